This is an optimization exercise on Yosys and OpenROAD, whose aim is small area, a short achievable clock period and few clock cycles per item, not a production implementation. Where RTL was checked, it was by simulation tests only, not by an equivalence proof against the original. Order is by start time. A run may have started before the one above it ended, and the first run may already hold edits. Not every run is shown, and edits may drop behaviour that the tests do not exercise. Only the layout flow was run in runs 2 to 8, 15, 19 and 21; the RTL was not checked for function there. No activity file was given, so power comes from the tool's default toggle rates.

==> design.v <==
module joinC #(parameter N = 2)(
	input [N - 1 : 0] valid_in,
	output reg  [N - 1 : 0] ready_in,
	output valid_out,
	input ready_out
);
	assign valid_out = &valid_in; 
	reg[N - 1 : 0] singleValid;
	integer i, j;
	always @(*)begin
		for(i = 0; i < N; i = i + 1)begin
			singleValid[i] = 1;
			for(j = 0; j < N; j = j + 1)
				if(i != j)
					singleValid[i] = singleValid[i] & valid_in[j];
		end
		for(i = 0; i < N; i = i + 1)begin
			ready_in[i] = singleValid[i] & ready_out;
		end
	end
endmodule
module OEHB #(parameter INPUTS = 2,
		parameter OUTPUTS = 1,
		parameter DATA_IN_SIZE = 32,
		parameter DATA_OUT_SIZE = 32)
	(
		input clk,
		input rst,
		input [INPUTS * (DATA_IN_SIZE)- 1 : 0]data_in_bus,
		input [INPUTS - 1 : 0]valid_in_bus,
		output [INPUTS - 1 : 0] ready_in_bus,
		output [OUTPUTS * (DATA_OUT_SIZE) - 1 : 0]data_out_bus,
		output reg [OUTPUTS - 1 : 0]valid_out_bus,
		input 	[OUTPUTS - 1 : 0] ready_out_bus
);
	wire reg_en;
	reg [DATA_IN_SIZE - 1 : 0] data_reg;
	always@(posedge clk, posedge rst)
		if(rst)
			valid_out_bus[0] <= 0;
		else
			valid_out_bus[0] <= valid_in_bus[0] | ~ready_in_bus[0];
	always@(posedge clk, posedge rst)
		if(rst)
			data_reg <= 0;
		else if(reg_en)
			data_reg <= data_in_bus[0 * DATA_IN_SIZE +: DATA_IN_SIZE];
	assign data_out_bus[0 * DATA_OUT_SIZE +: DATA_OUT_SIZE] = data_reg;
	assign ready_in_bus[0] = ~valid_out_bus[0] | ready_out_bus[0];
	assign reg_en = ready_in_bus[0] & valid_in_bus[0];
endmodule
module sdiv_op #(parameter INPUTS = 2,
		parameter OUTPUTS = 1,
		parameter DATA_IN_SIZE = 32,
		parameter DATA_OUT_SIZE = 32)
		(
		input clk,
		input rst,
		input [INPUTS * (DATA_IN_SIZE)- 1 : 0]data_in_bus,
		input [INPUTS - 1 : 0]valid_in_bus,
		output [INPUTS - 1 : 0] ready_in_bus,
		output [OUTPUTS * (DATA_OUT_SIZE) - 1 : 0]data_out_bus,
		output [OUTPUTS - 1 : 0]valid_out_bus,
		input [OUTPUTS - 1 : 0] ready_out_bus
);
	wire signed [(DATA_IN_SIZE)- 1 : 0] data_in_0, data_in_1;
	wire signed [(DATA_OUT_SIZE)- 1 : 0] data_out_0;
	assign data_in_0 = data_in_bus[0 * DATA_IN_SIZE +: DATA_IN_SIZE];
	assign data_in_1 = data_in_bus[1 * DATA_IN_SIZE +: DATA_IN_SIZE];
	assign data_out_0 = data_in_0 / data_in_1;
	wire join_valid, oehb_ready;
	joinC #(.N(INPUTS)) add_fork(.valid_in(valid_in_bus), .ready_in(ready_in_bus), .valid_out(join_valid), .ready_out(oehb_ready));
	OEHB #(.INPUTS(1), .OUTPUTS(1), .DATA_IN_SIZE(DATA_OUT_SIZE), .DATA_OUT_SIZE(DATA_OUT_SIZE)) oehb_buffer (.clk(clk), .rst(rst),
		.data_in_bus(data_out_0), .valid_in_bus(join_valid), .ready_in_bus(oehb_ready),
		.data_out_bus(data_out_bus[0 * DATA_OUT_SIZE +: DATA_OUT_SIZE]), .valid_out_bus(valid_out_bus[0]), .ready_out_bus(ready_out_bus[0]));
endmodule
==> run.sh <==
#!/bin/bash
# synth_recipe.tcl (not shown) runs the flow's synth.tcl, then flattens the netlist and writes it again
# the make line also repeats each setting of config.mk as NAME=value (left out here)
make -C /OpenROAD-flow-scripts/flow DESIGN_CONFIG=/design/flow/config.mk WORK_HOME=/design/flow/orfs CLKGATE_MAP_FILE= SYNTH_SCRIPT=/design/flow/synth_recipe.tcl finish
==> config.mk <==
export PLATFORM = sky130hd
export DESIGN_NAME = sdiv_op
export DESIGN_NICKNAME = sdiv_op
export VERILOG_FILES = /design/flow/design.v
export SDC_FILE = /design/flow/constraint.sdc
export NUM_CORES = 4
export LEC_CHECK = 0
export CAP_MARGIN = 20
export CORE_MARGIN = 2
export CORE_UTILIZATION = 40
export SLEW_MARGIN = 20
==> constraint.sdc <==
create_clock -name core_clock -period 90.0 [get_ports {clk}]
set_input_delay 18.0000 -clock core_clock [delete_from_list [all_inputs] [get_ports {clk}]]
set_output_delay 18.0000 -clock core_clock [all_outputs]
set_load 0.01 [all_outputs]
==> results of run 1 <==
## layout by cell type (no fill, tap or decap), drive strengths merged, types with 36 or more instances in the layout
master / instances
or3: 65
a211oi: 37
a21o: 160
xnor2: 257
mux2: 59
xor2: 180
inv: 147
mux2i: 40
clkdlybuf4s50: 101
nor2: 429
o21a: 121
ha: 532
o31ai: 62
nor2b: 71
o21ai: 319
buf: 544
nand2: 499
nand4: 67
nand3: 122
a21oi: 407
o21bai: 41
nand2b: 54
and3: 40
a31oi: 70
nor3: 166
or2: 36
and2: 45
o211ai: 48
## final cells by class
type,instances,area [um2]
Fill cell,8075,39200
Antenna cell,4,10.0
Tap cell,1060,1330
Timing Repair Buffer,651,5500
Sequential cell,33,826
Inverter,149,563
Clock buffer,6,139
Clock inverter,2,37.5
Multi-Input combinational cell,4332,32500
## path summary, 6_finish.rpt
path,to,startpoint,cells after the start,slack [ns]
min,oehb_buffer.data_reg[29],oehb_buffer.data_reg[29],2,0.48
max in group asynchronous,oehb_buffer.data_reg[3],rst,2,71.14
min in group asynchronous,oehb_buffer.data_reg[15],rst,2,18.19
max,oehb_buffer.data_reg[28],data_in_bus[32],342,2.58
max reg2reg,oehb_buffer.data_reg[2],oehb_buffer.valid_out_bus,4,88.50
min reg2reg,oehb_buffer.data_reg[29],oehb_buffer.data_reg[29],2,0.48
## power by group
group | internal (W) | switching (W) | total (W)
Sequential | 0.0000215 | 0.00000574 | 0.0000273
Clock | 0.0000139 | 0.0000102 | 0.0000241
Combinational | 0.000285 | 0.000371 | 0.000656
Total | 0.000320 | 0.000387 | 0.000707
## through the flow
step	area [um2]	hold slack, ns	worst slack [ns]
after floorplan	32400	0.516	0.0351
after global placement	37600	0.461	-2.27
after detailed placement	37600	0.470	-3.25
after CTS	38200	0.486	0.0112
after global routing	40900	0.506	-0.569
final	40900	0.482	2.58
## what timing repair did
item	CTS	global route
setup buffers	15	104
endpoints found under the setup margin	32	32
pin swaps	11	121
gates cloned	0	9
resized for setup	67	391
## cell families after synthesis
family / Yosys count
AND/OR/NAND/NOR: 1705
AO/OA/AOI/OAI: 1556
adder cells (fa/ha/maj): 532
XOR/XNOR: 437
buffers and inverters: 323
multiplexers: 99
flip-flops: 33
## routing by layer
layer,share of wire [%],up-vias,GRT usage (%),routed length (um)
li1,-,18479,-,-
met2,44,1877,57.2,68400
met3,8.9,385,5.62,13900
met4,4.4,2,11.8,6920
met1,43,18578,48.2,67100
met5,0.0083,-,0,13
## critical path: cells and delay by family
family	cells	cell delay (ns)
buffers and inverters	38	6.44
XOR/XNOR	2	0.40
AO/OA/AOI/OAI	169	33.10
multiplexers	6	1.94
adder cells (fa/ha/maj)	33	9.30
AND/OR/NAND/NOR	94	18.24
==> metrics.md, run 1 <==
| Metric | Value |
|---|---|
| DRC errors left | 0 |
| Synth async-reset ratio | 100% |
| Synth area leader | ha_1 |
| Pin count of the biggest net entering global routing | 65 |
| Mean Syn Cell Area | 6.88 um2 |
| Largest cells by area after synthesis | ha_1 (21%), xnor2_1 (7.0%), a21oi_1 (6.3%) |
| Most common cell in the netlist | ha_1 |
| Clock sink total | 33 |
| Core Region | 80200 um2 |
| Synth Net Count | 5286 |
| Vias per Instance | 6.30 |
| Global-route wire length before repair | 226 mm |
| Yosys warns | 2 |
| Die H | 288 um |
| Post-Synth Simple-Gate Area | 25.6% |
| Max stage delay cell, worst path | or4_4 |
| CTS tree | yes |
| Post-route ant nets | 0 |
| Compound-cell area share of the yosys netlist | 32.0% |
| Peak Freq | 11.4 MHz |
| Routed wire length | 156 mm |
| Number of synthesized flops with an enable pin | 0 |
| Initial core utilization | 40.2% |
| Final core occ | 51.1% |
| Total gr overflow | 0 |
| CP Data Required Time | 90.16 ns |
| DRT Pass-1 Iters | 6 |
| Vias in the first global route | 36355 |
| Startpoint Class | input pin |
| CTS root buf | clkbuf_16 |
| Crit path arrival time | 87.58 ns |
| Tcrit/Tclk final | 97.1% |
| Nature of the critical path endpoint | register |
| DP HPWL | 123 mm |
| Max rail drop VDD | 0.0000138 V |
| Max-cap violations | 0 |
| Slew Limit Fails | 0 |
| Largest family of logic cells by synthesized area | compound AO/OA/AOI/OAI gates |
| Slowest stage delay, CP | 0.58 ns |
| Max clock buf depth | 2 |
| Worst-Margin Slew | 1.21 ns |
| Starting DRT DRC Count | 3464 |
| Die width | 288 um |
| Slew HR | 19.2% |
| Worst hold path class | register to register |
| Post-Synthesis Cell Area | 32200 um2 |
| Power density cells | 17.3 nW/um2 |
| Final setup vio count | 0 |
| Clock skew | 0.0190 ns |
| Initial antenna violation count | 3 |
| DR WL/cell | 25.1 um |
| Post-Syn Instances | 4685 |
| Via Count | 39321 |
| P_leak | 18.2 nW |
| Yosys reg bits | 33 |
| Die ar. | 82800 um2 |
| Fraction of synthesized area in multiplexers | 3.32% |
| Placed Cells | 6097 |
| Outcome | complete, no violations |
| Most used cell along the critical path | ha_1 |
| Cell Rows | 104 |
| Synth cell count leaders | ha_1 (532), nand2_1 (497), nor2_1 (429), a21oi_1 (405), o21ai_0 (298) |
| Hold_buf cts | 0 |
| Top FF cell, synth | dfrtp_1 |
| Boundary pin count | 104 |
| Cell Count, Final, Fillers Out | 6237 |
| CTS buffer count | 5 |
| Setup TNS | 0 ns |
| Adder-cell share of the synthesized area | 20.7% |
| Post-Synth XOR/XNOR Area | 11.9% |
| Tmin final | 87.42 ns |
| Top-area cell type share of the netlist area | 20.7% |
| Nets | 5773 |
| GP Congestion | 1.04 |
| Post-synthesis sequential area ratio | 2.56% |
| Final hold viol count | 0 |
| Synth cell types | 112 |
| Worst-path clk slew | 0.07 ns |
| Flip-flop count of the largest register after layout | 32 |
| IO Port Bufs | 103 |
| Power, Total | 0.000707 W |
| Ratio of cells with drive above 1 in the final layout | 20.9% |
| WS Path Type | input pin to register |
| Clk latency of the worst-skew pair | 0.33 ns |
| CTS H-tree lvls | 2 |
| Synthesis-to-finish area growth | 27.1% |
| CP Max Fanout | 18 |
| Total GRT Usage | 35.6% |
Testbench counts, summed over its fixed seeds: cycles 2,408, items 2,400.
==> inputs of run 2 (changes only) <==
--- a/design.v
+++ b/design.v
@@ -64,13 +64,121 @@
 		input [OUTPUTS - 1 : 0] ready_out_bus
 );
-	wire signed [(DATA_IN_SIZE)- 1 : 0] data_in_0, data_in_1;
-	wire signed [(DATA_OUT_SIZE)- 1 : 0] data_out_0;
-	assign data_in_0 = data_in_bus[0 * DATA_IN_SIZE +: DATA_IN_SIZE];
-	assign data_in_1 = data_in_bus[1 * DATA_IN_SIZE +: DATA_IN_SIZE];
-	assign data_out_0 = data_in_0 / data_in_1;
-	wire join_valid, oehb_ready;
-	joinC #(.N(INPUTS)) add_fork(.valid_in(valid_in_bus), .ready_in(ready_in_bus), .valid_out(join_valid), .ready_out(oehb_ready));
-	OEHB #(.INPUTS(1), .OUTPUTS(1), .DATA_IN_SIZE(DATA_OUT_SIZE), .DATA_OUT_SIZE(DATA_OUT_SIZE)) oehb_buffer (.clk(clk), .rst(rst),
-		.data_in_bus(data_out_0), .valid_in_bus(join_valid), .ready_in_bus(oehb_ready),
-		.data_out_bus(data_out_bus[0 * DATA_OUT_SIZE +: DATA_OUT_SIZE]), .valid_out_bus(valid_out_bus[0]), .ready_out_bus(ready_out_bus[0]));
+	localparam K    = 4;                  
+	localparam MODE = 1;                  
+	localparam NC   = (32 + K - 1) / K;   
+	localparam CW   = (NC > 1) ? $clog2(NC) : 1;
+	localparam DW   = NC * K;             
+	function [5:0] clz;
+		input [31:0] x;
+		integer i;
+		begin
+			clz = 6'd32;
+			for (i = 0; i < 32; i = i + 1)
+				if (x[i]) clz = 6'd31 - i;
+		end
+	endfunction
+	reg [31:0] ia, ib;
+	reg f0, f1;           
+	reg rdy0, rdy1;       
+	reg          busy;
+	reg          fin;     
+	reg [CW-1:0] cnt;     
+	reg [30:0]   rem;
+	reg [DW-1:0] dq;      
+	reg [31:0]   dvs;     
+	reg          dsn;     
+	reg          neg;     
+	reg [31:0] qout;
+	reg        qvalid;
+	assign ready_in_bus  = {rdy1, rdy0};
+	assign data_out_bus  = qout;
+	assign valid_out_bus = qvalid;
+	wire start    = ~busy & f0 & f1;
+	wire [31:0] amag = ia[31] ? -ia : ia;
+	wire [31:0] bx   = ib ^ {32{ib[31]}};    
+	wire [31:0] bmag = bx + ib[31];
+	reg [CW-1:0] c1;      
+	reg [30:0]   rem0;
+	reg [DW-1:0] dq0;
+	reg [6:0]    nb;      
+	integer c;
+	always @(*) begin
+		c1 = NC - 1;
+		if (MODE == 0) begin
+			for (c = NC - 1; c >= 1; c = c - 1)
+				if ((amag >> (c * K)) < bmag)
+					c1 = c - 1;
+		end else begin
+			if (MODE == 1)
+				nb = {1'b0, clz(bx)} - {1'b0, clz(amag)} + 7'd1;
+			else
+				nb = {1'b0, clz(bx)} - {1'b0, clz(ia ^ {32{ia[31]}})} + ia[31] + 7'd1;
+			for (c = NC - 1; c >= 1; c = c - 1)
+				if ($signed(nb) <= c * K)
+					c1 = c - 1;
+		end
+		rem0 = 31'd0;
+		dq0  = {DW{1'b0}};
+		for (c = 1; c <= NC; c = c + 1)
+			if (c1 == c - 1) begin
+				rem0 = (c * K >= 32) ? 31'd0 : (amag >> (c * K));
+				dq0  = {{(DW-32){1'b0}}, amag} << (DW - c * K);
+			end
+	end
+	reg [30:0]   r;
+	reg [DW-1:0] d;
+	reg [31:0]   bv;
+	reg          bs;
+	reg [33:0]   sum;
+	integer j;
+	always @(*) begin
+		r  = busy ? rem : rem0;
+		d  = busy ? dq  : dq0;
+		bv = busy ? dvs : bx;
+		bs = busy ? dsn : ib[31];
+		for (j = 0; j < K; j = j + 1) begin
+			sum = {1'b0, r, d[DW-1], 1'b1} + {1'b0, ~bv, ~bs};
+			r   = sum[33] ? sum[31:1] : {r[29:0], d[DW-1]};
+			d   = {d[DW-2:0], sum[33]};
+		end
+	end
+	wire        last = busy ? ((cnt == 0) | fin) : (c1 == 0);
+	wire        sgn  = busy ? neg : (ia[31] ^ ib[31]);
+	wire [31:0] qf   = (busy & fin) ? dq[31:0] : d[31:0];
+	wire [31:0] res  = sgn ? -qf : qf;
+	wire take    = start | busy;                   
+	wire wload   = start | (busy & ~last);         
+	wire hold_o  = qvalid & ~ready_out_bus[0];     
+	wire busy_n  = (take & ~last) | (take & last & hold_o);
+	wire f0_n    = rdy0 ? valid_in_bus[0] : f0;
+	wire f1_n    = rdy1 ? valid_in_bus[1] : f1;
+	always @(posedge clk, posedge rst)
+		if (rst) begin
+			f0 <= 1'b0; f1 <= 1'b0;
+			rdy0 <= 1'b1; rdy1 <= 1'b1;
+			busy <= 1'b0;
+			qvalid <= 1'b0;
+		end else begin
+			f0 <= f0_n; f1 <= f1_n;
+			rdy0 <= ~f0_n | (f1_n & ~busy_n);
+			rdy1 <= ~f1_n | (f0_n & ~busy_n);
+			busy <= busy_n;
+			qvalid <= hold_o | (take & last);
+		end
+	always @(posedge clk) begin
+		if (~f0 | start) ia <= data_in_bus[31:0];    
+		if (~f1 | start) ib <= data_in_bus[63:32];   
+		if (~hold_o) qout <= res;
+		if (start) begin
+			dvs <= bx;
+			dsn <= ib[31];
+			neg <= ia[31] ^ ib[31];
+		end
+		if (wload) begin
+			rem <= r;
+			dq  <= d;
+			cnt <= busy ? cnt - 1'b1 : c1 - 1'b1;
+			fin <= ~busy & last;
+		end
+	end
 endmodule
==> metrics.md, run 2 <==
| Metric | Value |
|---|---|
| CP startpoint | ia[6] (was data_in_bus[32]) |
| Synthesis-to-finish area growth | 13.3% (was 27.1%) |
| CTS root buf | clkbuf_16 (unchanged) |
| CTS resizes | 0 (was 67) |
| Die H | 227 um (was 288 um) |
| Max stage delay cell, worst path | ha_1 (was or4_4) |
| Synth Net Count | 2431 (was 5286) |
| Synth async-reset ratio | 2.97% (was 100%) |
| Fillers | 4723 (was 8075) |
| Core Region | 49000 um2 (was 80200 um2) |
| Hold Crit Start | dq[18] (was oehb_buffer.data_reg[29]) |
| Worst-path clk slew | 0.06 ns (was 0.07 ns) |
| Post-route setup slack | 66.56 ns (was 2.58 ns) |
| Adder-cell share of the synthesized area | 9.66% (was 20.7%) |
| Design Area, Final | 22400 um2 (was 40900 um2) |
| DR WL/cell | 21.6 um (was 25.1 um) |
| IO Port Bufs | 103 (unchanged) |
| RR Endpoint | qout[28] (was oehb_buffer.data_reg[2]) |
| Most common cell in the netlist | a21oi_1 (was ha_1) |
| Synth cell count leaders | a21oi_1 (206), edfxtp_1 (196), nand2_1 (191), nor2_1 (175), ha_1 (145) (was ha_1 (532), nand2_1 (497), nor2_1 (429), a21oi_1 (405), o21ai_0 (298)) |
| Synth area leader | edfxtp_1 (was ha_1) |
| Peak Freq | 42.7 MHz (was 11.4 MHz) |
| Vias per Instance | 5.95 (was 6.30) |
| Total gr overflow | 0 (unchanged) |
| CTS H-tree lvls | 1 (was 2) |
| Crit path arrival time | 23.75 ns (was 87.58 ns) |
| Die width | 227 um (was 288 um) |
| Starting DRT DRC Count | 1317 (was 3464) |
| Most frequent cells in the layout | a21oi_1 (206), edfxtp_1 (196), nand2_1 (191) (was ha_1 (509), buf_4 (506), nand2_1 (486)) |
| Yosys reg bits | 202 (was 33) |
| Setup TNS | 0 ns (unchanged) |
| Multi-input gate area | 13100 um2 (was 32500 um2) |
| Initial core utilization | 40.5% (was 40.2%) |
| Clock skew | 0.0187 ns (was 0.0190 ns) |
| Hold path cells | 1 (was 2) |
| Slew Limit Fails | 0 (unchanged) |
| Clock sink total | 202 (was 33) |
| Hold_buf cts | 0 (unchanged) |
| R2r setup slk | 66.56 ns (was 88.50 ns) |
| CP Max Fanout | 38 (was 18) |
| Post-route ant nets | 0 (unchanged) |
| Startpoint Class | register (was input pin) |
| Boundary pin count | 104 (unchanged) |
| Max clock buf depth | 3 (was 2) |
| DRT Pass-1 Iters | 6 (unchanged) |
| Tmin final | 23.44 ns (was 87.42 ns) |
| Most used cell along the critical path | ha_1 (unchanged) |
| Max-cap violations | 0 (unchanged) |
| Post-Synth Simple-Gate Area | 14.5% (was 25.6%) |
| GP Congestion | 0.988 (was 1.04) |
| Largest family of logic cells by synthesized area | compound AO/OA/AOI/OAI gates (unchanged) |
| WS Path Type | register to register (was input pin to register) |
| Cells on worst reg2reg path | 73 (was 4) |
| Global-route wire length before repair | 98.2 mm (was 226 mm) |
| Compound-cell area share of the yosys netlist | 23.7% (was 32.0%) |
| DRC errors left | 0 (unchanged) |
| Die ar. | 51300 um2 (was 82800 um2) |
| Setup Buffers After CTS | 0 (was 15) |
| Ratio of cells with drive above 1 in the final layout | 9.71% (was 20.9%) |
| Tcrit/Tclk final | 26.0% (was 97.1%) |
| Top-area cell type share of the netlist area | 29.7% (was 20.7%) |
| Slew HR | 24.7% (was 19.2%) |
| DP HPWL | 50.1 mm (was 123 mm) |
| Worst Hold Path EP | dq[22] (was oehb_buffer.data_reg[29]) |
| Yosys warns | 1 (was 2) |
| Commonest non-fill, non-tap cell in the layout | a21oi_1 (was ha_1) |
| Final setup vio count | 0 (unchanged) |
| Total GRT Usage | 24.6% (was 35.6%) |
| Cell Rows | 81 (was 104) |
| Largest cells by area after synthesis | edfxtp_1 (30%), ha_1 (9.2%), mux2_2 (5.6%) (was ha_1 (21%), xnor2_1 (7.0%), a21oi_1 (6.3%)) |
| Area of placed instances | 21500 um2 (was 37600 um2) |
| Mean Syn Cell Area | 8.96 um2 (was 6.88 um2) |
| Routed wire length | 64.0 mm (was 156 mm) |
| Post-synthesis sequential area ratio | 30.5% (was 2.56%) |
| Via Count | 17598 (was 39321) |
| Pin count of the biggest net entering global routing | 56 (was 65) |
| Pre-CTS setup slack | 66.88 ns (was -3.25 ns) |
| Post-Synth XOR/XNOR Area | 8.97% (was 11.9%) |
| Initial antenna violation count | 0 (was 3) |
| RSZ-0062 raised after global routing | false |
| CTS buffer count | 26 (was 5) |
| CP Data Required Time | 90.31 ns (was 90.16 ns) |
| Nets | 2495 (was 5773) |
| Final hold viol count | 0 (unchanged) |
| Post-Syn Instances | 2212 (was 4685) |
| Synth cell types | 100 (was 112) |
| Outcome | complete, no violations (unchanged) |
| Worst-Margin Slew | 1.12 ns (was 1.21 ns) |
| Clk latency of the worst-skew pair | 0.58 ns (was 0.33 ns) |
| Nature of the critical path endpoint | register (unchanged) |
| Storage cell area | 6040 um2 (was 826 um2) |
| Post-Synthesis Cell Area | 19800 um2 (was 32200 um2) |
| Number of synthesized flops with an enable pin | 196 (was 0) |
| Fraction of synthesized area in multiplexers | 9.28% (was 3.32%) |
| Worst hold path class | register to register (unchanged) |
| Vias in the first global route | 17122 (was 36355) |
| N_diodes | 0 (was 4) |
| CTS tree | yes (unchanged) |
| FF-to-FF Start | ia[6] (was oehb_buffer.valid_out_bus) |
| Top FF cell, synth | edfxtp_1 (was dfrtp_1) |
| Slowest stage delay, CP | 0.89 ns (was 0.58 ns) |
==> run 2: cells by family after synthesis <==
group | count (synthesis)
AND/OR/NAND/NOR | 611
XOR/XNOR | 202
buffers and inverters | 172
AO/OA/AOI/OAI | 709
adder cells (fa/ha/maj) | 150
flip-flops | 202
multiplexers | 166
==> run 2: metrics by stage <==
step	utilization, %	instances	hold slack [ns]
floorplan	-	2212	0.421
global placement	43.9	2911	0.553
detailed placement	43.9	2911	0.566
CTS	45.8	2959	0.576
global route	45.8	2960	0.601
finish	45.8	2960	0.577
==> run 2: area by class of cell <==
type                    instances  area share, %
clock buffers                  32           3.09
clock inverters                16          0.848
inverters                      81           1.37
multi-input cells            1838           58.6
flip-flops and latches        202           26.9
well taps                     664           3.70
repair buffers                127           5.49
==> run 2: how the worst max path moves through the flow <==
stage                     to  slack, ns  cells past startpoint
detailed placement  qout[28]      66.88                     72
finish              qout[28]      66.56                     73
floorplan            qout[0]      70.93                      2
global placement    qout[28]      67.29                     72
CTS                 qout[28]      66.77                     72
global route        qout[28]      64.79                     73
==> run 2: metal layers <==
layer | track usage, % | wire, um
met1 | 32.3 | 28300
met2 | 41.6 | 29700
met3 | 2.73 | 3390
met4 | 9.38 | 2680
met5 | 0 | 0
==> run 2: critical path, delay by kind of cell, from the launching register on <==
| kind | cells | cell delay, ns |
|---|---|---|
| fa+ha+maj | 9 | 3.38 |
| compound gates | 33 | 9.54 |
| flops | 1 | 0.52 |
| buf+inv | 3 | 1.24 |
| mux | 4 | 1.25 |
| simple gates | 21 | 6.05 |
| xor+xnor | 3 | 1.08 |
Power of run 2 is left out: the tool's default activity adds up to more than one toggle a clock period on the data nets, which glitch-free logic cannot reach.
==> inputs of run 3 (changes only) <==
--- a/design.v
+++ b/design.v
@@ -65,5 +65,4 @@
 );
 	localparam K    = 4;                  
-	localparam MODE = 1;                  
 	localparam NC   = (32 + K - 1) / K;   
 	localparam CW   = (NC > 1) ? $clog2(NC) : 1;
@@ -98,24 +97,16 @@
 	wire [31:0] bx   = ib ^ {32{ib[31]}};    
 	wire [31:0] bmag = bx + ib[31];
+	wire [31:0] ax   = ia ^ {32{ia[31]}};
+	wire        apow = ia[31] & ~|(ia[30:0] & ~ia[31:1]);    
+	wire [6:0]  nb   = {1'b0, clz(bx)} - {1'b0, clz(ax)} + {6'd0, apow} + 7'd1;
 	reg [CW-1:0] c1;      
 	reg [30:0]   rem0;
 	reg [DW-1:0] dq0;
-	reg [6:0]    nb;      
 	integer c;
 	always @(*) begin
 		c1 = NC - 1;
-		if (MODE == 0) begin
-			for (c = NC - 1; c >= 1; c = c - 1)
-				if ((amag >> (c * K)) < bmag)
-					c1 = c - 1;
-		end else begin
-			if (MODE == 1)
-				nb = {1'b0, clz(bx)} - {1'b0, clz(amag)} + 7'd1;
-			else
-				nb = {1'b0, clz(bx)} - {1'b0, clz(ia ^ {32{ia[31]}})} + ia[31] + 7'd1;
-			for (c = NC - 1; c >= 1; c = c - 1)
-				if ($signed(nb) <= c * K)
-					c1 = c - 1;
-		end
+		for (c = NC - 1; c >= 1; c = c - 1)
+			if ($signed(nb) <= c * K)
+				c1 = c - 1;
 		rem0 = 31'd0;
 		dq0  = {DW{1'b0}};
--- a/config.mk
+++ b/config.mk
@@ -8,4 +8,5 @@
 export CAP_MARGIN = 20
 export CORE_MARGIN = 2
-export CORE_UTILIZATION = 40
+export CORE_UTILIZATION = 70
+export PLACE_DENSITY = 0.75
 export SLEW_MARGIN = 20
==> metrics.md, run 3 <==
| Metric | Value |
|---|---|
| Peak Freq | 40.6 MHz (was 42.7 MHz) |
| Synth area leader | edfxtp_1 (unchanged) |
| Boundary pin count | 104 (unchanged) |
| IO Port Bufs | 103 (unchanged) |
| Die width | 176 um (was 227 um) |
| CP Max Fanout | 75 (was 38) |
| CTS tree | yes (unchanged) |
| Final hold viol count | 0 (unchanged) |
| CTS resizes | 0 (unchanged) |
| Cell Rows | 62 (was 81) |
| Top FF cell, synth | edfxtp_1 (unchanged) |
| Synth async-reset ratio | 2.97% (unchanged) |
| Max clock buf depth | 3 (unchanged) |
| Slew Limit Fails | 0 (unchanged) |
| WS Path Type | register to register (unchanged) |
| Synth Net Count | 2573 (was 2431) |
| Nature of the critical path endpoint | register (unchanged) |
| Synthesis-to-finish area growth | 9.87% (was 13.3%) |
| DRT Pass-1 Iters | 7 (was 6) |
| Vias in the first global route | 19511 (was 17122) |
| Global-route wire length before repair | 112 mm (was 98.2 mm) |
| Pin count of the biggest net entering global routing | 76 (was 56) |
| Post-synthesis sequential area ratio | 29.2% (was 30.5%) |
| Commonest non-fill, non-tap cell in the layout | nand2_1 (was a21oi_1) |
| Total gr overflow | 0 (unchanged) |
| Crit path arrival time | 24.87 ns (was 23.75 ns) |
| Core Region | 28900 um2 (was 49000 um2) |
| Nets | 2610 (was 2495) |
| Post-Synthesis Cell Area | 20700 um2 (was 19800 um2) |
| Clock sink total | 202 (unchanged) |
| Startpoint Class | register (unchanged) |
| Tmin final | 24.61 ns (was 23.44 ns) |
| Post-Syn Instances | 2354 (was 2212) |
| Setup Buffers After CTS | 0 (unchanged) |
| DP HPWL | 52.5 mm (was 50.1 mm) |
| Worst hold path class | register to register (unchanged) |
| Slew HR | 19.0% (was 24.7%) |
| CTS buffer count | 23 (was 26) |
| DR WL/cell | 26.3 um (was 21.6 um) |
| Clock skew | 0.0130 ns (was 0.0187 ns) |
| Slowest stage delay, CP | 0.72 ns (was 0.89 ns) |
| Top-area cell type share of the netlist area | 28.4% (was 29.7%) |
| Most common cell in the netlist | nand2_1 (was a21oi_1) |
| Clk latency of the worst-skew pair | 0.53 ns (was 0.58 ns) |
| Final setup vio count | 0 (unchanged) |
| Yosys warns | 1 (unchanged) |
| Initial antenna violation count | 3 (was 0) |
| Most frequent cells in the layout | nand2_1 (243), edfxtp_1 (196), a21oi_1 (186) (was a21oi_1 (206), edfxtp_1 (196), nand2_1 (191)) |
| Hold_buf cts | 0 (unchanged) |
| Outcome | complete, no violations (unchanged) |
| Fillers | 1820 (was 4723) |
| RSZ-0062 raised after global routing | false (unchanged) |
| CP Data Required Time | 90.26 ns (was 90.31 ns) |
| Vias per Instance | 7.43 (was 5.95) |
| Max stage delay cell, worst path | a2111oi_1 (was ha_1) |
| Largest cells by area after synthesis | edfxtp_1 (28%), ha_1 (8.7%), mux2_2 (5.3%) (was edfxtp_1 (30%), ha_1 (9.2%), mux2_2 (5.6%)) |
| Synth cell types | 100 (unchanged) |
| Synth cell count leaders | nand2_1 (244), edfxtp_1 (196), a21oi_1 (186), nor2_1 (160), ha_1 (144) (was a21oi_1 (206), edfxtp_1 (196), nand2_1 (191), nor2_1 (175), ha_1 (145)) |
| Total GRT Usage | 46.4% (was 24.6%) |
| Post-route ant nets | 0 (unchanged) |
| Die ar. | 31000 um2 (was 51300 um2) |
| Tcrit/Tclk final | 27.3% (was 26.0%) |
| Via Count | 20751 (was 17598) |
| Number of synthesized flops with an enable pin | 196 (unchanged) |
| Worst-path clk slew | 0.07 ns (was 0.06 ns) |
| Initial core utilization | 71.6% (was 40.5%) |
| GP Congestion | 1.09 (was 0.988) |
| Yosys reg bits | 202 (unchanged) |
| Worst-Margin Slew | 1.21 ns (was 1.12 ns) |
| CTS root buf | clkbuf_16 (unchanged) |
| CTS H-tree lvls | 1 (unchanged) |
| Die H | 176 um (was 227 um) |
| Starting DRT DRC Count | 3482 (was 1317) |
| Mean Syn Cell Area | 8.80 um2 (was 8.96 um2) |
| Max-cap violations | 0 (unchanged) |
| Ratio of cells with drive above 1 in the final layout | 9.14% (was 9.71%) |
| Setup TNS | 0 ns (unchanged) |
| Routed wire length | 73.5 mm (was 64.0 mm) |
| DRC errors left | 0 (unchanged) |
[run 3: cell count changes after synthesis, moves of 9 or more]
| cell | previous run | this run |
|---|---|---|
| a211oi_1 | 20 | 30 |
| nand2_1 | 191 | 244 |
| o21ai_0 | 126 | 135 |
| xnor2_1 | 98 | 117 |
| buf_2 | 3 | 13 |
| a21oi_1 | 206 | 186 |
| nor2_1 | 175 | 160 |
| a21o_1 | 64 | 80 |
| a32oi_1 | 0 | 9 |
[run 3: layer usage]
layer,global-route usage (%),up-vias,wire length (um)
li1,-,8892,-
met1,57.0,9376,25600
met2,72.2,1958,31900
met3,13.8,521,10200
met4,28.0,4,5730
met5,0,-,34
[run 3: critical path: cells and delay by family, from the launching register on]
kind,cells,cell delay [ns]
buffers and inverters,10,4.22
XOR/XNOR,1,0.16
AND/OR/NAND/NOR,21,5.99
adder cells (fa/ha/maj),8,2.41
flip-flops,1,0.34
AO/OA/AOI/OAI,37,9.44
multiplexers,4,1.62
[run 3: cell type report]
cell class                 instances  area [um2]  area share (%)
clock buffer                      28         594            2.61
clock inverter                    12         163           0.715
tap                              384         480            2.11
timing repair buffer             131        1260            5.54
sequential                       202        6040            26.6
inverter                          84         315            1.39
antenna                            2        5.00          0.0220
multi-input combinational       1949       13900            61.0
[run 3: final timing paths]
| path | from | end | slack [ns] | cells after the start |
|---|---|---|---|---|
| setup / recovery | ia[31] | qout[28] | 65.39 | 81 |
| hold reg to reg | dq[19] | dq[23] | 0.60 | 2 |
| setup reg to reg | ia[31] | qout[28] | 65.39 | 81 |
| max in group asynchronous | rst | rdy0 | 72.04 | 2 |
| min in group asynchronous | rst | f1 | 17.70 | 2 |
| hold / removal | dq[19] | dq[23] | 0.60 | 2 |
[run 3: kinds of logic after synthesis]
group / after synthesis / share of synthesized area (%)
multiplexers: 160 / 8.47
buffers and inverters: 203 / 3.91
XOR/XNOR: 217 / 9.29
AND/OR/NAND/NOR: 662 / 15.0
AO/OA/AOI/OAI: 760 / 24.8
flip-flops: 202 / 29.2
adder cells (fa/ha/maj): 150 / 9.28
[run 3: per-stage QoR]
stage | instance area (um2) | hold slack [ns] | util [%] | worst slack [ns] | cells
2_1_floorplan | 20700 | 0.421 | - | 70.61 | 2354
3_3_place_gp | 21900 | 0.562 | 75.8 | 67.80 | 2748
3_5_place_dp | 21900 | 0.563 | 75.8 | 66.89 | 2748
4_1_cts | 22700 | 0.587 | 78.5 | 66.43 | 2788
5_1_grt | 22700 | 0.614 | 78.6 | 64.46 | 2790
6_report | 22700 | 0.600 | 78.6 | 65.39 | 2792
Power of run 3 is left out for the same reason.
==> inputs of run 4 (changes only) <==
--- a/config.mk
+++ b/config.mk
@@ -6,7 +6,7 @@
 export NUM_CORES = 4
 export LEC_CHECK = 0
-export CAP_MARGIN = 20
+export CAP_MARGIN = 60
 export CORE_MARGIN = 2
 export CORE_UTILIZATION = 70
 export PLACE_DENSITY = 0.75
-export SLEW_MARGIN = 20
+export SLEW_MARGIN = 60
==> metrics.md, run 4 <==
| Metric | Value |
|---|---|
| Outcome | complete, no violations (unchanged) |
| Synth cell types | 100 (unchanged) |
| Max stage delay cell, worst path | edfxtp_1 (was a2111oi_1) |
| Nets | 2615 (was 2610) |
| Top-area cell type share of the netlist area | 28.4% (unchanged) |
| Final hold viol count | 0 (unchanged) |
| Design Area, Final | 23300 um2 (was 22700 um2) |
| Cell Rows | 62 (unchanged) |
| Commonest non-fill, non-tap cell in the layout | nand2_1 (unchanged) |
| CTS tree | yes (unchanged) |
| Yosys reg bits | 202 (unchanged) |
| Die width | 176 um (unchanged) |
| CTS buffer count | 22 (was 23) |
| Boundary pin count | 104 (unchanged) |
| Initial core utilization | 71.6% (unchanged) |
| N_diodes | 0 (was 2) |
| Tmin final | 22.80 ns (was 24.61 ns) |
| Setup Buffers After CTS | 0 (unchanged) |
| CTS resizes | 0 (unchanged) |
| CP Data Required Time | 90.29 ns (was 90.26 ns) |
| Slew HR | 54.9% (was 19.0%) |
| Worst-Margin Slew | 0.674 ns (was 1.21 ns) |
| Total gr overflow | 0 (unchanged) |
| Synthesis-to-finish area growth | 12.7% (was 9.87%) |
| Mean Syn Cell Area | 8.80 um2 (unchanged) |
| Post-route ant nets | 0 (unchanged) |
| Post-Syn Instances | 2354 (unchanged) |
| Yosys warns | 1 (unchanged) |
| Vias per Instance | 7.50 (was 7.43) |
| Die ar. | 31000 um2 (unchanged) |
| Slew Limit Fails | 0 (unchanged) |
| Vias in the first global route | 19632 (was 19511) |
| IO Port Bufs | 103 (unchanged) |
| Synth Net Count | 2573 (unchanged) |
| Peak Freq | 43.9 MHz (was 40.6 MHz) |
| Most used cell along the critical path | a21oi_1 |
| Cells on worst reg2reg path | 80 (was 81) |
| Total GRT Usage | 45.7% (was 46.4%) |
| Area of placed instances | 22500 um2 (was 21900 um2) |
| Worst Hold Path EP | dq[28] (was dq[23]) |
| Slowest stage delay, CP | 0.65 ns (was 0.72 ns) |
| DR WL/cell | 26.8 um (was 26.3 um) |
| RSZ-0062 raised after global routing | false (unchanged) |
| Nature of the critical path endpoint | register (unchanged) |
| Clock skew | 0.0420 ns (was 0.0130 ns) |
| Clock sink total | 202 (unchanged) |
| Most common cell in the netlist | nand2_1 (unchanged) |
| RR Endpoint | qout[18] (was qout[28]) |
| Crit path arrival time | 23.08 ns (was 24.87 ns) |
| Clk latency of the worst-skew pair | 0.55 ns (was 0.53 ns) |
| Hold_buf cts | 0 (unchanged) |
| Hold Crit Start | dq[24] (was dq[19]) |
| CTS root buf | clkbuf_16 (unchanged) |
| Largest cells by area after synthesis | edfxtp_1 (28%), ha_1 (8.7%), mux2_2 (5.3%) (unchanged) |
| GP Congestion | 1.09 (unchanged) |
| DP HPWL | 53.8 mm (was 52.5 mm) |
| Initial antenna violation count | 1 (was 3) |
| Synth async-reset ratio | 2.97% (unchanged) |
| Worst hold path class | register to register (unchanged) |
| WS Path Type | register to register (unchanged) |
| R2r setup slk | 67.20 ns (was 65.39 ns) |
| DRC errors left | 0 (unchanged) |
| Hold path cells | 1 (was 2) |
| Synth cell count leaders | nand2_1 (244), edfxtp_1 (196), a21oi_1 (186), nor2_1 (160), ha_1 (144) (unchanged) |
| Routed wire length | 74.8 mm (was 73.5 mm) |
| DRT Pass-1 Iters | 10 (was 7) |
| Die H | 176 um (unchanged) |
| Tcrit/Tclk final | 25.3% (was 27.3%) |
| Max clock buf depth | 3 (unchanged) |
| Ratio of cells with drive above 1 in the final layout | 12.6% (was 9.14%) |
| Setup TNS | 0 ns (unchanged) |
| CP Max Fanout | 58 (was 75) |
| Starting DRT DRC Count | 3514 (was 3482) |
| CTS H-tree lvls | 1 (unchanged) |
| Top FF cell, synth | edfxtp_1 (unchanged) |
| Worst-path clk slew | 0.07 ns (about the same) |
| Via Count | 20949 (was 20751) |
| FF-to-FF Start | ib[31] (was ia[31]) |
| Final setup vio count | 0 (unchanged) |
| Core Region | 28900 um2 (unchanged) |
| Number of synthesized flops with an enable pin | 196 (unchanged) |
| Post-Synthesis Cell Area | 20700 um2 (unchanged) |
| Startpoint Class | register (unchanged) |
| Synth area leader | edfxtp_1 (unchanged) |
| Most frequent cells in the layout | nand2_1 (242), edfxtp_1 (196), a21oi_1 (184) (was nand2_1 (243), edfxtp_1 (196), a21oi_1 (186)) |
| Post-synthesis sequential area ratio | 29.2% (unchanged) |
| Global-route wire length before repair | 110 mm (was 112 mm) |
| Pin count of the biggest net entering global routing | 76 (unchanged) |
| Max-cap violations | 0 (unchanged) |
==> run 4: changes by cell type in the layout (fill, tap and decap cells not counted), sizes merged <==
cell | before | now
inv | 84 | 86
clkinv | 7 | 5
clkinvlp | 1 | 2
bufinv | 4 | 0
diode | 2 | 0
buf | 28 | 33
clkbuf | 28 | 29
==> run 4: metal layers <==
layer	vias to the layer above	wire, um	track usage, %
met5	-	16	0
met4	2	6360	27.5
met1	9620	25700	56.0
li1	8937	-	-
met3	529	10100	12.8
met2	1861	32600	72.1
==> run 4: kinds of logic after synthesis <==
kind of cell | after synthesis | share of synthesized area (%)
simple gates | 662 | 15.0
buf+inv | 203 | 3.91
mux | 160 | 8.47
compound gates | 760 | 24.8
flops | 202 | 29.2
xor+xnor | 217 | 9.29
fa+ha+maj | 150 | 9.28
==> run 4: stage by stage <==
stage          instances  util (%)  setup WS (ns)  hold WS (ns)
2_1_floorplan       2354         -          70.61         0.421
3_5_place_dp        2756      77.7          67.69         0.571
3_3_place_gp        2748      75.8          67.80         0.562
4_1_cts             2793      80.0          67.57         0.589
6_report            2793      80.7          67.20         0.595
5_1_grt             2793      80.7          66.27         0.619
==> run 4: how the worst max path moves through the flow <==
stage                     start       end  slack, ns  cells after the start
5_1_grt                  ia[31]  qout[18]      66.27                     81
3_5_place_dp             ia[31]  qout[18]      67.69                     81
6_report                 ib[31]  qout[18]      67.20                     80
4_1_cts                  ia[31]  qout[18]      67.57                     81
3_3_place_gp             ia[31]  qout[18]      67.80                     81
2_1_floorplan  ready_out_bus[0]      rdy0      70.61                      3
==> run 4: final cells by class <==
type	instances	area [um2]
multi-input cells	1949	14500
flip-flops and latches	202	6040
fillers	1748	5590
repair buffers	137	1330
clock buffers	28	594
well taps	384	480
inverters	84	330
clock inverters	9	57.6
==> run 4: critical path, delay by kind of cell, from the launching register on <==
kind	cells	cell delay, ns
AO/OA/AOI/OAI	36	8.51
AND/OR/NAND/NOR	21	5.73
buffers and inverters	9	2.77
flip-flops	1	0.65
multiplexers	4	1.51
XOR/XNOR	2	0.82
adder cells (fa/ha/maj)	8	2.45
Power of run 4 is left out for the same reason.
==> inputs of run 5 (changes only) <==
--- a/design.v
+++ b/design.v
@@ -65,7 +65,8 @@
 );
 	localparam K    = 4;                  
-	localparam NC   = (32 + K - 1) / K;   
+	localparam K1   = 3;                  
+	localparam NC   = 1 + (32 - K1 + K - 1) / K;   
 	localparam CW   = (NC > 1) ? $clog2(NC) : 1;
-	localparam DW   = NC * K;             
+	localparam DW   = K1 + (NC - 1) * K;  
 	function [5:0] clz;
 		input [31:0] x;
@@ -77,5 +78,39 @@
 		end
 	endfunction
-	reg [31:0] ia, ib;
+	function [32:0] add32;
+		input [31:0] x, y;
+		input        cin;
+		reg [31:0] g, p, G, P;
+		reg [32:0] cy;
+		integer i, l, w;
+		begin
+			g = x & y;
+			p = x ^ y;
+			G = g;
+			P = p;
+			for (l = 0; l < 5; l = l + 1) begin
+				w = 1 << l;
+				for (i = 31; i >= 0; i = i - 1)
+					if (i % (2 * w) == 2 * w - 1) begin
+						G[i] = G[i] | (P[i] & G[i - w]);
+						P[i] = P[i] & P[i - w];
+					end
+			end
+			for (l = 3; l >= 0; l = l - 1) begin
+				w = 1 << l;
+				for (i = 31; i >= 0; i = i - 1)
+					if (i >= 3 * w - 1 && i % (2 * w) == w - 1) begin
+						G[i] = G[i] | (P[i] & G[i - w]);
+						P[i] = P[i] & P[i - w];
+					end
+			end
+			cy[0] = cin;
+			for (i = 0; i < 32; i = i + 1)
+				cy[i + 1] = G[i] | (P[i] & cin);
+			add32 = {cy[32], p ^ cy[31:0]};
+		end
+	endfunction
+	reg        sa, sb;
+	reg [30:0] ma, mb;
 	reg f0, f1;           
 	reg rdy0, rdy1;       
@@ -83,5 +118,5 @@
 	reg          fin;     
 	reg [CW-1:0] cnt;     
-	reg [30:0]   rem;
+	reg [31:0]   rem;     
 	reg [DW-1:0] dq;      
 	reg [31:0]   dvs;     
@@ -94,9 +129,11 @@
 	assign valid_out_bus = qvalid;
 	wire start    = ~busy & f0 & f1;
-	wire [31:0] amag = ia[31] ? -ia : ia;
-	wire [31:0] bx   = ib ^ {32{ib[31]}};    
-	wire [31:0] bmag = bx + ib[31];
-	wire [31:0] ax   = ia ^ {32{ia[31]}};
-	wire        apow = ia[31] & ~|(ia[30:0] & ~ia[31:1]);    
+	wire [31:0] ax   = {1'b0, ma};            
+	wire [31:0] bx   = {1'b0, mb};            
+	wire [31:0] amag = ax + sa;
+	wire [32:0] adif = {1'b0, amag} + {1'b0, ~bx} + {32'd0, ~sb};    
+	wire        sgn1 = (sa ^ sb) & adif[32];
+	wire [31:0] dvd  = sgn1 ? adif[31:0] : amag;
+	wire        apow = sa & ~|(ma[30:1] & ~ma[29:0]);    
 	wire [6:0]  nb   = {1'b0, clz(bx)} - {1'b0, clz(ax)} + {6'd0, apow} + 7'd1;
 	reg [CW-1:0] c1;      
@@ -107,41 +144,49 @@
 		c1 = NC - 1;
 		for (c = NC - 1; c >= 1; c = c - 1)
-			if ($signed(nb) <= c * K)
+			if ($signed(nb) <= K1 + (c - 1) * K)
 				c1 = c - 1;
 		rem0 = 31'd0;
 		dq0  = {DW{1'b0}};
-		for (c = 1; c <= NC; c = c + 1)
-			if (c1 == c - 1) begin
-				rem0 = (c * K >= 32) ? 31'd0 : (amag >> (c * K));
-				dq0  = {{(DW-32){1'b0}}, amag} << (DW - c * K);
-			end
-	end
-	reg [30:0]   r;
+		for (c = 0; c < NC; c = c + 1)
+			if (c1 == c) begin
+				rem0 = (K1 + c * K >= 32) ? 31'd0 : (dvd >> (K1 + c * K));
+				dq0  = {{(DW-32){1'b0}}, dvd} << (DW - K1 - c * K);
+			end
+	end
+	reg [31:0]   w;
 	reg [DW-1:0] d;
 	reg [31:0]   bv;
 	reg          bs;
-	reg [33:0]   sum;
+	reg          op;
+	reg [32:0]   sum;
 	integer j;
 	always @(*) begin
-		r  = busy ? rem : rem0;
-		d  = busy ? dq  : dq0;
-		bv = busy ? dvs : bx;
-		bs = busy ? dsn : ib[31];
+		w  = rem;
+		d  = dq;
+		bv = dvs;
+		bs = dsn;
 		for (j = 0; j < K; j = j + 1) begin
-			sum = {1'b0, r, d[DW-1], 1'b1} + {1'b0, ~bv, ~bs};
-			r   = sum[33] ? sum[31:1] : {r[29:0], d[DW-1]};
-			d   = {d[DW-2:0], sum[33]};
+			if (j == K - K1 && !busy) begin
+				w  = {1'b0, rem0};
+				d  = dq0;
+				bv = bx;
+				bs = sb;
+			end
+			op  = ~w[31];
+			sum = add32({w[30:0], d[DW-1]}, bv ^ {32{op}}, op ^ bs);
+			w   = sum[31:0];
+			d   = {d[DW-2:0], ~w[31]};
 		end
 	end
 	wire        last = busy ? ((cnt == 0) | fin) : (c1 == 0);
-	wire        sgn  = busy ? neg : (ia[31] ^ ib[31]);
+	wire        sgn  = busy ? neg : sgn1;
 	wire [31:0] qf   = (busy & fin) ? dq[31:0] : d[31:0];
-	wire [31:0] res  = sgn ? -qf : qf;
+	wire [31:0] res  = qf ^ {32{sgn}};
 	wire take    = start | busy;                   
 	wire wload   = start | (busy & ~last);         
 	wire hold_o  = qvalid & ~ready_out_bus[0];     
 	wire busy_n  = (take & ~last) | (take & last & hold_o);
-	wire f0_n    = rdy0 ? valid_in_bus[0] : f0;
-	wire f1_n    = rdy1 ? valid_in_bus[1] : f1;
+	wire f0_n    = (~f0 | start) ? valid_in_bus[0] : f0;    
+	wire f1_n    = (~f1 | start) ? valid_in_bus[1] : f1;
 	always @(posedge clk, posedge rst)
 		if (rst) begin
@@ -158,14 +203,20 @@
 		end
 	always @(posedge clk) begin
-		if (~f0 | start) ia <= data_in_bus[31:0];    
-		if (~f1 | start) ib <= data_in_bus[63:32];   
+		if (~f0 | start) begin                       
+			sa <= data_in_bus[31];
+			ma <= data_in_bus[30:0] ^ {31{data_in_bus[31]}};
+		end
+		if (~f1 | start) begin                       
+			sb <= data_in_bus[63];
+			mb <= data_in_bus[62:32] ^ {31{data_in_bus[63]}};
+		end
 		if (~hold_o) qout <= res;
 		if (start) begin
 			dvs <= bx;
-			dsn <= ib[31];
-			neg <= ia[31] ^ ib[31];
+			dsn <= sb;
+			neg <= sgn1;
 		end
 		if (wload) begin
-			rem <= r;
+			rem <= w;
 			dq  <= d;
 			cnt <= busy ? cnt - 1'b1 : c1 - 1'b1;
--- a/config.mk
+++ b/config.mk
@@ -6,7 +6,6 @@
 export NUM_CORES = 4
 export LEC_CHECK = 0
-export CAP_MARGIN = 60
+export CAP_MARGIN = 20
 export CORE_MARGIN = 2
-export CORE_UTILIZATION = 70
-export PLACE_DENSITY = 0.75
-export SLEW_MARGIN = 60
+export CORE_UTILIZATION = 40
+export SLEW_MARGIN = 20
==> metrics.md, run 5 <==
| Metric | Value |
|---|---|
| Post-Syn Instances | 2389 (was 2354) |
| Nature of the critical path endpoint | primary output (was register) |
| Synthesis-to-finish area growth | 12.9% (was 12.7%) |
| CP Max Fanout | 1 (was 58) |
| Startpoint Class | register (unchanged) |
| Cell Rows | 84 (was 62) |
| Setup Buffers After CTS | 0 (unchanged) |
| CTS H-tree lvls | 1 (unchanged) |
| Worst-Margin Slew | 1.13 ns (was 0.674 ns) |
| Worst-path clk slew | 0.06 ns (was 0.07 ns) |
| CTS tree | yes (unchanged) |
| Hold Crit Start | f1 (was dq[24]) |
| R2r setup slk | 71.85 ns (was 67.20 ns) |
| Crit path buffers/inverters | 1 (was 9) |
| Fillers | 5060 (was 1748) |
| Commonest non-fill, non-tap cell in the layout | xnor2_1 (was nand2_1) |
| Vias in the first global route | 18040 (was 19632) |
| Global-route wire length before repair | 107 mm (was 110 mm) |
| Top-area cell type share of the netlist area | 28.6% (was 28.4%) |
| Die H | 234 um (was 176 um) |
| Initial antenna violation count | 0 (was 1) |
| Starting DRT DRC Count | 1967 (was 3514) |
| Tmin final | 19.62 ns (was 22.80 ns) |
| Hold_buf cts | 0 (unchanged) |
| Total gr overflow | 0 (unchanged) |
| Core Region | 52300 um2 (was 28900 um2) |
| Worst Hold Path EP | f1 (was dq[28]) |
| CP delay by family, top | buffers and inverters (was compound AO/OA/AOI/OAI gates) |
| Most frequent cells in the layout | xnor2_1 (259), edfxtp_1 (201), nor2_1 (191) (was nand2_1 (242), edfxtp_1 (196), a21oi_1 (184)) |
| CP Data Required Time | 72.00 ns (was 90.29 ns) |
| Slew Limit Fails | 0 (unchanged) |
| Largest cells by area after synthesis | edfxtp_1 (29%), xnor2_1 (11%), ha_1 (10%) (was edfxtp_1 (28%), ha_1 (8.7%), mux2_2 (5.3%)) |
| FF-to-FF Start | mb[1] (was ib[31]) |
| Worst hold path class | register to register (unchanged) |
| Die width | 234 um (was 176 um) |
| Tcrit/Tclk final | 21.8% (was 25.3%) |
| Routed wire length | 70.9 mm (was 74.8 mm) |
| RSZ-0062 raised after global routing | false (unchanged) |
| Setup TNS | 0 ns (unchanged) |
| Pin count of the biggest net entering global routing | 73 (was 76) |
| Initial core utilization | 40.3% (was 71.6%) |
| Crit path arrival time | 1.62 ns (was 23.08 ns) |
| Most common cell in the netlist | xnor2_1 (was nand2_1) |
| Ratio of cells with drive above 1 in the final layout | 5.17% (was 12.6%) |
| Number of synthesized flops with an enable pin | 201 (was 196) |
| Max stage delay cell, worst path | clkdlybuf4s50_1 (was edfxtp_1) |
| Via Count | 18839 (was 20949) |
| Cells on worst reg2reg path | 78 (was 80) |
| CTS resizes | 0 (unchanged) |
| Final hold viol count | 0 (unchanged) |
| Mean Syn Cell Area | 8.82 um2 (was 8.80 um2) |
| WS Path Type | register to primary output (was register to register) |
| Synth cell types | 91 (was 100) |
| Yosys warns | 1 (unchanged) |
| Total GRT Usage | 25.5% (was 45.7%) |
| Hold path cells | 2 (was 1) |
| Flip-flop count of the largest register after layout | 35 |
| Slew HR | 24.3% (was 54.9%) |
| Yosys reg bits | 207 (was 202) |
| Clock sink total | 207 (was 202) |
| Boundary pin count | 104 (unchanged) |
| CTS root buf | clkbuf_16 (unchanged) |
| IO Port Bufs | 103 (unchanged) |
| DP HPWL | 53.6 mm (was 53.8 mm) |
| Post-synthesis sequential area ratio | 29.4% (was 29.2%) |
| DR WL/cell | 22.4 um (was 26.8 um) |
| Die ar. | 54600 um2 (was 31000 um2) |
| DRT Pass-1 Iters | 6 (was 10) |
| Placed Cells | 3116 (was 2756) |
| Cell Count, Final, Fillers Out | 3163 (was 2793) |
| Vias per Instance | 5.96 (was 7.50) |
| Nets | 2704 (was 2615) |
| N_diodes | 0 (unchanged) |
| Final setup vio count | 0 (unchanged) |
| Outcome | complete, no violations (unchanged) |
| Max-cap violations | 0 (unchanged) |
| Crit-path cells | clkdlybuf4s50_1 |
| Top FF cell, synth | edfxtp_1 (unchanged) |
| Clock skew | 0.0313 ns (was 0.0420 ns) |
| Peak Freq | 51.0 MHz (was 43.9 MHz) |
| Post-Synthesis Cell Area | 21100 um2 (was 20700 um2) |
| CTS buffer count | 26 (was 22) |
| GP Congestion | 0.962 (was 1.09) |
| Slowest stage delay, CP | 0.53 ns (was 0.65 ns) |
| Synth async-reset ratio | 2.90% (was 2.97%) |
| DRC errors left | 0 (unchanged) |
| Synth cell count leaders | xnor2_1 (261), edfxtp_1 (201), nor2_1 (192), ha_1 (171), a21oi_1 (168) (was nand2_1 (244), edfxtp_1 (196), a21oi_1 (186), nor2_1 (160), ha_1 (144)) |
| Clk latency of the worst-skew pair | 0.59 ns (was 0.55 ns) |
| Max clock buf depth | 3 (unchanged) |
| RR Endpoint | qout[0] (was qout[18]) |
| Post-route ant nets | 0 (unchanged) |
| Synth area leader | edfxtp_1 (unchanged) |
| Synth Net Count | 2637 (was 2573) |
## run 5: cell count changes after synthesis, moves of 32 or more
| cell | change |
|---|---|
| xnor2_1 | +144 |
| mux2_2 | -95 |
| nand2_1 | -93 |
| inv_1 | +45 |
| o22ai_1 | +40 |
| nor2_1 | +32 |
## run 5: per-stage QoR
| stage | hold slack (ns) | util, % | worst slack (ns) | instance area (um2) |
|---|---|---|---|---|
| finish | 0.560 | 45.5 | 70.38 | 23800 |
| global route | 0.598 | 45.5 | 70.34 | 23800 |
| CTS | 0.548 | 45.4 | 70.34 | 23800 |
| detailed placement | 0.534 | 43.7 | 70.53 | 22900 |
| global placement | 0.526 | 43.7 | 70.09 | 22900 |
| floorplan | 0.473 | - | 70.88 | 21100 |
## run 5: layout make-up
cell class	count	area, um2	area share, %
Sequential cell	207	6190	26.0
Inverter	130	490	2.06
Timing Repair Buffer	145	1340	5.62
Tap cell	688	861	3.62
Clock buffer	31	669	2.81
Multi-Input combinational cell	1946	14000	58.9
Clock inverter	16	221	0.931
## run 5: how the worst max path moves through the flow
stage                     startpoint         endpoint  slack [ns]  cells after the start
floorplan           ready_out_bus[0]           qvalid       70.88                      3
global placement    ready_out_bus[0]           qvalid       70.09                      4
detailed placement  ready_out_bus[0]           qvalid       70.53                      4
CTS                             rdy0  ready_in_bus[0]       70.34                      1
global route                    rdy1  ready_in_bus[1]       70.34                      1
finish                          rdy0  ready_in_bus[0]       70.38                      1
## run 5: kinds of logic after synthesis
family	count (synthesis)	synth area share [%]
flops	207	29.4
compound gates	692	21.9
mux	74	3.53
fa+ha+maj	179	10.9
xor+xnor	382	16.0
buf+inv	236	4.35
simple gates	619	13.9
## run 5: worst reg2reg max path, delay by kind of cell (launching register included)
family	cells	cell delay, ns
fa+ha+maj	7	2.31
simple gates	17	4.14
xor+xnor	6	1.03
flops	1	0.60
buf+inv	7	1.61
compound gates	41	8.21
## run 5: routing by layer
metal | part of all wire, % | up-vias | track usage, %
li1 | - | 8927 | -
met1 | 44 | 8912 | 35.0
met2 | 43 | 827 | 38.9
met3 | 8.7 | 173 | 4.94
met4 | 4.8 | 0 | 11.0
met5 | 0 | - | 0
Power of run 5 is left out for the same reason.
==> inputs of run 6 (changes only) <==
--- a/config.mk
+++ b/config.mk
@@ -6,6 +6,6 @@
 export NUM_CORES = 4
 export LEC_CHECK = 0
-export CAP_MARGIN = 20
+export CAP_MARGIN = 80
 export CORE_MARGIN = 2
 export CORE_UTILIZATION = 40
-export SLEW_MARGIN = 20
+export SLEW_MARGIN = 80
==> metrics.md, run 6 <==
| Metric | Value |
|---|---|
| Synth Net Count | 2637 (unchanged) |
| DR WL/cell | 22.1 um (was 22.4 um) |
| Nature of the critical path endpoint | primary output (unchanged) |
| Vias in the first global route | 19245 (was 18040) |
| Slowest stage delay, CP | 0.53 ns (about the same) |
| Worst hold path class | register to register (unchanged) |
| Top FF cell, synth | edfxtp_1 (unchanged) |
| Boundary pin count | 104 (unchanged) |
| Die ar. | 54600 um2 (unchanged) |
| Routed wire length | 73.8 mm (was 70.9 mm) |
| Startpoint Class | register (unchanged) |
| N_diodes | 0 (unchanged) |
| Synth cell types | 91 (unchanged) |
| Slew Limit Fails | 0 (unchanged) |
| Starting DRT DRC Count | 1930 (was 1967) |
| Largest cells by area after synthesis | edfxtp_1 (29%), xnor2_1 (11%), ha_1 (10%) (unchanged) |
| IO Port Bufs | 103 (unchanged) |
| Area of placed instances | 26000 um2 (was 22900 um2) |
| Initial antenna violation count | 1 (was 0) |
| Final setup vio count | 0 (unchanged) |
| Min Hold Slack | 0.544 ns (was 0.560 ns) |
| Synth async-reset ratio | 2.90% (unchanged) |
| Worst-Margin Slew | 0.319 ns (was 1.13 ns) |
| Post-synthesis sequential area ratio | 29.4% (unchanged) |
| Post-Synthesis Cell Area | 21100 um2 (unchanged) |
| Post-Syn Instances | 2389 (unchanged) |
| CTS resizes | 0 (unchanged) |
| Synthesis-to-finish area growth | 30.4% (was 12.9%) |
| Most common cell in the netlist | xnor2_1 (unchanged) |
| Yosys warns | 1 (unchanged) |
| Core Region | 52300 um2 (unchanged) |
| DRC errors left | 0 (unchanged) |
| Clock sink total | 207 (unchanged) |
| DRT Pass-1 Iters | 8 (was 6) |
| Total gr overflow | 0 (unchanged) |
| Crit-path cells | clkdlybuf4s50_1 (unchanged) |
| Mean Syn Cell Area | 8.82 um2 (unchanged) |
| Ratio of cells with drive above 1 in the final layout | 19.2% (was 5.17%) |
| Most frequent cells in the layout | xnor2_1 (237), edfxtp_1 (201), nor2_1 (175) (was xnor2_1 (259), edfxtp_1 (201), nor2_1 (191)) |
| Post-route ant nets | 0 (unchanged) |
| Number of synthesized flops with an enable pin | 201 (unchanged) |
| RSZ-0062 raised after global routing | false (unchanged) |
| Commonest non-fill, non-tap cell in the layout | xnor2_1 (unchanged) |
| Top-area cell type share of the netlist area | 28.6% (unchanged) |
| Outcome | complete, no violations (unchanged) |
| WS Path Type | register to primary output (unchanged) |
| Max clock buf depth | 3 (unchanged) |
| Setup Buffers After CTS | 0 (unchanged) |
| Nets | 2887 (was 2704) |
| Tcrit/Tclk final | 21.8% (about the same) |
| Cell Rows | 84 (unchanged) |
| Clock skew | 0.0195 ns (was 0.0313 ns) |
| Synth area leader | edfxtp_1 (unchanged) |
| Initial core utilization | 40.3% (unchanged) |
| Via Count | 19785 (was 18839) |
| Clk latency of the worst-skew pair | 0.59 ns (about the same) |
| Fillers | 4784 (was 5060) |
| Design Area, Final | 27500 um2 (was 23800 um2) |
| Final hold viol count | 0 (unchanged) |
| Global-route wire length before repair | 112 mm (was 107 mm) |
| Total GRT Usage | 26.5% (was 25.5%) |
| CTS buffer count | 27 (was 26) |
| Vias per Instance | 5.91 (was 5.96) |
| Yosys reg bits | 207 (unchanged) |
| CTS H-tree lvls | 1 (unchanged) |
| Crit path buffers/inverters | 1 (unchanged) |
| Worst-path clk slew | 0.06 ns (about the same) |
| GP Congestion | 0.962 (unchanged) |
| CP Data Required Time | 72.00 ns (about the same) |
| Pin count of the biggest net entering global routing | 47 (was 73) |
| Storage cell area | 6190 um2 (unchanged) |
| CTS root buf | clkbuf_16 (unchanged) |
| Peak Freq | 51.0 MHz (about the same) |
| Tmin final | 19.63 ns (was 19.62 ns) |
| Die width | 234 um (unchanged) |
| Max stage delay cell, worst path | clkdlybuf4s50_1 (unchanged) |
| DP HPWL | 58.0 mm (was 53.6 mm) |
| Crit path arrival time | 1.63 ns (was 1.62 ns) |
| CP delay by family, top | buffers and inverters (unchanged) |
| Flip-flop count of the largest register after layout | 35 (unchanged) |
| Multi-input gate area | 16100 um2 (was 14000 um2) |
| Slew HR | 78.5% (was 24.3%) |
| Synth cell count leaders | xnor2_1 (261), edfxtp_1 (201), nor2_1 (192), ha_1 (171), a21oi_1 (168) (unchanged) |
| Setup TNS | 0 ns (unchanged) |
| Die H | 234 um (unchanged) |
| CP Max Fanout | 1 (unchanged) |
| Hold_buf cts | 0 (unchanged) |
| CTS tree | yes (unchanged) |
| Max-cap violations | 0 (unchanged) |
-- run 6: cell counts after synthesis --
No cell type changed its count.
-- run 6: logic make-up after synthesis --
logic type / after synthesis / share of synthesized area [%]
AO/OA/AOI/OAI: 692 / 21.9
AND/OR/NAND/NOR: 619 / 13.9
XOR/XNOR: 382 / 16.0
buffers and inverters: 236 / 4.35
flip-flops: 207 / 29.4
adder cells (fa/ha/maj): 179 / 10.9
multiplexers: 74 / 3.53
-- run 6: per-layer routing --
layer	up-vias	wire length, um	track usage, %
met1	9460	32700	36.5
met4	0	2970	10.5
li1	9311	-	-
met3	163	5590	4.14
met2	851	32500	41.6
met5	-	0	0
-- run 6: worst paths after layout --
path | start | end | slack (ns) | depth (start not counted)
min reg2reg | mb[13] | dvs[13] | 0.54 | 0
max reg2reg | sa | dq[0] | 73.30 | 74
max | rdy0 | ready_in_bus[0] | 70.37 | 1
min | mb[13] | dvs[13] | 0.54 | 0
max in group asynchronous | rst | rdy0 | 72.12 | 2
min in group asynchronous | rst | busy | 17.63 | 2
-- run 6: per-stage QoR --
step / utilization [%] / cells / setup WS [ns]
6_report: 52.5 / 3346 / 70.37
5_1_grt: 52.5 / 3346 / 70.31
4_1_cts: 51.2 / 3320 / 70.34
3_5_place_dp: 49.6 / 3272 / 70.78
3_3_place_gp: 43.7 / 3116 / 70.09
2_1_floorplan: - / 2389 / 70.88
-- run 6: area by class of cell --
class | instances | area share [%]
inverter | 130 | 1.92
clock buffer | 34 | 2.55
timing repair buffer | 327 | 10.7
sequential | 207 | 22.5
multi-input combinational | 1946 | 58.7
clock inverter | 14 | 0.532
tap | 688 | 3.13
Power of run 6 is left out for the same reason.
==> inputs of run 7 (changes only) <==
--- a/design.v
+++ b/design.v
@@ -184,5 +184,4 @@
 	wire [31:0] res  = qf ^ {32{sgn}};
 	wire take    = start | busy;                   
-	wire wload   = start | (busy & ~last);         
 	wire hold_o  = qvalid & ~ready_out_bus[0];     
 	wire busy_n  = (take & ~last) | (take & last & hold_o);
@@ -192,14 +191,15 @@
 		if (rst) begin
 			f0 <= 1'b0; f1 <= 1'b0;
-			rdy0 <= 1'b1; rdy1 <= 1'b1;
 			busy <= 1'b0;
 			qvalid <= 1'b0;
 		end else begin
 			f0 <= f0_n; f1 <= f1_n;
-			rdy0 <= ~f0_n | (f1_n & ~busy_n);
-			rdy1 <= ~f1_n | (f0_n & ~busy_n);
 			busy <= busy_n;
 			qvalid <= hold_o | (take & last);
 		end
+	always @(posedge clk) begin
+		rdy0 <= ~f0_n | (f1_n & ~busy_n);
+		rdy1 <= ~f1_n | (f0_n & ~busy_n);
+	end
 	always @(posedge clk) begin
 		if (~f0 | start) begin                       
@@ -212,15 +212,13 @@
 		end
 		if (~hold_o) qout <= res;
-		if (start) begin
+		if (~busy) begin
 			dvs <= bx;
 			dsn <= sb;
 			neg <= sgn1;
 		end
-		if (wload) begin
-			rem <= w;
-			dq  <= d;
-			cnt <= busy ? cnt - 1'b1 : c1 - 1'b1;
-			fin <= ~busy & last;
-		end
+		rem <= w;
+		if (~(busy & fin)) dq <= d;
+		fin <= last;
+		if (start | busy) cnt <= busy ? cnt - 1'b1 : c1 - 1'b1;
 	end
 endmodule
--- a/config.mk
+++ b/config.mk
@@ -6,6 +6,6 @@
 export NUM_CORES = 4
 export LEC_CHECK = 0
-export CAP_MARGIN = 80
+export CAP_MARGIN = 20
 export CORE_MARGIN = 2
 export CORE_UTILIZATION = 40
-export SLEW_MARGIN = 80
+export SLEW_MARGIN = 20
==> metrics.md, run 7 <==
| Metric | Value |
|---|---|
| Die H | 228 um (was 234 um) |
| RSZ-0062 raised after global routing | false (unchanged) |
| Worst-Margin Slew | 1.22 ns (was 0.319 ns) |
| Max-cap violations | 0 (unchanged) |
| Worst-path clk slew | 0.06 ns (about the same) |
| Cell Rows | 82 (was 84) |
| CTS buffer count | 26 (was 27) |
| Largest cells by area after synthesis | edfxtp_1 (20%), xnor2_1 (12%), ha_1 (11%) (was edfxtp_1 (29%), xnor2_1 (11%), ha_1 (10%)) |
| Die width | 228 um (was 234 um) |
| Yosys warns | 1 (unchanged) |
| DR WL/cell | 21.6 um (was 22.1 um) |
| Post-Syn Instances | 2351 (was 2389) |
| Final hold viol count | 0 (unchanged) |
| Slowest stage delay, CP | 0.56 ns (was 0.53 ns) |
| Synth async-reset ratio | 1.92% (was 2.90%) |
| CTS resizes | 0 (unchanged) |
| Tcrit/Tclk final | 21.6% (was 21.8%) |
| Cells on worst reg2reg path | 71 (was 74) |
| Hold path cells | 1 (was 0) |
| Pin count of the biggest net entering global routing | 60 (was 47) |
| Initial antenna violation count | 1 (unchanged) |
| Peak Freq | 51.4 MHz (was 51.0 MHz) |
| Most common cell in the netlist | xnor2_1 (unchanged) |
| FF-to-FF Start | mb[1] (was sa) |
| IO Port Bufs | 103 (unchanged) |
| Clock sink total | 208 (was 207) |
| CTS root buf | clkbuf_16 (unchanged) |
| N_diodes | 0 (unchanged) |
| Synth Net Count | 2599 (was 2637) |
| Flip-flop count of the largest register after layout | 35 (unchanged) |
| CP delay by family, top | buffers and inverters (unchanged) |
| Top FF cell, synth | edfxtp_1 (unchanged) |
| Pre-CTS setup slack | 70.38 ns (was 70.78 ns) |
| Multi-input gate area | 13600 um2 (was 16100 um2) |
| Via Count | 18144 (was 19785) |
| Tmin final | 19.47 ns (was 19.63 ns) |
| Worst Hold Path EP | dq[7] (was dvs[13]) |
| DRT Pass-1 Iters | 9 (was 8) |
| Clock skew | 0.0101 ns (was 0.0195 ns) |
| Post-route setup slack | 70.53 ns (was 70.37 ns) |
| Ratio of cells with drive above 1 in the final layout | 4.82% (was 19.2%) |
| Vias in the first global route | 17327 (was 19245) |
| Crit path arrival time | 1.47 ns (was 1.63 ns) |
| Commonest non-fill, non-tap cell in the layout | xnor2_1 (unchanged) |
| Total gr overflow | 0 (unchanged) |
| Setup TNS | 0 ns (unchanged) |
| Synth area leader | edfxtp_1 (unchanged) |
| Vias per Instance | 5.85 (was 5.91) |
| Hold_buf cts | 0 (unchanged) |
| Mean Syn Cell Area | 8.57 um2 (was 8.82 um2) |
| Final setup vio count | 0 (unchanged) |
| RR Endpoint | qout[0] (was dq[0]) |
| Setup Buffers After CTS | 0 (unchanged) |
| Post-Synthesis Cell Area | 20100 um2 (was 21100 um2) |
| Worst hold path class | register to register (unchanged) |
| Boundary pin count | 104 (unchanged) |
| R2r setup slk | 71.42 ns (was 73.30 ns) |
| Post-synthesis sequential area ratio | 27.5% (was 29.4%) |
| GP Congestion | 0.963 (was 0.962) |
| Clk latency of the worst-skew pair | 0.56 ns (was 0.59 ns) |
| Total GRT Usage | 25.1% (was 26.5%) |
| DRC errors left | 0 (unchanged) |
| Post-route ant nets | 0 (unchanged) |
| Max stage delay cell, worst path | clkdlybuf4s50_1 (unchanged) |
| DP HPWL | 52.1 mm (was 58.0 mm) |
| Outcome | complete, no violations (unchanged) |
| Nature of the critical path endpoint | primary output (unchanged) |
| Global-route wire length before repair | 103 mm (was 112 mm) |
| Hold Crit Start | dq[3] (was mb[13]) |
| Top-area cell type share of the netlist area | 20.1% (was 28.6%) |
| Synth cell count leaders | xnor2_1 (274), a21oi_1 (188), inv_1 (179), ha_1 (171), nor2_1 (170) (was xnor2_1 (261), edfxtp_1 (201), nor2_1 (192), ha_1 (171), a21oi_1 (168)) |
| WS Path Type | register to primary output (unchanged) |
| CTS tree | yes (unchanged) |
| CP Data Required Time | 72.00 ns (about the same) |
| Slew HR | 16.3% (was 78.5%) |
| Routed wire length | 67.1 mm (was 73.8 mm) |
| CP Max Fanout | 1 (unchanged) |
| Nets | 2657 (was 2887) |
| Die ar. | 52200 um2 (was 54600 um2) |
| Initial core utilization | 40.3% (about the same) |
| Number of synthesized flops with an enable pin | 135 (was 201) |
| Storage cell area | 5540 um2 (was 6190 um2) |
| Core Region | 50000 um2 (was 52300 um2) |
| Slew Limit Fails | 0 (unchanged) |
| Synth cell types | 81 (was 91) |
| Most frequent cells in the layout | xnor2_1 (274), a21oi_1 (186), inv_1 (179) (was xnor2_1 (237), edfxtp_1 (201), nor2_1 (175)) |
| Crit-path cells | clkdlybuf4s50_1 (unchanged) |
| CTS H-tree lvls | 1 (unchanged) |
| Fillers | 4965 (was 4784) |
| Startpoint Class | register (unchanged) |
| Yosys reg bits | 208 (was 207) |
| Synthesis-to-finish area growth | 13.1% (was 30.4%) |
| Starting DRT DRC Count | 1670 (was 1930) |
| Max clock buf depth | 3 (unchanged) |
| Crit path buffers/inverters | 1 (unchanged) |
run 7: cell types whose count changed after synthesis, sizes merged, moves of 8 or more:
cell    before  now
o22ai       60   49
o21bai      17   27
a21o        57   49
mux2         2   13
edfxtp     201  135
nand2      151  134
xor2       118  109
xnor2      262  274
dfxtp        0   69
nor2       193  170
inv        130  183
a21oi      168  188
o21ai      128  114
o211ai      26   10
run 7: layer usage:
metal	track usage [%]	vias up	share of wire, %
met5	0	-	0.022
met4	7.64	2	3.5
met3	4.85	147	8.1
li1	-	8582	-
met2	39.8	773	44
met1	34.5	8640	45
run 7: final cells by class:
| cell class | count | share of cell area [%] |
|---|---|---|
| Timing Repair Buffer | 133 | 5.47 |
| Clock inverter | 14 | 0.807 |
| Sequential cell | 208 | 24.3 |
| Clock buffer | 34 | 3.17 |
| Inverter | 183 | 3.01 |
| Multi-Input combinational cell | 1857 | 59.5 |
| Tap cell | 672 | 3.69 |
run 7: cells by family after synthesis:
logic type,count (synthesis),synth area share [%]
compound gates,649,21.2
simple gates,555,13.0
xor+xnor,386,17.1
buf+inv,286,5.43
flops,208,27.5
fa+ha+maj,179,11.4
mux,88,4.45
run 7: stage by stage:
step,instance area [um2],std cells,utilization [%],hold slack [ns]
detailed placement,21900,3053,43.8,0.562
global placement,21900,3053,43.8,0.546
finish,22800,3101,45.6,0.580
CTS,22800,3101,45.6,0.577
global route,22800,3101,45.6,0.605
floorplan,20100,2351,-,0.482
run 7: how the worst max path moves through the flow:
stage | startpoint | endpoint | slack [ns] | cells after the start
2_1_floorplan | ready_out_bus[0] | rdy1 | 70.71 | 3
3_3_place_gp | ready_out_bus[0] | rdy0 | 70.39 | 4
3_5_place_dp | ready_out_bus[0] | rdy1 | 70.38 | 4
4_1_cts | qout[2] | data_out_bus[2] | 70.47 | 1
5_1_grt | mb[1] | qout[0] | 70.12 | 72
6_report | qout[1] | data_out_bus[1] | 70.53 | 1
Power of run 7 is left out for the same reason.
==> inputs of run 8 (changes only) <==
--- a/config.mk
+++ b/config.mk
@@ -9,3 +9,4 @@
 export CORE_MARGIN = 2
 export CORE_UTILIZATION = 40
+export CTS_BUF_LIST = sky130_fd_sc_hd__clkbuf_4
 export SLEW_MARGIN = 20
==> metrics.md, run 8 <==
| Metric | Value |
|---|---|
| Outcome | complete, no violations (unchanged) |
| Most common cell in the netlist | xnor2_1 (unchanged) |
| Peak Freq | 50.7 MHz (was 51.4 MHz) |
| Nature of the critical path endpoint | primary output (unchanged) |
| Pin count of the biggest net entering global routing | 60 (unchanged) |
| Fillers | 4992 (was 4965) |
| DRT Pass-1 Iters | 9 (unchanged) |
| Global-route wire length before repair | 104 mm (was 103 mm) |
| Initial core utilization | 40.3% (unchanged) |
| Post-synthesis sequential area ratio | 27.5% (unchanged) |
| Hold_buf cts | 0 (unchanged) |
| Worst Hold Path EP | dvs[31] (was dq[7]) |
| Worst hold path class | register to register (unchanged) |
| CP delay by family, top | buffers and inverters (unchanged) |
| Die width | 228 um (unchanged) |
| Core Region | 50000 um2 (unchanged) |
| Post-route setup slack | 70.28 ns (was 70.53 ns) |
| Routed wire length | 67.7 mm (was 67.1 mm) |
| Synth cell count leaders | xnor2_1 (274), a21oi_1 (188), inv_1 (179), ha_1 (171), nor2_1 (170) (unchanged) |
| Post-Syn Instances | 2351 (unchanged) |
| Post-route ant nets | 0 (unchanged) |
| Die ar. | 52200 um2 (unchanged) |
| Synthesis-to-finish area growth | 12.7% (was 13.1%) |
| Most frequent cells in the layout | xnor2_1 (274), a21oi_1 (187), inv_1 (179) (was xnor2_1 (274), a21oi_1 (186), inv_1 (179)) |
| Crit-path cells | clkdlybuf4s50_1 (unchanged) |
| Max stage delay cell, worst path | clkdlybuf4s50_1 (unchanged) |
| Die H | 228 um (unchanged) |
| Vias per Instance | 5.79 (was 5.85) |
| Cell Rows | 82 (unchanged) |
| Initial antenna violation count | 2 (was 1) |
| Clk latency of the worst-skew pair | 0.85 ns (was 0.56 ns) |
| FF-to-FF Start | mb[1] (unchanged) |
| Worst-Margin Slew | 1.33 ns (was 1.22 ns) |
| Total GRT Usage | 25.5% (was 25.1%) |
| Worst-path clk slew | 0.07 ns (was 0.06 ns) |
| Setup TNS | 0 ns (unchanged) |
| Synth Net Count | 2599 (unchanged) |
| IO Port Bufs | 103 (unchanged) |
| Synth cell types | 81 (unchanged) |
| Max-cap violations | 0 (unchanged) |
| Final setup vio count | 0 (unchanged) |
| Max clock buf depth | 3 (unchanged) |
| Yosys warns | 1 (unchanged) |
| Crit path arrival time | 1.72 ns (was 1.47 ns) |
| Total gr overflow | 0 (unchanged) |
| Post-Synthesis Cell Area | 20100 um2 (unchanged) |
| WS Path Type | register to primary output (unchanged) |
| CP Max Fanout | 2 (was 1) |
| Cells on worst reg2reg path | 71 (unchanged) |
| Boundary pin count | 104 (unchanged) |
| Setup Buffers After CTS | 0 (unchanged) |
| RR Endpoint | qout[0] (unchanged) |
| GP Congestion | 0.963 (unchanged) |
| Crit path buffers/inverters | 1 (unchanged) |
| Mean Syn Cell Area | 8.57 um2 (unchanged) |
| CTS tree | yes (unchanged) |
| Number of synthesized flops with an enable pin | 135 (unchanged) |
| Tmin final | 19.72 ns (was 19.47 ns) |
| RSZ-0062 raised after global routing | false (unchanged) |
| CTS resizes | 0 (unchanged) |
| Clock skew | 0.0508 ns (was 0.0101 ns) |
| Pre-CTS setup slack | 70.38 ns (unchanged) |
| Slowest stage delay, CP | 0.55 ns (was 0.56 ns) |
| CP Data Required Time | 72.00 ns (about the same) |
| Starting DRT DRC Count | 1498 (was 1670) |
| Hold Crit Start | dvs[31] (was dq[3]) |
| Largest cells by area after synthesis | edfxtp_1 (20%), xnor2_1 (12%), ha_1 (11%) (unchanged) |
| Startpoint Class | register (unchanged) |
| Nets | 2687 (was 2657) |
| Slew HR | 11.3% (was 16.3%) |
| Vias in the first global route | 17614 (was 17327) |
| Slew Limit Fails | 0 (unchanged) |
| Yosys reg bits | 208 (unchanged) |
| Synth area leader | edfxtp_1 (unchanged) |
| DR WL/cell | 21.4 um (was 21.6 um) |
| DP HPWL | 52.1 mm (unchanged) |
| DRC errors left | 0 (unchanged) |
| Commonest non-fill, non-tap cell in the layout | xnor2_1 (unchanged) |
| Flip-flop count of the largest register after layout | 35 (unchanged) |
| Tcrit/Tclk final | 21.9% (was 21.6%) |
| Hold path cells | 2 (was 1) |
| Final hold viol count | 0 (unchanged) |
| CTS root buf | clkbuf_4 (was clkbuf_16) |
| Ratio of cells with drive above 1 in the final layout | 6.84% (was 4.82%) |
| Clock sink total | 208 (unchanged) |
| Final core occ | 45.4% (was 45.6%) |
| Synth async-reset ratio | 1.92% (unchanged) |
| Via Count | 18277 (was 18144) |
| CTS H-tree lvls | 2 (was 1) |
| Top-area cell type share of the netlist area | 20.1% (unchanged) |
| CTS buffer count | 56 (was 26) |
| R2r setup slk | 71.33 ns (was 71.42 ns) |
| Top FF cell, synth | edfxtp_1 (unchanged) |
## run 8: worst register-to-register path: cells and delay by family, from the launching register on
family | cells | cell delay, ns
and+or+nand+nor | 11 | 3.53
AOI/OAI and AO/OA | 41 | 8.77
DFF | 1 | 0.61
xor gates and xnor gates | 6 | 1.67
adders and majority gates | 7 | 2.37
buffers and inverters | 6 | 1.46
## run 8: worst max path at each step
stage,startpoint,end,slack (ns),cells after the start
2_1_floorplan,ready_out_bus[0],rdy1,70.71,3
3_3_place_gp,ready_out_bus[0],rdy0,70.39,4
3_5_place_dp,ready_out_bus[0],rdy1,70.38,4
4_1_cts,qout[2],data_out_bus[2],70.18,1
5_1_grt,mb[1],qout[0],70.13,72
6_report,qvalid,valid_out_bus[0],70.28,1
## run 8: layer usage
metal / global-route usage (%) / routed length [um]
met1: 34.1 / 30100
met5: 0 / 0
met3: 5.99 / 5720
met4: 10.1 / 2540
met2: 39.5 / 29300
## run 8: cells by family after synthesis
group | count (synthesis) | synth area share (%)
flops | 208 | 27.5
xor+xnor | 386 | 17.1
fa+ha+maj | 179 | 11.4
mux | 88 | 4.45
buf+inv | 286 | 5.43
simple gates | 555 | 13.0
compound gates | 649 | 21.2
## run 8: final cells by class
class	instances	area, um2	share of cell area, %
multi-input combinational	1857	13600	59.7
sequential	208	5540	24.4
timing repair buffer	133	1250	5.49
tap	672	841	3.70
inverter	183	687	3.03
clock buffer	77	578	2.55
clock inverter	27	245	1.08
antenna	1	2.50	0.0110
## run 8: per-stage QoR
stage	hold slack, ns	instance area [um2]	cells
detailed placement	0.562	21900	3053
global placement	0.546	21900	3053
global route	0.605	22700	3158
finish	0.580	22700	3158
floorplan	0.482	20100	2351
CTS	0.581	22700	3157
Power of run 8 is left out for the same reason.
==> inputs of run 9 (changes only) <==
--- a/design.v
+++ b/design.v
@@ -67,5 +67,5 @@
 	localparam K1   = 3;                  
 	localparam NC   = 1 + (32 - K1 + K - 1) / K;   
-	localparam CW   = (NC > 1) ? $clog2(NC) : 1;
+	localparam CW   = (NC > 8) ? 4 : (NC > 4) ? 3 : (NC > 2) ? 2 : 1;
 	localparam DW   = K1 + (NC - 1) * K;  
 	function [5:0] clz;
@@ -144,5 +144,5 @@
 		c1 = NC - 1;
 		for (c = NC - 1; c >= 1; c = c - 1)
-			if ($signed(nb) <= K1 + (c - 1) * K)
+			if (nb[6] || nb <= K1 + (c - 1) * K)        
 				c1 = c - 1;
 		rem0 = 31'd0;
--- a/config.mk
+++ b/config.mk
@@ -9,4 +9,3 @@
 export CORE_MARGIN = 2
 export CORE_UTILIZATION = 40
-export CTS_BUF_LIST = sky130_fd_sc_hd__clkbuf_4
 export SLEW_MARGIN = 20
==> metrics.md, run 9 <==
| Metric | Value |
|---|---|
| Post-Synth XOR/XNOR Area | 17.4% (was 17.1%) |
| Synth async-reset ratio | 1.92% (unchanged) |
| Post-Syn Instances | 2353 (was 2351) |
| Clock sink total | 208 (unchanged) |
| Max clock buf depth | 3 (unchanged) |
| Commonest non-fill, non-tap cell in the layout | xnor2_1 (unchanged) |
| Crit-path cells | clkdlybuf4s50_1 (unchanged) |
| CTS buffer count | 25 (was 56) |
| Largest cells by area after synthesis | edfxtp_1 (20%), xnor2_1 (12%), ha_1 (11%) (unchanged) |
| Routed wire length | 67.2 mm (was 67.7 mm) |
| Setup TNS | 0 ns (unchanged) |
| Final hold viol count | 0 (unchanged) |
| Synth area leader | edfxtp_1 (unchanged) |
| Yosys reg bits | 208 (unchanged) |
| Number of synthesized flops with an enable pin | 135 (unchanged) |
| CTS resizes | 0 (unchanged) |
| Compound-cell area share of the yosys netlist | 21.3% (was 21.2%) |
| Die width | 229 um (was 228 um) |
| Worst-Margin Slew | 1.25 ns (was 1.33 ns) |
| Slew Limit Fails | 0 (unchanged) |
| Tcrit/Tclk final | 21.6% (was 21.9%) |
| Tmin final | 19.44 ns (was 19.72 ns) |
| Largest family of logic cells by synthesized area | compound AO/OA/AOI/OAI gates (unchanged) |
| Boundary pin count | 104 (unchanged) |
| CTS tree | yes (unchanged) |
| Post-route ant nets | 0 (unchanged) |
| Max stage delay cell, worst path | clkdlybuf4s50_1 (unchanged) |
| Min Hold Slack | 0.570 ns (was 0.580 ns) |
| Storage cell area | 5540 um2 (unchanged) |
| Flip-flop count of the largest register after layout | 35 (unchanged) |
| Setup Buffers After CTS | 0 (unchanged) |
| R2r setup slk | 72.18 ns (was 71.33 ns) |
| Die ar. | 52600 um2 (was 52200 um2) |
| RR Endpoint | qout[0] (unchanged) |
| Via Count | 18041 (was 18277) |
| Most common cell in the netlist | xnor2_1 (unchanged) |
| Mean Syn Cell Area | 8.63 um2 (was 8.57 um2) |
| Nature of the critical path endpoint | primary output (unchanged) |
| DR WL/cell | 21.7 um (was 21.4 um) |
| Vias per Instance | 5.81 (was 5.79) |
| Synth cell count leaders | xnor2_1 (274), a21oi_1 (191), ha_1 (171), inv_1 (171), nor2_1 (159) (was xnor2_1 (274), a21oi_1 (188), inv_1 (179), ha_1 (171), nor2_1 (170)) |
| Starting DRT DRC Count | 1712 (was 1498) |
| Post-synthesis sequential area ratio | 27.3% (was 27.5%) |
| Worst-path clk slew | 0.06 ns (was 0.07 ns) |
| DRC errors left | 0 (unchanged) |
| Hold path cells | 2 (unchanged) |
| Crit path arrival time | 1.44 ns (was 1.72 ns) |
| Nets | 2662 (was 2687) |
| Post-Synthesis Cell Area | 20300 um2 (was 20100 um2) |
| Top FF cell, synth | edfxtp_1 (unchanged) |
| RSZ-0062 raised after global routing | false (unchanged) |
| Top-area cell type share of the netlist area | 20.0% (was 20.1%) |
| Pin count of the biggest net entering global routing | 68 (was 60) |
| Die H | 229 um (was 228 um) |
| Ratio of cells with drive above 1 in the final layout | 5.31% (was 6.84%) |
| Hold_buf cts | 0 (unchanged) |
| Slowest stage delay, CP | 0.54 ns (was 0.55 ns) |
| WS Path Type | register to primary output (unchanged) |
| Design Area, Final | 22900 um2 (was 22700 um2) |
| Total gr overflow | 0 (unchanged) |
| Worst hold path class | register to register (unchanged) |
| Slew HR | 16.2% (was 11.3%) |
| Post-Synth Simple-Gate Area | 12.6% (was 13.0%) |
| Synth Net Count | 2601 (was 2599) |
| Fillers | 4930 (was 4992) |
| Most frequent cells in the layout | xnor2_1 (273), a21oi_1 (191), inv_1 (171), ha_1 (171), nor2_1 (159) (was xnor2_1 (274), a21oi_1 (187), inv_1 (179)) |
| Yosys warns | 1 (unchanged) |
| Initial antenna violation count | 1 (was 2) |
| Core Region | 50200 um2 (was 50000 um2) |
| Peak Freq | 51.4 MHz (was 50.7 MHz) |
| GP Congestion | 0.966 (was 0.963) |
| CP Data Required Time | 72.00 ns (about the same) |
| CTS root buf | clkbuf_16 (was clkbuf_4) |
| Global-route wire length before repair | 105 mm (was 104 mm) |
| Clock skew | 0.0186 ns (was 0.0508 ns) |
| FF-to-FF Start | mb[2] (was mb[1]) |
| DP HPWL | 51.9 mm (was 52.1 mm) |
| Outcome | complete, no violations (unchanged) |
| Vias in the first global route | 17965 (was 17614) |
| Adder-cell share of the synthesized area | 11.4% (about the same) |
| Area of placed instances | 22000 um2 (was 21900 um2) |
| CP Max Fanout | 1 (was 2) |
| Fraction of synthesized area in multiplexers | 4.68% (was 4.45%) |
| Clk latency of the worst-skew pair | 0.56 ns (was 0.85 ns) |
| Multi-input gate area | 13700 um2 (was 13600 um2) |
| Synth cell types | 98 (was 81) |
| DRT Pass-1 Iters | 9 (unchanged) |
| Total GRT Usage | 25.2% (was 25.5%) |
| Synthesis-to-finish area growth | 12.6% (was 12.7%) |
| Initial core utilization | 40.5% (was 40.3%) |
| Final setup vio count | 0 (unchanged) |
| Hold Crit Start | dvs[31] (unchanged) |
| CP delay by family, top | buffers and inverters (unchanged) |
| IO Port Bufs | 103 (unchanged) |
| Crit path buffers/inverters | 1 (unchanged) |
| Worst Hold Path EP | dvs[31] (unchanged) |
| CTS H-tree lvls | 1 (was 2) |
| Max-cap violations | 0 (unchanged) |
| Startpoint Class | register (unchanged) |
| Cell Rows | 82 (unchanged) |
| Cells on worst reg2reg path | 77 (was 71) |
[run 9: cell types whose count changed after synthesis, moves of 9 or more]
| cell | previous run | this run |
|---|---|---|
| o21ai_1 | 2 | 29 |
| a31oi_1 | 22 | 10 |
| o221ai_1 | 27 | 15 |
| buf_1 | 20 | 9 |
| nor2_1 | 170 | 159 |
| a21boi_0 | 10 | 1 |
[run 9: cells by family after synthesis]
| logic type | count (synthesis) |
|---|---|
| simple gates | 539 |
| buf+inv | 276 |
| xor+xnor | 394 |
| flops | 208 |
| mux | 90 |
| fa+ha+maj | 180 |
| compound gates | 666 |
[run 9: area by class of cell]
cell class	count	share of cell area [%]
multi-input cells	1869	60.0
clock inverters	17	0.908
diodes	1	0.0109
well taps	672	3.68
inverters	175	2.87
flip-flops and latches	208	24.2
repair buffers	135	5.53
clock buffers	27	2.77
[run 9: how the worst max path moves through the flow]
stage / from / slack, ns / end / cells after the start
finish: qout[1] / 70.56 / data_out_bus[1] / 1
floorplan: ready_out_bus[0] / 70.71 / rdy1 / 3
global route: qout[2] / 70.52 / data_out_bus[2] / 1
CTS: qout[1] / 70.52 / data_out_bus[1] / 1
global placement: ready_out_bus[0] / 70.60 / rdy1 / 5
detailed placement: ready_out_bus[0] / 70.60 / rdy1 / 5
[run 9: per-stage QoR]
stage / utilization, % / setup WS [ns] / instances
final: 45.6 / 70.56 / 3104
after global placement: 43.9 / 70.60 / 3057
after CTS: 45.5 / 70.52 / 3102
after detailed placement: 43.9 / 70.60 / 3058
after floorplan: - / 70.71 / 2353
after global routing: 45.6 / 70.52 / 3103
[run 9: per-layer routing]
metal	up-vias	share of wire, %	global-route usage [%]
met2	724	43	39.6
li1	8587	-	-
met4	0	4.3	9.66
met5	-	0	0
met3	160	7.2	4.26
met1	8570	45	34.6
Testbench counts for the RTL of run 9, summed over its fixed seeds: cycles 5,387, items 2,400.
Power of run 9 is left out for the same reason.
==> inputs of run 10 (changes only) <==
==> flow/run.sh (new file) <==
#!/bin/bash
# The standard layout, except that the port buffers are buf_2 cells
# rather than the cell buffer_ports picks by default (clkdlybuf4s50_1).
set -euo pipefail
export BUFFER_PORTS_ARGS="-buffer_cell sky130_fd_sc_hd__buf_2"
bash standard.sh > standard_make.log 2>&1
==> standard.sh (new file) <==
#!/bin/bash
# synth_recipe.tcl (not shown) runs the flow's synth.tcl, then flattens the netlist and writes it again
# the make line also repeats each setting of config.mk as NAME=value (left out here)
make -C /OpenROAD-flow-scripts/flow DESIGN_CONFIG=/design/flow/config.mk WORK_HOME=/design/flow/orfs CLKGATE_MAP_FILE= SYNTH_SCRIPT=/design/flow/synth_recipe.tcl "${@:-finish}"
removed: run.sh
==> metrics.md, run 10 <==
| Metric | Value |
|---|---|
| Outcome | complete, no violations (unchanged) |
| Tmin final | 19.08 ns (was 19.44 ns) |
| Max stage delay cell, worst path | edfxtp_1 (was clkdlybuf4s50_1) |
| Cells on worst reg2reg path | 77 (unchanged) |
| Nature of the critical path endpoint | primary output (unchanged) |
| Top FF cell, synth | edfxtp_1 (unchanged) |
| GP Congestion | 0.955 (was 0.966) |
| Pin count of the biggest net entering global routing | 53 (was 68) |
| Final hold viol count | 0 (unchanged) |
| IO Port Bufs | 103 (unchanged) |
| Hold path cells | 1 (was 2) |
| Die ar. | 52600 um2 (unchanged) |
| Number of synthesized flops with an enable pin | 135 (unchanged) |
| Crit-path cells | buf_2 (was clkdlybuf4s50_1) |
| Worst-path clk slew | 0.06 ns (about the same) |
| Synth async-reset ratio | 1.92% (unchanged) |
| Most common cell in the netlist | xnor2_1 (unchanged) |
| Routed wire length | 66.3 mm (was 67.2 mm) |
| Hold Crit Start | dq[3] (was dvs[31]) |
| Post-Synthesis Cell Area | 20300 um2 (unchanged) |
| DRC errors left | 0 (unchanged) |
| Worst hold path class | register to register (unchanged) |
| Peak Freq | 52.4 MHz (was 51.4 MHz) |
| Fillers | 4963 (was 4930) |
| Die width | 229 um (unchanged) |
| Worst-Margin Slew | 1.17 ns (was 1.25 ns) |
| Yosys reg bits | 208 (unchanged) |
| Core Region | 50200 um2 (unchanged) |
| Nets | 2661 (was 2662) |
| Boundary pin count | 104 (unchanged) |
| CTS H-tree lvls | 1 (unchanged) |
| Max-cap violations | 0 (unchanged) |
| Vias in the first global route | 17371 (was 17965) |
| Slowest stage delay, CP | 0.38 ns (was 0.54 ns) |
| WS Path Type | register to primary output (unchanged) |
| Synthesis-to-finish area growth | 9.89% (was 12.6%) |
| Setup TNS | 0 ns (unchanged) |
| Vias per Instance | 5.81 (about the same) |
| DP HPWL | 51.3 mm (was 51.9 mm) |
| Clock skew | 0.0205 ns (was 0.0186 ns) |
| Starting DRT DRC Count | 1606 (was 1712) |
| Yosys warns | 1 (unchanged) |
| Ratio of cells with drive above 1 in the final layout | 9.42% (was 5.31%) |
| RSZ-0062 raised after global routing | false (unchanged) |
| RR Endpoint | qout[0] (unchanged) |
| Max clock buf depth | 3 (unchanged) |
| Synth area leader | edfxtp_1 (unchanged) |
| CTS resizes | 0 (unchanged) |
| Total GRT Usage | 24.5% (was 25.2%) |
| Synth cell count leaders | xnor2_1 (274), a21oi_1 (191), ha_1 (171), inv_1 (171), nor2_1 (159) (unchanged) |
| Crit path buffers/inverters | 1 (unchanged) |
| Global-route wire length before repair | 102 mm (was 105 mm) |
| Clk latency of the worst-skew pair | 0.56 ns (about the same) |
| N_diodes | 0 (was 1) |
| DR WL/cell | 21.4 um (was 21.7 um) |
| CP delay by family, top | flip-flops (was buffers and inverters) |
| Final setup vio count | 0 (unchanged) |
| Clock sink total | 208 (unchanged) |
| Slew Limit Fails | 0 (unchanged) |
| Total gr overflow | 0 (unchanged) |
| Die H | 229 um (unchanged) |
| Setup Buffers After CTS | 0 (unchanged) |
| CTS root buf | clkbuf_16 (unchanged) |
| CTS buffer count | 25 (unchanged) |
| Synth cell types | 98 (unchanged) |
| Flip-flop count of the largest register after layout | 35 (unchanged) |
| CTS tree | yes (unchanged) |
| Hold_buf cts | 0 (unchanged) |
| Worst Hold Path EP | dq[7] (was dvs[31]) |
| Startpoint Class | register (unchanged) |
| Post-synthesis sequential area ratio | 27.3% (unchanged) |
| Initial antenna violation count | 0 (was 1) |
| Largest cells by area after synthesis | edfxtp_1 (20%), xnor2_1 (12%), ha_1 (11%) (unchanged) |
| Crit path arrival time | 1.08 ns (was 1.44 ns) |
| Mean Syn Cell Area | 8.63 um2 (unchanged) |
| Most frequent cells in the layout | xnor2_1 (273), a21oi_1 (191), inv_1 (171), ha_1 (171), nor2_1 (159) (unchanged) |
| Post-route ant nets | 0 (unchanged) |
| Slew HR | 19.7% (was 16.2%) |
| CP Max Fanout | 1 (unchanged) |
| R2r setup slk | 72.00 ns (was 72.18 ns) |
| Synth Net Count | 2601 (unchanged) |
| CP Data Required Time | 72.00 ns (about the same) |
| Commonest non-fill, non-tap cell in the layout | xnor2_1 (unchanged) |
| Tcrit/Tclk final | 21.2% (was 21.6%) |
| Initial core utilization | 40.5% (unchanged) |
| Top-area cell type share of the netlist area | 20.0% (unchanged) |
| Post-Syn Instances | 2353 (unchanged) |
| DRT Pass-1 Iters | 6 (was 9) |
| FF-to-FF Start | mb[1] (was mb[2]) |
| Via Count | 18030 (was 18041) |
| Cell Rows | 82 (unchanged) |
-- run 10: cell types whose count changed in the layout (fill, tap and decap cells not counted), sizes merged --
cell,change
clkdlybuf4s50,-101
buf,+100
clkbuf,+5
bufinv,-2
clkinv,-1
clkinvlp,-1
diode,-1
-- run 10: cell families after synthesis --
logic type / count (synthesis) / synth area share (%)
buffers and inverters: 276 / 5.34
flip-flops: 208 / 27.3
AND/OR/NAND/NOR: 539 / 12.6
XOR/XNOR: 394 / 17.4
AO/OA/AOI/OAI: 666 / 21.3
multiplexers: 90 / 4.68
adder cells (fa/ha/maj): 180 / 11.4
-- run 10: worst register-to-register path: cells and delay by family, from the launching register on --
kind                       cells  cell delay (ns)
adders and majority gates      6             1.87
buffers and inverters          3             0.47
and+or+nand+nor               13             3.58
DFF                            1             0.58
xor gates and xnor gates       6             1.10
AOI/OAI and AO/OA             49            10.16
-- run 10: through the flow --
stage	util, %	area [um2]	cells	hold WS [ns]	setup slack (ns)
3_5_place_dp	42.9	21500	3058	0.564	70.81
3_3_place_gp	42.9	21500	3058	0.565	70.86
2_1_floorplan	-	20300	2353	0.486	70.71
6_report	44.5	22300	3103	0.582	70.92
4_1_cts	44.5	22300	3103	0.580	70.88
5_1_grt	44.5	22300	3103	0.599	70.89
-- run 10: worst max-delay path by stage --
stage	from	end	slack, ns	cells past startpoint
3_3_place_gp	data_in_bus[63]	mb[28]	70.86	2
6_report	qout[23]	data_out_bus[23]	70.92	1
3_5_place_dp	data_in_bus[31]	ma[27]	70.81	2
4_1_cts	qout[23]	data_out_bus[23]	70.88	1
5_1_grt	qout[23]	data_out_bus[23]	70.89	1
2_1_floorplan	ready_out_bus[0]	rdy1	70.71	3
-- run 10: final cells by class --
cell class | count | area (um2) | area share (%)
sequential | 208 | 5540 | 24.8
inverter | 175 | 657 | 2.94
multi-input combinational | 1869 | 13700 | 61.5
clock inverter | 13 | 150 | 0.673
clock buffer | 32 | 662 | 2.97
timing repair buffer | 134 | 748 | 3.35
tap | 672 | 841 | 3.77
-- run 10: per-layer routing --
layer | routed length (um) | global-route usage (%) | vias to the layer above
met5 | 0 | 0 | -
met4 | 2150 | 7.43 | 0
met3 | 4880 | 3.69 | 144
met2 | 29500 | 39.3 | 732
met1 | 29800 | 34.0 | 8568
li1 | - | - | 8586
Power of run 10 is left out for the same reason.
==> inputs of run 11 (changes only) <==
--- a/design.v
+++ b/design.v
@@ -66,5 +66,5 @@
 	localparam K    = 4;                  
 	localparam K1   = 3;                  
-	localparam NC   = 1 + (32 - K1 + K - 1) / K;   
+	localparam NC   = 1 + (31 - K1 + K - 1) / K;   
 	localparam CW   = (NC > 8) ? 4 : (NC > 4) ? 3 : (NC > 2) ? 2 : 1;
 	localparam DW   = K1 + (NC - 1) * K;  
@@ -150,6 +150,6 @@
 		for (c = 0; c < NC; c = c + 1)
 			if (c1 == c) begin
-				rem0 = (K1 + c * K >= 32) ? 31'd0 : (dvd >> (K1 + c * K));
-				dq0  = {{(DW-32){1'b0}}, dvd} << (DW - K1 - c * K);
+				rem0 = dvd >> (K1 + c * K);
+				dq0  = dvd << (DW - K1 - c * K);
 			end
 	end
@@ -181,6 +181,6 @@
 	wire        last = busy ? ((cnt == 0) | fin) : (c1 == 0);
 	wire        sgn  = busy ? neg : sgn1;
-	wire [31:0] qf   = (busy & fin) ? dq[31:0] : d[31:0];
-	wire [31:0] res  = qf ^ {32{sgn}};
+	wire [30:0] qf   = (busy & fin) ? dq[30:0] : d[30:0];    
+	wire [31:0] res  = {1'b0, qf} ^ {32{sgn}};
 	wire take    = start | busy;                   
 	wire hold_o  = qvalid & ~ready_out_bus[0];     
==> metrics.md, run 11 <==
| Metric | Value |
|---|---|
| Outcome | complete, no violations (unchanged) |
| FF-to-FF Start | mb[0] (was mb[1]) |
| Yosys reg bits | 203 (was 208) |
| Hold_buf cts | 0 (unchanged) |
| GP Congestion | 0.968 (was 0.955) |
| Most frequent cells in the layout | xnor2_1 (241), ha_1 (173), a21oi_1 (165) (was xnor2_1 (273), a21oi_1 (191), inv_1 (171), ha_1 (171), nor2_1 (159)) |
| Final hold viol count | 0 (unchanged) |
| Fillers | 4655 (was 4963) |
| DRC errors left | 0 (unchanged) |
| Yosys warns | 1 (unchanged) |
| Peak Freq | 52.4 MHz (about the same) |
| CTS H-tree lvls | 1 (unchanged) |
| Worst hold path class | register to register (unchanged) |
| Setup Buffers After CTS | 0 (unchanged) |
| IO Port Bufs | 103 (unchanged) |
| Worst-path clk slew | 0.06 ns (about the same) |
| Cell Count, Final, Fillers Out | 3014 (was 3103) |
| Placed Cells | 2968 (was 3058) |
| Routed wire length | 62.1 mm (was 66.3 mm) |
| CTS resizes | 0 (unchanged) |
| Initial antenna violation count | 0 (unchanged) |
| Die width | 225 um (was 229 um) |
| CP startpoint | qout[26] (was qout[23]) |
| R2r setup slk | 71.89 ns (was 72.00 ns) |
| Synthesis-to-finish area growth | 11.2% (was 9.89%) |
| Multi-input gate area | 13600 um2 (was 13700 um2) |
| Number of synthesized flops with an enable pin | 99 (was 135) |
| Pin count of the biggest net entering global routing | 57 (was 53) |
| Post-route ant nets | 0 (unchanged) |
| Tmin final | 19.09 ns (was 19.08 ns) |
| Crit path arrival time | 1.09 ns (was 1.08 ns) |
| Die H | 225 um (was 229 um) |
| Max clock buf depth | 3 (unchanged) |
| Hold Crit Start | dq[2] (was dq[3]) |
| Post-Syn Instances | 2300 (was 2353) |
| Starting DRT DRC Count | 1585 (was 1606) |
| Total GRT Usage | 24.1% (was 24.5%) |
| Mean Syn Cell Area | 8.48 um2 (was 8.63 um2) |
| CTS tree | yes (unchanged) |
| Setup TNS | 0 ns (unchanged) |
| Post-Synthesis Cell Area | 19500 um2 (was 20300 um2) |
| Synth cell types | 81 (was 98) |
| Max stage delay cell, worst path | edfxtp_1 (unchanged) |
| Max-cap violations | 0 (unchanged) |
| Ratio of cells with drive above 1 in the final layout | 9.88% (was 9.42%) |
| CP delay by family, top | flip-flops (unchanged) |
| Initial core utilization | 40.7% (was 40.5%) |
| Clock sink total | 203 (was 208) |
| Nets | 2630 (was 2661) |
| Tcrit/Tclk final | 21.2% (about the same) |
| DP HPWL | 48.3 mm (was 51.3 mm) |
| Top-area cell type share of the netlist area | 15.2% (was 20.0%) |
| Synth async-reset ratio | 1.97% (was 1.92%) |
| Die ar. | 50500 um2 (was 52600 um2) |
| RSZ-0062 raised after global routing | false (unchanged) |
| Cell Rows | 80 (was 82) |
| Total gr overflow | 0 (unchanged) |
| DRT Pass-1 Iters | 6 (unchanged) |
| Clock skew | 0.0240 ns (was 0.0205 ns) |
| DR WL/cell | 20.6 um (was 21.4 um) |
| Slew Limit Fails | 0 (unchanged) |
| Worst-Margin Slew | 1.09 ns (was 1.17 ns) |
| N_diodes | 0 (unchanged) |
| Clk latency of the worst-skew pair | 0.57 ns (was 0.56 ns) |
| Commonest non-fill, non-tap cell in the layout | xnor2_1 (unchanged) |
| Vias in the first global route | 17202 (was 17371) |
| CP Max Fanout | 1 (unchanged) |
| Largest cells by area after synthesis | edfxtp_1 (15%), ha_1 (11%), xnor2_1 (11%) (was edfxtp_1 (20%), xnor2_1 (12%), ha_1 (11%)) |
| Storage cell area | 5080 um2 (was 5540 um2) |
| CP Data Required Time | 72.00 ns (about the same) |
| Synth cell count leaders | xnor2_1 (241), ha_1 (173), a21oi_1 (166), nor2_1 (162), inv_1 (148) (was xnor2_1 (274), a21oi_1 (191), ha_1 (171), inv_1 (171), nor2_1 (159)) |
| Global-route wire length before repair | 96.0 mm (was 102 mm) |
| Final setup vio count | 0 (unchanged) |
| Top FF cell, synth | dfxtp_1 (was edfxtp_1) |
| Core Region | 47900 um2 (was 50200 um2) |
| CTS buffer count | 25 (unchanged) |
| Startpoint Class | register (unchanged) |
| Via Count | 17719 (was 18030) |
| WS Path Type | register to primary output (unchanged) |
| Most common cell in the netlist | xnor2_1 (unchanged) |
| CTS root buf | clkbuf_16 (unchanged) |
| Crit path buffers/inverters | 1 (unchanged) |
| Crit-path cells | buf_2 (unchanged) |
| Synth Net Count | 2550 (was 2601) |
| Slew HR | 27.4% (was 19.7%) |
| Nature of the critical path endpoint | primary output (unchanged) |
| Vias per Instance | 5.88 (was 5.81) |
| Post-synthesis sequential area ratio | 26.0% (was 27.3%) |
| Synth area leader | edfxtp_1 (unchanged) |
| Slowest stage delay, CP | 0.37 ns (was 0.38 ns) |
| Boundary pin count | 104 (unchanged) |
[run 11: cell count changes after synthesis, sizes merged, moves of 29 or more]
cell	before	now
dfxtp	69	100
edfxtp	135	99
o22ai	56	27
xnor2	277	241
[run 11: final timing paths]
path	end	depth (start not counted)
setup / recovery	data_out_bus[26]	1
hold / removal	dq[2]	1
setup reg to reg	qout[0]	73
hold reg to reg	dq[2]	1
max in group asynchronous	busy	2
min in group asynchronous	busy	2
[run 11: stage by stage]
step / utilization [%] / cell area [um2] / hold slack, ns / setup WS, ns
2_1_floorplan: - / 19500 / 0.486 / 70.71
3_3_place_gp: 43.3 / 20800 / 0.526 / 70.81
3_5_place_dp: 43.4 / 20800 / 0.522 / 70.76
4_1_cts: 45.2 / 21700 / 0.537 / 70.87
5_1_grt: 45.2 / 21700 / 0.553 / 70.71
6_report: 45.2 / 21700 / 0.531 / 70.91
[run 11: final cells by class]
class,count,area share [%]
Multi-Input combinational cell,1858,62.5
Sequential cell,203,23.4
Timing Repair Buffer,143,3.85
Tap cell,615,3.55
Clock buffer,32,3.34
Inverter,149,2.58
Clock inverter,14,0.704
[run 11: logic make-up after synthesis]
kind of cell / count (synthesis) / synth area share, %
AO/OA/AOI/OAI: 628 / 21.3
multiplexers: 87 / 4.60
adder cells (fa/ha/maj): 181 / 11.9
AND/OR/NAND/NOR: 580 / 14.2
XOR/XNOR: 382 / 17.3
buffers and inverters: 239 / 4.69
flip-flops: 203 / 26.0
[run 11: metal layers]
| metal | wire, um | track usage (%) | vias up |
|---|---|---|---|
| met4 | 2580 | 8.82 | 0 |
| met3 | 4450 | 4.36 | 167 |
| met2 | 27800 | 39.8 | 623 |
| met5 | 0 | 0 | - |
| li1 | - | - | 8477 |
| met1 | 27200 | 31.5 | 8452 |
Testbench counts for the RTL of run 11, summed over its fixed seeds: cycles 5,387, items 2,400.
Power of run 11 is left out for the same reason.
==> inputs of run 12 (changes only) <==
--- a/config.mk
+++ b/config.mk
@@ -9,3 +9,5 @@
 export CORE_MARGIN = 2
 export CORE_UTILIZATION = 40
+export CTS_CLUSTER_DIAMETER = 100
+export CTS_CLUSTER_SIZE = 20
 export SLEW_MARGIN = 20
==> metrics.md, run 12 <==
| Metric | Value |
|---|---|
| RSZ-0062 raised after global routing | false (unchanged) |
| Synth cell count leaders | xnor2_1 (241), ha_1 (173), a21oi_1 (166), nor2_1 (162), inv_1 (148) (unchanged) |
| Synth async-reset ratio | 1.97% (unchanged) |
| Slew HR | 26.1% (was 27.4%) |
| Die width | 225 um (unchanged) |
| Max clock buf depth | 3 (unchanged) |
| Boundary pin count | 104 (unchanged) |
| GP Congestion | 0.968 (unchanged) |
| Synth Net Count | 2550 (unchanged) |
| Total GRT Usage | 24.1% (about the same) |
| N_diodes | 0 (unchanged) |
| Design Area, Final | 21300 um2 (was 21700 um2) |
| Slew Limit Fails | 0 (unchanged) |
| Post-route ant nets | 0 (unchanged) |
| CTS resizes | 0 (unchanged) |
| Max-cap violations | 0 (unchanged) |
| Post-Syn Instances | 2300 (unchanged) |
| Tmin final | 19.07 ns (was 19.09 ns) |
| DRC errors left | 0 (unchanged) |
| Crit path arrival time | 1.07 ns (was 1.09 ns) |
| Commonest non-fill, non-tap cell in the layout | xnor2_1 (unchanged) |
| Hold_buf cts | 0 (unchanged) |
| Clock skew | 0.0234 ns (was 0.0240 ns) |
| Post-synthesis sequential area ratio | 26.0% (unchanged) |
| Synth cell types | 81 (unchanged) |
| Most Crowded Layer GR | met2 (unchanged) |
| Nature of the critical path endpoint | primary output (unchanged) |
| Final hold viol count | 0 (unchanged) |
| Total gr overflow | 0 (unchanged) |
| WS Path Type | register to primary output (unchanged) |
| Peak Freq | 52.4 MHz (about the same) |
| Cell Rows | 80 (unchanged) |
| Die H | 225 um (unchanged) |
| DR WL/cell | 20.7 um (was 20.6 um) |
| R2r setup slk | 71.92 ns (was 71.89 ns) |
| Initial core utilization | 40.7% (unchanged) |
| Worst-Margin Slew | 1.10 ns (was 1.09 ns) |
| Clk latency of the worst-skew pair | 0.54 ns (was 0.57 ns) |
| Via Count | 17745 (was 17719) |
| Die ar. | 50500 um2 (unchanged) |
| DP HPWL | 48.3 mm (unchanged) |
| Nets | 2622 (was 2630) |
| Synthesis-to-finish area growth | 9.43% (was 11.2%) |
| Met1 usage | 31.7% (was 31.5%) |
| Most common cell in the netlist | xnor2_1 (unchanged) |
| Yosys reg bits | 203 (unchanged) |
| Largest cells by area after synthesis | edfxtp_1 (15%), ha_1 (11%), xnor2_1 (11%) (unchanged) |
| Startpoint Class | register (unchanged) |
| CTS buffer count | 17 (was 25) |
| CTS H-tree lvls | 1 (unchanged) |
| Setup Buffers After CTS | 0 (unchanged) |
| Yosys warns | 1 (unchanged) |
| CTS tree | yes (unchanged) |
| Core Region | 47900 um2 (unchanged) |
| Vias in the first global route | 17049 (was 17202) |
| DRT Pass-1 Iters | 6 (unchanged) |
| Post-Synthesis Cell Area | 19500 um2 (unchanged) |
| Global-route wire length before repair | 95.8 mm (was 96.0 mm) |
| Outcome | complete, no violations (unchanged) |
| Vias per Instance | 5.92 (was 5.88) |
| Routed wire length | 61.9 mm (was 62.1 mm) |
| CP delay by family, top | flip-flops (unchanged) |
| Setup TNS | 0 ns (unchanged) |
| Slowest stage delay, CP | 0.38 ns (was 0.37 ns) |
| Ratio of cells with drive above 1 in the final layout | 9.32% (was 9.88%) |
| Initial antenna violation count | 0 (unchanged) |
| Final setup vio count | 0 (unchanged) |
| Min Hold Slack | 0.537 ns (was 0.531 ns) |
| Max stage delay cell, worst path | edfxtp_1 (unchanged) |
| Area of placed instances | 20800 um2 (unchanged) |
| CP Max Fanout | 1 (unchanged) |
| CP Data Required Time | 72.00 ns (about the same) |
| IO Port Bufs | 103 (unchanged) |
| Worst-path clk slew | 0.09 ns (was 0.06 ns) |
| Mean Syn Cell Area | 8.48 um2 (unchanged) |
| Cell Count, Final, Fillers Out | 2997 (was 3014) |
| Met2 usage | 39.5% (was 39.8%) |
| CTS root buf | clkbuf_16 (unchanged) |
| Top FF cell, synth | dfxtp_1 (unchanged) |
| Clock sink total | 203 (unchanged) |
| Met3 Use GR | 4.05% (was 4.36%) |
| Synth area leader | edfxtp_1 (unchanged) |
| Top-area cell type share of the netlist area | 15.2% (unchanged) |
| Crit-path cells | buf_2 (unchanged) |
| Most frequent cells in the layout | xnor2_1 (241), ha_1 (173), a21oi_1 (165) (unchanged) |
| Crit path buffers/inverters | 1 (unchanged) |
| Placed Cells | 2968 (unchanged) |
| Worst hold path class | register to register (unchanged) |
| Tcrit/Tclk final | 21.2% (about the same) |
| Starting DRT DRC Count | 1486 (was 1585) |
| Pin count of the biggest net entering global routing | 57 (unchanged) |
| Number of synthesized flops with an enable pin | 99 (unchanged) |
==> run 12: area by class of cell <==
| cell class | count | area, um2 |
|---|---|---|
| fill | 4681 | 26600 |
| multi-input combinational | 1858 | 13600 |
| sequential | 203 | 5080 |
| timing repair buffer | 143 | 836 |
| tap | 615 | 769 |
| inverter | 149 | 559 |
| clock buffer | 19 | 433 |
| clock inverter | 10 | 101 |
==> run 12: cells by family after synthesis <==
| group | after synthesis | synth area share (%) |
|---|---|---|
| AO/OA/AOI/OAI | 628 | 21.3 |
| XOR/XNOR | 382 | 17.3 |
| adder cells (fa/ha/maj) | 181 | 11.9 |
| buffers and inverters | 239 | 4.69 |
| flip-flops | 203 | 26.0 |
| multiplexers | 87 | 4.60 |
| AND/OR/NAND/NOR | 580 | 14.2 |
==> run 12: worst paths after layout <==
| kind | depth (start not counted) | to | start |
|---|---|---|---|
| setup / recovery | 1 | data_out_bus[26] | qout[26] |
| hold / removal | 1 | dq[2] | dq[2] |
| setup reg to reg | 71 | qout[0] | mb[0] |
| hold reg to reg | 1 | dq[2] | dq[2] |
| max in group asynchronous | 2 | busy | rst |
| min in group asynchronous | 2 | f0 | rst |
==> run 12: routing by layer <==
| layer | up-vias | share of wire (%) | wire [um] |
|---|---|---|---|
| li1 | 8457 | - | - |
| met1 | 8464 | 44 | 27000 |
| met2 | 683 | 45 | 27800 |
| met3 | 141 | 7.4 | 4560 |
| met4 | 0 | 4.1 | 2550 |
| met5 | - | 0 | 0 |
==> run 12: metrics by stage <==
| stage | util (%) | worst slack, ns |
|---|---|---|
| 6_report | 44.5 | 70.93 |
| 2_1_floorplan | - | 70.71 |
| 3_3_place_gp | 43.3 | 70.81 |
| 4_1_cts | 44.5 | 70.89 |
| 5_1_grt | 44.5 | 70.71 |
| 3_5_place_dp | 43.4 | 70.76 |
Power of run 12 is left out for the same reason.
==> inputs of run 13 (changes only) <==
--- a/config.mk
+++ b/config.mk
@@ -6,8 +6,8 @@
 export NUM_CORES = 4
 export LEC_CHECK = 0
-export CAP_MARGIN = 20
+export CAP_MARGIN = 0
 export CORE_MARGIN = 2
 export CORE_UTILIZATION = 40
 export CTS_CLUSTER_DIAMETER = 100
 export CTS_CLUSTER_SIZE = 20
-export SLEW_MARGIN = 20
+export SLEW_MARGIN = 0
==> metrics.md, run 13 <==
| Metric | Value |
|---|---|
| Most frequent cells in the layout | xnor2_1 (241), ha_1 (173), a21oi_1 (165) (unchanged) |
| CTS root buf | clkbuf_16 (unchanged) |
| Commonest non-fill, non-tap cell in the layout | xnor2_1 (unchanged) |
| Crit path arrival time | 1.05 ns (was 1.07 ns) |
| WS Path Type | register to primary output (unchanged) |
| Synth area leader | edfxtp_1 (unchanged) |
| DP HPWL | 48.2 mm (was 48.3 mm) |
| Met1 usage | 31.9% (was 31.7%) |
| Via Count | 17506 (was 17745) |
| CP startpoint | qout[4] (was qout[26]) |
| Adder-cell share of the synthesized area | 11.9% (unchanged) |
| Synth async-reset ratio | 1.97% (unchanged) |
| Largest cells by area after synthesis | edfxtp_1 (15%), ha_1 (11%), xnor2_1 (11%) (unchanged) |
| Met3 Use GR | 3.87% (was 4.05%) |
| Post-Synthesis Cell Area | 19500 um2 (unchanged) |
| Boundary pin count | 104 (unchanged) |
| Post-route setup slack | 70.95 ns (was 70.93 ns) |
| Worst setup endpoint | data_out_bus[4] (was data_out_bus[26]) |
| Max-cap violations | 0 (unchanged) |
| Top-area cell type share of the netlist area | 15.2% (unchanged) |
| Yosys warns | 1 (unchanged) |
| Setup Buffers After CTS | 0 (unchanged) |
| Crit-path cells | buf_2 (unchanged) |
| R2r setup slk | 71.76 ns (was 71.92 ns) |
| Initial core utilization | 40.7% (unchanged) |
| Slowest stage delay, CP | 0.38 ns (about the same) |
| RR Endpoint | qout[0] (unchanged) |
| Yosys reg bits | 203 (unchanged) |
| Starting DRT DRC Count | 1545 (was 1486) |
| Post-Syn Instances | 2300 (unchanged) |
| FF-to-FF Start | mb[0] (unchanged) |
| Max stage delay cell, worst path | edfxtp_1 (unchanged) |
| GP Congestion | 0.968 (unchanged) |
| CTS tree | yes (unchanged) |
| WP depth | 1 (unchanged) |
| Total GRT Usage | 24.2% (was 24.1%) |
| Worst-Margin Slew | 1.24 ns (was 1.10 ns) |
| Ratio of cells with drive above 1 in the final layout | 9.20% (was 9.32%) |
| Pin count of the biggest net entering global routing | 57 (unchanged) |
| Number of synthesized flops with an enable pin | 99 (unchanged) |
| Post-route ant nets | 0 (unchanged) |
| Cell Count, Final, Fillers Out | 2995 (was 2997) |
| Tcrit/Tclk final | 21.2% (about the same) |
| Vias in the first global route | 17039 (was 17049) |
| Fraction of synthesized area in multiplexers | 4.60% (unchanged) |
| Die width | 225 um (unchanged) |
| Hold Crit Start | dq[2] (unchanged) |
| Total gr overflow | 0 (unchanged) |
| Die H | 225 um (unchanged) |
| Synth Net Count | 2550 (unchanged) |
| CP Data Required Time | 72.00 ns (about the same) |
| Synth cell types | 81 (unchanged) |
| IO Port Bufs | 103 (unchanged) |
| Initial antenna violation count | 0 (unchanged) |
| Post-Synth XOR/XNOR Area | 17.3% (unchanged) |
| Max clock buf depth | 3 (unchanged) |
| Pre-CTS setup slack | 70.75 ns (was 70.76 ns) |
| Mean Syn Cell Area | 8.48 um2 (unchanged) |
| Cells on worst reg2reg path | 73 (was 71) |
| Crit path buffers/inverters | 1 (unchanged) |
| Largest family of logic cells by synthesized area | compound AO/OA/AOI/OAI gates (unchanged) |
| Setup TNS | 0 ns (unchanged) |
| Post-Synth Simple-Gate Area | 14.2% (unchanged) |
| Worst-path clk slew | 0.08 ns (was 0.09 ns) |
| CTS resizes | 0 (unchanged) |
| Routed wire length | 61.8 mm (was 61.9 mm) |
| Clock sink total | 203 (unchanged) |
| DR WL/cell | 20.6 um (was 20.7 um) |
| Placed Cells | 2967 (was 2968) |
| CTS H-tree lvls | 1 (unchanged) |
| Met2 usage | 40.1% (was 39.5%) |
| Final hold viol count | 0 (unchanged) |
| Slew HR | 16.9% (was 26.1%) |
| Tmin final | 19.05 ns (was 19.07 ns) |
| Startpoint Class | register (unchanged) |
| RSZ-0062 raised after global routing | false (unchanged) |
| Vias per Instance | 5.85 (was 5.92) |
| Core Region | 47900 um2 (unchanged) |
| Synthesis-to-finish area growth | 9.35% (was 9.43%) |
| Most Crowded Layer GR | met2 (unchanged) |
| Slew Limit Fails | 0 (unchanged) |
| N_diodes | 0 (unchanged) |
| Outcome | complete, no violations (unchanged) |
| DRC errors left | 0 (unchanged) |
| CP delay by family, top | flip-flops (unchanged) |
| Hold_buf cts | 0 (unchanged) |
| Top FF cell, synth | dfxtp_1 (unchanged) |
| Cell Rows | 80 (unchanged) |
| Global-route wire length before repair | 96.2 mm (was 95.8 mm) |
| Clock skew | 0.0292 ns (was 0.0234 ns) |
| Nets | 2620 (was 2622) |
| Final setup vio count | 0 (unchanged) |
| Post-synthesis sequential area ratio | 26.0% (unchanged) |
| Nature of the critical path endpoint | primary output (unchanged) |
| Worst hold path class | register to register (unchanged) |
| CP Max Fanout | 1 (unchanged) |
| CTS buffer count | 16 (was 17) |
| DRT Pass-1 Iters | 6 (unchanged) |
| Peak Freq | 52.5 MHz (was 52.4 MHz) |
| Synth cell count leaders | xnor2_1 (241), ha_1 (173), a21oi_1 (166), nor2_1 (162), inv_1 (148) (unchanged) |
| Most common cell in the netlist | xnor2_1 (unchanged) |
| Die ar. | 50500 um2 (unchanged) |
| Clk latency of the worst-skew pair | 0.54 ns (about the same) |
| Compound-cell area share of the yosys netlist | 21.3% (unchanged) |
## run 13: cell counts after synthesis
No cell type changed its count.
## run 13: how the worst min path moves through the flow
stage,depth (start not counted),slack (ns),to
after floorplan,1,0.49,dq[1]
after global placement,1,0.53,dq[2]
after detailed placement,1,0.54,dq[2]
after CTS,1,0.56,dq[2]
after global routing,1,0.58,dq[2]
final,1,0.55,dq[2]
## run 13: stage by stage
stage,hold WS [ns],area (um2),util [%]
CTS,0.557,21300,44.5
detailed placement,0.539,20800,43.3
global route,0.578,21300,44.5
finish,0.555,21300,44.5
floorplan,0.486,19500,-
global placement,0.526,20800,43.3
## run 13: layer usage
layer	vias up	part of all wire, %
met4	0	3.8
met2	613	45
li1	8449	-
met3	130	6.5
met5	-	0
met1	8314	44
## run 13: cells by family (layout without fill, tap and decap cells)
group	count (synthesis)	count (layout)
compound gates	628	628
fa+ha+maj	181	181
xor+xnor	382	382
buf+inv	239	319
simple gates	580	580
mux	87	87
flops	203	203
## run 13: cell type report
cell class	instances	area, um2
fill	4737	26600
multi-input combinational	1858	13600
sequential	203	5080
timing repair buffer	142	808
tap	615	769
inverter	149	559
clock buffer	21	460
clock inverter	7	90.1
Power of run 13 is left out for the same reason.
==> inputs of run 14 (changes only) <==
--- a/config.mk
+++ b/config.mk
@@ -6,8 +6,8 @@
 export NUM_CORES = 4
 export LEC_CHECK = 0
-export CAP_MARGIN = 0
+export CAP_MARGIN = 20
 export CORE_MARGIN = 2
-export CORE_UTILIZATION = 40
+export CORE_UTILIZATION = 55
 export CTS_CLUSTER_DIAMETER = 100
 export CTS_CLUSTER_SIZE = 20
-export SLEW_MARGIN = 0
+export SLEW_MARGIN = 20
==> metrics.md, run 14 <==
| Metric | Value |
|---|---|
| Outcome | complete, no violations (unchanged) |
| GP Congestion | 0.988 (was 0.968) |
| Worst-Margin Slew | 1.20 ns (was 1.24 ns) |
| CP delay by family, top | flip-flops (unchanged) |
| Most Crowded Layer GR | met2 (unchanged) |
| Hold_buf cts | 0 (unchanged) |
| Cell Rows | 68 (was 80) |
| IO Port Bufs | 103 (unchanged) |
| Boundary pin count | 104 (unchanged) |
| Vias in the first global route | 16921 (was 17039) |
| Setup TNS | 0 ns (unchanged) |
| CTS resizes | 0 (unchanged) |
| Worst hold path class | register to register (unchanged) |
| Crit path buffers/inverters | 1 (unchanged) |
| Nets | 2613 (was 2620) |
| Mean Syn Cell Area | 8.48 um2 (unchanged) |
| Routed wire length | 60.5 mm (was 61.8 mm) |
| Setup Buffers After CTS | 0 (unchanged) |
| Starting DRT DRC Count | 1622 (was 1545) |
| Crit-path cells | buf_2 (unchanged) |
| Die width | 192 um (was 225 um) |
| Via Count | 17583 (was 17506) |
| Synth cell count leaders | xnor2_1 (241), ha_1 (173), a21oi_1 (166), nor2_1 (162), inv_1 (148) (unchanged) |
| Met2 usage | 52.7% (was 40.1%) |
| Post-route ant nets | 0 (unchanged) |
| CTS root buf | clkbuf_16 (unchanged) |
| CTS H-tree lvls | 1 (unchanged) |
| DP HPWL | 47.2 mm (was 48.2 mm) |
| Post-Synthesis Cell Area | 19500 um2 (unchanged) |
| Total GRT Usage | 32.6% (was 24.2%) |
| RSZ-0062 raised after global routing | false (unchanged) |
| Slowest stage delay, CP | 0.39 ns (was 0.38 ns) |
| Die ar. | 37000 um2 (was 50500 um2) |
| Post-Syn Instances | 2300 (unchanged) |
| Crit path arrival time | 1.05 ns (about the same) |
| Max-cap violations | 0 (unchanged) |
| Met1 usage | 44.1% (was 31.9%) |
| Most common cell in the netlist | xnor2_1 (unchanged) |
| WS Path Type | register to primary output (unchanged) |
| Cell Count, Final, Fillers Out | 2826 (was 2995) |
| Placed Cells | 2800 (was 2967) |
| N_diodes | 0 (unchanged) |
| Initial core utilization | 56.2% (was 40.7%) |
| Final setup vio count | 0 (unchanged) |
| Final hold viol count | 0 (unchanged) |
| Post-synthesis sequential area ratio | 26.0% (unchanged) |
| Synthesis-to-finish area growth | 7.90% (was 9.35%) |
| Die H | 192 um (was 225 um) |
| Startpoint Class | register (unchanged) |
| Core Region | 34700 um2 (was 47900 um2) |
| Design Area, Final | 21000 um2 (was 21300 um2) |
| Slew Limit Fails | 0 (unchanged) |
| Clock skew | 0.0165 ns (was 0.0292 ns) |
| Synth cell types | 81 (unchanged) |
| Commonest non-fill, non-tap cell in the layout | xnor2_1 (unchanged) |
| Most frequent cells in the layout | xnor2_1 (241), ha_1 (173), a21oi_1 (165) (unchanged) |
| Slew HR | 17.5% (was 16.9%) |
| Top FF cell, synth | dfxtp_1 (unchanged) |
| Yosys warns | 1 (unchanged) |
| Max stage delay cell, worst path | edfxtp_1 (unchanged) |
| CTS tree | yes (unchanged) |
| Ratio of cells with drive above 1 in the final layout | 8.69% (was 9.20%) |
| Top-area cell type share of the netlist area | 15.2% (unchanged) |
| Total gr overflow | 0 (unchanged) |
| Pin count of the biggest net entering global routing | 46 (was 57) |
| CP Max Fanout | 1 (unchanged) |
| Area of placed instances | 20500 um2 (was 20800 um2) |
| DR WL/cell | 21.4 um (was 20.6 um) |
| Synth area leader | edfxtp_1 (unchanged) |
| Vias per Instance | 6.22 (was 5.85) |
| Synth Net Count | 2550 (unchanged) |
| Max clock buf depth | 3 (unchanged) |
| DRT Pass-1 Iters | 6 (unchanged) |
| Tcrit/Tclk final | 21.2% (about the same) |
| Worst-path clk slew | 0.08 ns (about the same) |
| CTS buffer count | 14 (was 16) |
| CP Data Required Time | 72.00 ns (about the same) |
| Initial antenna violation count | 1 (was 0) |
| Largest cells by area after synthesis | edfxtp_1 (15%), ha_1 (11%), xnor2_1 (11%) (unchanged) |
| Tmin final | 19.05 ns (about the same) |
| Yosys reg bits | 203 (unchanged) |
| Synth async-reset ratio | 1.97% (unchanged) |
| Peak Freq | 52.5 MHz (about the same) |
| Global-route wire length before repair | 93.8 mm (was 96.2 mm) |
| Met3 Use GR | 5.24% (was 3.87%) |
| Nature of the critical path endpoint | primary output (unchanged) |
| Clk latency of the worst-skew pair | 0.51 ns (was 0.54 ns) |
| DRC errors left | 0 (unchanged) |
| Clock sink total | 203 (unchanged) |
| Number of synthesized flops with an enable pin | 99 (unchanged) |
-- run 14: cell counts after synthesis --
No cell type changed its count.
-- run 14: area by class of cell --
class / instances / area (um2)
inverters: 149 / 559
clock buffers: 22 / 454
multi-input cells: 1858 / 13600
flip-flops and latches: 203 / 5080
well taps: 455 / 569
repair buffers: 137 / 811
clock inverters: 2 / 11.3
fillers: 3173 / 13700
-- run 14: path summary, 6_finish.rpt --
| check | start | cells after the start | end | slack, ns |
|---|---|---|---|---|
| max | qout[11] | 1 | data_out_bus[11] | 70.95 |
| min | cnt[0] | 1 | cnt[0] | 0.58 |
| max reg2reg | ma[0] | 58 | qout[0] | 71.01 |
| min reg2reg | cnt[0] | 1 | cnt[0] | 0.58 |
| max in group asynchronous | rst | 2 | busy | 72.47 |
| min in group asynchronous | rst | 2 | qvalid | 17.36 |
-- run 14: cell families after synthesis --
kind of cell	after synthesis	share of synthesized area [%]
AOI/OAI and AO/OA	628	21.3
and+or+nand+nor	580	14.2
xor gates and xnor gates	382	17.3
buffers and inverters	239	4.69
DFF	203	26.0
adders and majority gates	181	11.9
muxes	87	4.60
-- run 14: stage by stage --
step / hold WS, ns / util [%] / setup WS (ns)
after floorplan: 0.486 / - / 70.71
after global placement: 0.555 / 59.1 / 70.90
after detailed placement: 0.561 / 59.1 / 70.85
after CTS: 0.581 / 60.5 / 70.94
after global routing: 0.594 / 60.6 / 70.11
final: 0.582 / 60.6 / 70.95
-- run 14: routing by layer --
| layer | vias up | wire (um) |
|---|---|---|
| met3 | 145 | 4670 |
| met1 | 8303 | 26500 |
| met4 | 0 | 2360 |
| met2 | 710 | 27000 |
| met5 | - | 0 |
| li1 | 8425 | - |
Power of run 14 is left out for the same reason.
==> inputs of run 15 (changes only) <==
--- a/design.v
+++ b/design.v
@@ -133,6 +133,8 @@
 	wire [31:0] amag = ax + sa;
 	wire [32:0] adif = {1'b0, amag} + {1'b0, ~bx} + {32'd0, ~sb};    
-	wire        sgn1 = (sa ^ sb) & adif[32];
-	wire [31:0] dvd  = sgn1 ? adif[31:0] : amag;
+	wire        dsg  = sa ^ sb;
+	wire        sgn1 = dsg & adif[32];
+	wire        zq   = dsg & ~adif[32];       
+	wire [31:0] dvd  = dsg ? adif[31:0] : amag;
 	wire        apow = sa & ~|(ma[30:1] & ~ma[29:0]);    
 	wire [6:0]  nb   = {1'b0, clz(bx)} - {1'b0, clz(ax)} + {6'd0, apow} + 7'd1;
@@ -181,5 +183,6 @@
 	wire        last = busy ? ((cnt == 0) | fin) : (c1 == 0);
 	wire        sgn  = busy ? neg : sgn1;
-	wire [30:0] qf   = (busy & fin) ? dq[30:0] : d[30:0];    
+	wire [30:0] df   = d[30:0] & {31{busy | ~zq}};
+	wire [30:0] qf   = (busy & fin) ? dq[30:0] : df;       
 	wire [31:0] res  = {1'b0, qf} ^ {32{sgn}};
 	wire take    = start | busy;                   
@@ -218,5 +221,5 @@
 		end
 		rem <= w;
-		if (~(busy & fin)) dq <= d;
+		if (~(busy & fin)) dq <= df;    
 		fin <= last;
 		if (start | busy) cnt <= busy ? cnt - 1'b1 : c1 - 1'b1;
--- a/config.mk
+++ b/config.mk
@@ -8,5 +8,5 @@
 export CAP_MARGIN = 20
 export CORE_MARGIN = 2
-export CORE_UTILIZATION = 55
+export CORE_UTILIZATION = 40
 export CTS_CLUSTER_DIAMETER = 100
 export CTS_CLUSTER_SIZE = 20
==> metrics.md, run 15 <==
| Metric | Value |
|---|---|
| Fraction of synthesized area in multiplexers | 3.33% (was 4.60%) |
| Setup Buffers After CTS | 0 (unchanged) |
| Most frequent cells in the layout | xnor2_1 (263), a21oi_1 (174), ha_1 (173) (was xnor2_1 (241), ha_1 (173), a21oi_1 (165)) |
| Die H | 224 um (was 192 um) |
| Outcome | complete, no violations (unchanged) |
| Clock skew | 0.0226 ns (was 0.0165 ns) |
| Final hold viol count | 0 (unchanged) |
| Boundary pin count | 104 (unchanged) |
| Largest cells by area after synthesis | edfxtp_1 (15%), xnor2_1 (12%), ha_1 (11%) (was edfxtp_1 (15%), ha_1 (11%), xnor2_1 (11%)) |
| Storage cell area | 5080 um2 (unchanged) |
| Global-route wire length before repair | 96.7 mm (was 93.8 mm) |
| Met3 Use GR | 3.46% (was 5.24%) |
| Tmin final | 19.08 ns (was 19.05 ns) |
| Vias in the first global route | 16812 (was 16921) |
| Yosys reg bits | 203 (unchanged) |
| Clk latency of the worst-skew pair | 0.53 ns (was 0.51 ns) |
| Routed wire length | 62.4 mm (was 60.5 mm) |
| CTS resizes | 0 (unchanged) |
| Most common cell in the netlist | xnor2_1 (unchanged) |
| Slew HR | 21.8% (was 17.5%) |
| Synth cell count leaders | xnor2_1 (264), a21oi_1 (174), ha_1 (173), o21ai_0 (157), inv_1 (153) (was xnor2_1 (241), ha_1 (173), a21oi_1 (166), nor2_1 (162), inv_1 (148)) |
| Pin count of the biggest net entering global routing | 40 (was 46) |
| Worst-path clk slew | 0.09 ns (was 0.08 ns) |
| CP Max Fanout | 33 (was 1) |
| Most Crowded Layer GR | met2 (unchanged) |
| Synth Net Count | 2566 (was 2550) |
| IO Port Bufs | 103 (unchanged) |
| Adder-cell share of the synthesized area | 12.0% (was 11.9%) |
| Post-Synthesis Cell Area | 19400 um2 (was 19500 um2) |
| Post-Synth XOR/XNOR Area | 17.3% (about the same) |
| Clock sink total | 203 (unchanged) |
| Post-Synth Simple-Gate Area | 13.5% (was 14.2%) |
| DRC errors left | 0 (unchanged) |
| Largest family of logic cells by synthesized area | compound AO/OA/AOI/OAI gates (unchanged) |
| Commonest non-fill, non-tap cell in the layout | xnor2_1 (unchanged) |
| Total gr overflow | 0 (unchanged) |
| Top-area cell type share of the netlist area | 15.3% (was 15.2%) |
| CTS tree | yes (unchanged) |
| Core Region | 47800 um2 (was 34700 um2) |
| Nature of the critical path endpoint | register (was primary output) |
| Tcrit/Tclk final | 21.2% (about the same) |
| Via Count | 17387 (was 17583) |
| Fillers | 4721 (was 3173) |
| Hold path cells | 2 (was 1) |
| Cell Count, Final, Fillers Out | 2994 (was 2826) |
| Top FF cell, synth | dfxtp_1 (unchanged) |
| Nets | 2619 (was 2613) |
| Most used cell along the critical path | a21oi_1 |
| Post-synthesis sequential area ratio | 26.1% (was 26.0%) |
| Post-route ant nets | 0 (unchanged) |
| Final setup vio count | 0 (unchanged) |
| WS Path Type | register to register (was register to primary output) |
| Met2 usage | 39.0% (was 52.7%) |
| Synth async-reset ratio | 1.97% (unchanged) |
| Die width | 224 um (was 192 um) |
| Slew Limit Fails | 0 (unchanged) |
| Cells on worst reg2reg path | 79 (was 58) |
| Starting DRT DRC Count | 1606 (was 1622) |
| Hold_buf cts | 0 (unchanged) |
| CTS root buf | clkbuf_16 (unchanged) |
| RSZ-0062 raised after global routing | false (unchanged) |
| Ratio of cells with drive above 1 in the final layout | 8.58% (was 8.69%) |
| Total GRT Usage | 24.4% (was 32.6%) |
| Post-route setup slack | 70.92 ns (was 70.95 ns) |
| Crit path arrival time | 19.36 ns (was 1.05 ns) |
| Max stage delay cell, worst path | edfxtp_1 (unchanged) |
| Multi-input gate area | 13400 um2 (was 13600 um2) |
| Synth cell types | 78 (was 81) |
| Die ar. | 50400 um2 (was 37000 um2) |
| Peak Freq | 52.4 MHz (was 52.5 MHz) |
| N_diodes | 0 (unchanged) |
| Met1 usage | 34.2% (was 44.1%) |
| Initial core utilization | 40.6% (was 56.2%) |
| Vias per Instance | 5.81 (was 6.22) |
| GP Congestion | 0.949 (was 0.988) |
| Yosys warns | 1 (unchanged) |
| Startpoint Class | register (unchanged) |
| Post-Syn Instances | 2316 (was 2300) |
| Pre-CTS setup slack | 70.78 ns (was 70.85 ns) |
| Max clock buf depth | 3 (unchanged) |
| Synth area leader | edfxtp_1 (unchanged) |
| CTS buffer count | 16 (was 14) |
| CP Data Required Time | 90.28 ns (was 72.00 ns) |
| DP HPWL | 48.9 mm (was 47.2 mm) |
| Number of synthesized flops with an enable pin | 99 (unchanged) |
| Worst-Margin Slew | 1.14 ns (was 1.20 ns) |
| Cell Rows | 80 (was 68) |
| Setup TNS | 0 ns (unchanged) |
| Max-cap violations | 0 (unchanged) |
| Compound-cell area share of the yosys netlist | 22.8% (was 21.3%) |
| DR WL/cell | 20.8 um (was 21.4 um) |
| Mean Syn Cell Area | 8.39 um2 (was 8.48 um2) |
| Slowest stage delay, CP | 0.67 ns (was 0.39 ns) |
| CTS H-tree lvls | 1 (unchanged) |
| Synthesis-to-finish area growth | 8.85% (was 7.90%) |
| DRT Pass-1 Iters | 7 (was 6) |
| Worst hold path class | register to register (unchanged) |
| Initial antenna violation count | 0 (was 1) |
| Placed Cells | 2966 (was 2800) |
## run 15: cell types whose count changed after synthesis, moves of 17 or more
cell and change:
clkbuf_1 +23, mux2i_1 -17, nand3_1 -21, o21ai_0 +43, xnor2_1 +23, xor2_1 -21
## run 15: worst max-delay path, delay by kind of cell (launching register included)
family,cells,cell delay [ns]
adder cells (fa/ha/maj),7,2.25
AND/OR/NAND/NOR,15,3.34
XOR/XNOR,3,0.56
multiplexers,1,0.48
buffers and inverters,3,0.75
flip-flops,1,0.67
AO/OA/AOI/OAI,50,10.73
## run 15: path summary, 6_finish.rpt
path | slack, ns | to | from
max | 70.92 | qout[0] | mb[1]
max in group asynchronous | 72.48 | busy | rst
min in group asynchronous | 17.35 | qvalid | rst
max reg2reg | 70.92 | qout[0] | mb[1]
min reg2reg | 0.53 | dq[4] | dq[4]
min | 0.53 | dq[4] | dq[4]
## run 15: cell families (layout without fill, tap and decap cells)
group                      Yosys count  count (layout)
DFF                                203             203
AOI/OAI and AO/OA                  682             682
xor gates and xnor gates           383             383
adders and majority gates          181             181
muxes                               63              63
and+or+nand+nor                    547             547
buffers and inverters              257             320
## run 15: routing by layer
| layer | part of all wire [%] | vias to the layer above |
|---|---|---|
| met2 | 44 | 563 |
| met4 | 3.2 | 0 |
| met3 | 6.4 | 99 |
| met5 | 0 | - |
| met1 | 46 | 8265 |
| li1 | - | 8460 |
## run 15: through the flow
step | hold slack, ns | instance area [um2] | utilization [%]
6_report | 0.533 | 21200 | 44.2
5_1_grt | 0.551 | 21200 | 44.2
4_1_cts | 0.525 | 21200 | 44.2
3_5_place_dp | 0.513 | 20600 | 43.2
3_3_place_gp | 0.504 | 20600 | 43.2
2_1_floorplan | 0.455 | 19400 | -
## run 15: layout make-up
type	instances	share of cell area (%)
clock buffers	22	2.10
clock inverters	6	0.307
inverters	154	2.73
multi-input cells	1856	63.5
flip-flops and latches	203	24.0
well taps	615	3.64
repair buffers	138	3.68
Power of run 15 is left out for the same reason.
==> inputs of run 16 (changes only) <==
--- a/design.v
+++ b/design.v
@@ -133,8 +133,6 @@
 	wire [31:0] amag = ax + sa;
 	wire [32:0] adif = {1'b0, amag} + {1'b0, ~bx} + {32'd0, ~sb};    
-	wire        dsg  = sa ^ sb;
-	wire        sgn1 = dsg & adif[32];
-	wire        zq   = dsg & ~adif[32];       
-	wire [31:0] dvd  = dsg ? adif[31:0] : amag;
+	wire        sgn1 = (sa ^ sb) & adif[32];
+	wire [31:0] dvd  = sgn1 ? adif[31:0] : amag;
 	wire        apow = sa & ~|(ma[30:1] & ~ma[29:0]);    
 	wire [6:0]  nb   = {1'b0, clz(bx)} - {1'b0, clz(ax)} + {6'd0, apow} + 7'd1;
@@ -183,6 +181,5 @@
 	wire        last = busy ? ((cnt == 0) | fin) : (c1 == 0);
 	wire        sgn  = busy ? neg : sgn1;
-	wire [30:0] df   = d[30:0] & {31{busy | ~zq}};
-	wire [30:0] qf   = (busy & fin) ? dq[30:0] : df;       
+	wire [30:0] qf   = (busy & fin) ? dq[30:0] : d[30:0];    
 	wire [31:0] res  = {1'b0, qf} ^ {32{sgn}};
 	wire take    = start | busy;                   
@@ -221,5 +218,5 @@
 		end
 		rem <= w;
-		if (~(busy & fin)) dq <= df;    
+		if (~(busy & fin)) dq <= d;
 		fin <= last;
 		if (start | busy) cnt <= busy ? cnt - 1'b1 : c1 - 1'b1;
--- a/config.mk
+++ b/config.mk
@@ -9,5 +9,5 @@
 export CORE_MARGIN = 2
 export CORE_UTILIZATION = 40
-export CTS_CLUSTER_DIAMETER = 100
-export CTS_CLUSTER_SIZE = 20
+export CTS_CLUSTER_DIAMETER = 120
+export CTS_CLUSTER_SIZE = 24
 export SLEW_MARGIN = 20
==> metrics.md, run 16 <==
| Metric | Value |
|---|---|
| Pin count of the biggest net entering global routing | 57 (was 40) |
| DRT Pass-1 Iters | 6 (was 7) |
| WS Path Type | register to primary output (was register to register) |
| Clk latency of the worst-skew pair | 0.52 ns (was 0.53 ns) |
| RSZ-0062 raised after global routing | false (unchanged) |
| DR WL/cell | 20.6 um (was 20.8 um) |
| Tmin final | 19.05 ns (was 19.08 ns) |
| GP Congestion | 0.968 (was 0.949) |
| Max stage delay cell, worst path | edfxtp_1 (unchanged) |
| CTS tree | yes (unchanged) |
| Final setup vio count | 0 (unchanged) |
| Nature of the critical path endpoint | primary output (was register) |
| Synth area leader | edfxtp_1 (unchanged) |
| Global-route wire length before repair | 95.5 mm (was 96.7 mm) |
| Synth cell count leaders | xnor2_1 (241), ha_1 (173), a21oi_1 (166), nor2_1 (162), inv_1 (148) (was xnor2_1 (264), a21oi_1 (174), ha_1 (173), o21ai_0 (157), inv_1 (153)) |
| Total GRT Usage | 24.0% (was 24.4%) |
| Starting DRT DRC Count | 1625 (was 1606) |
| Setup Buffers After CTS | 0 (unchanged) |
| Top sig layer | met4 (unchanged) |
| Max clock buf depth | 3 (unchanged) |
| Post-route ant nets | 0 (unchanged) |
| Worst-path clk slew | 0.10 ns (was 0.09 ns) |
| Crit path buffers/inverters | 1 (was 3) |
| Routed wl met3 | 4.22 mm (was 3.98 mm) |
| Yosys warns | 1 (unchanged) |
| Vias per Instance | 5.90 (was 5.81) |
| Met1 WL | 27.3 mm (was 28.9 mm) |
| IO Port Bufs | 103 (unchanged) |
| Synth async-reset ratio | 1.97% (unchanged) |
| Fillers | 4702 (was 4721) |
| Die H | 225 um (was 224 um) |
| Worst hold path class | register to register (unchanged) |
| Clock skew | 0.0218 ns (was 0.0226 ns) |
| Vias in the first global route | 17042 (was 16812) |
| Top-area cell type share of the netlist area | 15.2% (was 15.3%) |
| Largest cells by area after synthesis | edfxtp_1 (15%), ha_1 (11%), xnor2_1 (11%) (was edfxtp_1 (15%), xnor2_1 (12%), ha_1 (11%)) |
| Slew Limit Fails | 0 (unchanged) |
| Initial antenna violation count | 0 (unchanged) |
| Crit-path cells | buf_2 |
| CTS resizes | 0 (unchanged) |
| Final hold viol count | 0 (unchanged) |
| Hold_buf cts | 0 (unchanged) |
| Die ar. | 50500 um2 (was 50400 um2) |
| Max-cap violations | 0 (unchanged) |
| Slowest stage delay, CP | 0.39 ns (was 0.67 ns) |
| Placed Cells | 2968 (was 2966) |
| Startpoint Class | register (unchanged) |
| Cell Count, Final, Fillers Out | 2989 (was 2994) |
| Storage cell area | 5080 um2 (about the same) |
| Boundary pin count | 104 (unchanged) |
| Number of synthesized flops with an enable pin | 99 (unchanged) |
| Ratio of cells with drive above 1 in the final layout | 8.93% (was 8.58%) |
| CP delay by family, top | flip-flops (was compound AO/OA/AOI/OAI gates) |
| N_diodes | 0 (unchanged) |
| Synth cell types | 81 (was 78) |
| Multi-input gate area | 13600 um2 (was 13400 um2) |
| Setup TNS | 0 ns (unchanged) |
| Cell Rows | 80 (unchanged) |
| Mean Syn Cell Area | 8.48 um2 (was 8.39 um2) |
| Commonest non-fill, non-tap cell in the layout | xnor2_1 (unchanged) |
| Met2 WL | 27.8 mm (was 27.5 mm) |
| DP HPWL | 48.3 mm (was 48.9 mm) |
| Nets | 2618 (was 2619) |
| Total gr overflow | 0 (unchanged) |
| Tcrit/Tclk final | 21.2% (about the same) |
| Most frequent cells in the layout | xnor2_1 (241), ha_1 (173), a21oi_1 (165) (was xnor2_1 (263), a21oi_1 (174), ha_1 (173)) |
| Most common cell in the netlist | xnor2_1 (unchanged) |
| R2r setup slk | 71.84 ns (was 70.92 ns) |
| Post-Syn Instances | 2300 (was 2316) |
| Routed wire length | 61.7 mm (was 62.4 mm) |
| CP Data Required Time | 72.00 ns (was 90.28 ns) |
| CTS H-tree lvls | 1 (unchanged) |
| Outcome | complete, no violations (unchanged) |
| Worst-Margin Slew | 1.11 ns (was 1.14 ns) |
| Post-synthesis sequential area ratio | 26.0% (was 26.1%) |
| Synthesis-to-finish area growth | 8.68% (was 8.85%) |
| Top FF cell, synth | dfxtp_1 (unchanged) |
| CTS buffer count | 13 (was 16) |
| CP Max Fanout | 1 (was 33) |
| Core Region | 47900 um2 (was 47800 um2) |
| Die width | 225 um (was 224 um) |
| Crit path arrival time | 1.05 ns (was 19.36 ns) |
| Via Count | 17643 (was 17387) |
| CTS root buf | clkbuf_16 (unchanged) |
| Clock sink total | 203 (unchanged) |
| Yosys reg bits | 203 (unchanged) |
| DRC errors left | 0 (unchanged) |
| Synth Net Count | 2550 (was 2566) |
| Peak Freq | 52.5 MHz (was 52.4 MHz) |
| Post-Synthesis Cell Area | 19500 um2 (was 19400 um2) |
| Initial core utilization | 40.7% (was 40.6%) |
| Slew HR | 25.8% (was 21.8%) |
[run 16: metal layers]
| metal | GRT usage (%) | up-vias |
|---|---|---|
| li1 | - | 8428 |
| met1 | 31.6 | 8463 |
| met2 | 39.6 | 641 |
| met3 | 3.83 | 111 |
| met4 | 8.91 | 0 |
| met5 | 0 | - |
[run 16: area by class of cell]
type,instances,area share [%]
Multi-Input combinational cell,1858,64.0
Sequential cell,203,24.0
Tap cell,615,3.63
Timing Repair Buffer,143,3.94
Inverter,149,2.64
Clock buffer,17,1.61
Clock inverter,4,0.224
[run 16: metrics by stage]
stage | worst slack, ns | instance area, um2 | util, % | hold WS, ns
5_1_grt | 70.69 | 21200 | 44.2 | 0.560
3_5_place_dp | 70.76 | 20800 | 43.4 | 0.522
6_report | 70.95 | 21200 | 44.2 | 0.543
2_1_floorplan | 70.71 | 19500 | - | 0.486
4_1_cts | 70.91 | 21200 | 44.2 | 0.544
3_3_place_gp | 70.81 | 20800 | 43.3 | 0.526
[run 16: path summary, 6_finish.rpt]
| path | from | end | cells after the start |
|---|---|---|---|
| worst min register to register | dq[2] | dq[2] | 1 |
| worst min-delay path | dq[2] | dq[2] | 1 |
| min in group asynchronous | rst | qvalid | 2 |
| worst max-delay path | qout[26] | data_out_bus[26] | 1 |
| max in group asynchronous | rst | busy | 2 |
| worst max register to register | mb[0] | qout[0] | 71 |
[run 16: logic make-up (layout without fill, tap and decap cells)]
logic type / count (synthesis) / after routing / synth area share [%]
mux: 87 / 87 / 4.60
buf+inv: 239 / 313 / 4.69
xor+xnor: 382 / 382 / 17.3
simple gates: 580 / 580 / 14.2
flops: 203 / 203 / 26.0
compound gates: 628 / 628 / 21.3
fa+ha+maj: 181 / 181 / 11.9
Testbench counts for the RTL of run 16, summed over its fixed seeds: cycles 5,387, items 2,400.
Power of run 16 is left out for the same reason.
==> inputs of run 17 (changes only) <==
--- a/design.v
+++ b/design.v
@@ -151,7 +151,8 @@
 			if (c1 == c) begin
 				rem0 = dvd >> (K1 + c * K);
-				dq0  = dvd << (DW - K1 - c * K);
-			end
-	end
+				dq0  = (dvd << (DW - K1 - c * K)) | ({DW{sgn1}} >> (K1 + c * K));
+			end
+	end
+	wire        sgn  = busy ? neg : sgn1;    
 	reg [31:0]   w;
 	reg [DW-1:0] d;
@@ -176,11 +177,10 @@
 			sum = add32({w[30:0], d[DW-1]}, bv ^ {32{op}}, op ^ bs);
 			w   = sum[31:0];
-			d   = {d[DW-2:0], ~w[31]};
+			d   = {d[DW-2:0], ~w[31] ^ sgn};    
 		end
 	end
 	wire        last = busy ? ((cnt == 0) | fin) : (c1 == 0);
-	wire        sgn  = busy ? neg : sgn1;
 	wire [30:0] qf   = (busy & fin) ? dq[30:0] : d[30:0];    
-	wire [31:0] res  = {1'b0, qf} ^ {32{sgn}};
+	wire [31:0] res  = {sgn, qf};    
 	wire take    = start | busy;                   
 	wire hold_o  = qvalid & ~ready_out_bus[0];     
==> metrics.md, run 17 <==
| Metric | Value |
|---|---|
| Outcome | complete, no violations (unchanged) |
| Peak Freq | 52.5 MHz (about the same) |
| Via Count | 17224 (was 17643) |
| Most common cell in the netlist | xnor2_1 (unchanged) |
| Final setup vio count | 0 (unchanged) |
| CP startpoint | qout[31] (was qout[26]) |
| Largest family of logic cells by synthesized area | compound AO/OA/AOI/OAI gates (unchanged) |
| Post-Synth XOR/XNOR Area | 16.9% (was 17.3%) |
| CTS H-tree lvls | 1 (unchanged) |
| Post-route ant nets | 0 (unchanged) |
| Clk latency of the worst-skew pair | 0.51 ns (was 0.52 ns) |
| Die width | 223 um (was 225 um) |
| Number of synthesized flops with an enable pin | 99 (unchanged) |
| Cell Rows | 80 (unchanged) |
| CP Data Required Time | 72.00 ns (about the same) |
| Post-Synth Simple-Gate Area | 13.9% (was 14.2%) |
| Final core occ | 43.4% (was 44.2%) |
| Commonest non-fill, non-tap cell in the layout | xnor2_1 (unchanged) |
| Post-Syn Instances | 2288 (was 2300) |
| Compound-cell area share of the yosys netlist | 21.3% (about the same) |
| Clock sink total | 203 (unchanged) |
| CP Max Fanout | 1 (unchanged) |
| Yosys reg bits | 203 (unchanged) |
| CP delay by family, top | flip-flops (unchanged) |
| Synth cell types | 78 (was 81) |
| Post-Synthesis Cell Area | 19200 um2 (was 19500 um2) |
| Slew HR | 11.5% (was 25.8%) |
| Setup TNS | 0 ns (unchanged) |
| Startpoint Class | register (unchanged) |
| Setup Buffers After CTS | 0 (unchanged) |
| Mean Syn Cell Area | 8.38 um2 (was 8.48 um2) |
| Vias per Instance | 5.86 (was 5.90) |
| Slowest stage delay, CP | 0.39 ns (about the same) |
| Tmin final | 19.05 ns (unchanged) |
| Synth cell count leaders | xnor2_1 (244), a21oi_1 (193), ha_1 (173), nor2_1 (166), o21ai_0 (152) (was xnor2_1 (241), ha_1 (173), a21oi_1 (166), nor2_1 (162), inv_1 (148)) |
| Nature of the critical path endpoint | primary output (unchanged) |
| DRC errors left | 0 (unchanged) |
| Fillers | 4693 (was 4702) |
| DR WL/cell | 20.9 um (was 20.6 um) |
| Routed wire length | 61.4 mm (was 61.7 mm) |
| FF-to-FF Start | mb[2] (was mb[0]) |
| Die ar. | 49700 um2 (was 50500 um2) |
| Clock skew | 0.0294 ns (was 0.0218 ns) |
| Total GRT Usage | 24.2% (was 24.0%) |
| Initial core utilization | 40.3% (was 40.7%) |
| CTS root buf | clkbuf_16 (unchanged) |
| CTS buffer count | 13 (unchanged) |
| Synth Net Count | 2538 (was 2550) |
| Die H | 223 um (was 225 um) |
| Slew Limit Fails | 0 (unchanged) |
| Initial antenna violation count | 1 (was 0) |
| Post-route setup slack | 70.95 ns (unchanged) |
| N_diodes | 0 (unchanged) |
| Ratio of cells with drive above 1 in the final layout | 7.87% (was 8.93%) |
| CTS tree | yes (unchanged) |
| Adder-cell share of the synthesized area | 12.1% (was 11.9%) |
| Synth area leader | edfxtp_1 (unchanged) |
| Pin count of the biggest net entering global routing | 48 (was 57) |
| IO Port Bufs | 103 (unchanged) |
| Top FF cell, synth | dfxtp_1 (unchanged) |
| Tcrit/Tclk final | 21.2% (unchanged) |
| Final hold viol count | 0 (unchanged) |
| Worst-Margin Slew | 1.32 ns (was 1.11 ns) |
| Hold Crit Start | dq[0] (was dq[2]) |
| GP Congestion | 0.943 (was 0.968) |
| Largest cells by area after synthesis | edfxtp_1 (16%), ha_1 (11%), xnor2_1 (11%) (was edfxtp_1 (15%), ha_1 (11%), xnor2_1 (11%)) |
| Worst hold path class | register to register (unchanged) |
| DRT Pass-1 Iters | 9 (was 6) |
| Fraction of synthesized area in multiplexers | 4.31% (was 4.60%) |
| Crit path buffers/inverters | 1 (unchanged) |
| Top-area cell type share of the netlist area | 15.5% (was 15.2%) |
| WS Path Type | register to primary output (unchanged) |
| Global-route wire length before repair | 94.8 mm (was 95.5 mm) |
| Crit-path cells | buf_2 (unchanged) |
| Yosys warns | 1 (unchanged) |
| Synth async-reset ratio | 1.97% (unchanged) |
| Post-synthesis sequential area ratio | 26.5% (was 26.0%) |
| Max-cap violations | 0 (unchanged) |
| Total gr overflow | 0 (unchanged) |
| Hold_buf cts | 0 (unchanged) |
| Starting DRT DRC Count | 1496 (was 1625) |
| DP HPWL | 48.1 mm (was 48.3 mm) |
| Pre-CTS setup slack | 70.86 ns (was 70.76 ns) |
| Nets | 2569 (was 2618) |
| Core Region | 47500 um2 (was 47900 um2) |
| Most frequent cells in the layout | xnor2_1 (244), a21oi_1 (193), ha_1 (173) (was xnor2_1 (241), ha_1 (173), a21oi_1 (165)) |
| CTS resizes | 0 (unchanged) |
| Vias in the first global route | 16512 (was 17042) |
| RSZ-0062 raised after global routing | false (unchanged) |
| Max clock buf depth | 3 (unchanged) |
| Worst-path clk slew | 0.11 ns (was 0.10 ns) |
| Boundary pin count | 104 (unchanged) |
| Max stage delay cell, worst path | edfxtp_1 (unchanged) |
| Crit path arrival time | 1.05 ns (about the same) |
| Synthesis-to-finish area growth | 7.73% (was 8.68%) |
## run 17: cell type report
class | instances | area (um2) | area share, %
inverter | 142 | 533 | 2.58
timing repair buffer | 124 | 693 | 3.36
tap | 615 | 769 | 3.73
multi-input combinational | 1835 | 13200 | 63.9
clock buffer | 18 | 344 | 1.67
sequential | 203 | 5080 | 24.6
clock inverter | 3 | 43.8 | 0.212
## run 17: cells by family (layout without fill, tap and decap cells)
logic type | count (synthesis) | in the layout
simple gates | 559 | 559
mux | 81 | 81
flops | 203 | 203
fa+ha+maj | 181 | 181
compound gates | 648 | 648
buf+inv | 250 | 287
xor+xnor | 366 | 366
## run 17: final timing paths
| path | end | slack [ns] | cells after the start |
|---|---|---|---|
| setup / recovery | data_out_bus[31] | 70.95 | 1 |
| hold / removal | dq[0] | 0.52 | 2 |
| setup reg to reg | qout[0] | 71.28 | 71 |
| hold reg to reg | dq[0] | 0.52 | 2 |
| max in group asynchronous | busy | 72.48 | 2 |
| min in group asynchronous | busy | 17.35 | 2 |
## run 17: layer usage
| layer | up-vias | wire, um | global-route usage (%) |
|---|---|---|---|
| met5 | - | 13 | 0 |
| met4 | 2 | 1450 | 5.80 |
| met3 | 89 | 4360 | 3.15 |
| met2 | 719 | 27300 | 39.0 |
| met1 | 8161 | 28300 | 34.4 |
| li1 | 8253 | - | - |
## run 17: through the flow
step	hold WS, ns	std cells	instance area, um2
after floorplan	0.476	2288	19200
after global placement	0.500	2918	20200
after detailed placement	0.497	2918	20200
after CTS	0.522	2939	20600
after global routing	0.544	2940	20700
final	0.520	2940	20700
Testbench counts for the RTL of run 17, summed over its fixed seeds: cycles 5,387, items 2,400.
Power of run 17 is left out for the same reason.
==> inputs of run 18 (changes only) <==
--- a/design.v
+++ b/design.v
@@ -131,6 +131,13 @@
 	wire [31:0] ax   = {1'b0, ma};            
 	wire [31:0] bx   = {1'b0, mb};            
-	wire [31:0] amag = ax + sa;
-	wire [32:0] adif = {1'b0, amag} + {1'b0, ~bx} + {32'd0, ~sb};    
+	reg  [31:0] aone;                         
+	integer t;
+	always @(*) begin
+		aone[0] = 1'b1;
+		for (t = 1; t < 32; t = t + 1)
+			aone[t] = &(ax | ~((32'd1 << t) - 32'd1));
+	end
+	wire [31:0] amag = ax ^ (aone & {32{sa}});
+	wire [32:0] adif = add32(amag, ~bx, ~sb);    
 	wire        sgn1 = (sa ^ sb) & adif[32];
 	wire [31:0] dvd  = sgn1 ? adif[31:0] : amag;
==> metrics.md, run 18 <==
| Metric | Value |
|---|---|
| Most frequent cells in the layout | xnor2_1 (244), a21oi_1 (202), ha_1 (174) (was xnor2_1 (244), a21oi_1 (193), ha_1 (173)) |
| Clk latency of the worst-skew pair | 0.52 ns (was 0.51 ns) |
| Total gr overflow | 0 (unchanged) |
| Core Region | 46800 um2 (was 47500 um2) |
| DR WL/cell | 20.2 um (was 20.9 um) |
| Worst-path clk slew | 0.10 ns (was 0.11 ns) |
| Die ar. | 49400 um2 (was 49700 um2) |
| CP delay by family, top | flip-flops (unchanged) |
| Post-Synthesis Cell Area | 19100 um2 (was 19200 um2) |
| Crit path arrival time | 1.04 ns (was 1.05 ns) |
| RSZ-0062 raised after global routing | false (unchanged) |
| CTS root buf | clkbuf_16 (unchanged) |
| Startpoint Class | register (unchanged) |
| Crit-path cells | buf_2 (unchanged) |
| N_diodes | 0 (unchanged) |
| Starting DRT DRC Count | 1719 (was 1496) |
| Number of synthesized flops with an enable pin | 99 (unchanged) |
| Nets | 2548 (was 2569) |
| Setup Buffers After CTS | 0 (unchanged) |
| Clock skew | 0.0212 ns (was 0.0294 ns) |
| Global-route wire length before repair | 92.0 mm (was 94.8 mm) |
| Most common cell in the netlist | xnor2_1 (unchanged) |
| Fillers | 4554 (was 4693) |
| CP Data Required Time | 72.00 ns (about the same) |
| Vias per Instance | 5.84 (was 5.86) |
| CP Max Fanout | 1 (unchanged) |
| Yosys warns | 1 (unchanged) |
| Pin count of the biggest net entering global routing | 98 (was 48) |
| Ratio of cells with drive above 1 in the final layout | 8.77% (was 7.87%) |
| Total GRT Usage | 23.4% (was 24.2%) |
| Slowest stage delay, CP | 0.38 ns (was 0.39 ns) |
| Post-route ant nets | 0 (unchanged) |
| Routed wire length | 58.8 mm (was 61.4 mm) |
| Synth async-reset ratio | 1.97% (unchanged) |
| Initial antenna violation count | 0 (was 1) |
| CTS tree | yes (unchanged) |
| Peak Freq | 52.5 MHz (about the same) |
| Final setup vio count | 0 (unchanged) |
| Top-area cell type share of the netlist area | 15.6% (was 15.5%) |
| Min Hold Slack | 0.521 ns (was 0.520 ns) |
| Slew HR | 16.1% (was 11.5%) |
| Final hold viol count | 0 (unchanged) |
| Outcome | complete, no violations (unchanged) |
| Post-synthesis sequential area ratio | 26.6% (was 26.5%) |
| Synth Net Count | 2492 (was 2538) |
| Initial core utilization | 40.7% (was 40.3%) |
| Synth area leader | edfxtp_1 (unchanged) |
| Synth cell types | 79 (was 78) |
| Die width | 222 um (was 223 um) |
| Crit path buffers/inverters | 1 (unchanged) |
| Synthesis-to-finish area growth | 8.43% (was 7.73%) |
| GP Congestion | 0.961 (was 0.943) |
| DRT Pass-1 Iters | 6 (was 9) |
| CTS resizes | 0 (unchanged) |
| IO Port Bufs | 103 (unchanged) |
| Max-cap violations | 0 (unchanged) |
| Post-route setup slack | 70.96 ns (was 70.95 ns) |
| CTS buffer count | 12 (was 13) |
| Boundary pin count | 104 (unchanged) |
| Area of placed instances | 20300 um2 (was 20200 um2) |
| Clock sink total | 203 (unchanged) |
| Hold_buf cts | 0 (unchanged) |
| Cell Rows | 79 (was 80) |
| Slew Limit Fails | 0 (unchanged) |
| Die H | 222 um (was 223 um) |
| Design Area, Final | 20700 um2 (about the same) |
| Synth cell count leaders | xnor2_1 (246), a21oi_1 (202), ha_1 (174), nor2_1 (160), inv_1 (144) (was xnor2_1 (244), a21oi_1 (193), ha_1 (173), nor2_1 (166), o21ai_0 (152)) |
| CTS H-tree lvls | 1 (unchanged) |
| Setup TNS | 0 ns (unchanged) |
| DP HPWL | 46.2 mm (was 48.1 mm) |
| DRC errors left | 0 (unchanged) |
| Tmin final | 19.04 ns (was 19.05 ns) |
| Worst-Margin Slew | 1.22 ns (was 1.32 ns) |
| Top FF cell, synth | dfxtp_1 (unchanged) |
| Max stage delay cell, worst path | edfxtp_1 (unchanged) |
| Post-Syn Instances | 2242 (was 2288) |
| Yosys reg bits | 203 (unchanged) |
| Commonest non-fill, non-tap cell in the layout | xnor2_1 (unchanged) |
| Largest cells by area after synthesis | edfxtp_1 (16%), ha_1 (11%), xnor2_1 (11%) (unchanged) |
| Mean Syn Cell Area | 8.50 um2 (was 8.38 um2) |
| Pre-CTS setup slack | 70.81 ns (was 70.86 ns) |
| Via Count | 17005 (was 17224) |
| Nature of the critical path endpoint | primary output (unchanged) |
| Tcrit/Tclk final | 21.2% (about the same) |
| WS Path Type | register to primary output (unchanged) |
| Worst hold path class | register to register (unchanged) |
| Max clock buf depth | 3 (unchanged) |
| Vias in the first global route | 16453 (was 16512) |
run 18: cell count changes after synthesis, sizes merged, moves of 8 or more:
| cell | change |
|---|---|
| a211oi | +21 |
| clkbuf | -11 |
| o21ai | -48 |
| nor3 | +9 |
| a22o | +8 |
| nand2b | -13 |
| a21oi | +10 |
| a21o | -23 |
| o31ai | +9 |
| a31oi | -8 |
| o21a | +8 |
run 18: tightest hold or removal path, cell delays in order, from the launching register on:
cell,delay [ns]
dfxtp_1,0.32
nand2_1,0.05
o21ai_0,0.09
run 18: metrics by stage:
stage | std cells | utilization [%]
floorplan | 2242 | -
CTS | 2910 | 44.1
global route | 2911 | 44.2
finish | 2911 | 44.2
global placement | 2890 | 43.3
detailed placement | 2890 | 43.3
run 18: kinds of logic after synthesis:
| group | after synthesis | share of synthesized area (%) |
|---|---|---|
| adders and majority gates | 181 | 12.2 |
| buffers and inverters | 241 | 4.82 |
| DFF | 203 | 26.6 |
| AOI/OAI and AO/OA | 626 | 21.4 |
| muxes | 88 | 4.75 |
| and+or+nand+nor | 538 | 13.2 |
| xor gates and xnor gates | 365 | 17.0 |
run 18: final cells by class:
type                    instances  area [um2]  area share (%)
well taps                     607         759            3.68
inverters                     146         548            2.65
clock inverters                 2        16.3          0.0787
repair buffers                137         803            3.89
clock buffers                  18         354            1.71
multi-input cells            1798       13100            63.4
flip-flops and latches        203        5080            24.6
run 18: final timing paths:
kind	startpoint	endpoint	slack [ns]	cells past startpoint
min reg2reg	dq[1]	dq[1]	0.52	2
min in group asynchronous	rst	qvalid	17.36	2
max in group asynchronous	rst	busy	72.46	2
min	dq[1]	dq[1]	0.52	2
max reg2reg	mb[1]	qout[0]	71.46	71
max	qout[13]	data_out_bus[13]	70.96	1
run 18: per-layer routing:
metal  wire length [um]  vias to the layer above  track usage (%)
li1                   -                     8195                -
met1              27000                     8113             31.9
met2              25300                      566             36.7
met3               3540                      131             3.25
met4               3040                        0             10.8
met5                  0                        -                0
Testbench counts for the RTL of run 18, summed over its fixed seeds: cycles 5,387, items 2,400.
Power of run 18 is left out for the same reason.
==> inputs of run 19 (changes only) <==
--- a/design.v
+++ b/design.v
@@ -140,6 +140,8 @@
 	wire [31:0] amag = ax ^ (aone & {32{sa}});
 	wire [32:0] adif = add32(amag, ~bx, ~sb);    
-	wire        sgn1 = (sa ^ sb) & adif[32];
-	wire [31:0] dvd  = sgn1 ? adif[31:0] : amag;
+	wire        dsg  = sa ^ sb;
+	wire        sgn1 = dsg & adif[32];
+	wire        zq   = dsg & ~adif[32];      
+	wire [31:0] dvd  = dsg ? adif[31:0] : amag;
 	wire        apow = sa & ~|(ma[30:1] & ~ma[29:0]);    
 	wire [6:0]  nb   = {1'b0, clz(bx)} - {1'b0, clz(ax)} + {6'd0, apow} + 7'd1;
@@ -188,11 +190,12 @@
 	end
 	wire        last = busy ? ((cnt == 0) | fin) : (c1 == 0);
-	wire [30:0] qf   = (busy & fin) ? dq[30:0] : d[30:0];    
+	wire [30:0] df   = d[30:0] & {31{busy | ~zq}};
+	wire [30:0] qf   = (busy & fin) ? dq[30:0] : df;       
 	wire [31:0] res  = {sgn, qf};    
 	wire take    = start | busy;                   
 	wire hold_o  = qvalid & ~ready_out_bus[0];     
 	wire busy_n  = (take & ~last) | (take & last & hold_o);
-	wire f0_n    = (~f0 | start) ? valid_in_bus[0] : f0;    
-	wire f1_n    = (~f1 | start) ? valid_in_bus[1] : f1;
+	wire f0_n    = rdy0 ? valid_in_bus[0] : f0;
+	wire f1_n    = rdy1 ? valid_in_bus[1] : f1;
 	always @(posedge clk, posedge rst)
 		if (rst) begin
@@ -210,9 +213,9 @@
 	end
 	always @(posedge clk) begin
-		if (~f0 | start) begin                       
+		if (rdy0) begin
 			sa <= data_in_bus[31];
 			ma <= data_in_bus[30:0] ^ {31{data_in_bus[31]}};
 		end
-		if (~f1 | start) begin                       
+		if (rdy1) begin
 			sb <= data_in_bus[63];
 			mb <= data_in_bus[62:32] ^ {31{data_in_bus[63]}};
@@ -225,5 +228,5 @@
 		end
 		rem <= w;
-		if (~(busy & fin)) dq <= d;
+		if (~(busy & fin)) dq <= df;    
 		fin <= last;
 		if (start | busy) cnt <= busy ? cnt - 1'b1 : c1 - 1'b1;
==> metrics.md, run 19 <==
| Metric | Value |
|---|---|
| Outcome | complete, no violations (unchanged) |
| Cell Rows | 80 (was 79) |
| Via Count | 17359 (was 17005) |
| Slew Limit Fails | 0 (unchanged) |
| CP Max Fanout | 34 (was 1) |
| Final setup vio count | 0 (unchanged) |
| DR WL/cell | 20.4 um (was 20.2 um) |
| Initial antenna violation count | 0 (unchanged) |
| N_diodes | 0 (unchanged) |
| IO Port Bufs | 103 (unchanged) |
| Routed wire length | 60.8 mm (was 58.8 mm) |
| Nature of the critical path endpoint | primary output (unchanged) |
| Most common cell in the netlist | xnor2_1 (unchanged) |
| Setup TNS | 0 ns (unchanged) |
| Crit path buffers/inverters | 1 (unchanged) |
| Yosys warns | 1 (unchanged) |
| WS Path Type | register to primary output (unchanged) |
| Startpoint Class | register (unchanged) |
| Max-cap violations | 0 (unchanged) |
| DRT Pass-1 Iters | 6 (unchanged) |
| Total gr overflow | 0 (unchanged) |
| FF-to-FF Start | mb[1] (unchanged) |
| Post-synthesis sequential area ratio | 26.1% (was 26.6%) |
| Synth cell count leaders | xnor2_1 (238), a21oi_1 (181), ha_1 (174), nand2_1 (160), nor2_1 (160) (was xnor2_1 (246), a21oi_1 (202), ha_1 (174), nor2_1 (160), inv_1 (144)) |
| GP Congestion | 0.941 (was 0.961) |
| Crit path arrival time | 1.72 ns (was 1.04 ns) |
| CTS tree | yes (unchanged) |
| Die ar. | 50300 um2 (was 49400 um2) |
| Crit-path cells | buf_2 (unchanged) |
| R2r setup slk | 71.50 ns (was 71.46 ns) |
| Clock skew | 0.0294 ns (was 0.0212 ns) |
| CTS buffer count | 13 (was 12) |
| Yosys reg bits | 203 (unchanged) |
| Most frequent cells in the layout | xnor2_1 (237), a21oi_1 (180), ha_1 (174) (was xnor2_1 (244), a21oi_1 (202), ha_1 (174)) |
| Synth cell types | 92 (was 79) |
| CTS H-tree lvls | 1 (unchanged) |
| Top-area cell type share of the netlist area | 15.3% (was 15.6%) |
| DP HPWL | 47.8 mm (was 46.2 mm) |
| Tmin final | 19.72 ns (was 19.04 ns) |
| Nets | 2608 (was 2548) |
| Worst-Margin Slew | 1.21 ns (was 1.22 ns) |
| Vias per Instance | 5.83 (was 5.84) |
| Global-route wire length before repair | 95.0 mm (was 92.0 mm) |
| Commonest non-fill, non-tap cell in the layout | xnor2_1 (unchanged) |
| Final hold viol count | 0 (unchanged) |
| Starting DRT DRC Count | 1526 (was 1719) |
| Setup Buffers After CTS | 0 (unchanged) |
| Post-Syn Instances | 2317 (was 2242) |
| Synthesis-to-finish area growth | 8.20% (was 8.43%) |
| Max stage delay cell, worst path | dfxtp_2 (was edfxtp_1) |
| Post-Synthesis Cell Area | 19400 um2 (was 19100 um2) |
| Synth area leader | edfxtp_1 (unchanged) |
| Peak Freq | 50.7 MHz (was 52.5 MHz) |
| Total GRT Usage | 23.9% (was 23.4%) |
| Pin count of the biggest net entering global routing | 66 (was 98) |
| Boundary pin count | 104 (unchanged) |
| Largest cells by area after synthesis | edfxtp_1 (15%), ha_1 (11%), xnor2_1 (11%) (was edfxtp_1 (16%), ha_1 (11%), xnor2_1 (11%)) |
| Die width | 224 um (was 222 um) |
| Core Region | 47800 um2 (was 46800 um2) |
| CP delay by family, top | flip-flops (unchanged) |
| Tcrit/Tclk final | 21.9% (was 21.2%) |
| Clock sink total | 203 (unchanged) |
| CP startpoint | rdy1 (was qout[13]) |
| Post-route ant nets | 0 (unchanged) |
| CTS resizes | 0 (unchanged) |
| DRC errors left | 0 (unchanged) |
| Vias in the first global route | 16837 (was 16453) |
| Mean Syn Cell Area | 8.38 um2 (was 8.50 um2) |
| CTS root buf | clkbuf_16 (unchanged) |
| Slowest stage delay, CP | 0.91 ns (was 0.38 ns) |
| Worst-path clk slew | 0.10 ns (about the same) |
| Ratio of cells with drive above 1 in the final layout | 9.01% (was 8.77%) |
| Synth async-reset ratio | 1.97% (unchanged) |
| Worst hold path class | register to register (unchanged) |
| Synth Net Count | 2567 (was 2492) |
| Hold Crit Start | dq[24] (was dq[1]) |
| Top FF cell, synth | dfxtp_1 (unchanged) |
| Number of synthesized flops with an enable pin | 99 (unchanged) |
| Hold_buf cts | 0 (unchanged) |
| CP Data Required Time | 72.00 ns (about the same) |
| Clk latency of the worst-skew pair | 0.52 ns (about the same) |
| Die H | 224 um (was 222 um) |
| RSZ-0062 raised after global routing | false (unchanged) |
| Initial core utilization | 40.6% (was 40.7%) |
| Max clock buf depth | 3 (unchanged) |
| Slew HR | 19.1% (was 16.1%) |
-- run 19: cell count changes in the layout (fill, tap and decap cells not counted), sizes merged, moves of 7 or more --
| cell | previous run | this run |
|---|---|---|
| o21ai | 117 | 143 |
| a21oi | 203 | 182 |
| mux2i | 69 | 48 |
| nand2 | 139 | 160 |
| o211ai | 9 | 25 |
| a31oi | 8 | 22 |
| o22ai | 26 | 12 |
| nand4 | 35 | 25 |
| nand3 | 41 | 50 |
| xnor2 | 247 | 239 |
| inv | 144 | 151 |
| mux2 | 19 | 26 |
| nand2b | 12 | 19 |
-- run 19: metrics by stage --
stage	cells	worst slack, ns	area (um2)	hold WS (ns)	util, %
4_1_cts	2979	70.22	21000	0.526	43.9
2_1_floorplan	2317	70.71	19400	0.459	-
5_1_grt	2979	70.18	21000	0.550	43.9
3_5_place_dp	2958	70.79	20600	0.506	43.1
6_report	2979	70.28	21000	0.528	43.9
3_3_place_gp	2957	70.82	20600	0.505	43.1
-- run 19: cell families (layout without fill, tap and decap cells) --
logic type / Yosys count / in the layout / share of synthesized area (%)
mux: 74 / 74 / 4.00
compound gates: 641 / 641 / 21.5
flops: 203 / 203 / 26.1
simple gates: 596 / 596 / 14.7
xor+xnor: 360 / 360 / 16.5
buf+inv: 262 / 309 / 5.14
fa+ha+maj: 181 / 181 / 11.9
-- run 19: area by class of cell --
| class | instances | area, um2 |
|---|---|---|
| fill | 4811 | 26800 |
| multi-input combinational | 1852 | 13400 |
| timing repair buffer | 138 | 778 |
| inverter | 150 | 563 |
| clock buffer | 19 | 369 |
| sequential | 203 | 5080 |
| tap | 615 | 769 |
| clock inverter | 2 | 36.3 |
-- run 19: worst reg2reg max path: cells and delay by family, from the launching register on --
kind | cells | cell delay, ns
simple gates | 8 | 1.89
mux | 1 | 0.25
buf+inv | 3 | 0.71
fa+ha+maj | 7 | 2.25
compound gates | 51 | 10.82
xor+xnor | 6 | 1.63
flops | 1 | 0.72
-- run 19: per-layer routing --
metal	vias to the layer above	GRT usage (%)	wire length, um
li1	8402	-	-
met1	8229	32.3	27000
met3	121	3.53	4050
met5	-	0	0
met4	0	8.05	2230
met2	607	39.2	27600
-- run 19: final timing paths --
check,to,cells after the start
max in group asynchronous,busy,2
worst min register to register,dq[24],2
worst min-delay path,dq[24],2
min in group asynchronous,qvalid,2
worst max register to register,qout[0],76
worst max-delay path,ready_in_bus[1],1
Power of run 19 is left out for the same reason.
==> inputs of run 20 (changes only) <==
--- a/design.v
+++ b/design.v
@@ -140,8 +140,6 @@
 	wire [31:0] amag = ax ^ (aone & {32{sa}});
 	wire [32:0] adif = add32(amag, ~bx, ~sb);    
-	wire        dsg  = sa ^ sb;
-	wire        sgn1 = dsg & adif[32];
-	wire        zq   = dsg & ~adif[32];      
-	wire [31:0] dvd  = dsg ? adif[31:0] : amag;
+	wire        sgn1 = (sa ^ sb) & adif[32];
+	wire [31:0] dvd  = sgn1 ? adif[31:0] : amag;
 	wire        apow = sa & ~|(ma[30:1] & ~ma[29:0]);    
 	wire [6:0]  nb   = {1'b0, clz(bx)} - {1'b0, clz(ax)} + {6'd0, apow} + 7'd1;
@@ -190,6 +188,5 @@
 	end
 	wire        last = busy ? ((cnt == 0) | fin) : (c1 == 0);
-	wire [30:0] df   = d[30:0] & {31{busy | ~zq}};
-	wire [30:0] qf   = (busy & fin) ? dq[30:0] : df;       
+	wire [30:0] qf   = (busy & fin) ? dq[30:0] : d[30:0];    
 	wire [31:0] res  = {sgn, qf};    
 	wire take    = start | busy;                   
@@ -228,5 +225,5 @@
 		end
 		rem <= w;
-		if (~(busy & fin)) dq <= df;    
+		if (~(busy & fin)) dq <= d;
 		fin <= last;
 		if (start | busy) cnt <= busy ? cnt - 1'b1 : c1 - 1'b1;
==> metrics.md, run 20 <==
| Metric | Value |
|---|---|
| Worst-Margin Slew | 1.15 ns (was 1.21 ns) |
| Global-route wire length before repair | 92.3 mm (was 95.0 mm) |
| Post-route ant nets | 0 (unchanged) |
| Cells on worst reg2reg path | 73 (was 76) |
| R2r setup slk | 71.04 ns (was 71.50 ns) |
| Final hold viol count | 0 (unchanged) |
| Total gr overflow | 0 (unchanged) |
| Routed wire length | 59.3 mm (was 60.8 mm) |
| N_diodes | 0 (unchanged) |
| Cell Rows | 79 (was 80) |
| Core Region | 46800 um2 (was 47800 um2) |
| Tcrit/Tclk final | 21.7% (was 21.9%) |
| Setup TNS | 0 ns (unchanged) |
| Worst Hold Path EP | dq[0] (was dq[24]) |
| Synth cell count leaders | xnor2_1 (237), a21oi_1 (197), ha_1 (173), nor2_1 (154), inv_1 (153) (was xnor2_1 (238), a21oi_1 (181), ha_1 (174), nand2_1 (160), nor2_1 (160)) |
| DRC errors left | 0 (unchanged) |
| Worst-path clk slew | 0.10 ns (about the same) |
| Worst hold path class | register to register (unchanged) |
| Yosys warns | 1 (unchanged) |
| Max clock buf depth | 3 (unchanged) |
| Area of placed instances | 20100 um2 (was 20600 um2) |
| Post-synthesis sequential area ratio | 26.7% (was 26.1%) |
| Hold Crit Start | dq[0] (was dq[24]) |
| CTS H-tree lvls | 1 (unchanged) |
| CTS buffer count | 14 (was 13) |
| Clock sink total | 203 (unchanged) |
| Top FF cell, synth | dfxtp_1 (unchanged) |
| Design Area, Final | 20600 um2 (was 21000 um2) |
| Final setup vio count | 0 (unchanged) |
| Peak Freq | 51.3 MHz (was 50.7 MHz) |
| Commonest non-fill, non-tap cell in the layout | xnor2_1 (unchanged) |
| Yosys reg bits | 203 (unchanged) |
| Most common cell in the netlist | xnor2_1 (unchanged) |
| CTS resizes | 0 (unchanged) |
| Hold path cells | 2 (unchanged) |
| Boundary pin count | 104 (unchanged) |
| Synth cell types | 88 (was 92) |
| Tmin final | 19.49 ns (was 19.72 ns) |
| Outcome | complete, no violations (unchanged) |
| GP Congestion | 0.961 (was 0.941) |
| Die ar. | 49300 um2 (was 50300 um2) |
| Initial antenna violation count | 0 (unchanged) |
| Mean Syn Cell Area | 8.51 um2 (was 8.38 um2) |
| WS Path Type | register to primary output (unchanged) |
| DR WL/cell | 20.5 um (was 20.4 um) |
| DP HPWL | 46.7 mm (was 47.8 mm) |
| Largest cells by area after synthesis | edfxtp_1 (16%), ha_1 (11%), xnor2_1 (11%) (was edfxtp_1 (15%), ha_1 (11%), xnor2_1 (11%)) |
| Setup Buffers After CTS | 0 (unchanged) |
| Via Count | 16848 (was 17359) |
| Most frequent cells in the layout | xnor2_1 (237), a21oi_1 (197), ha_1 (173) (was xnor2_1 (237), a21oi_1 (180), ha_1 (174)) |
| CTS root buf | clkbuf_16 (unchanged) |
| Synth async-reset ratio | 1.97% (unchanged) |
| Vias in the first global route | 16233 (was 16837) |
| CP Data Required Time | 72.00 ns (about the same) |
| RR Endpoint | qout[0] (unchanged) |
| Post-Synthesis Cell Area | 19000 um2 (was 19400 um2) |
| Total GRT Usage | 23.7% (was 23.9%) |
| Hold_buf cts | 0 (unchanged) |
| CTS tree | yes (unchanged) |
| Slew HR | 20.9% (was 19.1%) |
| Starting DRT DRC Count | 1414 (was 1526) |
| Pin count of the biggest net entering global routing | 48 (was 66) |
| Clock skew | 0.0397 ns (was 0.0294 ns) |
| Max-cap violations | 0 (unchanged) |
| DRT Pass-1 Iters | 8 (was 6) |
| Fillers | 4646 (was 4811) |
| CP Max Fanout | 34 (unchanged) |
| Crit path arrival time | 1.49 ns (was 1.72 ns) |
| RSZ-0062 raised after global routing | false (unchanged) |
| Clk latency of the worst-skew pair | 0.53 ns (was 0.52 ns) |
| Ratio of cells with drive above 1 in the final layout | 8.46% (was 9.01%) |
| Synthesis-to-finish area growth | 8.31% (was 8.20%) |
| Die width | 222 um (was 224 um) |
| Synth area leader | edfxtp_1 (unchanged) |
| Post-Syn Instances | 2236 (was 2317) |
| Synth Net Count | 2485 (was 2567) |
| Nature of the critical path endpoint | primary output (unchanged) |
| Vias per Instance | 5.81 (was 5.83) |
| Nets | 2534 (was 2608) |
| IO Port Bufs | 103 (unchanged) |
| Initial core utilization | 40.7% (was 40.6%) |
| Top-area cell type share of the netlist area | 15.6% (was 15.3%) |
| Die H | 222 um (was 224 um) |
| Slew Limit Fails | 0 (unchanged) |
| FF-to-FF Start | mb[2] (was mb[1]) |
| Final core occ | 44.1% (was 43.9%) |
| Number of synthesized flops with an enable pin | 99 (unchanged) |
| Startpoint Class | register (unchanged) |
run 20: cell count changes after synthesis, sizes merged, moves of 10 or more:
cell,before,now
a22o,15,2
o22ai,12,23
mux2,26,11
nand2,160,137
nand3,50,40
a21oi,182,198
a31oi,22,12
clkbuf,92,72
and3,16,28
o211ai,25,14
mux2i,48,73
nor3,56,44
run 20: final cells by class:
type	count	area [um2]	area share [%]
flip-flops and latches	203	5080	24.7
clock inverters	4	65.1	0.316
multi-input cells	1783	13000	63.2
well taps	607	759	3.69
inverters	153	574	2.79
clock buffers	20	394	1.91
repair buffers	130	718	3.49
run 20: logic make-up after synthesis:
| group | count (synthesis) | synth area share, % |
|---|---|---|
| AOI/OAI and AO/OA | 635 | 21.6 |
| muxes | 84 | 4.49 |
| xor gates and xnor gates | 359 | 16.8 |
| adders and majority gates | 180 | 12.1 |
| DFF | 203 | 26.7 |
| buffers and inverters | 250 | 5.12 |
| and+or+nand+nor | 525 | 13.3 |
run 20: per-stage QoR:
stage | std cells | hold slack, ns | setup WS, ns
after detailed placement | 2876 | 0.523 | 70.85
after global placement | 2876 | 0.527 | 70.94
final | 2900 | 0.536 | 70.51
after floorplan | 2236 | 0.476 | 70.71
after global routing | 2900 | 0.561 | 69.61
after CTS | 2900 | 0.540 | 70.47
run 20: worst max path at each step:
stage | start | endpoint | cells past startpoint
global placement | data_in_bus[31] | ma[27] | 2
floorplan | ready_out_bus[0] | rdy0 | 3
global route | mb[2] | qout[0] | 73
detailed placement | data_in_bus[31] | ma[1] | 2
finish | rdy1 | ready_in_bus[1] | 2
CTS | rdy1 | ready_in_bus[1] | 2
run 20: layer usage:
metal / routed length, um / part of all wire [%] / global-route usage (%)
met4: 2030 / 3.4 / 8.22
met3: 3930 / 6.6 / 3.10
met5: 0 / 0 / 0
met1: 27500 / 46 / 33.8
met2: 25900 / 44 / 36.6
run 20: critical path, cell delays in order, from the launching register on:
cell     delay, ns
dfxtp_1       0.32
buf_4         0.38
buf_2         0.22
Testbench counts for the RTL of run 20, summed over its fixed seeds: cycles 5,387, items 2,400.
Power of run 20 is left out for the same reason.
==> inputs of run 21 (changes only) <==
--- a/design.v
+++ b/design.v
@@ -131,12 +131,6 @@
 	wire [31:0] ax   = {1'b0, ma};            
 	wire [31:0] bx   = {1'b0, mb};            
-	reg  [31:0] aone;                         
-	integer t;
-	always @(*) begin
-		aone[0] = 1'b1;
-		for (t = 1; t < 32; t = t + 1)
-			aone[t] = &(ax | ~((32'd1 << t) - 32'd1));
-	end
-	wire [31:0] amag = ax ^ (aone & {32{sa}});
+	wire [31:0] amag;
+	sdiv_inc ainc (.x(ax), .c(sa), .y(amag));
 	wire [32:0] adif = add32(amag, ~bx, ~sb);    
 	wire        sgn1 = (sa ^ sb) & adif[32];
@@ -162,29 +156,19 @@
 	end
 	wire        sgn  = busy ? neg : sgn1;    
-	reg [31:0]   w;
-	reg [DW-1:0] d;
-	reg [31:0]   bv;
-	reg          bs;
-	reg          op;
-	reg [32:0]   sum;
-	integer j;
-	always @(*) begin
-		w  = rem;
-		d  = dq;
-		bv = dvs;
-		bs = dsn;
-		for (j = 0; j < K; j = j + 1) begin
-			if (j == K - K1 && !busy) begin
-				w  = {1'b0, rem0};
-				d  = dq0;
-				bv = bx;
-				bs = sb;
-			end
-			op  = ~w[31];
-			sum = add32({w[30:0], d[DW-1]}, bv ^ {32{op}}, op ^ bs);
-			w   = sum[31:0];
-			d   = {d[DW-2:0], ~w[31] ^ sgn};    
-		end
-	end
+	wire [31:0]   wc [0:K];    
+	wire [DW-1:0] dc [0:K];
+	wire [31:0]   w  = wc[K];
+	wire [DW-1:0] d  = dc[K];
+	genvar j;
+	generate
+		for (j = 0; j < K; j = j + 1) begin : step
+			wire [31:0]   wi = (j == K - K1 && !busy) ? {1'b0, rem0} : (j == 0 ? rem : wc[j]);
+			wire [DW-1:0] di = (j == K - K1 && !busy) ? dq0 : (j == 0 ? dq : dc[j]);
+			wire [31:0]   bi = (j >= K - K1 && !busy) ? bx : dvs;
+			wire          si = (j >= K - K1 && !busy) ? sb : dsn;
+			sdiv_step u (.w(wi), .dbit(di[DW-1]), .b(bi), .bsign(si), .wn(wc[j + 1]));
+			assign dc[j + 1] = {di[DW-2:0], ~wc[j + 1][31] ^ sgn};
+		end
+	endgenerate
 	wire        last = busy ? ((cnt == 0) | fin) : (c1 == 0);
 	wire [30:0] qf   = (busy & fin) ? dq[30:0] : d[30:0];    
@@ -230,2 +214,45 @@
 	end
 endmodule
+module sdiv_inc (input [31:0] x, input c, output [31:0] y);
+	reg [31:0] ones;                          
+	integer t;
+	always @(*) begin
+		ones[0] = 1'b1;
+		for (t = 1; t < 32; t = t + 1)
+			ones[t] = &(x | ~((32'd1 << t) - 32'd1));
+	end
+	assign y = x ^ (ones & {32{c}});
+endmodule
+module sdiv_step (input [31:0] w, input dbit, input [31:0] b, input bsign, output [31:0] wn);
+	wire op = ~w[31];
+	wire [31:0] y = b ^ {32{op}};
+	wire        ci = op ^ bsign;
+	wire [31:0] x = {w[30:0], dbit};
+	reg [31:0] G, P;
+	reg [32:0] cy;
+	integer i, l, s;
+	always @(*) begin
+		G = x & y;
+		P = x ^ y;
+		for (l = 0; l < 5; l = l + 1) begin
+			s = 1 << l;
+			for (i = 31; i >= 0; i = i - 1)
+				if (i % (2 * s) == 2 * s - 1) begin
+					G[i] = G[i] | (P[i] & G[i - s]);
+					P[i] = P[i] & P[i - s];
+				end
+		end
+		for (l = 3; l >= 0; l = l - 1) begin
+			s = 1 << l;
+			for (i = 31; i >= 0; i = i - 1)
+				if (i >= 3 * s - 1 && i % (2 * s) == s - 1) begin
+					G[i] = G[i] | (P[i] & G[i - s]);
+					P[i] = P[i] & P[i - s];
+				end
+		end
+		cy[0] = ci;
+		for (i = 0; i < 32; i = i + 1)
+			cy[i + 1] = G[i] | (P[i] & ci);
+	end
+	assign wn = x ^ y ^ cy[31:0];
+endmodule
--- a/config.mk
+++ b/config.mk
@@ -12,2 +12,3 @@
 export CTS_CLUSTER_SIZE = 24
 export SLEW_MARGIN = 20
+export SYNTH_HIERARCHICAL = 1
==> metrics.md, run 21 <==
| Metric | Value |
|---|---|
| Synth cell types | 103 (was 88) |
| Yosys reg bits | 203 (unchanged) |
| Final setup vio count | 0 (unchanged) |
| Worst hold path class | register to register (unchanged) |
| Post-Synth Simple-Gate Area | 13.9% (was 13.3%) |
| GP Congestion | 0.959 (was 0.961) |
| Startpoint Class | register (unchanged) |
| Initial core utilization | 40.3% (was 40.7%) |
| Slew HR | 30.0% (was 20.9%) |
| Final hold viol count | 0 (unchanged) |
| Mean Syn Cell Area | 8.72 um2 (was 8.51 um2) |
| Top-area cell type share of the netlist area | 15.5% (was 15.6%) |
| Global-route wire length before repair | 93.8 mm (was 92.3 mm) |
| Post-synthesis sequential area ratio | 26.5% (was 26.7%) |
| Total GRT Usage | 23.9% (was 23.7%) |
| Cell Rows | 80 (was 79) |
| Number of synthesized flops with an enable pin | 99 (unchanged) |
| Setup TNS | 0 ns (unchanged) |
| Die H | 223 um (was 222 um) |
| Post-Syn Instances | 2194 (was 2236) |
| Die width | 223 um (was 222 um) |
| Ratio of cells with drive above 1 in the final layout | 11.3% (was 8.46%) |
| Storage cell area | 5080 um2 (about the same) |
| Met2 usage | 38.3% (was 36.6%) |
| DP HPWL | 47.0 mm (was 46.7 mm) |
| CTS resizes | 0 (unchanged) |
| Core Region | 47400 um2 (was 46800 um2) |
| RSZ-0062 raised after global routing | false (unchanged) |
| Setup Buffers After CTS | 0 (unchanged) |
| Fillers | 4699 (was 4646) |
| Largest family of logic cells by synthesized area | compound AO/OA/AOI/OAI gates (unchanged) |
| DRT Pass-1 Iters | 5 (was 8) |
| Top FF cell, synth | dfxtp_1 (unchanged) |
| Adder-cell share of the synthesized area | 12.0% (was 12.1%) |
| CP Data Required Time | 72.00 ns (about the same) |
| Boundary pin count | 104 (unchanged) |
| Clk latency of the worst-skew pair | 0.51 ns (was 0.53 ns) |
| Tcrit/Tclk final | 21.7% (about the same) |
| Cell Count, Final, Fillers Out | 2880 (was 2900) |
| Die ar. | 49600 um2 (was 49300 um2) |
| CTS root buf | clkbuf_16 (unchanged) |
| Most frequent cells in the layout | xnor2_1 (240), nand2_1 (190), a21oi_1 (179) (was xnor2_1 (237), a21oi_1 (197), ha_1 (173)) |
| Total gr overflow | 0 (unchanged) |
| Via Count | 16852 (was 16848) |
| DRC errors left | 0 (unchanged) |
| Yosys warns | 9 (was 1) |
| CTS tree | yes (unchanged) |
| Synthesis-to-finish area growth | 8.18% (was 8.31%) |
| Peak Freq | 51.3 MHz (about the same) |
| Max-cap violations | 0 (unchanged) |
| WS Path Type | register to primary output (unchanged) |
| Hold_buf cts | 0 (unchanged) |
| Met3 Use GR | 3.24% (was 3.10%) |
| Worst-path clk slew | 0.10 ns (about the same) |
| Final core occ | 43.6% (was 44.1%) |
| Vias in the first global route | 16426 (was 16233) |
| Initial antenna violation count | 3 (was 0) |
| Post-Synth XOR/XNOR Area | 16.8% (about the same) |
| CP Max Fanout | 34 (unchanged) |
| Largest cells by area after synthesis | edfxtp_1 (16%), ha_1 (11%), xnor2_1 (11%) (unchanged) |
| Multi-input gate area | 13400 um2 (was 13000 um2) |
| Post-Synthesis Cell Area | 19100 um2 (was 19000 um2) |
| Commonest non-fill, non-tap cell in the layout | xnor2_1 (unchanged) |
| Nets | 2508 (was 2534) |
| Synth area leader | edfxtp_1 (unchanged) |
| Synth cell count leaders | xnor2_1 (242), nand2_1 (190), a21oi_1 (179), ha_1 (173), nor2_1 (167) (was xnor2_1 (237), a21oi_1 (197), ha_1 (173), nor2_1 (154), inv_1 (153)) |
| Placed Cells | 2859 (was 2876) |
| IO Port Bufs | 103 (unchanged) |
| Starting DRT DRC Count | 1510 (was 1414) |
| CTS buffer count | 13 (was 14) |
| Clock sink total | 203 (unchanged) |
| Synth async-reset ratio | 1.97% (unchanged) |
| Pin count of the biggest net entering global routing | 73 (was 48) |
| DR WL/cell | 20.9 um (was 20.5 um) |
| Routed wire length | 60.3 mm (was 59.3 mm) |
| Nature of the critical path endpoint | primary output (unchanged) |
| Synth Net Count | 2443 (was 2485) |
| Tmin final | 19.49 ns (about the same) |
| Post-route ant nets | 0 (unchanged) |
| Most common cell in the netlist | xnor2_1 (unchanged) |
| Crit path arrival time | 1.49 ns (about the same) |
| Fraction of synthesized area in multiplexers | 3.04% (was 4.49%) |
| Most Crowded Layer GR | met2 (unchanged) |
| Min Hold Slack | 0.515 ns (was 0.536 ns) |
| Max clock buf depth | 3 (unchanged) |
| Worst-Margin Slew | 1.04 ns (was 1.15 ns) |
| Clock skew | 0.0304 ns (was 0.0397 ns) |
| Slew Limit Fails | 0 (unchanged) |
| Compound-cell area share of the yosys netlist | 23.9% (was 21.6%) |
| N_diodes | 0 (unchanged) |
| CTS H-tree lvls | 1 (unchanged) |
| Met1 usage | 32.6% (was 33.8%) |
| Vias per Instance | 5.85 (was 5.81) |
| Outcome | complete, no violations (unchanged) |
-- run 21: layout make-up --
cell class / count / share of cell area (%)
well taps: 615 / 3.72
repair buffers: 139 / 3.80
multi-input cells: 1822 / 64.5
clock inverters: 4 / 0.296
flip-flops and latches: 203 / 24.6
inverters: 80 / 1.46
clock buffers: 17 / 1.64
-- run 21: cells by family (layout without fill, tap and decap cells) --
family	count (synthesis)	in the layout
fa+ha+maj	180	180
compound gates	663	663
mux	52	52
xor+xnor	364	364
other cells	1	1
simple gates	562	562
flops	203	203
buf+inv	169	240
-- run 21: critical path, stage by stage, from the launching register on --
cell and delay, ns:
dfxtp_1 0.32, buf_4 0.39, buf_2 0.22
-- run 21: path summary, 6_finish.rpt --
check                       from         endpoint  slack (ns)  depth (start not counted)
hold / removal             dq[2]            dq[2]        0.52                          2
max in group asynchronous    rst             busy       72.45                          2
min in group asynchronous    rst               f0       17.36                          2
setup / recovery            rdy0  ready_in_bus[0]       70.51                          2
hold reg to reg            dq[2]            dq[2]        0.52                          2
setup reg to reg           mb[5]          qout[0]       74.26                         60
-- run 21: through the flow --
stage          cell area [um2]  worst slack, ns
3_5_place_dp             20300            70.77
2_1_floorplan            19100            70.71
4_1_cts                  20700            70.50
6_report                 20700            70.51
5_1_grt                  20700            70.45
3_3_place_gp             20300            70.85
-- run 21: per-layer routing --
layer	vias up	routed length, um	part of all wire (%)
li1	8158	-	-
met1	7944	27200	45
met2	618	26700	44
met3	130	3880	6.4
met4	2	2560	4.2
met5	-	13	0.022
-- run 21: modules after synthesis (local to each module, per instance) --
module	flip-flops and latches	area, um2	cells
sdiv_step	0	1530	194
sdiv_inc	0	662	85
sdiv_op	203	12400	1333
Power of run 21 is left out for the same reason.

[re-timing with driven ports]
No port has a modelled driver above. Below, the same layouts with a new extraction and two added sets of constraints.
Step 1, drivers: a clkbuf_16 drives clk and a buf_2 each remaining input, both assumed.
Step 2 moves the port delays by t, midway between the first and last clock arrival at a register: inputs arrive t later, outputs are due t later. That takes back most of the time a late clock gives input paths.
Slacks: ideal ports / drivers / drivers and shift; pairs: ideal ports / drivers.
run | t, ns | slack for setup (ns) | pins driven straight from the clock port
run 1 | 0.376 | 2.579 / 2.617 / 2.241 | 1
run 2 | 0.619 | 66.555 / 66.555 / 66.555 | 1
run 3 | 0.571 | 65.390 / 65.390 / 65.390 | 1
run 4 | 0.581 | 67.205 / 67.205 / 67.205 | 1
run 5 | 0.629 | 70.378 / 70.321 / 70.553 | 1
run 6 | 0.640 | 70.373 / 70.315 / 70.866 | 1
run 7 | 0.611 | 70.530 / 70.470 / 70.416 | 1
run 8 | 0.875 | 70.275 / 70.222 / 70.424 | 1
run 9 | 0.609 | 70.561 / 70.507 / 70.607 | 1
run 10 | 0.597 | 70.916 / 70.864 / 70.817 | 1
run 11 | 0.615 | 70.910 / 70.853 / 70.739 | 1
run 12 | 0.586 | 70.929 / 70.874 / 70.756 | 1
run 13 | 0.582 | 70.952 / 70.896 / 70.755 | 1
run 14 | 0.558 | 70.954 / 70.898 / 70.846 | 1
run 15 | 0.566 | 70.917 / 70.888 / 70.812 | 1
run 16 | 0.564 | 70.951 / 70.897 / 70.777 | 1
run 17 | 0.555 | 70.951 / 70.890 / 70.869 | 1
run 18 | 0.554 | 70.962 / 70.913 / 70.820 | 1
run 19 | 0.555 | 70.275 / 70.225 / 70.780 | 1
run 20 | 0.570 | 70.507 / 70.449 / 70.879 | 1
run 21 | 0.556 | 70.506 / 70.449 / 70.821 | 1
After both steps every run listed still meets setup and hold. The setup slack of run 1, which loses most, moves by +0.038 ns with the drivers and by -0.338 ns with both steps.
